What follows belongs to an exercise in optimizing a design on an open flow for small area, a short achievable clock period and few clock cycles per item; a production flow would make more cautious choices.
Where RTL was checked, it was by simulation tests only, not by an equivalence proof against the original.
Order is by start time. A run may have started before the one above it ended, and the first run may already hold edits.
Not every run is shown, and edits may drop behaviour that the tests do not exercise.
Function not checked in runs 4 to 11, 20, 30 and 32: the RTL went through the layout flow alone.

`flow/run.sh`:
```
#!/bin/bash
# synth_recipe.tcl (not shown) runs the flow's synth.tcl, then flattens the netlist and writes it again
# the make line also repeats each setting of config.mk as NAME=value (left out here)
make -C /OpenROAD-flow-scripts/flow DESIGN_CONFIG=/design/flow/config.mk WORK_HOME=/design/flow/orfs CLKGATE_MAP_FILE= SYNTH_SCRIPT=/design/flow/synth_recipe.tcl finish
```
`flow/constraint.sdc`:
```
create_clock -name core_clock -period 8.0 [get_ports {clk}]
set_input_delay 1.6000 -clock core_clock [delete_from_list [all_inputs] [get_ports {clk}]]
set_output_delay 1.6000 -clock core_clock [all_outputs]
set_load 0.01 [all_outputs]
```
`flow/design.v`:
```
module Halver(a, b);
	input [6:0] a;
	output [6:0] b;
	assign b[0] = a[1] ^ a[0];
	assign b[1] = a[2];
	assign b[2] = a[3];
	assign b[3] = a[4];
	assign b[4] = a[5];
	assign b[5] = a[6];
	assign b[6] = a[0];
endmodule 
module Squarer(a, b);	
	input [6:0] a;
	output [6:0] b;
	assign b[0] = a[0];
	assign b[1] = a[4];
	assign b[2] = a[4] ^ a[1];
	assign b[3] = a[5];
	assign b[4] = a[5] ^ a[2];
	assign b[5] = a[6];
	assign b[6] = a[6] ^ a[3];
endmodule 
module Mastrovito7(a, b, c);
	input [6:0] a, b;
	output wire [6:0] c;
	wire s0, s1, s2, s3, s4, s5, s6, s7, s8, s9, s10, s11, s12;
	assign s0 = a[0] & b[0];
	assign s1 = (a[1] & b[0]) ^ (a[0] & b[1]);
	assign s2 = (a[2] & b[0]) ^ (a[1] & b[1]) ^ (a[0] & b[2]);
	assign s3 = (a[3] & b[0]) ^ (a[2] & b[1]) ^ (a[1] & b[2]) ^ (a[0] & b[3]);
	assign s4 = (a[4] & b[0]) ^ (a[3] & b[1]) ^ (a[2] & b[2]) ^ (a[1] & b[3]) ^ (a[0] & b[4]);
	assign s5 = (a[5] & b[0]) ^ (a[4] & b[1]) ^ (a[3] & b[2]) ^ (a[2] & b[3]) ^ (a[1] & b[4]) ^ (a[0] & b[5]);
	assign s6 = (a[6] & b[0]) ^ (a[5] & b[1]) ^ (a[4] & b[2]) ^ (a[3] & b[3]) ^ (a[2] & b[4]) ^ (a[1] & b[5]) ^ (a[0] & b[6]);
	assign s7 = (a[6] & b[1]) ^ (a[5] & b[2]) ^ (a[4] & b[3]) ^ (a[3] & b[4]) ^ (a[2] & b[5]) ^ (a[1] & b[6]);
	assign s8 = (a[6] & b[2]) ^ (a[5] & b[3]) ^ (a[4] & b[4]) ^ (a[3] & b[5]) ^ (a[2] & b[6]);
	assign s9 = (a[6] & b[3]) ^ (a[5] & b[4]) ^ (a[4] & b[5]) ^ (a[3] & b[6]);
	assign s10 = (a[6] & b[4]) ^ (a[5] & b[5]) ^ (a[4] & b[6]);
	assign s11 = (a[6] & b[5]) ^ (a[5] & b[6]);
	assign s12 = (a[6] & b[6]);
	assign c[0] = s7 ^ s0;
	assign c[1] = s8 ^ s7 ^ s1;
	assign c[2] = s9 ^ s8 ^ s2;
	assign c[3] = s10 ^ s9 ^ s3;
	assign c[4] = s11 ^ s10 ^ s4;
	assign c[5] = s12 ^ s11 ^ s5;
	assign c[6] = s12 ^ s6;
endmodule 
module Inverse(a, b, clk, load);
	input [6:0] a;
	output reg [6:0] b;
	input clk;
	input load;
	reg [7:0] s, t;
	reg [7:0] h1, h2, k1, k2;
	wire [6:0] adder1, adder2, adder3, adder4;
	wire [6:0] h1_half, h2_half, k1_half, k2_half;
	assign adder1 = (h1 ^ a);
	assign adder2 = (h2^ 7'b0000011);
	assign adder3 = (k1 ^ a);
	assign adder4 = (k2 ^ 7'b0000011);
	Halver halver1(adder1, h1_half);
	Halver halver2(adder2, h2_half);
	Halver halver3(adder3, k1_half);
	Halver halver4(adder4, k2_half);
	always@(posedge clk) begin
		if (load) begin
			s <= 8'b10000011;
			t <= a;
			h1 <= 8'b1;
			h2 <= 8'b0;
			k1 <= 8'b0;
			k2 <= 8'b1;
		end else if (s == 0) begin  
			b <= k2[6:0];
		end else begin
			if (s[0] == 0) begin 
				s <= s >> 1;
				if (h1[0] == 0 && h2[0] == 0) begin  
					h1 <= h1 >> 1;
					h2 <= h2 >> 1;
				end else begin  
					h1 <= h1_half;
					h2 <= h2_half ^ 7'b1000000;
				end
			end else if (t[0] == 0) begin  
				t <= t >> 1;
				if (k1[0] == 0 && k2[0] == 0) begin
					k1 <= k1 >> 1;
					k2 <= k2 >> 1;
				end else begin
					k1 <= k1_half;
					k2 <= k2_half ^ 7'b1000000;
				end
			end else if (s >= t) begin  
				s <= s ^ t;
				h1 <= h1 ^ k1;
				h2 <= h2 ^ k2;
			end else begin  
				t <= s ^ t;
				k1 <= h1 ^ k1;
				k2 <= h2 ^ k2;			
			end
			b <= b;
		end
	end
endmodule
module PointAdder(clk, point1, point2, load, sum);
	input [13:0] point1;
	input [13:0] point2;
	input load, clk;
	output [13:0] sum;
	wire [6:0] point1x;
	wire [6:0] point1y;
	wire [6:0] point2x;
	wire [6:0] point2y;
	wire [6:0] point3x;
	wire [6:0] point3y;
	wire [6:0] partial;
	wire [6:0] numerator;
	wire [6:0] denominator;
	wire [6:0] denominator_inv;
	wire [6:0] slope;
	wire [6:0] slopeSquared;
 	assign point1x = point1[6:0];
	assign point1y = point1[13:7];
	assign point2x = point2[6:0];
	assign point2y = point2[13:7];
	assign numerator = point1y ^ point2y;
	assign denominator = point1x ^ point2x;
	Inverse divider(denominator, denominator_inv, clk, load);
	Mastrovito7 mult2(numerator, denominator_inv, slope);
	Squarer square(slope, slopeSquared);
	assign point3x = (slopeSquared ^ slope) ^ (denominator ^ 7'b1);
	wire [6:0] out;
	assign partial = point1x ^ point3x;
	Mastrovito7 mult(slope, partial, out);
	assign point3y = ((out ^ point3x) ^ point1y);
	assign sum = (point1 == 0) ? point2 : ((point2 == 0) ? point1 : ((point1x == point2x) ? 14'b0 : {point3y, point3x}));
endmodule
module PointDouble(point, clk, load, sum);	
	input [13:0] point;
	input load, clk;
	output [13:0] sum;
	wire [6:0] pointx;
	wire [6:0] pointy;
	wire [6:0] point3x;
	wire [6:0] point3y;
	wire [6:0] partial;
	wire [6:0] partial2;
	wire [6:0] partial3;
	wire [6:0] slope;
	wire [6:0] slopeSquared;
 	assign pointx = point[6:0];
	assign pointy = point[13:7];
	Inverse divider(pointx, partial2, clk, load);
	Mastrovito7 mult2(partial2, pointy, partial3);
	assign slope = pointx ^ partial3;
	Squarer square2(slope, slopeSquared);
	assign point3x = (slopeSquared ^ slope ^ 7'b1);
	wire [6:0] out;
	assign partial = pointx ^ point3x;
	Mastrovito7 mult(slope, partial, out);
	assign point3y = ((out ^ point3x) ^ pointy);
	assign sum = (pointx == 0) ? 14'b0 : {point3y, point3x};
endmodule 
module PointMultiplier(point, scalar, clk, start, result, done);
	input [13:0] point;
	input [6:0] scalar;
	input clk, start;
	output reg [13:0] result;
	output reg done;
	reg [7:0] counter;
	reg [13:0] accumulator;
	reg [13:0] currentP;
	reg [6:0] currentS;
	reg cycle;
	wire [13:0] doubledPoint;
	wire [13:0] addedPoint;
	PointDouble doubler(currentP, clk, cycle, doubledPoint);
	PointAdder adder(clk, currentP, accumulator, cycle, addedPoint);
	always@(posedge clk) begin
		if (start) begin
			counter <= 7'b0;
			accumulator <= 14'b0;
			currentP <= point;
			currentS <= scalar;
			cycle <= 1'b1;
			result <= 14'b0;
			done <= 1'b0;
		end else begin
			if (counter[7:5] == 3'b111) begin  
				result <= accumulator;
				done <= 1'b1;
			end else if (counter[4:0] == 5'b11111) begin  
				if (currentS[0] == 1'b1)
					accumulator <= addedPoint;
				counter <= counter + 1'b1;
				cycle <= 1'b1;
				currentP <= doubledPoint;
				currentS <= currentS >> 1;
				result <= 14'b0;
				done <= 1'b0;
			end else begin
				counter <= counter + 1'b1;
				cycle <= 1'b0;
				result <= 14'b0;
				done <= 1'b0;
			end
		end
	end
endmodule 
```
`flow/config.mk`:
```
export PLATFORM = sky130hd
export DESIGN_NAME = PointMultiplier
export DESIGN_NICKNAME = PointMultiplier
export VERILOG_FILES = /design/flow/design.v
export SDC_FILE = /design/flow/constraint.sdc
export NUM_CORES = 4
export LEC_CHECK = 0
export CAP_MARGIN = 20
export CORE_MARGIN = 2
export CORE_UTILIZATION = 40
export SLEW_MARGIN = 20
```
==> impl_results.md, run 1 <==
* Mapped Cells at 1,597
* CP required at 8330 ps
* Synth unique cells at 67
* Clk sinks at 169
* Top post-synthesis cells by area: dfxtp_1, edfxtp_1, xnor2_1
* Initial core utilization at 0.408
* Setup bufs post-CTS at 0
* Final Hold Viols at 0
* Async set-or-reset flop fraction in the synthesized netlist at 0
* Synth warn at 2
* Final period util at 0.630
* Number of global-route vias before repair at 10,200
* Area share of the largest cell type after synthesis at 0.186
* Cell breakdown of the critical path: xor2_1 -> nand2_1 -> xnor3_1 -> xnor2_1 -> xor2_2 -> xnor3_1 -> nand2_1 -> xor2_1 -> xnor2_1 -> xnor3_1 -> and4_1 -> a2111oi_2 -> nand2_1
* Clock Path Buffers at 2
* Top FF cell, synth: dfxtp_1
* WP buf/inv at 0
* Post-synthesis cell area at 12,900 µm²
* Clk Latency, worst-skew pair at 450 ps
* Critical Path Source Type: flip-flop
* CP Capture Type: flip-flop
* Initial antenna violation count at 0
* ANT cells at 0
* Core Area at 31,700 µm²
* DRT Pass-1 Iters at 5
* Mean Syn Cell Area at 8.10 µm²
* Worst-path maximum fanout at 15
* H-tree levels at 4
* Max Cap Viol at 0
* Final setup viols at 0
* Layout cells sized above 1 at 0.0689
* Synth-to-layout area growth at 9.83%
* Largest net degree at the start of global routing at 85
* Global route total overflow at 0
* Routed Antenna Nets at 0
* Peak Freq at between 150 and 200 MHz
* TritonCTS buffer count at 17
* Port bufs at 37
* Residual DRC at 0
* Dpl cells at 1,953
* CP max stage delay at 660 ps
* Unrepaired setup endpoints after global routing: no
* Die height at roughly 180 µm
* Root Driver: clkbuf_16
* Max_slew headroom at 0.255
* Outcome: finished clean
* # fillers at 3,095
* Slew Viols, Final at 0
* Die footprint at 33,800 µm²
* FP Rows at 65
* DR iter-0 viols at 873
* Vias post-DR at 11,200
* Critical path class: reg2reg
* Minimum clock period at 5040 ps
* Worst-path clk slew at approximately 80 ps
* Worst slew pin tran at 1110 ps
* Average via count per standard cell at 5.62
* Fin nets at 1,614
* Clock Skew at 14.1 ps
* I/O Pins at 38
* Slowest CP cell: edfxtp_1
* Cts hold-fix bufs at 0
* Top-count cell post-synth: nand2_1
* WL per Instance at 17.2 µm
* Largest delay share family, worst path: XOR/XNOR gates
* Number of flops mapped to enable cells by yosys at 49
* CTS tree: built
* Part of the Yosys area used for sequential elements at 0.300
* Final Wtd Congestion at between 0.8 and 0.9
* Post_cts resized at 0
* CP Data Arrival Time at 5380 ps
* List of most frequent post-synthesis cells: nand2_1, nor2_1, xnor2_1, o21ai_0, dfxtp_1
* Top cell type by total area after synthesis: dfxtp_1
* Drt total wl at around 34,000 µm
* Mapped Nets at 1,641
* Die W at about 180 µm
* Synthesis-stage register bit count at 169
* Fin cells at between 1,500 and 2,000
* Final TNS setup at 0 ps
* First-pass GRT wire length at 55,300 µm
* GRT Util Overall at 0.204
* Hold Crit Class: reg2reg
* Post-DP HPWL at about 23,000 µm
[final cells by class]
type	instances	area [µm²]	share of cell area
multi-input cells	1271	8490	0.598
flip-flops and latches	169	3870	0.273
repair buffers	68	598	0.0421
well taps	402	503	0.0354
clock buffers	17	425	0.0300
inverters	43	161	0.0114
clock inverters	15	153	0.0107
[sequential cells by signal, summed over array words and instances, names as in the netlist]
name and count:
doubler.divider.k2 8, doubler.divider.s 8, doubler.divider.t 8, done 1, cycle 1, adder.divider.h1 8
currentP 14, adder.divider.b 7, counter 8, doubler.divider.h2 8, adder.divider.k1 8, accumulator 14
adder.divider.s 8, currentS 7, adder.divider.t 8, adder.divider.h2 8, doubler.divider.k1 8, doubler.divider.b 7
result 14, adder.divider.k2 8, doubler.divider.h1 8
[kinds of logic (layout without fill, tap and decap cells)]
kind of cell / count (synthesis) / in the layout / synth area share
xor gates and xnor gates: 269 / 269 / 0.225
adders and majority gates: 21 / 21 / 0.0203
AOI/OAI and AO/OA: 385 / 385 / 0.188
DFF: 169 / 169 / 0.300
buffers and inverters: 157 / 143 / 0.0459
muxes: 42 / 42 / 0.0337
and+or+nand+nor: 554 / 554 / 0.187
[per-stage QoR]
stage,hold slack (ps),util,setup slack (ps),instance area (µm²)
2_1_floorplan,445,-,3990,12900
3_3_place_gp,456,0.429,3030,13600
3_5_place_dp,465,0.429,2950,13600
4_1_cts,474,0.447,2920,14200
5_1_grt,504,0.448,2590,14200
6_report,473,0.448,2960,14200
[cells in the final DEF, fill, tap and decap left out, types with 30 or more instances in the layout]
cell               n
clkdlybuf4s50_1   36
edfxtp_1          49
nor3_1            31
xnor2_1          159
xor2_1            64
nor2_1           176
a21oi_1           80
inv_1             40
mux2i_1           30
dfxtp_1          119
o21ai_0          126
nand2_1          226
buf_4             31
a22oi_1           33
[metal layers]
layer  vias to the layer above  GRT usage  part of all wire  routed length (µm)
met1                      5321      0.293              0.49               16600
met4                         0     0.0477             0.012                 416
met5                         -          0                 0                   0
met3                        26     0.0349             0.055                1890
li1                       5517          -                 -                   -
met2                       297      0.318              0.45               15300
[worst min-delay path: stages (launching register included)]
cell,delay (ps)
dfxtp_1,320
nand2_1,60
a21oi_1,50
[final timing paths]
kind	start	end	slack [ps]	depth (start not counted)
max	currentP[9]	accumulator[9]	2960	13
max reg2reg	currentP[9]	accumulator[9]	2960	13
min reg2reg	doubler.divider.h1[7]	doubler.divider.h1[7]	470	2
min	doubler.divider.h1[7]	doubler.divider.h1[7]	470	2
Testbench counts, summed over its fixed seeds: cycles 86,784, items 384.
Power of run 1 is left out: the tool's default activity adds up to more than one toggle a clock period on the data nets, which glitch-free logic cannot reach.
==> inputs of run 2 (changes only) <==
==> flow/design.v (replaced) <==
module Squarer(a, b);	
	input [6:0] a;
	output [6:0] b;
	assign b[0] = a[0];
	assign b[1] = a[4];
	assign b[2] = a[4] ^ a[1];
	assign b[3] = a[5];
	assign b[4] = a[5] ^ a[2];
	assign b[5] = a[6];
	assign b[6] = a[6] ^ a[3];
endmodule 
module Mastrovito7(a, b, c);
	input [6:0] a, b;
	output wire [6:0] c;
	wire s0, s1, s2, s3, s4, s5, s6, s7, s8, s9, s10, s11, s12;
	assign s0 = a[0] & b[0];
	assign s1 = (a[1] & b[0]) ^ (a[0] & b[1]);
	assign s2 = (a[2] & b[0]) ^ (a[1] & b[1]) ^ (a[0] & b[2]);
	assign s3 = (a[3] & b[0]) ^ (a[2] & b[1]) ^ (a[1] & b[2]) ^ (a[0] & b[3]);
	assign s4 = (a[4] & b[0]) ^ (a[3] & b[1]) ^ (a[2] & b[2]) ^ (a[1] & b[3]) ^ (a[0] & b[4]);
	assign s5 = (a[5] & b[0]) ^ (a[4] & b[1]) ^ (a[3] & b[2]) ^ (a[2] & b[3]) ^ (a[1] & b[4]) ^ (a[0] & b[5]);
	assign s6 = (a[6] & b[0]) ^ (a[5] & b[1]) ^ (a[4] & b[2]) ^ (a[3] & b[3]) ^ (a[2] & b[4]) ^ (a[1] & b[5]) ^ (a[0] & b[6]);
	assign s7 = (a[6] & b[1]) ^ (a[5] & b[2]) ^ (a[4] & b[3]) ^ (a[3] & b[4]) ^ (a[2] & b[5]) ^ (a[1] & b[6]);
	assign s8 = (a[6] & b[2]) ^ (a[5] & b[3]) ^ (a[4] & b[4]) ^ (a[3] & b[5]) ^ (a[2] & b[6]);
	assign s9 = (a[6] & b[3]) ^ (a[5] & b[4]) ^ (a[4] & b[5]) ^ (a[3] & b[6]);
	assign s10 = (a[6] & b[4]) ^ (a[5] & b[5]) ^ (a[4] & b[6]);
	assign s11 = (a[6] & b[5]) ^ (a[5] & b[6]);
	assign s12 = (a[6] & b[6]);
	assign c[0] = s7 ^ s0;
	assign c[1] = s8 ^ s7 ^ s1;
	assign c[2] = s9 ^ s8 ^ s2;
	assign c[3] = s10 ^ s9 ^ s3;
	assign c[4] = s11 ^ s10 ^ s4;
	assign c[5] = s12 ^ s11 ^ s5;
	assign c[6] = s12 ^ s6;
endmodule 
module Inverse(a, b);
	input [6:0] a;
	output reg [6:0] b;
	always @(*) begin
		case (a)
			7'd0: b = 7'd0;
			7'd1: b = 7'd1;
			7'd2: b = 7'd65;
			7'd3: b = 7'd126;
			7'd4: b = 7'd97;
			7'd5: b = 7'd42;
			7'd6: b = 7'd63;
			7'd7: b = 7'd54;
			7'd8: b = 7'd113;
			7'd9: b = 7'd18;
			7'd10: b = 7'd21;
			7'd11: b = 7'd74;
			7'd12: b = 7'd94;
			7'd13: b = 7'd79;
			7'd14: b = 7'd27;
			7'd15: b = 7'd103;
			7'd16: b = 7'd121;
			7'd17: b = 7'd92;
			7'd18: b = 7'd9;
			7'd19: b = 7'd112;
			7'd20: b = 7'd75;
			7'd21: b = 7'd10;
			7'd22: b = 7'd37;
			7'd23: b = 7'd68;
			7'd24: b = 7'd47;
			7'd25: b = 7'd35;
			7'd26: b = 7'd102;
			7'd27: b = 7'd14;
			7'd28: b = 7'd76;
			7'd29: b = 7'd71;
			7'd30: b = 7'd114;
			7'd31: b = 7'd110;
			7'd32: b = 7'd125;
			7'd33: b = 7'd91;
			7'd34: b = 7'd46;
			7'd35: b = 7'd25;
			7'd36: b = 7'd69;
			7'd37: b = 7'd22;
			7'd38: b = 7'd56;
			7'd39: b = 7'd61;
			7'd40: b = 7'd100;
			7'd41: b = 7'd119;
			7'd42: b = 7'd5;
			7'd43: b = 7'd96;
			7'd44: b = 7'd83;
			7'd45: b = 7'd123;
			7'd46: b = 7'd34;
			7'd47: b = 7'd24;
			7'd48: b = 7'd86;
			7'd49: b = 7'd116;
			7'd50: b = 7'd80;
			7'd51: b = 7'd52;
			7'd52: b = 7'd51;
			7'd53: b = 7'd81;
			7'd54: b = 7'd7;
			7'd55: b = 7'd62;
			7'd56: b = 7'd38;
			7'd57: b = 7'd60;
			7'd58: b = 7'd98;
			7'd59: b = 7'd73;
			7'd60: b = 7'd57;
			7'd61: b = 7'd39;
			7'd62: b = 7'd55;
			7'd63: b = 7'd6;
			7'd64: b = 7'd127;
			7'd65: b = 7'd2;
			7'd66: b = 7'd108;
			7'd67: b = 7'd84;
			7'd68: b = 7'd23;
			7'd69: b = 7'd36;
			7'd70: b = 7'd77;
			7'd71: b = 7'd29;
			7'd72: b = 7'd99;
			7'd73: b = 7'd59;
			7'd74: b = 7'd11;
			7'd75: b = 7'd20;
			7'd76: b = 7'd28;
			7'd77: b = 7'd70;
			7'd78: b = 7'd95;
			7'd79: b = 7'd13;
			7'd80: b = 7'd50;
			7'd81: b = 7'd53;
			7'd82: b = 7'd122;
			7'd83: b = 7'd44;
			7'd84: b = 7'd67;
			7'd85: b = 7'd109;
			7'd86: b = 7'd48;
			7'd87: b = 7'd117;
			7'd88: b = 7'd104;
			7'd89: b = 7'd107;
			7'd90: b = 7'd124;
			7'd91: b = 7'd33;
			7'd92: b = 7'd17;
			7'd93: b = 7'd120;
			7'd94: b = 7'd12;
			7'd95: b = 7'd78;
			7'd96: b = 7'd43;
			7'd97: b = 7'd4;
			7'd98: b = 7'd58;
			7'd99: b = 7'd72;
			7'd100: b = 7'd40;
			7'd101: b = 7'd118;
			7'd102: b = 7'd26;
			7'd103: b = 7'd15;
			7'd104: b = 7'd88;
			7'd105: b = 7'd106;
			7'd106: b = 7'd105;
			7'd107: b = 7'd89;
			7'd108: b = 7'd66;
			7'd109: b = 7'd85;
			7'd110: b = 7'd31;
			7'd111: b = 7'd115;
			7'd112: b = 7'd19;
			7'd113: b = 7'd8;
			7'd114: b = 7'd30;
			7'd115: b = 7'd111;
			7'd116: b = 7'd49;
			7'd117: b = 7'd87;
			7'd118: b = 7'd101;
			7'd119: b = 7'd41;
			7'd120: b = 7'd93;
			7'd121: b = 7'd16;
			7'd122: b = 7'd82;
			7'd123: b = 7'd45;
			7'd124: b = 7'd90;
			7'd125: b = 7'd32;
			7'd126: b = 7'd3;
			7'd127: b = 7'd64;
			default: b = 7'd0;
		endcase
	end
endmodule
module PointAdder(point1, point2, dbl, sum);
	input [13:0] point1;
	input [13:0] point2;
	input dbl;
	output [13:0] sum;
	wire [6:0] x1 = point1[6:0];
	wire [6:0] y1 = point1[13:7];
	wire [6:0] x2 = point2[6:0];
	wire [6:0] y2 = point2[13:7];
	wire [6:0] den = x1 ^ (x2 & {7{~dbl}});
	wire [6:0] num = y1 ^ (y2 & {7{~dbl}});
	wire [6:0] den_inv, q, slope, slopeSquared, out;
	Inverse divider(den, den_inv);
	Mastrovito7 mult2(num, den_inv, q);
	assign slope = q ^ (x1 & {7{dbl}});
	Squarer square(slope, slopeSquared);
	wire [6:0] point3x = slopeSquared ^ slope ^ 7'b1 ^ (den & {7{~dbl}});
	Mastrovito7 mult(slope, x1 ^ point3x, out);
	wire [6:0] point3y = out ^ point3x ^ y1;
	assign sum = (den == 7'd0) ? 14'b0 : {point3y, point3x};
endmodule
module PointMultiplier(point, scalar, clk, start, result, done);
	input [13:0] point;
	input [6:0] scalar;
	input clk, start;
	output [13:0] result;
	output reg done;
	reg [13:0] cur;
	reg [13:0] acc;
	reg [6:0] ks;
	reg ph;
	reg accz;
	reg dbl;
	wire cur_zero = (cur == 14'b0);
	wire acc_zero = (acc == 14'b0);
	wire last = (ks[6:1] == 6'b0);
	wire add_now = ks[0] & ~ph;           
	wire [13:0] unit_out;
	PointAdder unit(cur, acc, dbl, unit_out);
	assign result = acc;
	reg [6:0] ks_n;
	reg ph_n, accz_n;
	always @(*) begin
		ks_n = ks;
		ph_n = ph;
		accz_n = acc_zero;
		if (add_now) begin
			if (accz) begin
				accz_n = 1'b0;
				ks_n = ks >> 1;
			end else begin
				ph_n = 1'b1;
			end
		end else begin
			ks_n = ks >> 1;
			ph_n = 1'b0;
		end
	end
	always @(posedge clk) begin
		if (start) begin
			cur <= point;
			acc <= 14'b0;
			ks <= scalar;
			ph <= 1'b0;
			accz <= 1'b1;
			dbl <= 1'b1;
			done <= 1'b0;
		end else if (!done) begin
			ks <= ks_n;
			ph <= ph_n;
			accz <= accz_n;
			dbl <= ~(ks_n[0] & ~ph_n & ~accz_n);
			if (ks == 7'b0 || cur_zero) begin
				done <= 1'b1;
			end else if (add_now) begin
				if (accz) begin
					acc <= cur;
					if (last) done <= 1'b1;
					else begin
						cur <= unit_out;
						if (cur[6:0] == 7'b0) done <= 1'b1;
					end
				end else begin
					acc <= unit_out;
					if (last) done <= 1'b1;
				end
			end else begin
				cur <= unit_out;
				if (cur[6:0] == 7'b0) done <= 1'b1;
			end
		end
	end
endmodule
==> impl_results.md, run 2 <==
* Outcome: finished clean
* Top post-synthesis cells by area: xnor2_1, edfxtp_1, xnor3_1
* Max_slew headroom at 0.238
* I/O Pins at 38
* Top cell type by total area after synthesis: xnor2_1
* Unrepaired setup endpoints after global routing: no
* Clk Latency, worst-skew pair at 290 ps
* Met3 Usage GRT at 0.0416
* DR iter-0 viols at 1,307
* WL per Instance at ~24 µm
* Minimum clock period at 7360 ps
* List of most frequent post-synthesis cells: nor2_1, nand2_1, xnor2_1, o21ai_0, a21oi_1
* CTS tree: built
* Mapped Cells at 1,081
* Mapped Nets at 1,112
* Critical Path Source Type: flip-flop
* Largest registers: acc: 14 flops, cur: 14 flops, ks: 7 flops
* Synthesis-stage register bit count at 39
* Largest net degree at the start of global routing at 64
* Post-DP HPWL at 24,300 µm
* CP Data Arrival Time at 7580 ps
* Final setup viols at 0
* Area share of the largest cell type after synthesis at 0.0832
* Met2 Usage GRT at 0.464
* Core Area at 20,000 µm²
* Most frequent cells in the layout: nor2_1, nand2_1, xnor2_1
* Die height at 146 µm
* Layout cells sized above 1 at 0.0887
* FP Rows at 52
* Clk sinks at 39
* Worst-path maximum fanout at 16
* Most Crowded Layer GR: met2
* Number of flops mapped to enable cells by yosys at 21
* Global route total overflow at 0
* R2R setup slack at about 640 ps
* Fin nets at 1,101
* Synth-to-layout area growth at 8.52%
* Met1 Use GR at 0.407
* GRT Util Overall at 0.299
* Commonest non-fill, non-tap cell in the layout: nor2_1
* Final period util at 0.920
* Mean Syn Cell Area at between 7 and 8 µm²
* Worst slew pin tran at between 1000 and 1500 ps
* Hold Crit Class: reg2reg
* Average via count per standard cell at approximately 6.5
* # fillers at 2,146
* DRT Pass-1 Iters at 7
* Initial core utilization at 0.405
* Clock Skew at 7.35 ps
* Part of the Yosys area used for sequential elements at 0.122
* Async set-or-reset flop fraction in the synthesized netlist at 0
* CP required at 8220 ps
* Vias post-DR at slightly below 9,000
* Root Driver: clkbuf_16
* CP Capture Type: flip-flop
* Die W at 146 µm
* First-pass GRT wire length at 50,200 µm
* Port bufs at 37
* Drt total wl at between 30,000 and 40,000 µm
* Clock Path Buffers at 2
* Residual DRC at 0
* Worst-path clk slew at approximately 60 ps
* Post-synthesis cell area at 8110 µm²
* Final Wtd Congestion at approximately 1
* Number of global-route vias before repair at 8,186
* Cts hold-fix bufs at 0
* Setup ws final at between 600 and 700 ps
* H-tree levels at 2
* Pre-CTS WS at 664 ps
* Setup bufs post-CTS at 0
* Final Hold Viols at 0
* Peak Freq at about 140 MHz
* Critical path class: reg2reg
* Top FF cell, synth: edfxtp_1
* Initial antenna violation count at 0
* Routed Antenna Nets at 0
* ANT cells at 0
* Synth unique cells at 99
* Max Cap Viol at 0
* Die footprint at 21,400 µm²
* TritonCTS buffer count at 5
* Slew Viols, Final at 0
* Synth warn at 2
* Final TNS setup at 0 ps
* Top-count cell post-synth: nor2_1
## run 2: final timing paths
kind	start	to	cells after the start
min	ph	ph	2
max reg2reg	acc[0]	acc[9]	21
max	acc[0]	acc[9]	21
min reg2reg	ph	ph	2
## run 2: layout make-up
cell class | count | area [µm²] | share of cell area
clock buffer | 5 | 125 | 0.0142
clock inverter | 3 | 42.5 | 0.00484
inverter | 26 | 97.6 | 0.0111
multi-input combinational | 922 | 6530 | 0.742
sequential | 39 | 995 | 0.113
tap | 270 | 338 | 0.0384
timing repair buffer | 76 | 671 | 0.0762
## run 2: per-layer routing
| metal | up-vias | wire [µm] |
|---|---|---|
| met5 | - | 0 |
| met1 | 4094 | 13400 |
| met2 | 586 | 14100 |
| met3 | 132 | 3110 |
| met4 | 0 | 1790 |
| li1 | 3951 | - |
## run 2: cell families after synthesis
group,after synthesis,share of synthesized area
AO/OA/AOI/OAI,340,0.309
XOR/XNOR,144,0.218
adder cells (fa/ha/maj),8,0.0123
buffers and inverters,120,0.0742
flip-flops,39,0.122
multiplexers,14,0.0173
AND/OR/NAND/NOR,416,0.247
## run 2: timing repair
item                                    4_1_cts  5_1_grt
resized for setup                             0        1
hold endpoints to repair                      0        0
endpoints found under the setup margin        0        1
## run 2: worst max-delay path, cell delays in order, from the launching register on
cell and delay, ps:
dfxtp_1 560, nor2b_1 330, xnor2_1 330, inv_1 350
ha_2 500, nand3b_1 190, a21oi_1 90, a2111oi_2 630
nand2_1 170, a211o_1 300, a32oi_2 440, nor2_1 100
xor2_1 200, xnor3_2 550, xor2_4 310, xnor3_1 520
nand2_1 120, xnor3_1 340, xnor2_2 230, xnor3_1 490
or3_1 370, a41oi_2 170
## run 2: through the flow
stage	instance area (µm²)	util	hold WS [ps]	instances
global placement	8630	0.431	482	1333
floorplan	8110	-	452	1081
detailed placement	8630	0.431	489	1333
finish	8800	0.439	497	1341
CTS	8800	0.439	498	1341
global route	8800	0.439	531	1341
Testbench counts for the RTL of run 2, summed over its fixed seeds: cycles 3,246, items 384.
Power of run 2 is left out for the same reason.
==> inputs of run 3 (changes only) <==
--- a/flow/config.mk
+++ b/flow/config.mk
@@ -5,6 +5,7 @@
 export SDC_FILE = /design/flow/constraint.sdc
 export NUM_CORES = 4
 export LEC_CHECK = 0
+export ABC_AREA = 1
 export CAP_MARGIN = 20
 export CORE_MARGIN = 2
 export CORE_UTILIZATION = 40
==> impl_results.md, run 3 <==
* First-pass GRT wire length at approximately 38,000 µm
* CTS tree: built
* Async set-or-reset flop fraction in the synthesized netlist at 0
* RR Startpoint: dbl
* Final setup viols at 0
* Top FF cell, synth: edfxtp_1
* Crit-path most repeated cell: nand2_1
* Global route total overflow at 0
* Port bufs at 37
* Top post-synthesis cells by area: nand2_1, nand3_1, edfxtp_1
* CP Data Arrival Time at 6590 ps
* Synth unique cells at 41
* Pre-CTS WS at about 1800 ps
* Clock Path Buffers at 2
* Unrepaired setup endpoints after global routing: no
* Mapped Cells at 1,267
* Drt total wl at roughly 23,000 µm
* Core Area at 16,700 µm²
* Most frequent cells in the layout: nand2_1, nand3_1, inv_1
* Routed Antenna Nets at 0
* Max_slew headroom at 0.358
* Worst slew pin tran at 961 ps
* Top cell type by total area after synthesis: nand2_1
* Peak Freq at 157 MHz
* CP max stage delay at 700 ps
* H-tree levels at 2
* Minimum clock period at about 6400 ps
* Number of flops mapped to enable cells by yosys at 21
* Vias post-DR at slightly above 8,000
* CP endpoint: acc[9]
* Area share of the largest cell type after synthesis at 0.290
* Final TNS setup at 0 ps
* R2R setup slack at 1620 ps
* Fin nets at 1,309
* CP required at 8210 ps
* Clock Skew at 11.1 ps
* Max Cap Viol at 0
* Setup bufs post-CTS at 0
* Initial core utilization at 0.411
* Mapped Nets at 1,298
* Outcome: finished clean
* Critical path class: reg2reg
* DR iter-0 viols at 917
* Clk sinks at 39
* Critical Path Source Type: flip-flop
* Post-synthesis cell area at 6860 µm²
* Synthesis-stage register bit count at 39
* Commonest non-fill, non-tap cell in the layout: nand2_1
* List of most frequent post-synthesis cells: nand2_1, nand3_1, inv_1, nor2_1, nand2_2
* Dpl cells at around 1,500
* Final Hold Viols at 0
* Residual DRC at 0
* Largest net degree at the start of global routing at 52
* Setup ws final at 1620 ps
* ANT cells at 0
* Average via count per standard cell at 5.44
* DRT Pass-1 Iters at 8
* Part of the Yosys area used for sequential elements at 0.144
* I/O Pins at 38
* Synth warn at 2
* Largest registers: acc: 14 flops, cur: 14 flops, ks: 7 flops
* Post-DP HPWL at 17,900 µm
* Cts hold-fix bufs at 0
* WL per Instance at 15.4 µm
* Final period util at 0.797
* FP Rows at 47
* Reg2reg end: acc[9]
* # fillers at 1,885
* Worst-path maximum fanout at 48
* Final Wtd Congestion at 0.994
* Synth-to-layout area growth at 8.32%
* Worst setup path startpoint: dbl
* Die height at 135 µm
* Die footprint at 18,200 µm²
* GRT Util Overall at 0.258
* Clk Latency, worst-skew pair at ~280 ps
* Number of global-route vias before repair at approximately 7,500
* Hold Crit Class: reg2reg
* Fin cells at 1,499
* Initial antenna violation count at 0
* Mean Syn Cell Area at 5.41 µm²
* Reg2reg path depth at 43
* Top-count cell post-synth: nand2_1
* TritonCTS buffer count at 5
* Die W at 135 µm
* Slew Viols, Final at 0
* Slowest CP cell: dfxtp_1
* Worst-path clk slew at 60 ps
* Layout cells sized above 1 at 0.0837
* WHS at 504 ps
* CP Capture Type: flip-flop
* Root Driver: clkbuf_16
* Post_cts resized at 0
## run 3: critical path: cells and delay by family (launching register included)
kind	cells	cell delay, ps
DFF	1	700
xor gates and xnor gates	1	170
AOI/OAI and AO/OA	1	120
buffers and inverters	9	1980
and+or+nand+nor	32	3310
## run 3: area by class of cell
class                      instances  area (µm²)  area share
clock inverter                     3        17.5     0.00236
timing repair buffer              43         415      0.0559
multi-input combinational       1067        5140       0.692
sequential                        39         991       0.133
inverter                         122         463      0.0623
clock buffer                       5         125      0.0168
tap                              220         275      0.0370
## run 3: worst min-delay path by stage
stage / from / to / slack [ps] / cells past startpoint
6_report: ph / ph / 500 / 2
5_1_grt: ph / ph / 560 / 2
4_1_cts: ph / ph / 520 / 2
3_3_place_gp: acc[9] / acc[9] / 500 / 2
3_5_place_dp: acc[7] / acc[7] / 500 / 2
2_1_floorplan: ph / ph / 450 / 2
## run 3: through the flow
stage | utilization | cell area, µm²
after floorplan | - | 6860
after global placement | 0.436 | 7280
after detailed placement | 0.436 | 7280
after CTS | 0.444 | 7420
after global routing | 0.445 | 7430
final | 0.445 | 7430
## run 3: cell families (layout without fill, tap and decap cells)
| logic type | count (synthesis) | after routing | synth area share |
|---|---|---|---|
| adders and majority gates | 8 | 8 | 0.0146 |
| and+or+nand+nor | 925 | 925 | 0.603 |
| buffers and inverters | 161 | 173 | 0.107 |
| xor gates and xnor gates | 51 | 51 | 0.0662 |
| AOI/OAI and AO/OA | 83 | 83 | 0.0651 |
| DFF | 39 | 39 | 0.144 |
## run 3: per-layer routing
layer	wire length, µm	share of wire	global-route usage
met1	10200	0.44	0.352
met2	10500	0.45	0.428
met3	1690	0.073	0.0308
met4	772	0.033	0.0770
met5	0	0	0
Power of run 3 is left out for the same reason.
==> inputs of run 4 (changes only) <==
--- a/flow/design.v
+++ b/flow/design.v
@@ -171,16 +171,15 @@
 		endcase
 	end
 endmodule
-module PointAdder(point1, point2, dbl, sum);
+module PointAdder(point1, point2, den, dbl, sum);
 	input [13:0] point1;
 	input [13:0] point2;
+	input [6:0] den;
 	input dbl;
 	output [13:0] sum;
 	wire [6:0] x1 = point1[6:0];
 	wire [6:0] y1 = point1[13:7];
-	wire [6:0] x2 = point2[6:0];
 	wire [6:0] y2 = point2[13:7];
-	wire [6:0] den = x1 ^ (x2 & {7{~dbl}});
 	wire [6:0] num = y1 ^ (y2 & {7{~dbl}});
 	wire [6:0] den_inv, q, slope, slopeSquared, out;
 	Inverse divider(den, den_inv);
@@ -204,15 +203,20 @@
 	reg ph;
 	reg accz;
 	reg dbl;
+	reg [6:0] den;
 	wire cur_zero = (cur == 14'b0);
 	wire acc_zero = (acc == 14'b0);
 	wire last = (ks[6:1] == 6'b0);
 	wire add_now = ks[0] & ~ph;           
 	wire [13:0] unit_out;
-	PointAdder unit(cur, acc, dbl, unit_out);
+	PointAdder unit(cur, acc, den, dbl, unit_out);
 	assign result = acc;
 	reg [6:0] ks_n;
 	reg ph_n, accz_n;
+	wire dbl_n = ~(ks_n[0] & ~ph_n & ~accz_n);
+	wire [6:0] den_add = accz ? cur[6:0] : acc[6:0];
+	wire [6:0] den_n = (add_now & ~accz) ? cur[6:0] :
+	                   (unit_out[6:0] ^ (den_add & {7{~dbl_n}}));
 	always @(*) begin
 		ks_n = ks;
 		ph_n = ph;
@@ -237,12 +241,14 @@
 			ph <= 1'b0;
 			accz <= 1'b1;
 			dbl <= 1'b1;
+			den <= point[6:0];
 			done <= 1'b0;
 		end else if (!done) begin
 			ks <= ks_n;
 			ph <= ph_n;
 			accz <= accz_n;
-			dbl <= ~(ks_n[0] & ~ph_n & ~accz_n);
+			dbl <= dbl_n;
+			den <= den_n;
 			if (ks == 7'b0 || cur_zero) begin
 				done <= 1'b1;
 			end else if (add_now) begin
==> impl_results.md, run 4 <==
* DR iter-0 viols at 938
* Met2 WL at 10,600 µm
* Worst slew pin tran at roughly 1100 ps
* Top layer in use: met4
* Critical path class: in2reg
* Clk sinks at 53
* ANT cells at 0
* Top post-synthesis cells by area: nand2_1, nand3_1, edfxtp_1
* Clk Latency, worst-skew pair at 320 ps
* Core Area at approximately 17,000 µm²
* Initial antenna violation count at 0
* Max_slew headroom at 0.247
* Cts hold-fix bufs at 0
* Top-count cell post-synth: nand2_1
* I/O Pins at 38
* CP max stage delay at between 700 and 800 ps
* Drt total wl at 23,800 µm
* Port bufs at 37
* Met3 WL post-DR at approximately 1700 µm
* Routed Antenna Nets at 0
* Final setup viols at 0
* Met1 Wirelength at around 11,000 µm
* Max Cap Viol at 0
* Slowest CP cell: o21ai_1
* Unrepaired setup endpoints after global routing: no
* First-pass GRT wire length at roughly 37,000 µm
* Number of flops mapped to enable cells by yosys at 28
* Largest net degree at the start of global routing at 42
* Async set-or-reset flop fraction in the synthesized netlist at 0
* CP required at 8260 ps
* Die height at 136 µm
* Initial core utilization at 0.406
* Post_cts resized at 0
* Peak Freq at approximately 180 MHz
* Part of the Yosys area used for sequential elements at 0.192
* Worst-path maximum fanout at 24
* Final period util at 0.699
* Layout cells sized above 1 at 0.0726
* Top cell type by total area after synthesis: nand2_1
* Mapped Cells at 1,240
* Vias post-DR at about 8,000
* WL per Instance at 16.1 µm
* Slew Viols, Final at 0
* Mapped Nets at 1,271
* Synth warn at 2
* Clock Skew at 9.64 ps
* Mean Syn Cell Area at 5.63 µm²
* Post-DP HPWL at 18,300 µm
* Cell breakdown of the critical path: clkdlybuf4s50_1 -> buf_4 -> nor2_1 -> clkinv_1 -> o21ai_1 -> inv_1 -> ha_1 -> inv_1 -> nor2_1 -> inv_1 -> o21ai_1 -> inv_1 -> nand3_1 -> nand2_1 -> o21ai_1 -> nand2_1 -> nand2_1
* Outcome: finished clean
* Post-synthesis cell area at 6980 µm²
* List of most frequent post-synthesis cells: nand2_1, nand3_1, inv_1, nor2_1, o21ai_0
* H-tree levels at 2
* GRT Util Overall at 0.256
* Residual DRC at 0
* Commonest non-fill, non-tap cell in the layout: nand2_1
* Crit-path most repeated cell: inv_1
* Area share of the largest cell type after synthesis at 0.238
* CTS tree: built
* Worst-path clk slew at 80 ps
* Synthesis-stage register bit count at 53
* Final Wtd Congestion at 0.970
* Synth-to-layout area growth at 9.27%
* Top FF cell, synth: edfxtp_1
* Critical Path Source Type: input pin
* Final TNS setup at 0 ps
* DRT Pass-1 Iters at 8
* Hold Crit Class: reg2reg
* Average via count per standard cell at 5.41
* Clock Path Buffers at 2
* Synth unique cells at 45
* Final Hold Viols at 0
* Root Driver: clkbuf_16
* Number of global-route vias before repair at slightly above 7,000
* Fin nets at 1,284
* Minimum clock period at 5590 ps
* Largest registers: acc: 14 flops, cur: 14 flops
* Global route total overflow at 0
* FP Rows at 48
* Setup bufs post-CTS at 0
* Most frequent cells in the layout: nand2_1, nand3_1, inv_1
* CP Data Arrival Time at 5850 ps
* CP Capture Type: flip-flop
* TritonCTS buffer count at 5
* Die W at 136 µm
* Die footprint at about 19,000 µm²
-- run 4: final timing paths --
kind,from,end,slack [ps],cells after the start
setup / recovery,start,unit.mult2.b[1],2410,17
hold / removal,ph,ph,490,2
setup reg to reg,dbl,unit.mult2.b[4],2610,32
hold reg to reg,ph,ph,490,2
-- run 4: final cells by class --
| cell class | count | area, µm² |
|---|---|---|
| fillers | 1911 | 9550 |
| multi-input cells | 1007 | 4900 |
| flip-flops and latches | 53 | 1340 |
| inverters | 144 | 543 |
| repair buffers | 42 | 408 |
| well taps | 225 | 282 |
| clock buffers | 5 | 125 |
| clock inverters | 3 | 28.8 |
-- run 4: per-stage QoR --
stage,util,hold WS (ps),instances,worst slack [ps],area (µm²)
final,0.444,492,1479,2410,7630
after CTS,0.444,497,1479,2430,7630
after global placement,0.435,475,1471,2210,7470
after detailed placement,0.435,480,1471,2120,7470
after floorplan,-,456,1240,3950,6980
after global routing,0.444,528,1479,1880,7630
-- run 4: logic make-up after synthesis --
group	synth area share
adder cells (fa/ha/maj)	0.0143
AND/OR/NAND/NOR	0.532
AO/OA/AOI/OAI	0.0979
buffers and inverters	0.106
XOR/XNOR	0.0575
flip-flops	0.192
-- run 4: layer usage --
layer / track usage / vias to the layer above
met5: 0 / -
met4: 0.0683 / 0
met3: 0.0362 / 41
met2: 0.411 / 314
met1: 0.360 / 3596
li1: - / 4049
-- run 4: worst max-delay path: cells and delay by family --
family	cells	cell delay, ps
AOI/OAI and AO/OA	3	1030
adders and majority gates	1	430
buffers and inverters	7	2190
and+or+nand+nor	6	580
Power of run 4 is left out for the same reason.
==> inputs of run 5 (changes only) <==
==> flow/flow/run.sh (new file) <==
#!/bin/bash
# Layout flow: the standard flow, except that the synthesis's final
# technology mapping (ABC) uses Yosys's default ABC script with a delay
# target instead of ORFS's abc_speed/abc_area script, and the half/full-adder
# extraction is off (this design is XOR logic, not arithmetic).
# Everything before ABC (and so every register, its name and cell) is
# the standard synthesis (synth_recipe.tcl); everything after synthesis
# is standard.sh.
set -euo pipefail
W=$(pwd)
export MY_ABC_D=$(cat "$W/flow/abc_d.txt" 2>/dev/null || echo 4000)
make -C "$FLOW_HOME" DESIGN_CONFIG="$W/config.mk" WORK_HOME="$W/orfs" CLKGATE_MAP_FILE= \
  SYNTH_SCRIPT="$W/flow/my_synth.tcl" ADDER_MAP_FILE= synth > "$W/synth.log" 2>&1
bash "$W/standard.sh" > "$W/layout.log" 2>&1
==> flow/flow/abc_d.txt (new file) <==
4000
==> flow/flow/my_synth.tcl (new file) <==
proc synth {args} { yosys synth -nofsm -noshare {*}$args }
# Same synthesis as synth_recipe.tcl, but the final technology mapping uses
# Yosys's default ABC script with the delay target from MY_ABC_D (ps).
proc abc {args} {
  set keep {}
  set i 0
  while {$i < [llength $args]} {
    set a [lindex $args $i]
    if {$a eq "-script" || $a eq "-D"} {
      incr i 2
      continue
    }
    lappend keep $a
    incr i
  }
  if {[info exists ::env(MY_ABC_SCRIPT)] && $::env(MY_ABC_SCRIPT) ne ""} {
    lappend keep -script $::env(MY_ABC_SCRIPT)
  }
  yosys abc {*}$keep -D [expr {[info exists ::env(MY_ABC_D)] ? $::env(MY_ABC_D) : 4000}]
}
source $::env(SCRIPTS_DIR)/synth.tcl
# left out here: clear keep_hierarchy, flatten, clean up, hide names made inside functions, write 1_2_yosys.v
==> flow/standard.sh (new file) <==
#!/bin/bash
# synth_recipe.tcl (not shown) runs the flow's synth.tcl, then flattens the netlist and writes it again
# the make line also repeats each setting of config.mk as NAME=value (left out here)
make -C /OpenROAD-flow-scripts/flow DESIGN_CONFIG=/design/flow/config.mk WORK_HOME=/design/flow/orfs CLKGATE_MAP_FILE= SYNTH_SCRIPT=/design/flow/synth_recipe.tcl "${@:-finish}"
--- a/flow/config.mk
+++ b/flow/config.mk
@@ -5,7 +5,6 @@
 export SDC_FILE = /design/flow/constraint.sdc
 export NUM_CORES = 4
 export LEC_CHECK = 0
-export ABC_AREA = 1
 export CAP_MARGIN = 20
 export CORE_MARGIN = 2
 export CORE_UTILIZATION = 40
removed: flow/run.sh
==> impl_results.md, run 5 <==
* Critical path class: reg2reg
* GRT Util Overall at 0.242
* Layout cells sized above 1 at 0.0556
* CP Capture Type: flip-flop
* DR iter-0 viols at 713
* Mapped Cells at 740
* RR Startpoint: dbl
* Worst-path clk slew at 80 ps
* Mean Syn Cell Area at 7.77 µm²
* WL per Instance at 19.4 µm
* Final TNS setup at 0 ps
* FP Rows at 43
* Top cell type by total area after synthesis: edfxtp_1
* Most frequent cells in the layout: nand2_1, nor2_1, xnor2_1
* Worst-path maximum fanout at 24
* Final period util at 0.742
* Synth-to-layout area growth at 11.7%
* Top FF cell, synth: edfxtp_1
* Max_slew headroom at 0.259
* ANT cells at 0
* Worst slew pin tran at approximately 1100 ps
* TritonCTS buffer count at 5
* H-tree levels at 2
* WP buf/inv at 0
* Synthesis-stage register bit count at 53
* Final Hold Viols at 0
* Top post-synthesis cells by area: edfxtp_1, xnor2_1, nand2_1
* DRT Pass-1 Iters at 5
* Initial antenna violation count at 0
* CP Data Arrival Time at about 6100 ps
* Async set-or-reset flop fraction in the synthesized netlist at 0
* List of most frequent post-synthesis cells: nand2_1, nor2_1, xnor2_1, a21oi_1, o21ai_0
* First-pass GRT wire length at 28,600 µm
* Final Wtd Congestion at between 0.9 and 1
* Reg2reg end: unit.mult2.b[4]
* Post-synthesis cell area at about 5800 µm²
* Largest delay share family, worst path: XOR/XNOR gates
* Multi-input gate area at between 4000 and 5000 µm²
* Routed Antenna Nets at 0
* Core Area at 14,000 µm²
* CTS tree: built
* Setup bufs post-CTS at 0
* Die height at 124 µm
* CP required at 8170 ps
* Unrepaired setup endpoints after global routing: no
* Final setup viols at 0
* I/O Pins at 38
* Area share of the largest cell type after synthesis at 0.146
* Residual DRC at 0
* Critical path depth at 17
* Critical Path Source Type: flip-flop
* Clk sinks at 53
* Storage element area at 1340 µm²
* Largest registers: acc: 14 flops, cur: 14 flops
* Mapped Nets at 763
* Synth unique cells at 59
* Average via count per standard cell at between 6 and 7
* Die W at 124 µm
* Number of global-route vias before repair at 5,291
* Post-DP HPWL at 13,600 µm
* Synth warn at 2
* CP max stage delay at 750 ps
* HP Start: ph
* Max Cap Viol at 0
* Drt total wl at between 15,000 and 20,000 µm
* Clk Latency, worst-skew pair at ~300 ps
* Fin nets at 777
* Reg2reg path depth at 17
* Hold Crit Class: reg2reg
* Clock Skew at between 10 and 15 ps
* Cts hold-fix bufs at 0
* Outcome: finished clean
* Root Driver: clkbuf_16
* Minimum clock period at 5940 ps
* Global route total overflow at 0
* Initial core utilization at 0.411
* Crit-path most repeated cell: xnor3_1
* Peak Freq at between 150 and 200 MHz
* Post_cts resized at 0
* Largest net degree at the start of global routing at between 50 and 60
* Hold worst-path end: ph
* Cell breakdown of the critical path: nand2b_1 -> xnor2_2 -> nand2_1 -> xnor3_1 -> xnor3_1 -> xor2_2 -> xnor3_1 -> or2_1 -> xor2_1 -> o211ai_1 -> mux2_2 -> nor2_1 -> a221oi_1 -> o21ai_0 -> o211ai_1 -> o21ai_1 -> a22oi_1
* Number of stages on the worst hold path at 2
* Slew Viols, Final at 0
* Commonest non-fill, non-tap cell in the layout: nand2_1
* R2R setup slack at 2060 ps
* Die footprint at approximately 15,000 µm²
* Part of the Yosys area used for sequential elements at 0.233
* Port bufs at 37
* Number of flops mapped to enable cells by yosys at 28
* # fillers at roughly 1,400
* Slowest CP cell: dfxtp_1
* Clock Path Buffers at 2
* Top-count cell post-synth: nand2_1
* Vias post-DR at 5,693
-- run 5: cell type report --
cell class | count | share of cell area
Clock buffer | 7 | 0.0240
Clock inverter | 1 | 0.00136
Inverter | 8 | 0.00467
Multi-Input combinational cell | 643 | 0.662
Sequential cell | 53 | 0.209
Tap cell | 180 | 0.0351
Timing Repair Buffer | 43 | 0.0639
-- run 5: metal layers --
metal / part of all wire / routed length [µm] / vias up / global-route usage
li1: - / - / 2637 / -
met1: 0.45 / 8240 / 2743 / 0.339
met2: 0.45 / 8120 / 269 / 0.372
met3: 0.071 / 1290 / 44 / 0.0504
met4: 0.028 / 512 / 0 / 0.0801
met5: 0 / 0 / - / 0
-- run 5: how the worst max path moves through the flow --
stage / slack [ps] / startpoint / endpoint
2_1_floorplan: 3580 / acc[11] / acc[8]
3_3_place_gp: 2010 / dbl / unit.mult2.b[4]
3_5_place_dp: 2220 / dbl / unit.mult2.b[4]
4_1_cts: 2200 / dbl / unit.mult2.b[4]
5_1_grt: 1670 / dbl / unit.mult2.b[4]
6_report: 2060 / dbl / unit.mult2.b[4]
-- run 5: logic make-up after synthesis --
family | share of synthesized area
simple gates | 0.233
buf+inv | 0.0302
xor+xnor | 0.264
mux | 0.0176
flops | 0.233
compound gates | 0.222
-- run 5: metrics by stage --
step | area (µm²) | setup WS, ps | hold WS, ps | cells | utilization
after floorplan | 5750 | 3580 | 451 | 740 | -
after global placement | 6250 | 2010 | 465 | 927 | 0.447
after detailed placement | 6260 | 2220 | 469 | 927 | 0.448
after CTS | 6420 | 2200 | 480 | 935 | 0.459
after global routing | 6420 | 1670 | 511 | 935 | 0.459
final | 6420 | 2060 | 480 | 935 | 0.459
-- run 5: worst reg2reg max path, cell delays in order (launching register included) --
cell	delay [ps]
dfxtp_1	750
nand2b_1	240
xnor2_2	200
nand2_1	130
xnor3_1	370
xnor3_1	480
xor2_2	400
xnor3_1	460
or2_1	300
xor2_1	160
o211ai_1	340
mux2_2	530
nor2_1	240
a221oi_1	370
o21ai_0	200
o211ai_1	190
o21ai_1	100
a22oi_1	350
Power of run 5 is left out for the same reason.
==> inputs of run 6 (changes only) <==
--- a/flow/config.mk
+++ b/flow/config.mk
@@ -8,4 +8,5 @@
 export CAP_MARGIN = 20
 export CORE_MARGIN = 2
 export CORE_UTILIZATION = 40
+export SETUP_SLACK_MARGIN = 2.5
 export SLEW_MARGIN = 20
==> impl_results.md, run 6 <==
* Outcome: finished clean
* Reg2reg path depth at 19
* Post-DP HPWL at 13,600 µm
* WL per Instance at 19.5 µm
* Synth warn at 2
* Critical path class: reg2reg
* Residual DRC at 0
* Critical Path Source Type: flip-flop
* Final TNS setup at 0 ps
* Final Hold Viols at 0
* Global route total overflow at 0
* Synth unique cells at roughly 60
* I/O Pins at 38
* FP Rows at 43
* Final Wtd Congestion at between 0.9 and 1
* Top post-synthesis cells by area: edfxtp_1, xnor2_1, nand2_1
* TritonCTS buffer count at 5
* Worst slew pin tran at 1090 ps
* Mapped Cells at 740
* Clk Latency, worst-skew pair at 300 ps
* Top-count cell post-synth: nand2_1
* Drt total wl at between 15,000 and 20,000 µm
* GRT Util Overall at 0.243
* Clk sinks at 53
* Part of the Yosys area used for sequential elements at 0.233
* Slew Viols, Final at 0
* Die height at roughly 120 µm
* Initial antenna violation count at 0
* Largest registers: acc: 14 flops, cur: 14 flops
* Mapped Nets at 763
* DR iter-0 viols at around 730
* Initial core utilization at 0.411
* CP Data Arrival Time at 5490 ps
* Largest net degree at the start of global routing at 57
* Vias post-DR at around 5,700
* First-pass GRT wire length at about 29,000 µm
* Mean Syn Cell Area at 7.77 µm²
* Die W at 124 µm
* Most frequent cells in the layout: nand2_1, nor2_1, xnor2_1
* Number of global-route vias before repair at between 5,000 and 6,000
* Number of stages on the worst hold path at 2
* Async set-or-reset flop fraction in the synthesized netlist at 0
* Average via count per standard cell at 6.04
* Final setup viols at 0
* Die footprint at 15,400 µm²
* Synthesis-stage register bit count at 53
* Root Driver: clkbuf_16
* ANT cells at 0
* Peak Freq at 187 MHz
* Cts hold-fix bufs at 0
* Minimum clock period at around 5400 ps
* Worst-path maximum fanout at 22
* Number of flops mapped to enable cells by yosys at 28
* Core Area at 14,000 µm²
* Commonest non-fill, non-tap cell in the layout: nand2_1
* Fin nets at 781
* CP Capture Type: flip-flop
* Top FF cell, synth: edfxtp_1
* Area share of the largest cell type after synthesis at 0.146
* Synth-to-layout area growth at 14.5%
* Layout cells sized above 1 at 0.0777
* CP required at slightly above 8000 ps
* Hold Crit Class: reg2reg
* Max Cap Viol at 0
* Post-synthesis cell area at 5750 µm²
* Clock Path Buffers at 2
* Unrepaired setup endpoints after global routing: yes
* H-tree levels at 2
* DRT Pass-1 Iters at 6
* Clock Skew at roughly 12 ps
* Port bufs at 37
* List of most frequent post-synthesis cells: nand2_1, nor2_1, xnor2_1, a21oi_1, o21ai_0
* CTS tree: built
* Final period util at 0.670
* Worst-path clk slew at 80 ps
* Max_slew headroom at 0.274
* Top cell type by total area after synthesis: edfxtp_1
* Routed Antenna Nets at 0
## run 6: cell counts after synthesis
No cell type changed its count.
## run 6: final timing paths
path | from | end | slack (ps)
hold reg to reg | ph | ph | 480
hold / removal | ph | ph | 480
setup reg to reg | dbl | unit.mult2.b[6] | 2640
setup / recovery | dbl | unit.mult2.b[6] | 2640
## run 6: logic make-up (layout without fill, tap and decap cells)
logic type,count (synthesis),after routing,share of synthesized area
buffers and inverters,44,63,0.0302
flip-flops,53,53,0.233
AO/OA/AOI/OAI,205,205,0.222
XOR/XNOR,123,123,0.264
multiplexers,10,10,0.0176
AND/OR/NAND/NOR,305,305,0.233
## run 6: timing repair
action	in CTS	in global routing
setup buffers	0	4
setup endpoints to repair	7	9
gates resized for setup	3	21
pin swaps	0	2
## run 6: through the flow
stage | instances | worst slack (ps) | util | cell area (µm²) | hold slack [ps]
final | 939 | 2640 | 0.471 | 6580 | 480
after global routing | 939 | 2480 | 0.471 | 6580 | 511
after CTS | 935 | 2500 | 0.460 | 6440 | 480
after detailed placement | 927 | 2220 | 0.448 | 6260 | 469
after global placement | 927 | 2010 | 0.447 | 6250 | 465
after floorplan | 740 | 3580 | - | 5750 | 451
## run 6: cell type report
type	instances	area (µm²)
tap	180	225
inverter	8	33.8
multi-input combinational	643	4380
fill	1395	7410
clock inverter	1	8.76
clock buffer	7	154
sequential	53	1350
timing repair buffer	47	440
## run 6: layer usage
metal / global-route usage / up-vias / part of all wire
li1: - / 2654 / -
met1: 0.341 / 2725 / 0.44
met4: 0.0815 / 0 / 0.023
met3: 0.0504 / 28 / 0.082
met5: 0 / - / 0
met2: 0.372 / 265 / 0.46
## run 6: worst max-delay path, stage by stage (launching register included)
cell	delay (ps)
dfxtp_4	420
nand2b_1	240
xnor2_4	270
nand2_1	120
xnor3_1	370
xnor3_1	530
xor2_4	300
xnor3_1	440
or2_1	300
xor2_1	160
o211ai_1	110
buf_4	160
buf_4	130
mux2i_4	340
buf_4	310
a21oi_1	130
a221oi_1	310
nor3_1	80
o21ai_0	270
o21ai_0	210
Power of run 6 is left out for the same reason.
==> inputs of run 7 (changes only) <==
--- a/flow/config.mk
+++ b/flow/config.mk
@@ -7,6 +7,6 @@
 export LEC_CHECK = 0
 export CAP_MARGIN = 20
 export CORE_MARGIN = 2
-export CORE_UTILIZATION = 40
+export CORE_UTILIZATION = 65
 export SETUP_SLACK_MARGIN = 2.5
 export SLEW_MARGIN = 20
==> impl_results.md, run 7 <==
* Reg2reg path depth at 16
* Most frequent cells in the layout: nand2_1, nor2_1, xnor2_1
* # fillers at around 630
* CTS tree: built
* FP Rows at 34
* CP Capture Type: flip-flop
* Synth Area in XOR/XNOR at 0.264
* Critical path class: reg2reg
* DRT Pass-1 Iters at 8
* Drt total wl at 18,000 µm
* Outcome: finished clean
* Final setup viols at 0
* Number of stages on the worst hold path at 2
* Port bufs at 37
* Mapped Nets at 763
* Mean Syn Cell Area at 7.77 µm²
* List of most frequent post-synthesis cells: nand2_1, nor2_1, xnor2_1, a21oi_1, o21ai_0
* Setup bufs post-CTS at 0
* First-pass GRT wire length at 28,200 µm
* Mux contribution to synthesized area at 0.0176
* Worst slew pin tran at 1140 ps
* Residual DRC at 0
* Dpl cells at approximately 850
* Slew Viols, Final at 0
* TritonCTS buffer count at 5
* Final TNS setup at 0 ps
* Adder-cell share of the synthesized area at 0
* GRT Util Overall at 0.364
* Final period util at 0.670
* Critical path depth at 16
* Clk sinks at 53
* Core Area at 8640 µm²
* Compound-Gate Fraction of Synth Area at 0.221
* Post-Synth Simple-Gate Area at 0.233
* Die footprint at 9620 µm²
* Fin cells at 862
* Cts hold-fix bufs at 0
* H-tree levels at 2
* CP max stage delay at 500 ps
* Synthesis-stage register bit count at 53
* Pre-CTS WS at 2110 ps
* Die height at 98.1 µm
* Synth unique cells at a little under 60
* Setup ws final at approximately 2600 ps
* Number of flops mapped to enable cells by yosys at 28
* Clk Latency, worst-skew pair at 320 ps
* Synth-to-layout area growth at 10.5%
* CP required at 8190 ps
* Final Hold Viols at 0
* Routed Antenna Nets at 0
* Mapped Cells at 740
* WL per Instance at around 21 µm
* Initial antenna violation count at 0
* Number of global-route vias before repair at 5,365
* Largest registers: acc: 14 flops, cur: 14 flops
* Placed Area at 6160 µm²
* Layout cells sized above 1 at 0.0676
* Max Cap Viol at 0
* DR iter-0 viols at between 700 and 800
* Largest delay share family, worst path: XOR/XNOR gates
* Main combinational cell family by area after synthesis: XOR/XNOR gates
* Synth warn at 2
* HP Start: ph
* WP buf/inv at 0
* Worst-path maximum fanout at 22
* Top FF cell, synth: edfxtp_1
* Post-DP HPWL at 13,100 µm
* Cell breakdown of the critical path: nand2b_1 -> xnor2_2 -> nand2_1 -> xor2_1 -> xnor3_1 -> xnor2_2 -> xnor3_1 -> xnor2_1 -> a21boi_1 -> o21ai_1 -> a31oi_4 -> nor2_1 -> nand2_1 -> a21oi_1 -> o311ai_0 -> a31oi_1
* Hold Crit Class: reg2reg
* Critical Path Source Type: flip-flop
* Hold worst-path end: ph
* Root Driver: clkbuf_8
* Worst setup path startpoint: dbl
* CP Data Arrival Time at 5550 ps
* Final instance area at between 6000 and 7000 µm²
* Top-count cell post-synth: nand2_1
* Average via count per standard cell at roughly 7
* I/O Pins at 38
* Largest net degree at the start of global routing at 57
* R2R setup slack at approximately 2600 ps
* Initial core utilization at 0.666
* Final Wtd Congestion at approximately 1.0
* Part of the Yosys area used for sequential elements at 0.233
* Slowest CP cell: xnor3_1
* Unrepaired setup endpoints after global routing: yes
* Vias post-DR at 5,981
* Reg2reg end: unit.mult2.b[5]
* Worst-path clk slew at 100 ps
* Max_slew headroom at 0.242
* Area share of the largest cell type after synthesis at 0.146
* Global route total overflow at 0
* ANT cells at 0
* Async set-or-reset flop fraction in the synthesized netlist at 0
* Post-synthesis cell area at around 5800 µm²
* Peak Freq at 187 MHz
* Top post-synthesis cells by area: edfxtp_1, xnor2_1, nand2_1
* Fin nets at 776
* Minimum clock period at 5360 ps
* Clock Skew at 19.1 ps
* RR Startpoint: dbl
* Commonest non-fill, non-tap cell in the layout: nand2_1
* Top cell type by total area after synthesis: edfxtp_1
* Die W at 98.1 µm
* Clock Path Buffers at 2
[run 7: cell count changes in the layout (fill, tap and decap cells not counted), sizes merged]
| cell | delta |
|---|---|
| buf | -5 |
| clkbuf | -1 |
| clkinv | +1 |
[run 7: routing by layer]
metal	global-route usage	share of wire
met3	0.0565	0.12
met1	0.485	0.36
met5	0	0
met4	0.145	0.060
met2	0.595	0.46
[run 7: cell type report]
| type | instances | area (µm²) | share of cell area |
|---|---|---|---|
| clock buffers | 6 | 72.6 | 0.0114 |
| clock inverters | 2 | 16.3 | 0.00256 |
| inverters | 8 | 30.0 | 0.00473 |
| multi-input cells | 643 | 4350 | 0.685 |
| flip-flops and latches | 53 | 1340 | 0.211 |
| well taps | 108 | 135 | 0.0213 |
| repair buffers | 42 | 403 | 0.0634 |
[run 7: timing repair]
item                                   CTS  global route
endpoints found under the hold margin    0             0
gates resized for setup                  2            16
setup endpoints to repair                7             9
[run 7: cell families after synthesis]
family	Yosys count
muxes	10
DFF	53
buffers and inverters	44
AOI/OAI and AO/OA	205
and+or+nand+nor	305
xor gates and xnor gates	123
[run 7: worst min-delay path, stage by stage, from the launching register on]
cell and delay (ps):
dfxtp_1 320, inv_1 70, a21oi_1 60
[run 7: metrics by stage]
stage / hold slack, ps / utilization
final: 492 / 0.736
after global routing: 519 / 0.736
after CTS: 494 / 0.724
after detailed placement: 480 / 0.713
after global placement: 464 / 0.713
after floorplan: 451 / -
[run 7: how the worst max path moves through the flow]
stage                                  to  slack [ps]
final                     unit.mult2.b[5]        2640
after global routing      unit.mult2.b[5]        2390
after CTS                 unit.mult2.b[5]        2610
after detailed placement  unit.mult2.b[4]        2110
after global placement    unit.mult2.b[4]        2130
after floorplan                    acc[8]        3580
Power of run 7 is left out for the same reason.
==> inputs of run 8 (changes only) <==
--- a/flow/design.v
+++ b/flow/design.v
@@ -171,25 +171,25 @@
 		endcase
 	end
 endmodule
-module PointAdder(point1, point2, den, dbl, sum);
+module PointAdder(point1, point2, den_inv, dbl, sum);
 	input [13:0] point1;
 	input [13:0] point2;
-	input [6:0] den;
+	input [6:0] den_inv;
 	input dbl;
 	output [13:0] sum;
 	wire [6:0] x1 = point1[6:0];
 	wire [6:0] y1 = point1[13:7];
+	wire [6:0] x2 = point2[6:0];
 	wire [6:0] y2 = point2[13:7];
 	wire [6:0] num = y1 ^ (y2 & {7{~dbl}});
-	wire [6:0] den_inv, q, slope, slopeSquared, out;
-	Inverse divider(den, den_inv);
+	wire [6:0] q, slope, slopeSquared, out;
 	Mastrovito7 mult2(num, den_inv, q);
 	assign slope = q ^ (x1 & {7{dbl}});
 	Squarer square(slope, slopeSquared);
-	wire [6:0] point3x = slopeSquared ^ slope ^ 7'b1 ^ (den & {7{~dbl}});
+	wire [6:0] point3x = slopeSquared ^ slope ^ 7'b1 ^ ((x1 ^ x2) & {7{~dbl}});
 	Mastrovito7 mult(slope, x1 ^ point3x, out);
 	wire [6:0] point3y = out ^ point3x ^ y1;
-	assign sum = (den == 7'd0) ? 14'b0 : {point3y, point3x};
+	assign sum = (den_inv == 7'd0) ? 14'b0 : {point3y, point3x};
 endmodule
 module PointMultiplier(point, scalar, clk, start, result, done);
 	input [13:0] point;
@@ -203,19 +203,22 @@
 	reg ph;
 	reg accz;
 	reg dbl;
-	reg [6:0] den;
+	reg [6:0] invd;
 	wire cur_zero = (cur == 14'b0);
 	wire acc_zero = (acc == 14'b0);
 	wire last = (ks[6:1] == 6'b0);
 	wire add_now = ks[0] & ~ph;           
 	wire [13:0] unit_out;
-	PointAdder unit(cur, acc, den, dbl, unit_out);
+	PointAdder unit(cur, acc, invd, dbl, unit_out);
+	wire [6:0] den_n;
+	wire [6:0] invd_n;
+	Inverse inv_next(start ? point[6:0] : den_n, invd_n);
 	assign result = acc;
 	reg [6:0] ks_n;
 	reg ph_n, accz_n;
 	wire dbl_n = ~(ks_n[0] & ~ph_n & ~accz_n);
 	wire [6:0] den_add = accz ? cur[6:0] : acc[6:0];
-	wire [6:0] den_n = (add_now & ~accz) ? cur[6:0] :
+	assign den_n = (add_now & ~accz) ? cur[6:0] :
 	                   (unit_out[6:0] ^ (den_add & {7{~dbl_n}}));
 	always @(*) begin
 		ks_n = ks;
@@ -241,14 +244,14 @@
 			ph <= 1'b0;
 			accz <= 1'b1;
 			dbl <= 1'b1;
-			den <= point[6:0];
+			invd <= invd_n;
 			done <= 1'b0;
 		end else if (!done) begin
 			ks <= ks_n;
 			ph <= ph_n;
 			accz <= accz_n;
 			dbl <= dbl_n;
-			den <= den_n;
+			invd <= invd_n;
 			if (ks == 7'b0 || cur_zero) begin
 				done <= 1'b1;
 			end else if (add_now) begin
--- a/flow/config.mk
+++ b/flow/config.mk
@@ -7,6 +7,6 @@
 export LEC_CHECK = 0
 export CAP_MARGIN = 20
 export CORE_MARGIN = 2
-export CORE_UTILIZATION = 65
-export SETUP_SLACK_MARGIN = 2.5
+export CORE_UTILIZATION = 55
+export SETUP_SLACK_MARGIN = 4
 export SLEW_MARGIN = 20
==> impl_results.md, run 8 <==
* Outcome: finished clean
* Die W at approximately 100 µm
* Mapped Nets at 744
* Max Cap Viol at 0
* Largest registers: acc: 14 flops, cur: 14 flops
* Minimum clock period at 4890 ps
* Pre-CTS WS at 2760 ps
* Dpl cells at 855
* Synth-to-layout area growth at 34.5%
* Clk sinks at 46
* First-pass GRT wire length at 32,600 µm
* Commonest non-fill, non-tap cell in the layout: nand2_1
* Number of stages on the worst hold path at 2
* Clock Skew at 12.7 ps
* Fin cells at 942
* RR Startpoint: cur[9]
* Number of global-route vias before repair at 6,000
* Initial antenna violation count at 0
* # fillers at 623
* Clk Latency, worst-skew pair at 320 ps
* Clock Path Buffers at 2
* Final TNS setup at 0 ps
* CP Data Arrival Time at 4990 ps
* TritonCTS buffer count at 5
* Fin nets at 831
* Average via count per standard cell at ~7.0
* Final setup viols at 0
* Area share of the largest cell type after synthesis at 0.151
* Routed Antenna Nets at 0
* Mean Syn Cell Area at 7.71 µm²
* Top cell type by total area after synthesis: edfxtp_1
* Hold worst-path end: acc[11]
* WL per Instance at 24.8 µm
* H-tree levels at 2
* CP Capture Type: flip-flop
* Final Wtd Congestion at 0.951
* Reg2reg path depth at 17
* Post-synthesis cell area at approximately 5600 µm²
* Die footprint at 10,900 µm²
* DR iter-0 viols at roughly 1,100
* Peak Freq at 204 MHz
* Synth unique cells at 59
* Hold Crit Class: reg2reg
* Unrepaired setup endpoints after global routing: yes
* Final Hold Viols at 0
* Max_slew headroom at 0.397
* HP Start: acc[11]
* Root Driver: clkbuf_8
* Largest net degree at the start of global routing at 59
* Cts hold-fix bufs at 0
* Part of the Yosys area used for sequential elements at 0.216
* ANT cells at 0
* Final Core Density at 0.765
* Global route total overflow at 0
* Top-count cell post-synth: nand2_1
* Port bufs at 37
* Setup ws final at 3110 ps
* Post-DP HPWL at 13,200 µm
* Residual DRC at 0
* Slew Viols, Final at 0
* Worst-path clk slew at 120 ps
* Synth warn at 2
* Drt total wl at between 20,000 and 25,000 µm
* DRT Pass-1 Iters at 9
* Critical path class: reg2reg
* FP Rows at 36
* Number of flops mapped to enable cells by yosys at 28
* Vias post-DR at 6,616
* Critical Path Source Type: flip-flop
* CTS tree: built
* Synthesis-stage register bit count at 46
* R2R setup slack at 3110 ps
* CP required at 8090 ps
* List of most frequent post-synthesis cells: nand2_1, nor2_1, xnor2_1, o21ai_0, a21oi_1
* Worst slew pin tran at 899 ps
* Most frequent cells in the layout: nand2_1, buf_4, nor2_1
* Top FF cell, synth: edfxtp_1
* Initial core utilization at 0.569
* GRT Util Overall at 0.378
* Die height at roughly 100 µm
* Reg2reg end: invd[1]
* Top post-synthesis cells by area: edfxtp_1, xnor2_1, nand2_1
* Async set-or-reset flop fraction in the synthesized netlist at 0
* Layout cells sized above 1 at 0.267
* Worst-path maximum fanout at 27
* Core Area at about 9800 µm²
* Final period util at 0.612
* I/O Pins at 38
* Mapped Cells at ~720
[run 8: cell types whose count changed in the layout (fill, tap and decap cells not counted), moves of 10 or more]
cell / change
dfxtp_1: -12
xnor2_1: -13
buf_4: +74
nand2_1: -18
xnor3_1: -10
xnor2_4: +11
a21oi_1: -21
nor2b_1: -10
[run 8: per-stage QoR]
stage          cell area, µm²  hold slack [ps]
2_1_floorplan            5810              470
3_3_place_gp             6190              478
3_5_place_dp             6200              484
4_1_cts                  7040              497
5_1_grt                  7480              561
6_report                 7480              550
[run 8: cell type report]
class	instances	area [µm²]	share of cell area
clock buffer	5	68.8	0.00920
clock inverter	3	28.8	0.00385
inverter	5	21.3	0.00284
multi-input combinational	632	4980	0.665
sequential	46	1210	0.162
tap	133	166	0.0223
timing repair buffer	118	1000	0.134
[run 8: cell families (layout without fill, tap and decap cells)]
logic type / count (synthesis) / count (layout) / share of synthesized area
flops: 46 / 46 / 0.216
compound gates: 196 / 196 / 0.227
mux: 7 / 7 / 0.0126
simple gates: 300 / 301 / 0.240
buf+inv: 44 / 131 / 0.0304
xor+xnor: 128 / 128 / 0.274
[run 8: repair_timing]
item | 4_1_cts | 5_1_grt
resized for setup | 69 | 48
buffers inserted | 54 | 24
cloned | 0 | 1
pin swaps | 22 | 17
setup endpoints to repair | 35 | 21
[run 8: layer usage]
layer	GRT usage	vias up	share of wire
li1	-	2758	-
met1	0.470	3016	0.33
met2	0.616	643	0.44
met3	0.0727	199	0.14
met4	0.205	0	0.086
met5	0	-	0
[run 8: how the worst max path moves through the flow]
stage	startpoint	end	slack (ps)	cells after the start
2_1_floorplan	dbl	invd[4]	3870	15
5_1_grt	cur[9]	invd[1]	2970	17
4_1_cts	dbl	invd[1]	3330	16
3_3_place_gp	start	invd[6]	2490	10
6_report	cur[9]	invd[1]	3110	17
3_5_place_dp	dbl	invd[6]	2760	16
[run 8: critical path, stage by stage (launching register included)]
cell and delay (ps):
edfxtp_1 520, xnor2_4 340, buf_4 210, nand2_1 110, xor2_2 200, xnor3_2 420
xnor2_2 230, xnor3_2 580, xnor2_4 270, nand3_2 130, a32oi_4 300, buf_12 170
nand2_8 160, xnor2_2 360, a21oi_1 120, a21oi_1 210, o22ai_1 130, a22o_1 210
Power of run 8 is left out for the same reason.
==> inputs of run 9 (changes only) <==
--- a/flow/config.mk
+++ b/flow/config.mk
@@ -8,5 +8,5 @@
 export CAP_MARGIN = 20
 export CORE_MARGIN = 2
 export CORE_UTILIZATION = 55
-export SETUP_SLACK_MARGIN = 4
+export SETUP_SLACK_MARGIN = 3
 export SLEW_MARGIN = 20
==> impl_results.md, run 9 <==
* Global route total overflow at 0
* Synth unique cells at 59
* Critical path class: reg2reg
* CTS tree: built
* FP Rows at 36
* Final Hold Viols at 0
* WL per Instance at 24.1 µm
* Top post-synthesis cells by area: edfxtp_1, xnor2_1, nand2_1
* Clk Latency, worst-skew pair at 330 ps
* Post-synthesis cell area at 5560 µm²
* Hold Crit Class: reg2reg
* TritonCTS buffer count at 5
* First-pass GRT wire length at 30,100 µm
* R2R setup slack at 2930 ps
* Largest net degree at the start of global routing at 59
* Final period util at 0.633
* Worst-path maximum fanout at 12
* Clock Skew at 5.14 ps
* Largest registers: acc: 14 flops, cur: 14 flops
* Synth warn at 2
* Reg2reg end: acc[10]
* Worst-path clk slew at 100 ps
* Drt total wl at 22,200 µm
* Initial core utilization at 0.569
* H-tree levels at 2
* Final Wtd Congestion at 1.00
* Residual DRC at 0
* Synthesis-stage register bit count at between 40 and 50
* Critical Path Source Type: flip-flop
* Average via count per standard cell at about 7.0
* Clock Path Buffers at 2
* Number of stages on the worst hold path at 2
* Hold worst-path end: acc[10]
* List of most frequent post-synthesis cells: nand2_1, nor2_1, xnor2_1, o21ai_0, a21oi_1
* WHS at 519 ps
* Final TNS setup at 0 ps
* Post-DP HPWL at 13,400 µm
* Area share of the largest cell type after synthesis at 0.151
* Die footprint at 10,900 µm²
* RR Startpoint: dbl
* DR iter-0 viols at 998
* Number of global-route vias before repair at 5,728
* Minimum clock period at around 5100 ps
* Top cell type by total area after synthesis: edfxtp_1
* Die height at 105 µm
* Die W at 105 µm
* Slew Viols, Final at 0
* Clk sinks at 46
* Storage element area at 1210 µm²
* CP required at 8250 ps
* Reg2reg path depth at 19
* Commonest non-fill, non-tap cell in the layout: nand2_1
* Part of the Yosys area used for sequential elements at 0.216
* Vias post-DR at 6,465
* Mean Syn Cell Area at 7.71 µm²
* Root Driver: clkbuf_8
* Routed Antenna Nets at 0
* # fillers at 674
* Core Area at 9770 µm²
* Mapped Cells at slightly above 700
* Final setup viols at 0
* Worst slew pin tran at 986 ps
* I/O Pins at 38
* Fin nets at 810
* Top FF cell, synth: edfxtp_1
* GRT Util Overall at 0.346
* HP Start: acc[10]
* Layout cells sized above 1 at 0.207
* Mapped Nets at approximately 740
* Peak Freq at slightly below 200 MHz
* Top-count cell post-synth: nand2_1
* Max Cap Viol at 0
* DRT Pass-1 Iters at 8
* ANT cells at 0
* CP Data Arrival Time at 5320 ps
* Unrepaired setup endpoints after global routing: no
* Most frequent cells in the layout: nand2_1, nor2_1, xnor2_1
* Port bufs at 37
* Multi-input gate area at 4880 µm²
* Cts hold-fix bufs at 0
* Max_slew headroom at 0.340
* Async set-or-reset flop fraction in the synthesized netlist at 0
* CP Capture Type: flip-flop
* Outcome: finished clean
* Synth-to-layout area growth at 30.3%
* Initial antenna violation count at 0
* Number of flops mapped to enable cells by yosys at 28
run 9: what timing repair did:
item | in CTS | in global routing
setup buffers | 16 | 36
pin swaps | 8 | 40
setup endpoints to repair | 9 | 16
cloned | 0 | 5
gates resized for setup | 46 | 85
run 9: critical path, cell delays in order, from the launching register on:
cell and delay, ps:
dfxtp_4 370, buf_12 150, nand2b_1 240, xnor2_4 270, buf_4 160, nand2_1 80, xor2_2 250, xnor3_1 340
xor3_2 450, buf_12 160, xnor2_4 230, xor3_2 440, nor2_1 150, xnor3_1 430, xor2_1 200, xnor3_1 280
a21oi_1 200, o21ai_0 180, a21o_1 220, a21oi_1 160
run 9: worst max path at each step:
stage             from  endpoint  slack, ps
6_report           dbl   acc[10]       2930
3_5_place_dp       dbl   invd[4]       1950
2_1_floorplan  acc[10]   invd[2]       3440
3_3_place_gp   acc[10]   invd[4]       2030
4_1_cts            dbl   invd[2]       2980
5_1_grt            dbl   acc[10]       2720
run 9: metal layers:
layer / up-vias / wire, µm / track usage
met5: - / 0 / 0
met4: 0 / 1300 / 0.159
met3: 136 / 2700 / 0.0815
li1: 2732 / - / -
met1: 3016 / 8060 / 0.459
met2: 581 / 10100 / 0.535
run 9: kinds of logic (layout without fill, tap and decap cells):
kind of cell	count (synthesis)	count (layout)	share of synthesized area
AND/OR/NAND/NOR	300	302	0.240
AO/OA/AOI/OAI	196	198	0.227
XOR/XNOR	128	128	0.274
multiplexers	7	7	0.0126
buffers and inverters	44	107	0.0304
flip-flops	46	46	0.216
run 9: layout make-up:
class                      instances  area share
clock inverter                     1     0.00104
clock buffer                       7      0.0135
tap                              133      0.0230
multi-input combinational        635       0.673
timing repair buffer              94       0.120
sequential                        46       0.166
inverter                           5     0.00259
run 9: metrics by stage:
step | cells | area, µm² | setup WS (ps) | utilization
after floorplan | 721 | 5560 | 3440 | -
after global placement | 856 | 5970 | 2030 | 0.611
after detailed placement | 856 | 5970 | 1950 | 0.611
after CTS | 880 | 6440 | 2980 | 0.659
after global routing | 921 | 7240 | 2720 | 0.741
final | 921 | 7240 | 2930 | 0.741
Power of run 9 is left out for the same reason.
==> inputs of run 10 (changes only) <==
--- a/flow/design.v
+++ b/flow/design.v
@@ -171,17 +171,17 @@
 		endcase
 	end
 endmodule
-module PointAdder(point1, point2, den_inv, dbl, sum);
+module PointAdder(point1, point2, y2m, den_inv, dbl, sum);
 	input [13:0] point1;
 	input [13:0] point2;
+	input [6:0] y2m;
 	input [6:0] den_inv;
 	input dbl;
 	output [13:0] sum;
 	wire [6:0] x1 = point1[6:0];
 	wire [6:0] y1 = point1[13:7];
 	wire [6:0] x2 = point2[6:0];
-	wire [6:0] y2 = point2[13:7];
-	wire [6:0] num = y1 ^ (y2 & {7{~dbl}});
+	wire [6:0] num = y1 ^ y2m;
 	wire [6:0] q, slope, slopeSquared, out;
 	Mastrovito7 mult2(num, den_inv, q);
 	assign slope = q ^ (x1 & {7{dbl}});
@@ -204,12 +204,13 @@
 	reg accz;
 	reg dbl;
 	reg [6:0] invd;
+	reg [6:0] y2m;
 	wire cur_zero = (cur == 14'b0);
 	wire acc_zero = (acc == 14'b0);
 	wire last = (ks[6:1] == 6'b0);
 	wire add_now = ks[0] & ~ph;           
 	wire [13:0] unit_out;
-	PointAdder unit(cur, acc, invd, dbl, unit_out);
+	PointAdder unit(cur, acc, y2m, invd, dbl, unit_out);
 	wire [6:0] den_n;
 	wire [6:0] invd_n;
 	Inverse inv_next(start ? point[6:0] : den_n, invd_n);
@@ -218,6 +219,7 @@
 	reg ph_n, accz_n;
 	wire dbl_n = ~(ks_n[0] & ~ph_n & ~accz_n);
 	wire [6:0] den_add = accz ? cur[6:0] : acc[6:0];
+	wire [6:0] den_add_y = accz ? cur[13:7] : acc[13:7];
 	assign den_n = (add_now & ~accz) ? cur[6:0] :
 	                   (unit_out[6:0] ^ (den_add & {7{~dbl_n}}));
 	always @(*) begin
@@ -245,6 +247,7 @@
 			accz <= 1'b1;
 			dbl <= 1'b1;
 			invd <= invd_n;
+			y2m <= 7'b0;
 			done <= 1'b0;
 		end else if (!done) begin
 			ks <= ks_n;
@@ -252,6 +255,7 @@
 			accz <= accz_n;
 			dbl <= dbl_n;
 			invd <= invd_n;
+			y2m <= den_add_y & {7{~dbl_n}};
 			if (ks == 7'b0 || cur_zero) begin
 				done <= 1'b1;
 			end else if (add_now) begin
==> flow/flow/run.sh (replaced) <==
#!/bin/bash
# Layout flow: the standard flow, except that the synthesis's final
# technology mapping (ABC) runs flow/abc.script (Yosys's default ABC script
# for a liberty library, with a relaxed delay target for area recovery)
# instead of ORFS's abc_speed/abc_area script, and the half/full-adder
# extraction is off (this design is XOR logic, not arithmetic).
# Everything before ABC (and so every register, its name and cell) is
# the standard synthesis (synth_recipe.tcl); everything after synthesis
# is standard.sh. Logs: synth.log, layout.log.
set -euo pipefail
W=$(pwd)
export MY_ABC_D=$(cat "$W/flow/abc_d.txt" 2>/dev/null || echo 4000)
export MY_ABC_SCRIPT="$W/flow/abc.script"
make -C "$FLOW_HOME" DESIGN_CONFIG="$W/config.mk" WORK_HOME="$W/orfs" CLKGATE_MAP_FILE= \
  SYNTH_SCRIPT="$W/flow/my_synth.tcl" ADDER_MAP_FILE= synth > "$W/synth.log" 2>&1
bash "$W/standard.sh" > "$W/layout.log" 2>&1
==> flow/flow/abc.script (new file) <==
strash; &get -n; &fraig -x; &put; dc2; strash; &get -n; &dch -f; &nf -R 20 {D}; &put; buffer; upsize {D}; dnsize {D}; stime -p
--- a/flow/config.mk
+++ b/flow/config.mk
@@ -8,5 +8,5 @@
 export CAP_MARGIN = 20
 export CORE_MARGIN = 2
 export CORE_UTILIZATION = 55
-export SETUP_SLACK_MARGIN = 3
+export SETUP_SLACK_MARGIN = 2
 export SLEW_MARGIN = 20
==> impl_results.md, run 10 <==
* Fin nets at 782
* Average via count per standard cell at roughly 6.5
* List of most frequent post-synthesis cells: nand2_1, nor2_1, xnor2_1, a21oi_1, o21ai_0
* Unrepaired setup endpoints after global routing: no
* Mapped Nets at a little under 800
* Die W at 107 µm
* Final Wtd Congestion at just over 1
* Die footprint at about 11,000 µm²
* RR Startpoint: cur[13]
* First-pass GRT wire length at around 29,000 µm
* Post-synthesis cell area at 5790 µm²
* Mean Syn Cell Area at 7.75 µm²
* Minimum clock period at roughly 5700 ps
* FP Rows at 37
* Storage element area at 1340 µm²
* Synth-to-layout area growth at 9.79%
* Largest net degree at the start of global routing at 56
* Initial core utilization at 0.563
* CP Capture Type: flip-flop
* Clk sinks at 53
* HP Start: ph
* Slowest CP cell: o311ai_4
* Final TNS setup at 0 ps
* ANT cells at 0
* Root Driver: clkbuf_8
* Layout cells sized above 1 at 0.0684
* # fillers at 908
* Max_slew headroom at 0.284
* WL per Instance at 20.3 µm
* WP buf/inv at 0
* Area share of the largest cell type after synthesis at 0.145
* GRT Util Overall at 0.322
* Hold worst-path end: ph
* Peak Freq at 177 MHz
* Residual DRC at 0
* DR iter-0 viols at 912
* TritonCTS buffer count at 5
* Synthesis-stage register bit count at 53
* Clk Latency, worst-skew pair at 320 ps
* H-tree levels at 2
* Max Cap Viol at 0
* Cell breakdown of the critical path: xor2_2 -> nand2_1 -> xor2_1 -> xnor3_1 -> xnor3_2 -> xnor2_1 -> xor2_2 -> nor3_1 -> o311ai_4 -> nand2_1 -> nand2_1 -> o21ai_0 -> a21oi_1 -> o21ai_0 -> o311ai_0 -> o21ai_1
* Number of flops mapped to enable cells by yosys at 28
* Clock Path Buffers at 2
* Final period util at 0.707
* Largest registers: acc: 14 flops, cur: 14 flops
* I/O Pins at 38
* Slew Viols, Final at 0
* Crit-path most repeated cell: nand2_1
* Number of global-route vias before repair at about 5,500
* Most frequent cells in the layout: nand2_1, nor2_1, xnor2_1
* Multi-input gate area at approximately 4300 µm²
* Routed Antenna Nets at 0
* Worst-path maximum fanout at 14
* Global route total overflow at 0
* Final Hold Viols at 0
* Worst slew pin tran at 1070 ps
* Final setup viols at 0
* CP Data Arrival Time at 5720 ps
* Critical path class: reg2reg
* Reg2reg end: invd[1]
* Core Area at 10,300 µm²
* Async set-or-reset flop fraction in the synthesized netlist at 0
* Post-DP HPWL at around 13,000 µm
* Synth warn at 2
* Reg2reg path depth at 16
* Initial antenna violation count at 0
* Drt total wl at 18,200 µm
* Largest delay share family, worst path: XOR/XNOR gates
* Port bufs at 37
* Worst-path clk slew at 110 ps
* Outcome: finished clean
* R2R setup slack at 2340 ps
* Mapped Cells at between 700 and 800
* Synth unique cells at 58
* CP max stage delay at 710 ps
* Clock Skew at 6.68 ps
* Critical Path Source Type: flip-flop
* Die height at between 100 and 150 µm
* Top FF cell, synth: edfxtp_1
* Number of stages on the worst hold path at 2
* CTS tree: built
* Top post-synthesis cells by area: edfxtp_1, nand2_1, xnor2_1
* Top-count cell post-synth: nand2_1
* Commonest non-fill, non-tap cell in the layout: nand2_1
* CP required at 8060 ps
* DRT Pass-1 Iters at 5
* Hold Crit Class: reg2reg
* Part of the Yosys area used for sequential elements at 0.232
* Vias post-DR at 5,780
* Top cell type by total area after synthesis: edfxtp_1
-- run 10: final cells by class --
class,count,area share
Sequential cell,53,0.211
Tap cell,136,0.0268
Multi-Input combinational cell,649,0.677
Clock buffer,7,0.0154
Clock inverter,1,0.00138
Timing Repair Buffer,43,0.0646
Inverter,7,0.00413
-- run 10: worst max-delay path by stage --
stage	end	from	cells after the start	slack [ps]
finish	invd[1]	cur[13]	16	2340
global route	invd[1]	cur[13]	16	2040
CTS	invd[5]	cur[8]	16	2320
detailed placement	invd[5]	cur[8]	16	2350
global placement	invd[5]	cur[8]	16	1850
floorplan	acc[8]	cur[13]	16	3710
-- run 10: worst register-to-register path, cell delays in order, from the launching register on --
cell and delay, ps:
edfxtp_1 520, xor2_2 440, nand2_1 140, xor2_1 200
xnor3_1 420, xnor3_2 520, xnor2_1 360, xor2_2 390
nor3_1 150, o311ai_4 710, nand2_1 470, nand2_1 420
o21ai_0 150, a21oi_1 180, o21ai_0 120, o311ai_0 110
o21ai_1 120
-- run 10: timing repair --
item | 4_1_cts | 5_1_grt
endpoints found under the setup margin | 0 | 5
resized for setup | 0 | 1
hold buffers | 0 | 0
endpoints found under the hold margin | 0 | 0
setup buffers | 0 | 0
-- run 10: cells by family (layout without fill, tap and decap cells) --
family          after synthesis  after routing  share of synthesized area
simple gates                311            311                      0.232
compound gates              193            193                      0.217
xor+xnor                    134            134                      0.270
flops                        53             53                      0.232
buf+inv                      45             58                     0.0300
mux                          11             11                     0.0190
-- run 10: layer usage --
layer / wire length [µm] / global-route usage / vias up
met3: 2050 / 0.0954 / 38
met2: 8030 / 0.482 / 347
met5: 0 / 0 / -
li1: - / - / 2654
met1: 7720 / 0.451 / 2741
met4: 364 / 0.0928 / 0
-- run 10: per-stage QoR --
step	worst slack [ps]	instance area, µm²	cells	util	hold WS (ps)
floorplan	3710	5790	747	-	445
global placement	1850	6230	888	0.606	459
detailed placement	2350	6240	888	0.607	464
CTS	2320	6350	896	0.618	481
global route	2040	6360	896	0.618	525
finish	2340	6360	896	0.618	480
Power of run 10 is left out for the same reason.
==> inputs of run 11 (changes only) <==
--- a/flow/design.v
+++ b/flow/design.v
@@ -171,17 +171,17 @@
 		endcase
 	end
 endmodule
-module PointAdder(point1, point2, y2m, den_inv, dbl, sum);
+module PointAdder(point1, point2, den_inv, dbl, sum);
 	input [13:0] point1;
 	input [13:0] point2;
-	input [6:0] y2m;
 	input [6:0] den_inv;
 	input dbl;
 	output [13:0] sum;
 	wire [6:0] x1 = point1[6:0];
 	wire [6:0] y1 = point1[13:7];
 	wire [6:0] x2 = point2[6:0];
-	wire [6:0] num = y1 ^ y2m;
+	wire [6:0] y2 = point2[13:7];
+	wire [6:0] num = y1 ^ (y2 & {7{~dbl}});
 	wire [6:0] q, slope, slopeSquared, out;
 	Mastrovito7 mult2(num, den_inv, q);
 	assign slope = q ^ (x1 & {7{dbl}});
@@ -204,13 +204,12 @@
 	reg accz;
 	reg dbl;
 	reg [6:0] invd;
-	reg [6:0] y2m;
 	wire cur_zero = (cur == 14'b0);
 	wire acc_zero = (acc == 14'b0);
 	wire last = (ks[6:1] == 6'b0);
 	wire add_now = ks[0] & ~ph;           
 	wire [13:0] unit_out;
-	PointAdder unit(cur, acc, y2m, invd, dbl, unit_out);
+	PointAdder unit(cur, acc, invd, dbl, unit_out);
 	wire [6:0] den_n;
 	wire [6:0] invd_n;
 	Inverse inv_next(start ? point[6:0] : den_n, invd_n);
@@ -219,7 +218,6 @@
 	reg ph_n, accz_n;
 	wire dbl_n = ~(ks_n[0] & ~ph_n & ~accz_n);
 	wire [6:0] den_add = accz ? cur[6:0] : acc[6:0];
-	wire [6:0] den_add_y = accz ? cur[13:7] : acc[13:7];
 	assign den_n = (add_now & ~accz) ? cur[6:0] :
 	                   (unit_out[6:0] ^ (den_add & {7{~dbl_n}}));
 	always @(*) begin
@@ -247,7 +245,6 @@
 			accz <= 1'b1;
 			dbl <= 1'b1;
 			invd <= invd_n;
-			y2m <= 7'b0;
 			done <= 1'b0;
 		end else if (!done) begin
 			ks <= ks_n;
@@ -255,7 +252,6 @@
 			accz <= accz_n;
 			dbl <= dbl_n;
 			invd <= invd_n;
-			y2m <= den_add_y & {7{~dbl_n}};
 			if (ks == 7'b0 || cur_zero) begin
 				done <= 1'b1;
 			end else if (add_now) begin
==> impl_results.md, run 11 <==
* Final Hold Viols at 0
* Root Driver: clkbuf_8
* Initial core utilization at 0.563
* WP buf/inv at 1
* Cell breakdown of the critical path: nand2b_4 -> xnor2_2 -> nand2_1 -> xnor3_1 -> xnor3_2 -> xor2_2 -> xnor3_2 -> xnor2_2 -> nand2_1 -> xor2_1 -> o211ai_1 -> buf_4 -> nand2_1 -> nand2_1 -> nor2_1 -> a21oi_1 -> a22oi_1 -> o22ai_1 -> o21a_1
* Clk sinks at 46
* DR iter-0 viols at 726
* Core Area at roughly 9700 µm²
* Vias post-DR at 5,686
* Largest registers: acc: 14 flops, cur: 14 flops
* Mean Syn Cell Area at roughly 7.5 µm²
* DRT Pass-1 Iters at 6
* Peak Freq at 175 MHz
* Clock Skew at roughly 14 ps
* Clock Path Buffers at 2
* Final setup viols at 0
* CP Capture Type: flip-flop
* Unrepaired setup endpoints after global routing: no
* Minimum clock period at about 5700 ps
* Post-synthesis cell area at 5460 µm²
* CTS tree: built
* Die footprint at about 11,000 µm²
* Clk Latency, worst-skew pair at 320 ps
* # fillers at 867
* Worst-path clk slew at about 110 ps
* Top FF cell, synth: edfxtp_1
* Slowest CP cell: dfxtp_2
* Die W at 104 µm
* Residual DRC at 0
* FP Rows at 36
* CP max stage delay at 610 ps
* List of most frequent post-synthesis cells: nand2_1, nor2_1, xnor2_1, o21ai_0, a21oi_1
* GRT Util Overall at 0.320
* Post-DP HPWL at 12,900 µm
* Area share of the largest cell type after synthesis at 0.154
* Drt total wl at 17,400 µm
* Number of flops mapped to enable cells by yosys at 28
* Max Cap Viol at 0
* First-pass GRT wire length at 27,800 µm
* Final Wtd Congestion at 1.01
* Fin nets at 770
* Synth-to-layout area growth at 10.2%
* Largest net degree at the start of global routing at 32
* Max_slew headroom at 0.358
* TritonCTS buffer count at 5
* Slew Viols, Final at 0
* Top post-synthesis cells by area: edfxtp_1, xnor2_1, nand2_1
* Worst slew pin tran at 960 ps
* Final TNS setup at 0 ps
* CP Data Arrival Time at 5810 ps
* Worst-path maximum fanout at 24
* Most frequent cells in the layout: nand2_1, nor2_1, xnor2_1
* Critical Path Source Type: flip-flop
* ANT cells at 0
* Top-count cell post-synth: nand2_1
* I/O Pins at 38
* Final period util at 0.716
* Critical path class: reg2reg
* Synthesis-stage register bit count at 46
* Average via count per standard cell at 6.45
* Part of the Yosys area used for sequential elements at 0.220
* Top cell type by total area after synthesis: edfxtp_1
* H-tree levels at 2
* Layout cells sized above 1 at 0.0668
* Outcome: finished clean
* Die height at 104 µm
* WL per Instance at 19.8 µm
* Largest delay share family, worst path: XOR/XNOR gates
* Synth unique cells at 60
* CP required at 8090 ps
* Port bufs at 37
* Number of global-route vias before repair at roughly 5,300
* Hold Crit Class: reg2reg
* Mapped Nets at 755
* Mapped Cells at 732
* Cts hold-fix bufs at 0
* Commonest non-fill, non-tap cell in the layout: nand2_1
* Synth warn at 2
* Async set-or-reset flop fraction in the synthesized netlist at 0
* Crit-path most repeated cell: nand2_1
* Initial antenna violation count at 0
* Routed Antenna Nets at 0
* Global route total overflow at 0
==> run 11: per-layer routing <==
metal | share of wire | track usage | vias up
met5 | 0 | 0 | -
met3 | 0.10 | 0.0522 | 73
li1 | - | - | 2589
met2 | 0.45 | 0.509 | 421
met4 | 0.050 | 0.160 | 0
met1 | 0.39 | 0.422 | 2603
==> run 11: stage by stage <==
step	util	instance area (µm²)	std cells	worst slack [ps]	hold slack [ps]
6_report	0.621	6010	881	2270	539
5_1_grt	0.621	6010	881	2000	555
4_1_cts	0.618	5990	878	2000	528
3_5_place_dp	0.607	5870	870	2040	514
3_3_place_gp	0.607	5870	870	1990	514
2_1_floorplan	-	5460	732	3470	490
==> run 11: final cells by class <==
cell class / instances / area, µm² / area share
multi-input cells: 641 / 4070 / 0.677
inverters: 7 / 26.3 / 0.00437
flip-flops and latches: 46 / 1200 / 0.200
clock buffers: 5 / 68.8 / 0.0114
clock inverters: 3 / 43.8 / 0.00728
well taps: 133 / 166 / 0.0277
repair buffers: 46 / 433 / 0.0720
==> run 11: cell families after synthesis <==
| logic type | share of synthesized area |
|---|---|
| flops | 0.220 |
| xor+xnor | 0.272 |
| mux | 0.0165 |
| simple gates | 0.240 |
| compound gates | 0.217 |
| buf+inv | 0.0339 |
==> run 11: worst min-delay path, delay by kind of cell (launching register included) <==
kind,cells,cell delay [ps]
compound gates,1,120
buf+inv,1,80
flops,1,320
==> run 11: worst paths after layout <==
kind,slack (ps),to,from,cells after the start
setup / recovery,2270,invd[5],dbl,19
hold / removal,540,ph,ph,2
setup reg to reg,2270,invd[5],dbl,19
hold reg to reg,540,ph,ph,2
==> run 11: repair_timing <==
| item | CTS | global route |
|---|---|---|
| buffers inserted | 0 | 3 |
| endpoints found under the setup margin | 0 | 7 |
| resized for setup | 0 | 2 |
Power of run 11 is left out for the same reason.
==> inputs of run 12 (changes only) <==
--- a/flow/design.v
+++ b/flow/design.v
@@ -11,29 +11,26 @@
 endmodule 
 module Mastrovito7(a, b, c);
 	input [6:0] a, b;
-	output wire [6:0] c;
-	wire s0, s1, s2, s3, s4, s5, s6, s7, s8, s9, s10, s11, s12;
-	assign s0 = a[0] & b[0];
-	assign s1 = (a[1] & b[0]) ^ (a[0] & b[1]);
-	assign s2 = (a[2] & b[0]) ^ (a[1] & b[1]) ^ (a[0] & b[2]);
-	assign s3 = (a[3] & b[0]) ^ (a[2] & b[1]) ^ (a[1] & b[2]) ^ (a[0] & b[3]);
-	assign s4 = (a[4] & b[0]) ^ (a[3] & b[1]) ^ (a[2] & b[2]) ^ (a[1] & b[3]) ^ (a[0] & b[4]);
-	assign s5 = (a[5] & b[0]) ^ (a[4] & b[1]) ^ (a[3] & b[2]) ^ (a[2] & b[3]) ^ (a[1] & b[4]) ^ (a[0] & b[5]);
-	assign s6 = (a[6] & b[0]) ^ (a[5] & b[1]) ^ (a[4] & b[2]) ^ (a[3] & b[3]) ^ (a[2] & b[4]) ^ (a[1] & b[5]) ^ (a[0] & b[6]);
-	assign s7 = (a[6] & b[1]) ^ (a[5] & b[2]) ^ (a[4] & b[3]) ^ (a[3] & b[4]) ^ (a[2] & b[5]) ^ (a[1] & b[6]);
-	assign s8 = (a[6] & b[2]) ^ (a[5] & b[3]) ^ (a[4] & b[4]) ^ (a[3] & b[5]) ^ (a[2] & b[6]);
-	assign s9 = (a[6] & b[3]) ^ (a[5] & b[4]) ^ (a[4] & b[5]) ^ (a[3] & b[6]);
-	assign s10 = (a[6] & b[4]) ^ (a[5] & b[5]) ^ (a[4] & b[6]);
-	assign s11 = (a[6] & b[5]) ^ (a[5] & b[6]);
-	assign s12 = (a[6] & b[6]);
-	assign c[0] = s7 ^ s0;
-	assign c[1] = s8 ^ s7 ^ s1;
-	assign c[2] = s9 ^ s8 ^ s2;
-	assign c[3] = s10 ^ s9 ^ s3;
-	assign c[4] = s11 ^ s10 ^ s4;
-	assign c[5] = s12 ^ s11 ^ s5;
-	assign c[6] = s12 ^ s6;
-endmodule 
+	output [6:0] c;
+	assign c[0] = (a[0] & b[0]) ^ (a[1] & b[6]) ^ (a[2] & b[5]) ^ (a[3] & b[4]) ^ (a[4] & b[3]) ^ (a[5] & b[2]) ^ (a[6] & b[1]);
+	assign c[1] = (a[0] & b[1]) ^ (a[1] & b[0]) ^ (a[1] & b[6]) ^ (a[2] & b[5]) ^ (a[2] & b[6]) ^ (a[3] & b[4]) ^ (a[3] & b[5]) ^ (a[4] & b[3]) ^ (a[4] & b[4]) ^ (a[5] & b[2]) ^ (a[5] & b[3]) ^ (a[6] & b[1]) ^ (a[6] & b[2]);
+	assign c[2] = (a[0] & b[2]) ^ (a[1] & b[1]) ^ (a[2] & b[0]) ^ (a[2] & b[6]) ^ (a[3] & b[5]) ^ (a[3] & b[6]) ^ (a[4] & b[4]) ^ (a[4] & b[5]) ^ (a[5] & b[3]) ^ (a[5] & b[4]) ^ (a[6] & b[2]) ^ (a[6] & b[3]);
+	assign c[3] = (a[0] & b[3]) ^ (a[1] & b[2]) ^ (a[2] & b[1]) ^ (a[3] & b[0]) ^ (a[3] & b[6]) ^ (a[4] & b[5]) ^ (a[4] & b[6]) ^ (a[5] & b[4]) ^ (a[5] & b[5]) ^ (a[6] & b[3]) ^ (a[6] & b[4]);
+	assign c[4] = (a[0] & b[4]) ^ (a[1] & b[3]) ^ (a[2] & b[2]) ^ (a[3] & b[1]) ^ (a[4] & b[0]) ^ (a[4] & b[6]) ^ (a[5] & b[5]) ^ (a[5] & b[6]) ^ (a[6] & b[4]) ^ (a[6] & b[5]);
+	assign c[5] = (a[0] & b[5]) ^ (a[1] & b[4]) ^ (a[2] & b[3]) ^ (a[3] & b[2]) ^ (a[4] & b[1]) ^ (a[5] & b[0]) ^ (a[5] & b[6]) ^ (a[6] & b[5]) ^ (a[6] & b[6]);
+	assign c[6] = (a[0] & b[6]) ^ (a[1] & b[5]) ^ (a[2] & b[4]) ^ (a[3] & b[3]) ^ (a[4] & b[2]) ^ (a[5] & b[1]) ^ (a[6] & b[0]) ^ (a[6] & b[6]);
+endmodule
+module MastrovitoL7(a, b, c);
+	input [6:0] a, b;
+	output [6:0] c;
+	assign c[0] = 1'b0;
+	assign c[1] = (a[0] & b[1]) ^ (a[0] & b[4]) ^ (a[1] & b[0]) ^ (a[1] & b[3]) ^ (a[1] & b[6]) ^ (a[2] & b[2]) ^ (a[2] & b[5]) ^ (a[2] & b[6]) ^ (a[3] & b[1]) ^ (a[3] & b[4]) ^ (a[3] & b[5]) ^ (a[4] & b[0]) ^ (a[4] & b[3]) ^ (a[4] & b[4]) ^ (a[4] & b[6]) ^ (a[5] & b[2]) ^ (a[5] & b[3]) ^ (a[5] & b[5]) ^ (a[5] & b[6]) ^ (a[6] & b[1]) ^ (a[6] & b[2]) ^ (a[6] & b[4]) ^ (a[6] & b[5]);
+	assign c[2] = (a[0] & b[1]) ^ (a[0] & b[2]) ^ (a[0] & b[4]) ^ (a[1] & b[0]) ^ (a[1] & b[1]) ^ (a[1] & b[3]) ^ (a[1] & b[6]) ^ (a[2] & b[0]) ^ (a[2] & b[2]) ^ (a[2] & b[5]) ^ (a[3] & b[1]) ^ (a[3] & b[4]) ^ (a[3] & b[6]) ^ (a[4] & b[0]) ^ (a[4] & b[3]) ^ (a[4] & b[5]) ^ (a[4] & b[6]) ^ (a[5] & b[2]) ^ (a[5] & b[4]) ^ (a[5] & b[5]) ^ (a[5] & b[6]) ^ (a[6] & b[1]) ^ (a[6] & b[3]) ^ (a[6] & b[4]) ^ (a[6] & b[5]);
+	assign c[3] = (a[0] & b[3]) ^ (a[0] & b[5]) ^ (a[1] & b[2]) ^ (a[1] & b[4]) ^ (a[2] & b[1]) ^ (a[2] & b[3]) ^ (a[3] & b[0]) ^ (a[3] & b[2]) ^ (a[3] & b[6]) ^ (a[4] & b[1]) ^ (a[4] & b[5]) ^ (a[4] & b[6]) ^ (a[5] & b[0]) ^ (a[5] & b[4]) ^ (a[5] & b[5]) ^ (a[5] & b[6]) ^ (a[6] & b[3]) ^ (a[6] & b[4]) ^ (a[6] & b[5]) ^ (a[6] & b[6]);
+	assign c[4] = (a[0] & b[2]) ^ (a[0] & b[4]) ^ (a[0] & b[5]) ^ (a[1] & b[1]) ^ (a[1] & b[3]) ^ (a[1] & b[4]) ^ (a[2] & b[0]) ^ (a[2] & b[2]) ^ (a[2] & b[3]) ^ (a[2] & b[6]) ^ (a[3] & b[1]) ^ (a[3] & b[2]) ^ (a[3] & b[5]) ^ (a[3] & b[6]) ^ (a[4] & b[0]) ^ (a[4] & b[1]) ^ (a[4] & b[4]) ^ (a[4] & b[5]) ^ (a[4] & b[6]) ^ (a[5] & b[0]) ^ (a[5] & b[3]) ^ (a[5] & b[4]) ^ (a[5] & b[5]) ^ (a[6] & b[2]) ^ (a[6] & b[3]) ^ (a[6] & b[4]) ^ (a[6] & b[6]);
+	assign c[5] = (a[0] & b[5]) ^ (a[0] & b[6]) ^ (a[1] & b[4]) ^ (a[1] & b[5]) ^ (a[2] & b[3]) ^ (a[2] & b[4]) ^ (a[3] & b[2]) ^ (a[3] & b[3]) ^ (a[4] & b[1]) ^ (a[4] & b[2]) ^ (a[5] & b[0]) ^ (a[5] & b[1]) ^ (a[5] & b[6]) ^ (a[6] & b[0]) ^ (a[6] & b[5]);
+	assign c[6] = (a[0] & b[3]) ^ (a[1] & b[2]) ^ (a[2] & b[1]) ^ (a[3] & b[0]) ^ (a[3] & b[6]) ^ (a[4] & b[5]) ^ (a[4] & b[6]) ^ (a[5] & b[4]) ^ (a[5] & b[5]) ^ (a[6] & b[3]) ^ (a[6] & b[4]);
+endmodule
 module Inverse(a, b);
 	input [6:0] a;
 	output reg [6:0] b;
@@ -171,24 +168,27 @@
 		endcase
 	end
 endmodule
-module PointAdder(point1, point2, den_inv, dbl, sum);
+module PointAdder(point1, point2, den_inv, dbl, sum, x3_raw);
 	input [13:0] point1;
 	input [13:0] point2;
 	input [6:0] den_inv;
 	input dbl;
 	output [13:0] sum;
+	output [6:0] x3_raw;
 	wire [6:0] x1 = point1[6:0];
 	wire [6:0] y1 = point1[13:7];
 	wire [6:0] x2 = point2[6:0];
 	wire [6:0] y2 = point2[13:7];
 	wire [6:0] num = y1 ^ (y2 & {7{~dbl}});
-	wire [6:0] q, slope, slopeSquared, out;
+	wire [6:0] c = x1 & {7{dbl}};
+	wire [6:0] q, c_sq, out;
 	Mastrovito7 mult2(num, den_inv, q);
-	assign slope = q ^ (x1 & {7{dbl}});
-	Squarer square(slope, slopeSquared);
-	wire [6:0] point3x = slopeSquared ^ slope ^ 7'b1 ^ ((x1 ^ x2) & {7{~dbl}});
+	wire [6:0] slope = q ^ c;
+	Squarer square(slope, c_sq);
+	wire [6:0] point3x = c_sq ^ slope ^ 7'b1 ^ ((x1 ^ x2) & {7{~dbl}});
 	Mastrovito7 mult(slope, x1 ^ point3x, out);
 	wire [6:0] point3y = out ^ point3x ^ y1;
+	assign x3_raw = point3x;
 	assign sum = (den_inv == 7'd0) ? 14'b0 : {point3y, point3x};
 endmodule
 module PointMultiplier(point, scalar, clk, start, result, done);
@@ -204,71 +204,52 @@
 	reg accz;
 	reg dbl;
 	reg [6:0] invd;
-	wire cur_zero = (cur == 14'b0);
+	wire add_now = ks[0] & ~ph;           
+	wire real_add = add_now & ~accz;      
+	wire triv = add_now & accz;           
+	wire last = (ks[6:1] == 6'b0);
 	wire acc_zero = (acc == 14'b0);
-	wire last = (ks[6:1] == 6'b0);
-	wire add_now = ks[0] & ~ph;           
 	wire [13:0] unit_out;
-	PointAdder unit(cur, acc, invd, dbl, unit_out);
-	wire [6:0] den_n;
+	wire [6:0] x3_raw;
+	PointAdder unit(cur, acc, invd, dbl, unit_out, x3_raw);
+	assign result = acc;
+	wire accz_n = ~triv & acc_zero;
+	wire ks1_n = real_add ? ks[0] : ks[1];
+	wire dbl_n = ~(ks1_n & ~real_add & ~accz_n);
+	wire [6:0] den_add = accz ? cur[6:0] : acc[6:0];
+	wire [6:0] den_n = real_add ? cur[6:0] : (x3_raw ^ (den_add & {7{~dbl_n}}));
 	wire [6:0] invd_n;
 	Inverse inv_next(start ? point[6:0] : den_n, invd_n);
-	assign result = acc;
-	reg [6:0] ks_n;
-	reg ph_n, accz_n;
-	wire dbl_n = ~(ks_n[0] & ~ph_n & ~accz_n);
-	wire [6:0] den_add = accz ? cur[6:0] : acc[6:0];
-	assign den_n = (add_now & ~accz) ? cur[6:0] :
-	                   (unit_out[6:0] ^ (den_add & {7{~dbl_n}}));
-	always @(*) begin
-		ks_n = ks;
-		ph_n = ph;
-		accz_n = acc_zero;
-		if (add_now) begin
-			if (accz) begin
-				accz_n = 1'b0;
-				ks_n = ks >> 1;
-			end else begin
-				ph_n = 1'b1;
+	always @(posedge clk) begin
+		invd <= invd_n;
+		if (start) begin
+			cur <= point;
+			ks <= scalar;
+			ph <= 1'b0;
+			accz <= 1'b1;
+			dbl <= 1'b1;
+		end else begin
+			ph <= real_add;
+			accz <= accz_n;
+			dbl <= dbl_n;
+			if (!real_add) begin
+				cur <= unit_out;
+				ks <= ks >> 1;
 			end
-		end else begin
-			ks_n = ks >> 1;
-			ph_n = 1'b0;
 		end
 	end
 	always @(posedge clk) begin
 		if (start) begin
-			cur <= point;
 			acc <= 14'b0;
-			ks <= scalar;
-			ph <= 1'b0;
-			accz <= 1'b1;
-			dbl <= 1'b1;
-			invd <= invd_n;
 			done <= 1'b0;
 		end else if (!done) begin
-			ks <= ks_n;
-			ph <= ph_n;
-			accz <= accz_n;
-			dbl <= dbl_n;
-			invd <= invd_n;
-			if (ks == 7'b0 || cur_zero) begin
+			if (ks == 7'b0) begin
 				done <= 1'b1;
-			end else if (add_now) begin
-				if (accz) begin
-					acc <= cur;
-					if (last) done <= 1'b1;
-					else begin
-						cur <= unit_out;
-						if (cur[6:0] == 7'b0) done <= 1'b1;
-					end
-				end else begin
-					acc <= unit_out;
-					if (last) done <= 1'b1;
-				end
 			end else begin
-				cur <= unit_out;
-				if (cur[6:0] == 7'b0) done <= 1'b1;
+				if (triv) acc <= cur;
+				if (real_add) acc <= unit_out;
+				if ((add_now & last) | (~real_add & (cur[6:0] == 7'b0)))
+					done <= 1'b1;
 			end
 		end
 	end
==> impl_results.md, run 12 <==
* Root Driver: clkbuf_8
* R2R setup slack at between 2000 and 3000 ps
* Post-DP HPWL at 13,100 µm
* Die footprint at 10,800 µm²
* Number of stages on the worst hold path at 2
* Minimum clock period at 5280 ps
* Top FF cell, synth: dfxtp_1
* Drt total wl at 17,600 µm
* Largest registers: acc: 14 flops, cur: 14 flops
* Slew Viols, Final at 0
* Cts hold-fix bufs at 0
* ANT cells at 0
* Final Hold Viols at 0
* Fin nets at 791
* Die W at approximately 100 µm
* Most frequent cells in the layout: nand2_1, xnor2_1, nor2_1
* Setup ws final at 2720 ps
* Layout cells sized above 1 at 0.0767
* Largest net degree at the start of global routing at 66
* Peak Freq at approximately 190 MHz
* Worst-path clk slew at 90 ps
* Synth warn at 2
* Synth-to-layout area growth at 9.78%
* H-tree levels at 2
* GRT Util Overall at 0.324
* Number of flops mapped to enable cells by yosys at 21
* Clock Skew at 24.7 ps
* Core Area at just under 10,000 µm²
* Worst slew pin tran at between 1000 and 1500 ps
* Post-synthesis cell area at around 5500 µm²
* Unrepaired setup endpoints after global routing: no
* Outcome: finished clean
* DRT Pass-1 Iters at 5
* Die height at 104 µm
* Average via count per standard cell at 6.24
* DR iter-0 viols at between 700 and 800
* Vias post-DR at around 5,600
* CTS tree: built
* Part of the Yosys area used for sequential elements at 0.205
* Clock Path Buffers at 2
* Reg2reg end: invd[4]
* Commonest non-fill, non-tap cell in the layout: nand2_1
* Residual DRC at 0
* First-pass GRT wire length at roughly 28,000 µm
* Clk Latency, worst-skew pair at 320 ps
* CP endpoint: invd[4]
* Initial antenna violation count at 0
* Final setup viols at 0
* WL per Instance at 19.5 µm
* Mean Syn Cell Area at ~7.3 µm²
* Top-count cell post-synth: nand2_1
* Mapped Nets at 783
* Mapped Cells at 760
* Top post-synthesis cells by area: xnor2_1, edfxtp_1, dfxtp_1
* I/O Pins at 38
* Worst-path maximum fanout at 23
* RR Startpoint: dbl
* Critical path class: reg2reg
* Reg2reg path depth at 19
* Port bufs at 37
* CP required at approximately 8200 ps
* Clk sinks at 46
* Top cell type by total area after synthesis: xnor2_1
* Number of global-route vias before repair at 5,317
* Hold Crit Class: reg2reg
* Initial core utilization at 0.567
* FP Rows at 36
* Global route total overflow at 0
* Area share of the largest cell type after synthesis at 0.164
* Max_slew headroom at 0.288
* Final period util at 0.660
* List of most frequent post-synthesis cells: nand2_1, xnor2_1, nor2_1, a21oi_1, o21ai_0
* Final Wtd Congestion at around 1.1
* Final TNS setup at 0 ps
* Synth unique cells at 56
* Max Cap Viol at 0
* Pre-CTS WS at approximately 2700 ps
* CP Data Arrival Time at 5460 ps
* TritonCTS buffer count at 5
* Worst setup path startpoint: dbl
* Synthesis-stage register bit count at between 40 and 50
* CP Capture Type: flip-flop
* Routed Antenna Nets at 0
* Critical Path Source Type: flip-flop
* Async set-or-reset flop fraction in the synthesized netlist at 0
==> run 12: cell count changes after synthesis, sizes merged, moves of 8 or more <==
cell    before  now
xnor2       88  121
a221oi       3   12
nor2b        5   15
inv          7   15
nand2      146  127
==> run 12: worst min path at each step <==
stage | end | slack [ps] | from
floorplan | acc[1] | 520 | acc[1]
global placement | done | 530 | done
detailed placement | acc[1] | 550 | acc[1]
CTS | acc[1] | 570 | acc[1]
global route | done | 600 | done
finish | acc[1] | 570 | acc[1]
==> run 12: stage by stage <==
stage | util | cells | hold WS, ps | instance area (µm²)
after floorplan | - | 760 | 520 | 5510
after global placement | 0.611 | 894 | 532 | 5940
after detailed placement | 0.611 | 894 | 552 | 5940
after CTS | 0.622 | 902 | 567 | 6050
after global routing | 0.622 | 902 | 601 | 6050
final | 0.622 | 902 | 568 | 6050
==> run 12: logic make-up after synthesis <==
| group | after synthesis | synth area share |
|---|---|---|
| simple gates | 301 | 0.236 |
| xor+xnor | 154 | 0.282 |
| mux | 11 | 0.0213 |
| compound gates | 188 | 0.211 |
| flops | 46 | 0.205 |
| buf+inv | 60 | 0.0443 |
==> run 12: timing repair <==
item / CTS / global route
buffers inserted: 0 / 0
gates resized for setup: 0 / 1
endpoints found under the setup margin: 0 / 1
==> run 12: worst max-delay path: stages (launching register included) <==
cell and delay, ps:
dfxtp_2 610, nor2b_1 110, xnor2_1 460, nand2_1 130
xnor2_1 180, xnor3_1 450, xnor2_2 390, xor2_2 210
xnor2_2 370, mux2i_1 370, o31a_1 500, nand2_2 190
nand3_1 190, nand2_1 130, o21ai_1 280, a21oi_1 60
o21ai_0 220, o21ai_0 140, nand2_1 110, o21ai_1 60
==> run 12: final cells by class <==
| type | count | area, µm² |
|---|---|---|
| Tap cell | 133 | 166 |
| Timing Repair Buffer | 46 | 433 |
| Fill cell | 908 | 3680 |
| Clock buffer | 5 | 68.8 |
| Sequential cell | 46 | 1130 |
| Clock inverter | 3 | 40.0 |
| Multi-Input combinational cell | 654 | 4160 |
| Inverter | 15 | 56.3 |
==> run 12: per-layer routing <==
layer  vias up  part of all wire  global-route usage
met3        49              0.10              0.0533
li1       2637                 -                   -
met2       356              0.46               0.524
met1      2588              0.41               0.439
met5         -                 0                   0
met4         0             0.036               0.114
Testbench counts for the RTL of run 12, summed over its fixed seeds: cycles 3,246, items 384.
Power of run 12 is left out for the same reason.
==> inputs of run 13 (changes only) <==
--- a/flow/config.mk
+++ b/flow/config.mk
@@ -8,5 +8,5 @@
 export CAP_MARGIN = 20
 export CORE_MARGIN = 2
 export CORE_UTILIZATION = 55
-export SETUP_SLACK_MARGIN = 2
+export SETUP_SLACK_MARGIN = 2.5
 export SLEW_MARGIN = 20
==> impl_results.md, run 13 <==
* Minimum clock period at 5180 ps
* Synth-to-layout area growth at 10.1%
* Post-DP HPWL at 13,100 µm
* List of most frequent post-synthesis cells: nand2_1, xnor2_1, nor2_1, a21oi_1, o21ai_0
* FP Rows at 36
* Max_slew headroom at 0.291
* Port bufs at 37
* Die footprint at 10,800 µm²
* ANT cells at 0
* Part of the Yosys area used for sequential elements at 0.205
* Top post-synthesis cells by area: xnor2_1, edfxtp_1, dfxtp_1
* Most Crowded Layer GR: met2
* Commonest non-fill, non-tap cell in the layout: nand2_1
* Average via count per standard cell at 6.31
* Post-Synth Simple-Gate Area at 0.236
* Pre-CTS WS at 2670 ps
* Adder-cell share of the synthesized area at 0
* DR iter-0 viols at 669
* CTS tree: built
* WHS at 572 ps
* CP Capture Type: flip-flop
* Vias post-DR at 5,689
* Setup bufs post-CTS at 0
* Number of flops mapped to enable cells by yosys at 21
* Largest registers: acc: 14 flops, cur: 14 flops
* Clock Path Buffers at 2
* Residual DRC at 0
* Met3 Usage GRT at 0.0533
* H-tree levels at 2
* Mapped Nets at 783
* Max Cap Viol at 0
* Final Core Density at 0.624
* Mux contribution to synthesized area at 0.0213
* Slew Viols, Final at 0
* Met1 Use GR at 0.439
* Synth warn at 2
* Area share of the largest cell type after synthesis at 0.164
* Layout cells sized above 1 at 0.0793
* Main combinational cell family by area after synthesis: XOR/XNOR gates
* CP required at 8190 ps
* DRT Pass-1 Iters at 6
* Compound-Gate Fraction of Synth Area at 0.211
* Clock Skew at approximately 21 ps
* Synthesis-stage register bit count at 46
* Final Wtd Congestion at roughly 1.1
* Synth unique cells at 56
* Die height at 104 µm
* Number of global-route vias before repair at 5,317
* Post-synthesis cell area at 5510 µm²
* Worst-path clk slew at 90 ps
* Clk Latency, worst-skew pair at 310 ps
* Global route total overflow at 0
* Largest net degree at the start of global routing at 66
* Final setup viols at 0
* Met2 Usage GRT at 0.524
* Initial antenna violation count at 0
* Drt total wl at around 18,000 µm
* Fin nets at 791
* Mean Syn Cell Area at ~7.3 µm²
* Unrepaired setup endpoints after global routing: yes
* Top cell type by total area after synthesis: xnor2_1
* Die W at 104 µm
* GRT Util Overall at 0.324
* Core Area at 9730 µm²
* Critical Path Source Type: flip-flop
* Top FF cell, synth: dfxtp_1
* WL per Instance at 19.6 µm
* TritonCTS buffer count at 5
* Initial core utilization at 0.567
* Hold Crit Class: reg2reg
* Top-count cell post-synth: nand2_1
* CP Data Arrival Time at 5370 ps
* Worst slew pin tran at 1060 ps
* Root Driver: clkbuf_8
* Outcome: finished clean
* Final TNS setup at 0 ps
* Synth Area in XOR/XNOR at 0.282
* Final period util at 0.648
* Critical path class: reg2reg
* Peak Freq at 193 MHz
* Worst-path maximum fanout at 23
* Setup ws final at 2820 ps
* Routed Antenna Nets at 0
* I/O Pins at 38
* Most frequent cells in the layout: nand2_1, xnor2_1, nor2_1
* First-pass GRT wire length at 28,400 µm
* Mapped Cells at 760
* Clk sinks at 46
* Async set-or-reset flop fraction in the synthesized netlist at 0
* Final Hold Viols at 0
==> run 13: cell counts after synthesis <==
Identical to the previous run, type by type.
==> run 13: cells by family (layout without fill, tap and decap cells) <==
family	count (synthesis)	after routing
and+or+nand+nor	301	301
AOI/OAI and AO/OA	188	188
xor gates and xnor gates	154	154
buffers and inverters	60	69
DFF	46	46
muxes	11	11
==> run 13: timing repair <==
action / CTS / global route
hold buffers: 0 / 0
setup endpoints to repair: 0 / 15
gates resized for setup: 0 / 4
==> run 13: worst max-delay path: stages, from the launching register on <==
cell	delay (ps)
dfxtp_2	610
nor2b_1	130
xnor2_1	470
nand2_1	130
xor2_1	190
xnor2_1	160
xnor3_2	560
xor2_2	250
xnor2_2	370
mux2i_1	370
o31a_1	480
nand2_2	180
nand3_1	190
nand2_1	130
o21ai_1	250
a21oi_1	60
o21ai_0	220
o21ai_0	140
nand2_1	110
o21ai_1	60
==> run 13: layer usage <==
| layer | share of wire | up-vias |
|---|---|---|
| met5 | 0 | - |
| met4 | 0.037 | 0 |
| met3 | 0.11 | 62 |
| met2 | 0.45 | 388 |
| met1 | 0.40 | 2603 |
| li1 | - | 2636 |
==> run 13: path summary, 6_finish.rpt <==
path | start | endpoint | slack [ps] | cells past startpoint
worst max-delay path | dbl | invd[4] | 2820 | 19
worst min-delay path | acc[1] | acc[1] | 570 | 2
worst max register to register | dbl | invd[4] | 2820 | 19
worst min register to register | acc[1] | acc[1] | 570 | 2
==> run 13: cell type report <==
class,instances,area (µm²)
timing repair buffer,46,433
tap,133,166
clock inverter,3,40.0
fill,908,3660
multi-input combinational,654,4170
inverter,15,56.3
clock buffer,5,68.8
sequential,46,1130
==> run 13: metrics by stage <==
step	cell area [µm²]	std cells
after floorplan	5510	760
after global placement	5940	894
after detailed placement	5940	894
after CTS	6050	902
after global routing	6070	902
final	6070	902
Power of run 13 is left out for the same reason.
==> inputs of run 14 (changes only) <==
--- a/flow/config.mk
+++ b/flow/config.mk
@@ -8,5 +8,5 @@
 export CAP_MARGIN = 20
 export CORE_MARGIN = 2
 export CORE_UTILIZATION = 55
-export SETUP_SLACK_MARGIN = 2.5
+export SETUP_SLACK_MARGIN = 4
 export SLEW_MARGIN = 20
==> impl_results.md, run 14 <==
* Top FF cell, synth: dfxtp_1
* Largest registers: acc: 14 flops, cur: 14 flops
* Async set-or-reset flop fraction in the synthesized netlist at 0
* Global route total overflow at 0
* Die height at 104 µm
* Layout cells sized above 1 at 0.335
* Number of flops mapped to enable cells by yosys at 21
* Part of the Yosys area used for sequential elements at 0.205
* WHS at about 560 ps
* Synthesis-stage register bit count at 46
* Worst-path maximum fanout at 8
* Initial antenna violation count at 0
* Area share of the largest cell type after synthesis at 0.164
* Synth unique cells at 56
* H-tree levels at 2
* CP Data Arrival Time at 4890 ps
* WL per Instance at approximately 25 µm
* CTS tree: built
* Unrepaired setup endpoints after global routing: yes
* Critical Path Source Type: flip-flop
* Die footprint at 10,800 µm²
* Final instance area at between 7000 and 8000 µm²
* Max_slew headroom at 0.350
* GRT Util Overall at 0.372
* Commonest non-fill, non-tap cell in the layout: nand2_1
* Port bufs at 37
* Die W at approximately 100 µm
* Mapped Cells at 760
* Minimum clock period at 4720 ps
* Slew Viols, Final at 0
* Clk Latency, worst-skew pair at 310 ps
* ANT cells at 0
* I/O Pins at 38
* Placed Area at 5960 µm²
* Met1 Use GR at 0.492
* CP Capture Type: flip-flop
* Final Hold Viols at 0
* Peak Freq at ~210 MHz
* Root Driver: clkbuf_8
* Largest net degree at the start of global routing at 66
* DR iter-0 viols at roughly 1,500
* Clk sinks at 46
* List of most frequent post-synthesis cells: nand2_1, xnor2_1, nor2_1, a21oi_1, o21ai_0
* Post-synthesis cell area at 5510 µm²
* Mapped Nets at 783
* Met2 Usage GRT at 0.578
* Vias post-DR at 6,963
* First-pass GRT wire length at 32,600 µm
* Final Wtd Congestion at 0.987
* Synth-to-layout area growth at 43.1%
* TritonCTS buffer count at 5
* Outcome: finished clean
* Critical path class: reg2reg
* Worst slew pin tran at 975 ps
* Core Area at just under 10,000 µm²
* Top-count cell post-synth: nand2_1
* DRT Pass-1 Iters at 8
* Final setup viols at 0
* Most Crowded Layer GR: met2
* Routed Antenna Nets at 0
* Drt total wl at ~25,000 µm
* Initial core utilization at 0.567
* Clock Path Buffers at 2
* Average via count per standard cell at 6.94
* Top cell type by total area after synthesis: xnor2_1
* Mean Syn Cell Area at approximately 7.3 µm²
* Final TNS setup at 0 ps
* Number of global-route vias before repair at approximately 6,000
* Clock Skew at ~20 ps
* Most frequent cells in the layout: nand2_1, buf_4, xnor2_1
* Met3 Usage GRT at 0.0708
* Fin nets at 893
* Top post-synthesis cells by area: xnor2_1, edfxtp_1, dfxtp_1
* CP required at 8170 ps
* Synth warn at 2
* Residual DRC at 0
* Final period util at 0.590
* Max Cap Viol at 0
* Hold Crit Class: reg2reg
* FP Rows at 36
* Post-DP HPWL at 13,000 µm
* Worst-path clk slew at 110 ps
[run 14: cell types whose count changed in the layout (fill, tap and decap cells not counted), sizes merged]
cell / before / now
clkinv: 2 / 1
buf: 10 / 111
bufinv: 1 / 0
clkdlybuf4s18: 0 / 1
inv: 15 / 17
[run 14: area by class of cell]
type	count	area, µm²
multi-input combinational	654	5080
fill	550	1840
timing repair buffer	148	1330
sequential	46	1150
tap	133	166
clock buffer	5	68.8
inverter	15	61.3
clock inverter	3	28.8
[run 14: metrics by stage]
stage               std cells  setup slack, ps  utilization
floorplan                 760             4010            -
global placement          893             2700        0.612
detailed placement        893             2700        0.612
CTS                       961             3880        0.724
global route             1004             3190        0.811
finish                   1004             3280        0.811
[run 14: critical path, cell delays in order (launching register included)]
cell and delay [ps]:
dfxtp_4 490, nor2b_2 80, xnor2_2 240, buf_4 170
nand2_1 80, xor2_2 200, xnor2_2 250, xnor3_2 480
xor2_4 210, buf_12 160, xnor2_4 150, buf_6 140
xnor2_4 290, nand2b_4 130, xor2_1 290, xnor2_1 150
xnor2_1 390, a21oi_1 140, o21ai_1 160, a221oi_1 130
a21oi_1 180, nor2_1 60
[run 14: final timing paths]
kind | startpoint | endpoint | slack, ps | cells past startpoint
setup / recovery | dbl | acc[8] | 3280 | 21
setup reg to reg | dbl | acc[8] | 3280 | 21
hold reg to reg | done | done | 560 | 2
hold / removal | done | done | 560 | 2
[run 14: what timing repair did]
action | 4_1_cts | 5_1_grt
gates resized for setup | 121 | 96
hold endpoints to repair | 0 | 0
pin swaps | 68 | 72
setup endpoints to repair | 21 | 21
hold buffers | 0 | 0
buffers inserted | 58 | 43
cloned | 2 | 0
[run 14: kinds of logic after synthesis]
kind of cell	after synthesis	share of synthesized area
buf+inv	60	0.0443
xor+xnor	154	0.282
simple gates	301	0.236
mux	11	0.0213
flops	46	0.205
compound gates	188	0.211
[run 14: per-layer routing]
| layer | part of all wire | vias to the layer above |
|---|---|---|
| met1 | 0.34 | 3112 |
| met4 | 0.099 | 2 |
| li1 | - | 2822 |
| met5 | 0.00024 | - |
| met3 | 0.14 | 268 |
| met2 | 0.42 | 759 |
Power of run 14 is left out for the same reason.
==> inputs of run 15 (changes only) <==
--- a/flow/config.mk
+++ b/flow/config.mk
@@ -8,5 +8,5 @@
 export CAP_MARGIN = 20
 export CORE_MARGIN = 2
 export CORE_UTILIZATION = 55
-export SETUP_SLACK_MARGIN = 4
+export SETUP_SLACK_MARGIN = 3.5
 export SLEW_MARGIN = 20
==> impl_results.md, run 15 <==
* Final setup viols at 0
* Top post-synthesis cells by area: xnor2_1, edfxtp_1, dfxtp_1
* Async set-or-reset flop fraction in the synthesized netlist at 0
* Initial antenna violation count at 0
* Routed Antenna Nets at 0
* DRT Pass-1 Iters at 8
* Final period util at 0.568
* Layout cells sized above 1 at 0.179
* CP max stage delay at 500 ps
* Storage element area at roughly 1100 µm²
* HP Start: acc[8]
* Crit-path most repeated cell: xnor2_1
* Met3 WL post-DR at 2100 µm
* Die footprint at 10,800 µm²
* Part of the Yosys area used for sequential elements at 0.205
* Synth Area in XOR/XNOR at 0.282
* WL per Instance at 21.3 µm
* Top-count cell post-synth: nand2_1
* Most frequent cells in the layout: nand2_1, xnor2_1, nor2_1
* Port bufs at 37
* Max Cap Viol at 0
* Synthesis-stage register bit count at 46
* Residual DRC at 0
* Post-DP HPWL at 13,100 µm
* Synth unique cells at between 50 and 60
* Clock Path Buffers at 2
* CTS tree: built
* Vias post-DR at 6,127
* Commonest non-fill, non-tap cell in the layout: nand2_1
* Minimum clock period at 4550 ps
* Fin nets at between 800 and 900
* CP Capture Type: flip-flop
* Final Wtd Congestion at 1.05
* Top FF cell, synth: dfxtp_1
* Synth-to-layout area growth at 24.5%
* Global route total overflow at 0
* Cts hold-fix bufs at 0
* Slew Viols, Final at 0
* Average via count per standard cell at 6.49
* Reg2reg end: acc[8]
* Mapped Cells at 760
* Top layer in use: met4
* Die height at 104 µm
* Max_slew headroom at 0.266
* Worst slew pin tran at approximately 1100 ps
* Largest net degree at the start of global routing at 66
* Met2 WL at 9120 µm
* Largest delay share family, worst path: XOR/XNOR gates
* Critical Path Source Type: flip-flop
* Worst-path clk slew at around 90 ps
* Root Driver: clkbuf_8
* GRT Util Overall at 0.334
* Top cell type by total area after synthesis: xnor2_1
* Clk sinks at 46
* I/O Pins at 38
* Unrepaired setup endpoints after global routing: yes
* Clock Skew at 27.5 ps
* R2R setup slack at between 3000 and 4000 ps
* TritonCTS buffer count at 5
* Peak Freq at 220 MHz
* Cell breakdown of the critical path: nor2b_2 -> xnor2_2 -> nand2_1 -> xnor2_1 -> xnor3_2 -> xnor2_4 -> xor2_4 -> buf_12 -> xnor2_4 -> xnor2_2 -> nor2b_1 -> xnor2_1 -> xnor2_1 -> xnor2_1 -> a21oi_1 -> o21ai_1 -> a221oi_1 -> a21oi_1 -> nor2_1
* DR iter-0 viols at about 870
* H-tree levels at 2
* Multi-input gate area at 4600 µm²
* Worst-path maximum fanout at 7
* Area share of the largest cell type after synthesis at 0.164
* Slowest CP cell: xnor3_2
* Reg2reg path depth at 19
* Clk Latency, worst-skew pair at 320 ps
* Hold Crit Class: reg2reg
* Outcome: finished clean
* Adder-cell share of the synthesized area at 0
* Initial core utilization at 0.567
* CP required at 8170 ps
* Mean Syn Cell Area at 7.25 µm²
* WP buf/inv at 1
* Hold worst-path end: acc[8]
* Mux contribution to synthesized area at 0.0213
* Mapped Nets at 783
* Drt total wl at 20,100 µm
* # fillers at 778
* First-pass GRT wire length at 29,200 µm
* ANT cells at 0
* Number of global-route vias before repair at 5,375
* Die W at 104 µm
* Final Hold Viols at 0
* Compound-Gate Fraction of Synth Area at 0.211
* Largest registers: acc: 14 flops, cur: 14 flops
* Number of stages on the worst hold path at 2
* CP Data Arrival Time at 4720 ps
* List of most frequent post-synthesis cells: nand2_1, xnor2_1, nor2_1, a21oi_1, o21ai_0
* Final TNS setup at 0 ps
* Worst setup path startpoint: acc[9]
* Met1 Wirelength at 7610 µm
* Critical path class: reg2reg
* Post-Synth Simple-Gate Area at 0.236
* Synth warn at 2
* FP Rows at 36
* Post-synthesis cell area at 5510 µm²
* Main combinational cell family by area after synthesis: XOR/XNOR gates
* RR Startpoint: acc[9]
* Core Area at roughly 9700 µm²
* Number of flops mapped to enable cells by yosys at 21
-- run 15: cell counts after synthesis --
Identical to the previous run, type by type.
-- run 15: cells by family after synthesis --
kind of cell	after synthesis
AOI/OAI and AO/OA	188
xor gates and xnor gates	154
buffers and inverters	60
DFF	46
muxes	11
and+or+nand+nor	301
-- run 15: worst max-delay path by stage --
stage	endpoint	slack [ps]	cells after the start
finish	acc[8]	3450	19
global route	acc[8]	3230	19
CTS	invd[5]	3500	18
detailed placement	invd[5]	2670	16
floorplan	invd[6]	3960	19
global placement	invd[5]	2620	17
-- run 15: final cells by class --
class,instances,area share
tap,133,0.0242
clock buffer,5,0.0100
timing repair buffer,88,0.115
sequential,46,0.166
clock inverter,3,0.00583
inverter,15,0.00820
multi-input combinational,654,0.670
-- run 15: per-layer routing --
metal / vias to the layer above / GRT usage
met5: - / 0
met2: 494 / 0.535
met4: 0 / 0.125
met1: 2800 / 0.458
li1: 2726 / -
met3: 107 / 0.0482
-- run 15: stage by stage --
stage | worst slack (ps) | instances | hold WS, ps | cell area [µm²] | utilization
after floorplan | 3960 | 760 | 520 | 5510 | -
after global placement | 2620 | 894 | 532 | 5940 | 0.611
after detailed placement | 2670 | 894 | 552 | 5940 | 0.611
after CTS | 3500 | 910 | 567 | 6280 | 0.645
after global routing | 3230 | 944 | 581 | 6870 | 0.706
final | 3450 | 944 | 564 | 6870 | 0.706
-- run 15: what timing repair did --
action	in CTS	in global routing
endpoints found under the setup margin	21	18
cloned	0	2
pin swaps	8	16
gates resized for setup	25	55
hold endpoints to repair	0	0
buffers inserted	8	32
-- run 15: worst register-to-register path, delay by kind of cell, from the launching register on --
kind | cells | cell delay (ps)
AND/OR/NAND/NOR | 4 | 740
AO/OA/AOI/OAI | 4 | 520
flip-flops | 1 | 470
buffers and inverters | 1 | 150
XOR/XNOR | 10 | 2530
Power of run 15 is left out for the same reason.
==> inputs of run 16 (changes only) <==
--- a/flow/config.mk
+++ b/flow/config.mk
@@ -8,5 +8,5 @@
 export CAP_MARGIN = 20
 export CORE_MARGIN = 2
 export CORE_UTILIZATION = 55
-export SETUP_SLACK_MARGIN = 3.5
+export SETUP_SLACK_MARGIN = 3
 export SLEW_MARGIN = 20
==> impl_results.md, run 16 <==
* Mapped Nets at 783
* Met1 Wirelength at between 7000 and 8000 µm
* Met2 WL at roughly 8300 µm
* H-tree levels at 2
* Synth-to-layout area growth at 13.3%
* WL per Instance at between 15 and 20 µm
* Cell breakdown of the critical path: nor2b_1 -> xnor2_2 -> buf_4 -> nand2_1 -> xnor2_1 -> xnor3_1 -> xnor2_4 -> xor2_4 -> xnor2_4 -> mux2i_2 -> o31a_2 -> nand2_2 -> nand3_1 -> nand2_1 -> o21ai_1 -> a21oi_1 -> o21ai_0 -> o21ai_0 -> nand2_1 -> o21ai_1
* Slowest CP cell: xnor3_1
* Die height at 104 µm
* Final period util at 0.598
* Placed Area at 5940 µm²
* Top FF cell, synth: dfxtp_1
* # fillers at 880
* ANT cells at 0
* Number of flops mapped to enable cells by yosys at 21
* Cts hold-fix bufs at 0
* Global route total overflow at 0
* Outcome: finished clean
* Crit-path most repeated cell: nand2_1
* CP required at 8190 ps
* Minimum clock period at 4780 ps
* Average via count per standard cell at 6.29
* Top-count cell post-synth: nand2_1
* Core Area at between 9000 and 10,000 µm²
* Worst slew pin tran at 1100 ps
* Die W at 104 µm
* Synth unique cells at 56
* Async set-or-reset flop fraction in the synthesized netlist at 0
* Commonest non-fill, non-tap cell in the layout: nand2_1
* DRT Pass-1 Iters at 8
* First-pass GRT wire length at 28,300 µm
* List of most frequent post-synthesis cells: nand2_1, xnor2_1, nor2_1, a21oi_1, o21ai_0
* Initial core utilization at 0.567
* Clk Latency, worst-skew pair at 320 ps
* Residual DRC at 0
* Final TNS setup at 0 ps
* Final instance area at 6240 µm²
* Vias post-DR at 5,721
* Critical Path Source Type: flip-flop
* Post-DP HPWL at 13,100 µm
* Fin nets at 798
* DR iter-0 viols at 753
* Port bufs at 37
* Mean Syn Cell Area at 7.25 µm²
* Final setup viols at 0
* Die footprint at around 11,000 µm²
* Top post-synthesis cells by area: xnor2_1, edfxtp_1, dfxtp_1
* Layout cells sized above 1 at 0.102
* Largest net degree at the start of global routing at 66
* FP Rows at 36
* Root Driver: clkbuf_8
* CTS tree: built
* Post-synthesis cell area at around 5500 µm²
* Synth warn at 2
* Hold Crit Class: reg2reg
* Largest registers: acc: 14 flops, cur: 14 flops
* Routed Antenna Nets at 0
* Most frequent cells in the layout: nand2_1, xnor2_1, nor2_1
* Drt total wl at 18,000 µm
* I/O Pins at 38
* Initial antenna violation count at 0
* Peak Freq at about 210 MHz
* Final Hold Viols at 0
* Max Cap Viol at 0
* CP max stage delay at roughly 490 ps
* CP Capture Type: flip-flop
* Worst-path clk slew at ~90 ps
* Clock Skew at 23.1 ps
* Worst-path maximum fanout at 10
* Mapped Cells at 760
* Area share of the largest cell type after synthesis at 0.164
* Top layer in use: met4
* Critical path class: reg2reg
* Met3 WL post-DR at 1850 µm
* Number of global-route vias before repair at approximately 5,300
* Slew Viols, Final at 0
* Max_slew headroom at 0.264
* Clk sinks at 46
* GRT Util Overall at 0.324
* Top cell type by total area after synthesis: xnor2_1
* Clock Path Buffers at 2
* TritonCTS buffer count at 5
* Unrepaired setup endpoints after global routing: no
* Final Wtd Congestion at 1.05
* Synthesis-stage register bit count at 46
* CP Data Arrival Time at about 5000 ps
* Part of the Yosys area used for sequential elements at 0.205
run 16: cell counts after synthesis:
Identical to the previous run, type by type.
run 16: cell families after synthesis:
group | share of synthesized area
buffers and inverters | 0.0443
AO/OA/AOI/OAI | 0.211
XOR/XNOR | 0.282
AND/OR/NAND/NOR | 0.236
multiplexers | 0.0213
flip-flops | 0.205
run 16: worst paths after layout:
check | cells after the start | start | endpoint | slack, ps
hold reg to reg | 2 | acc[1] | acc[1] | 570
hold / removal | 2 | acc[1] | acc[1] | 570
setup / recovery | 20 | acc[11] | invd[4] | 3220
setup reg to reg | 20 | acc[11] | invd[4] | 3220
run 16: per-stage QoR:
step	hold slack, ps	instances	util	worst slack [ps]
finish	566	909	0.642	3220
global placement	532	894	0.611	2620
global route	601	909	0.642	3030
CTS	567	902	0.623	3010
detailed placement	552	894	0.611	2670
floorplan	520	760	-	3960
run 16: timing repair:
item | 4_1_cts | 5_1_grt
pin swaps | 0 | 3
resized for setup | 4 | 18
setup buffers | 0 | 7
endpoints found under the setup margin | 15 | 20
run 16: routing by layer:
layer,up-vias,track usage
li1,2645,-
met1,2631,0.436
met2,381,0.524
met3,64,0.0533
met4,0,0.114
met5,-,0
run 16: cell type report:
class | instances | area [µm²] | area share
Clock buffer | 5 | 68.8 | 0.0110
Inverter | 15 | 56.3 | 0.00902
Sequential cell | 46 | 1130 | 0.182
Timing Repair Buffer | 53 | 502 | 0.0803
Tap cell | 133 | 166 | 0.0266
Multi-Input combinational cell | 654 | 4280 | 0.685
Clock inverter | 3 | 40.0 | 0.00641
run 16: critical path: cells and delay by family, from the launching register on:
| family | cells | cell delay, ps |
|---|---|---|
| XOR/XNOR | 6 | 1660 |
| AO/OA/AOI/OAI | 6 | 1110 |
| AND/OR/NAND/NOR | 6 | 920 |
| flip-flops | 1 | 470 |
| multiplexers | 1 | 330 |
| buffers and inverters | 1 | 160 |
Power of run 16 is left out for the same reason.
==> inputs of run 17 (changes only) <==
--- a/flow/flow/run.sh
+++ b/flow/flow/run.sh
@@ -6,11 +6,15 @@
 # extraction is off (this design is XOR logic, not arithmetic).
 # Everything before ABC (and so every register, its name and cell) is
 # the standard synthesis (synth_recipe.tcl); everything after synthesis
-# is standard.sh. Logs: synth.log, layout.log.
+# is standard.sh, with the port buffers that global placement inserts made
+# of buf_1 cells (ORFS's BUFFER_PORTS_ARGS) instead of the resizer's pick,
+# clkdlybuf4s50_1; repair_design and repair_timing still resize them.
+# Logs: synth.log, layout.log.
 set -euo pipefail
 W=$(pwd)
 export MY_ABC_D=$(cat "$W/flow/abc_d.txt" 2>/dev/null || echo 4000)
 export MY_ABC_SCRIPT="$W/flow/abc.script"
 make -C "$FLOW_HOME" DESIGN_CONFIG="$W/config.mk" WORK_HOME="$W/orfs" CLKGATE_MAP_FILE= \
   SYNTH_SCRIPT="$W/flow/my_synth.tcl" ADDER_MAP_FILE= synth > "$W/synth.log" 2>&1
+export BUFFER_PORTS_ARGS="-buffer_cell sky130_fd_sc_hd__buf_1"
 bash "$W/standard.sh" > "$W/layout.log" 2>&1
==> impl_results.md, run 17 <==
* Reg2reg path depth at 18
* Top post-synthesis cells by area: xnor2_1, edfxtp_1, dfxtp_1
* Final TNS setup at 0 ps
* Placed Area at ~5700 µm²
* Global route total overflow at 0
* Initial core utilization at 0.567
* FP Rows at 36
* Final setup viols at 0
* Worst slew pin tran at ~1100 ps
* GRT Util Overall at 0.315
* First-pass GRT wire length at between 20,000 and 30,000 µm
* Die footprint at between 10,000 and 15,000 µm²
* CP Capture Type: flip-flop
* Critical path class: reg2reg
* Post-synthesis cell area at 5510 µm²
* Mapped Nets at 783
* List of most frequent post-synthesis cells: nand2_1, xnor2_1, nor2_1, a21oi_1, o21ai_0
* Synthesis-stage register bit count at 46
* WHS at 552 ps
* Routed Antenna Nets at 0
* Drt total wl at around 18,000 µm
* CP Data Arrival Time at 5110 ps
* Cts hold-fix bufs at 0
* Worst-path clk slew at around 90 ps
* Top FF cell, synth: dfxtp_1
* Layout cells sized above 1 at 0.0832
* Clock Skew at between 10 and 15 ps
* Port bufs at 37
* Mean Syn Cell Area at 7.25 µm²
* DRT Pass-1 Iters at 6
* Minimum clock period at approximately 4900 ps
* Synth unique cells at 56
* Slew Viols, Final at 0
* Setup bufs post-CTS at 0
* Peak Freq at 205 MHz
* CP required at 8220 ps
* ANT cells at 0
* Async set-or-reset flop fraction in the synthesized netlist at 0
* Top cell type by total area after synthesis: xnor2_1
* H-tree levels at 2
* Synth warn at 2
* DR iter-0 viols at 740
* Final Wtd Congestion at 1.02
* Fin nets at around 790
* Top-count cell post-synth: nand2_1
* CP endpoint: invd[4]
* Area share of the largest cell type after synthesis at 0.164
* I/O Pins at 38
* Initial antenna violation count at 0
* Clk sinks at between 40 and 50
* Average via count per standard cell at 6.25
* Clock Path Buffers at 2
* Final Core Density at 0.608
* Reg2reg end: invd[4]
* TritonCTS buffer count at 5
* Critical Path Source Type: flip-flop
* Die height at 104 µm
* Vias post-DR at 5,638
* Clk Latency, worst-skew pair at 300 ps
* Number of flops mapped to enable cells by yosys at 21
* CTS tree: built
* Synth-to-layout area growth at 7.33%
* Mapped Cells at 760
* Largest net degree at the start of global routing at 66
* Core Area at 9730 µm²
* Worst setup path startpoint: dbl
* Most frequent cells in the layout: nand2_1, xnor2_1, nor2_1
* Unrepaired setup endpoints after global routing: yes
* Part of the Yosys area used for sequential elements at 0.205
* RR Startpoint: dbl
* Number of global-route vias before repair at 5,385
* Final period util at 0.611
* Outcome: finished clean
* Max_slew headroom at 0.266
* R2R setup slack at 3110 ps
* Residual DRC at 0
* Largest registers: acc: 14 flops, cur: 14 flops
* Final Hold Viols at 0
* Post-DP HPWL at 12,800 µm
* WL per Instance at 19.4 µm
* Final instance area at about 5900 µm²
* Commonest non-fill, non-tap cell in the layout: nand2_1
* Worst-path maximum fanout at 23
* Max Cap Viol at 0
* Root Driver: clkbuf_8
* Hold Crit Class: reg2reg
* Die W at 104 µm
## run 17: cell counts after synthesis
No cell type changed its count.
## run 17: cell type report
| class | instances | area [µm²] |
|---|---|---|
| multi-input cells | 654 | 4250 |
| repair buffers | 46 | 208 |
| clock buffers | 7 | 76.3 |
| fillers | 930 | 3810 |
| well taps | 133 | 166 |
| flip-flops and latches | 46 | 1130 |
| inverters | 15 | 56.3 |
| clock inverters | 1 | 30.0 |
## run 17: worst min path at each step
stage          startpoint      to  cells past startpoint
5_1_grt              done    done                      2
6_report             done    done                      2
3_3_place_gp         done    done                      2
3_5_place_dp         done    done                      2
2_1_floorplan      acc[1]  acc[1]                      2
4_1_cts              done    done                      2
## run 17: kinds of logic after synthesis
| logic type | synth area share |
|---|---|
| AND/OR/NAND/NOR | 0.236 |
| multiplexers | 0.0213 |
| flip-flops | 0.205 |
| AO/OA/AOI/OAI | 0.211 |
| XOR/XNOR | 0.282 |
| buffers and inverters | 0.0443 |
## run 17: critical path: stages, from the launching register on
cell      delay, ps
dfxtp_4         500
nor2b_1         110
xnor2_2         330
nand2_1         160
xnor2_1         240
xnor3_1         540
xnor2_4         340
xor2_4          170
xnor2_4         350
xor2_1          180
nor2_1           80
o31ai_2         230
buf_4           300
nand2_1         170
nand2_1         200
nor2_1          130
a311oi_1        410
o22ai_1         170
o21ai_1         170
## run 17: layer usage
layer | share of wire | track usage | vias to the layer above
li1 | - | - | 2633
met1 | 0.41 | 0.438 | 2597
met2 | 0.46 | 0.505 | 344
met3 | 0.091 | 0.0401 | 64
met4 | 0.037 | 0.109 | 0
met5 | 0 | 0 | -
## run 17: repair_timing
item	in CTS	in global routing
pin swaps	0	0
gates resized for setup	3	12
setup endpoints to repair	14	18
## run 17: stage by stage
| step | cells | setup WS, ps |
|---|---|---|
| 2_1_floorplan | 760 | 3960 |
| 3_3_place_gp | 894 | 2600 |
| 3_5_place_dp | 894 | 2570 |
| 4_1_cts | 902 | 3020 |
| 5_1_grt | 902 | 2920 |
| 6_report | 902 | 3110 |
Power of run 17 is left out for the same reason.
==> inputs of run 18 (changes only) <==
--- a/flow/config.mk
+++ b/flow/config.mk
@@ -7,6 +7,6 @@
 export LEC_CHECK = 0
 export CAP_MARGIN = 20
 export CORE_MARGIN = 2
-export CORE_UTILIZATION = 55
+export CORE_UTILIZATION = 65
 export SETUP_SLACK_MARGIN = 3
 export SLEW_MARGIN = 20
==> impl_results.md, run 18 <==
* WL per Instance at 20.3 µm
* Die W at between 90 and 100 µm
* List of most frequent post-synthesis cells: nand2_1, xnor2_1, nor2_1, a21oi_1, o21ai_0
* ANT cells at 0
* Post-Synth Simple-Gate Area at 0.236
* Fin nets at 793
* Die height at 96.1 µm
* Clk Latency, worst-skew pair at 300 ps
* Average via count per standard cell at 6.67
* Final setup viols at 0
* Final period util at 0.593
* Commonest non-fill, non-tap cell in the layout: nand2_1
* Global route total overflow at 0
* Post-synthesis cell area at around 5500 µm²
* Worst-path maximum fanout at 23
* Placed Area at about 5700 µm²
* RR Startpoint: dbl
* Max Cap Viol at 0
* DR iter-0 viols at 877
* Worst slew pin tran at between 1000 and 1500 ps
* Root Driver: clkbuf_8
* Critical path class: reg2reg
* Largest net degree at the start of global routing at 66
* Final TNS setup at 0 ps
* Worst setup path startpoint: dbl
* Clk sinks at between 40 and 50
* Drt total wl at 17,800 µm
* Cts hold-fix bufs at 0
* CTS tree: built
* Synth Area in XOR/XNOR at 0.282
* Final Hold Viols at 0
* Initial core utilization at 0.671
* Final Wtd Congestion at 1.00
* CP Data Arrival Time at 4970 ps
* Compound-Gate Fraction of Synth Area at 0.211
* Worst-path clk slew at 90 ps
* Slew Viols, Final at 0
* Top-count cell post-synth: nand2_1
* Synth warn at 2
* Pre-CTS WS at 2660 ps
* Vias post-DR at 5,845
* Minimum clock period at 4740 ps
* Post-DP HPWL at 13,000 µm
* Largest registers: acc: 14 flops, cur: 14 flops
* First-pass GRT wire length at 27,400 µm
* Core Area at around 8000 µm²
* Number of flops mapped to enable cells by yosys at 21
* Reg2reg path depth at 18
* Most frequent cells in the layout: nand2_1, xnor2_1, nor2_1
* I/O Pins at 38
* Port bufs at 37
* Storage element area at roughly 1100 µm²
* Unrepaired setup endpoints after global routing: yes
* Main combinational cell family by area after synthesis: XOR/XNOR gates
* Synthesis-stage register bit count at 46
* CP required at around 8200 ps
* Clock Skew at 9.58 ps
* Reg2reg end: invd[3]
* GRT Util Overall at 0.383
* Routed Antenna Nets at 0
* Layout cells sized above 1 at 0.0895
* Final instance area at around 5900 µm²
* Hold Crit Class: reg2reg
* Mux contribution to synthesized area at 0.0213
* Part of the Yosys area used for sequential elements at 0.205
* Clock Path Buffers at 2
* Synth-to-layout area growth at 7.17%
* # fillers at 608
* Adder-cell share of the synthesized area at 0
* Number of global-route vias before repair at 5,459
* Die footprint at 9230 µm²
* Residual DRC at 0
* Multi-input gate area at about 4300 µm²
* Mapped Nets at 783
* Peak Freq at 211 MHz
* Top FF cell, synth: dfxtp_1
* TritonCTS buffer count at 5
* CP endpoint: invd[3]
* Async set-or-reset flop fraction in the synthesized netlist at 0
* Area share of the largest cell type after synthesis at 0.164
* Setup ws final at about 3300 ps
* Synth unique cells at 56
* CP Capture Type: flip-flop
* R2R setup slack at about 3300 ps
* Mapped Cells at 760
* Critical Path Source Type: flip-flop
* DRT Pass-1 Iters at 8
* Final Core Density at 0.719
* Outcome: finished clean
* Top post-synthesis cells by area: xnor2_1, edfxtp_1, dfxtp_1
* Max_slew headroom at 0.269
* Top cell type by total area after synthesis: xnor2_1
* H-tree levels at 2
* Initial antenna violation count at 0
* FP Rows at 33
* Mean Syn Cell Area at 7.25 µm²
run 18: cell counts after synthesis:
No cell type changed its count.
run 18: final cells by class:
class                           instances  share of cell area
Multi-Input combinational cell        654               0.724
Sequential cell                        46               0.192
Clock buffer                            5              0.0116
Tap cell                              105              0.0222
Clock inverter                          3             0.00275
Inverter                               15             0.00953
Timing Repair Buffer                   48              0.0377
run 18: worst min-delay path by stage:
| stage | slack [ps] | to | startpoint | depth (start not counted) |
|---|---|---|---|---|
| final | 590 | acc[1] | acc[1] | 2 |
| after CTS | 580 | acc[1] | acc[1] | 2 |
| after global placement | 530 | done | done | 2 |
| after detailed placement | 560 | done | done | 2 |
| after global routing | 600 | acc[1] | acc[1] | 2 |
| after floorplan | 520 | acc[1] | acc[1] | 2 |
run 18: repair_timing:
action                                  4_1_cts  5_1_grt
pin swaps                                     0        1
endpoints found under the setup margin       13       18
buffers inserted                              0        2
endpoints found under the hold margin         0        0
gates resized for setup                       4       15
run 18: stage by stage:
step	hold WS (ps)	std cells
global placement	526	866
finish	589	876
global route	603	876
floorplan	520	760
CTS	581	874
detailed placement	560	866
run 18: critical path, cell delays in order (launching register included):
cell	delay, ps
dfxtp_4	500
nor2b_1	130
xnor2_2	300
nand2_1	170
xnor2_1	190
xnor3_1	490
xnor2_4	340
xor2_4	340
xnor2_4	200
mux2i_1	370
o31ai_4	150
buf_4	180
nand2_1	130
nand2_1	160
nor2_2	280
a21oi_1	60
a221oi_1	410
nor3_1	100
a21oi_1	150
run 18: logic make-up after synthesis:
logic type	count (synthesis)
AO/OA/AOI/OAI	188
multiplexers	11
AND/OR/NAND/NOR	301
flip-flops	46
buffers and inverters	60
XOR/XNOR	154
run 18: metal layers:
layer | vias up | part of all wire | track usage | routed length (µm)
met3 | 123 | 0.11 | 0.0666 | 2010
met2 | 465 | 0.46 | 0.615 | 8110
li1 | 2634 | - | - | -
met5 | - | 0 | 0 | 0
met4 | 0 | 0.058 | 0.177 | 1040
met1 | 2623 | 0.37 | 0.501 | 6630
Power of run 18 is left out for the same reason.
==> inputs of run 19 (changes only) <==
--- a/flow/design.v
+++ b/flow/design.v
@@ -168,27 +168,28 @@
 		endcase
 	end
 endmodule
-module PointAdder(point1, point2, den_inv, dbl, sum, x3_raw);
+module PointAdder(point1, point2, den_inv, dbl, add, sum, x3_q, x3_e);
 	input [13:0] point1;
 	input [13:0] point2;
 	input [6:0] den_inv;
-	input dbl;
+	input dbl, add;
 	output [13:0] sum;
-	output [6:0] x3_raw;
+	output [6:0] x3_q, x3_e;
 	wire [6:0] x1 = point1[6:0];
 	wire [6:0] y1 = point1[13:7];
 	wire [6:0] x2 = point2[6:0];
 	wire [6:0] y2 = point2[13:7];
-	wire [6:0] num = y1 ^ (y2 & {7{~dbl}});
+	wire [6:0] num = y1 ^ (y2 & {7{add}});
 	wire [6:0] c = x1 & {7{dbl}};
 	wire [6:0] q, c_sq, out;
 	Mastrovito7 mult2(num, den_inv, q);
 	wire [6:0] slope = q ^ c;
 	Squarer square(slope, c_sq);
-	wire [6:0] point3x = c_sq ^ slope ^ 7'b1 ^ ((x1 ^ x2) & {7{~dbl}});
+	wire [6:0] point3x = c_sq ^ slope ^ 7'b1 ^ ((x1 ^ x2) & {7{add}});
+	assign x3_q = point3x;
+	assign x3_e = 7'b0;
 	Mastrovito7 mult(slope, x1 ^ point3x, out);
 	wire [6:0] point3y = out ^ point3x ^ y1;
-	assign x3_raw = point3x;
 	assign sum = (den_inv == 7'd0) ? 14'b0 : {point3y, point3x};
 endmodule
 module PointMultiplier(point, scalar, clk, start, result, done);
@@ -203,6 +204,7 @@
 	reg ph;
 	reg accz;
 	reg dbl;
+	reg add;
 	reg [6:0] invd;
 	wire add_now = ks[0] & ~ph;           
 	wire real_add = add_now & ~accz;      
@@ -210,14 +212,14 @@
 	wire last = (ks[6:1] == 6'b0);
 	wire acc_zero = (acc == 14'b0);
 	wire [13:0] unit_out;
-	wire [6:0] x3_raw;
-	PointAdder unit(cur, acc, invd, dbl, unit_out, x3_raw);
+	wire [6:0] x3_q, x3_e;
+	PointAdder unit(cur, acc, invd, dbl, add, unit_out, x3_q, x3_e);
 	assign result = acc;
 	wire accz_n = ~triv & acc_zero;
 	wire ks1_n = real_add ? ks[0] : ks[1];
 	wire dbl_n = ~(ks1_n & ~real_add & ~accz_n);
 	wire [6:0] den_add = accz ? cur[6:0] : acc[6:0];
-	wire [6:0] den_n = real_add ? cur[6:0] : (x3_raw ^ (den_add & {7{~dbl_n}}));
+	wire [6:0] den_n = real_add ? cur[6:0] : (x3_q ^ (x3_e ^ (den_add & {7{~dbl_n}})));
 	wire [6:0] invd_n;
 	Inverse inv_next(start ? point[6:0] : den_n, invd_n);
 	always @(posedge clk) begin
@@ -228,10 +230,12 @@
 			ph <= 1'b0;
 			accz <= 1'b1;
 			dbl <= 1'b1;
+			add <= 1'b0;
 		end else begin
 			ph <= real_add;
 			accz <= accz_n;
 			dbl <= dbl_n;
+			add <= ~dbl_n;
 			if (!real_add) begin
 				cur <= unit_out;
 				ks <= ks >> 1;
--- a/flow/config.mk
+++ b/flow/config.mk
@@ -7,6 +7,6 @@
 export LEC_CHECK = 0
 export CAP_MARGIN = 20
 export CORE_MARGIN = 2
-export CORE_UTILIZATION = 65
+export CORE_UTILIZATION = 55
 export SETUP_SLACK_MARGIN = 3
 export SLEW_MARGIN = 20
==> impl_results.md, run 19 <==
* Final Hold Viols at 0
* CP Data Arrival Time at ~5000 ps
* Drt total wl at 17,900 µm
* Die height at 105 µm
* Worst slew pin tran at 962 ps
* Core Area at 9820 µm²
* Multi-input gate area at roughly 4300 µm²
* Max Cap Viol at 0
* I/O Pins at 38
* Number of global-route vias before repair at 5,217
* Async set-or-reset flop fraction in the synthesized netlist at 0
* Commonest non-fill, non-tap cell in the layout: nor2_1
* Top cell type by total area after synthesis: xnor2_1
* Minimum clock period at 4790 ps
* Port bufs at 37
* Post-synthesis cell area at ~5600 µm²
* Fin nets at 794
* Clk sinks at 47
* Top FF cell, synth: dfxtp_1
* Root Driver: clkbuf_8
* WHS at 568 ps
* Area share of the largest cell type after synthesis at 0.156
* CP required at 8240 ps
* Number of flops mapped to enable cells by yosys at 21
* TritonCTS buffer count at 5
* Clk Latency, worst-skew pair at 310 ps
* Routed Antenna Nets at 0
* Unrepaired setup endpoints after global routing: no
* Largest net degree at the start of global routing at 44
* Clock Path Buffers at 2
* Max_slew headroom at 0.358
* Largest registers: acc: 14 flops, cur: 14 flops
* Top-count cell post-synth: nor2_1
* Top post-synthesis cells by area: xnor2_1, edfxtp_1, dfxtp_1
* # fillers at 908
* Synth warn at 2
* Global route total overflow at 0
* CP Capture Type: flip-flop
* Final setup viols at 0
* Critical path class: reg2reg
* Hold Crit Class: reg2reg
* FP Rows at 36
* Final Core Density at 0.611
* Cts hold-fix bufs at 0
* Die footprint at 10,900 µm²
* Initial core utilization at 0.567
* Mapped Cells at between 700 and 800
* Critical Path Source Type: flip-flop
* Mapped Nets at 777
* Outcome: finished clean
* Mean Syn Cell Area at approximately 7.4 µm²
* List of most frequent post-synthesis cells: nor2_1, xnor2_1, nand2_1, a21oi_1, nand3_1
* Peak Freq at 209 MHz
* Average via count per standard cell at 6.42
* GRT Util Overall at 0.318
* DR iter-0 viols at around 490
* ANT cells at 0
* Final Wtd Congestion at 1.02
* WL per Instance at 19.8 µm
* Worst-path maximum fanout at 24
* Die W at 105 µm
* Clock Skew at 11.2 ps
* H-tree levels at 2
* Final period util at 0.599
* Post-DP HPWL at between 10,000 and 15,000 µm
* First-pass GRT wire length at 27,800 µm
* Storage element area at between 1000 and 1500 µm²
* Residual DRC at 0
* Fin cells at 905
* DRT Pass-1 Iters at 7
* Synthesis-stage register bit count at 47
* Synth unique cells at 62
* Worst-path clk slew at around 90 ps
* Layout cells sized above 1 at 0.102
* Synth-to-layout area growth at 7.80%
* Vias post-DR at 5,814
* Final TNS setup at 0 ps
* Most frequent cells in the layout: nor2_1, xnor2_1, nand2_1
* Dpl cells at between 800 and 900
* Slew Viols, Final at 0
* Initial antenna violation count at 0
* Part of the Yosys area used for sequential elements at 0.207
* CTS tree: built
==> run 19: kinds of logic after synthesis <==
family	after synthesis	synth area share
and+or+nand+nor	296	0.246
AOI/OAI and AO/OA	195	0.225
xor gates and xnor gates	148	0.259
buffers and inverters	56	0.0407
DFF	47	0.207
muxes	12	0.0229
==> run 19: metal layers <==
metal | GRT usage | vias up | routed length [µm]
li1 | - | 2710 | -
met1 | 0.424 | 2734 | 7500
met2 | 0.524 | 316 | 8400
met3 | 0.0274 | 54 | 1310
met4 | 0.145 | 0 | 726
met5 | 0 | - | 0
==> run 19: final cells by class <==
cell class | instances | area share
clock buffer | 5 | 0.0115
clock inverter | 3 | 0.00375
inverter | 14 | 0.00876
multi-input combinational | 651 | 0.714
sequential | 47 | 0.192
tap | 133 | 0.0277
timing repair buffer | 52 | 0.0421
==> run 19: through the flow <==
stage	area [µm²]	worst slack, ps
6_report	6000	3210
5_1_grt	6000	2910
4_1_cts	5870	3140
3_5_place_dp	5770	2590
3_3_place_gp	5760	2200
2_1_floorplan	5570	4030
==> run 19: final timing paths <==
check,slack (ps),to,cells after the start,start
max,3210,acc[11],18,add
min,570,acc[8],2,acc[8]
max reg2reg,3210,acc[11],18,add
min reg2reg,570,acc[8],2,acc[8]
==> run 19: what timing repair did <==
| item | in CTS | in global routing |
|---|---|---|
| buffers inserted | 1 | 7 |
| endpoints found under the setup margin | 17 | 11 |
| pin swaps | 1 | 2 |
| endpoints found under the hold margin | 0 | 0 |
| resized for setup | 2 | 12 |
==> run 19: worst max-delay path, cell delays in order (launching register included) <==
cell,delay [ps]
dfxtp_4,570
a21o_1,300
nand3_1,120
xor2_1,200
xnor2_1,320
xnor2_2,210
xnor2_1,570
xnor2_2,280
xor2_2,430
nor2_1,100
xor2_1,170
xnor2_1,190
xnor2_1,150
xnor2_1,120
a21oi_1,160
o21ai_0,140
a221oi_1,480
a21oi_1,100
nor2_1,120
Testbench counts for the RTL of run 19, summed over its fixed seeds: cycles 3,246, items 384.
Power of run 19 is left out for the same reason.
==> inputs of run 20 (changes only) <==
--- a/flow/design.v
+++ b/flow/design.v
@@ -168,28 +168,27 @@
 		endcase
 	end
 endmodule
-module PointAdder(point1, point2, den_inv, dbl, add, sum, x3_q, x3_e);
+module PointAdder(point1, point2, y2m, den_inv, dbl, sum, x3_raw);
 	input [13:0] point1;
 	input [13:0] point2;
+	input [6:0] y2m;
 	input [6:0] den_inv;
-	input dbl, add;
+	input dbl;
 	output [13:0] sum;
-	output [6:0] x3_q, x3_e;
+	output [6:0] x3_raw;
 	wire [6:0] x1 = point1[6:0];
 	wire [6:0] y1 = point1[13:7];
 	wire [6:0] x2 = point2[6:0];
-	wire [6:0] y2 = point2[13:7];
-	wire [6:0] num = y1 ^ (y2 & {7{add}});
+	wire [6:0] num = y1 ^ y2m;
 	wire [6:0] c = x1 & {7{dbl}};
 	wire [6:0] q, c_sq, out;
 	Mastrovito7 mult2(num, den_inv, q);
 	wire [6:0] slope = q ^ c;
 	Squarer square(slope, c_sq);
-	wire [6:0] point3x = c_sq ^ slope ^ 7'b1 ^ ((x1 ^ x2) & {7{add}});
-	assign x3_q = point3x;
-	assign x3_e = 7'b0;
+	wire [6:0] point3x = c_sq ^ slope ^ 7'b1 ^ ((x1 ^ x2) & {7{~dbl}});
 	Mastrovito7 mult(slope, x1 ^ point3x, out);
 	wire [6:0] point3y = out ^ point3x ^ y1;
+	assign x3_raw = point3x;
 	assign sum = (den_inv == 7'd0) ? 14'b0 : {point3y, point3x};
 endmodule
 module PointMultiplier(point, scalar, clk, start, result, done);
@@ -204,22 +203,22 @@
 	reg ph;
 	reg accz;
 	reg dbl;
-	reg add;
 	reg [6:0] invd;
+	reg [6:0] y2m;
 	wire add_now = ks[0] & ~ph;           
 	wire real_add = add_now & ~accz;      
 	wire triv = add_now & accz;           
 	wire last = (ks[6:1] == 6'b0);
 	wire acc_zero = (acc == 14'b0);
 	wire [13:0] unit_out;
-	wire [6:0] x3_q, x3_e;
-	PointAdder unit(cur, acc, invd, dbl, add, unit_out, x3_q, x3_e);
+	wire [6:0] x3_raw;
+	PointAdder unit(cur, acc, y2m, invd, dbl, unit_out, x3_raw);
 	assign result = acc;
 	wire accz_n = ~triv & acc_zero;
 	wire ks1_n = real_add ? ks[0] : ks[1];
 	wire dbl_n = ~(ks1_n & ~real_add & ~accz_n);
 	wire [6:0] den_add = accz ? cur[6:0] : acc[6:0];
-	wire [6:0] den_n = real_add ? cur[6:0] : (x3_q ^ (x3_e ^ (den_add & {7{~dbl_n}})));
+	wire [6:0] den_n = real_add ? cur[6:0] : (x3_raw ^ (den_add & {7{~dbl_n}}));
 	wire [6:0] invd_n;
 	Inverse inv_next(start ? point[6:0] : den_n, invd_n);
 	always @(posedge clk) begin
@@ -230,12 +229,12 @@
 			ph <= 1'b0;
 			accz <= 1'b1;
 			dbl <= 1'b1;
-			add <= 1'b0;
+			y2m <= 7'b0;
 		end else begin
 			ph <= real_add;
 			accz <= accz_n;
 			dbl <= dbl_n;
-			add <= ~dbl_n;
+			y2m <= (accz ? cur[13:7] : acc[13:7]) & {7{~dbl_n}};
 			if (!real_add) begin
 				cur <= unit_out;
 				ks <= ks >> 1;
==> impl_results.md, run 20 <==
* Root Driver: clkbuf_8
* Minimum clock period at just under 5000 ps
* Async set-or-reset flop fraction in the synthesized netlist at 0
* # fillers at 970
* Synth-to-layout area growth at 8.02%
* Most frequent cells in the layout: nand2_1, xnor2_1, nor2_1
* Number of global-route vias before repair at 5,406
* Outcome: finished clean
* Met3 WL post-DR at ~1400 µm
* RR Startpoint: invd[6]
* WHS at 539 ps
* DRT Pass-1 Iters at 6
* Largest net degree at the start of global routing at 41
* Clk Latency, worst-skew pair at 330 ps
* Reg2reg path depth at 17
* DR iter-0 viols at ~680
* R2R setup slack at 3120 ps
* H-tree levels at 2
* Routed Antenna Nets at 0
* Post-synthesis cell area at roughly 5700 µm²
* Post-DP HPWL at 12,800 µm
* Core Area at 10,200 µm²
* Post-Synth Simple-Gate Area at 0.236
* CP Data Arrival Time at 5070 ps
* Synthesis-stage register bit count at 53
* Fin nets at roughly 800
* Top FF cell, synth: dfxtp_1
* Peak Freq at 205 MHz
* Reg2reg end: invd[6]
* Mapped Cells at 765
* Compound-Gate Fraction of Synth Area at 0.217
* Final period util at 0.609
* Critical Path Source Type: flip-flop
* Critical path class: reg2reg
* Clk sinks at 53
* Part of the Yosys area used for sequential elements at 0.224
* Final instance area at 6140 µm²
* Die footprint at 11,200 µm²
* First-pass GRT wire length at 28,500 µm
* I/O Pins at 38
* Final TNS setup at 0 ps
* Top layer in use: met4
* Die height at about 110 µm
* Final Core Density at 0.602
* Residual DRC at 0
* Clock Path Buffers at 2
* Global route total overflow at 0
* Top cell type by total area after synthesis: xnor2_1
* FP Rows at 37
* CTS tree: built
* Initial antenna violation count at 0
* Hold Crit Class: reg2reg
* Area share of the largest cell type after synthesis at 0.156
* Clock Skew at 10.4 ps
* Number of flops mapped to enable cells by yosys at 21
* Top-count cell post-synth: nand2_1
* Final Wtd Congestion at 1.06
* Number of stages on the worst hold path at 2
* Max_slew headroom at 0.253
* Placed Area at just under 6000 µm²
* List of most frequent post-synthesis cells: nand2_1, xnor2_1, nor2_1, a21oi_1, o21ai_0
* Top post-synthesis cells by area: xnor2_1, dfxtp_1, edfxtp_1
* Layout cells sized above 1 at 0.0882
* Largest registers: acc: 14 flops, cur: 14 flops
* Met2 WL at 7980 µm
* Final Hold Viols at 0
* Die W at 106 µm
* Synth warn at 2
* Worst slew pin tran at 1120 ps
* GRT Util Overall at 0.320
* Synth Area in XOR/XNOR at 0.267
* Port bufs at 37
* HP Start: acc[12]
* Synth unique cells at 60
* Worst-path maximum fanout at 14
* Vias post-DR at 5,793
* CP required at 8200 ps
* Max Cap Viol at 0
* Commonest non-fill, non-tap cell in the layout: nand2_1
* Mapped Nets at 788
* Adder-cell share of the synthesized area at 0
* Hold worst-path end: y2m[5]
* Mux contribution to synthesized area at 0.0189
* WL per Instance at 19.1 µm
* Average via count per standard cell at between 6 and 7
* Final setup viols at 0
* Mean Syn Cell Area at 7.43 µm²
* Main combinational cell family by area after synthesis: XOR/XNOR gates
* Unrepaired setup endpoints after global routing: no
* Slew Viols, Final at 0
* CP Capture Type: flip-flop
* Met1 Wirelength at 7390 µm
* TritonCTS buffer count at 5
* ANT cells at 0
* Worst-path clk slew at 110 ps
* Initial core utilization at 0.558
* Drt total wl at 17,500 µm
==> run 20: critical path, cell delays in order, from the launching register on <==
cell      delay (ps)
dfxtp_1          570
xor2_1           380
nand2_1          120
xnor2_1          150
xnor2_1          260
xnor2_1          150
xnor2_2          380
xor2_2           380
xnor2_4          190
o211ai_1         220
a32oi_4          170
buf_12           180
nor2_2           390
nand2_1          250
nand2_1          150
nor3_1            70
o311ai_0         530
a31oi_1          180
==> run 20: what timing repair did <==
item,CTS,global route
buffers inserted,0,5
pin swaps,0,2
hold buffers,0,0
endpoints found under the setup margin,3,14
resized for setup,1,11
==> run 20: layout make-up <==
| class | instances | area (µm²) | share of cell area |
|---|---|---|---|
| Inverter | 9 | 33.8 | 0.00551 |
| Sequential cell | 53 | 1270 | 0.207 |
| Clock inverter | 2 | 13.8 | 0.00224 |
| Tap cell | 136 | 170 | 0.0277 |
| Multi-Input combinational cell | 660 | 4310 | 0.703 |
| Timing Repair Buffer | 52 | 263 | 0.0428 |
| Clock buffer | 6 | 72.6 | 0.0118 |
==> run 20: cells by family (layout without fill, tap and decap cells) <==
logic type | count (synthesis) | in the layout
multiplexers | 10 | 10
XOR/XNOR | 151 | 151
buffers and inverters | 52 | 69
AND/OR/NAND/NOR | 304 | 304
flip-flops | 53 | 53
AO/OA/AOI/OAI | 195 | 195
==> run 20: per-stage QoR <==
step	std cells	setup slack, ps
2_1_floorplan	765	3830
3_3_place_gp	904	2950
3_5_place_dp	904	2990
4_1_cts	912	3070
5_1_grt	918	2980
6_report	918	3120
==> run 20: worst max path at each step <==
stage	start	endpoint	slack, ps	depth (start not counted)
detailed placement	cur[13]	invd[6]	2990	17
finish	invd[6]	invd[6]	3120	17
global route	invd[6]	invd[2]	2980	17
CTS	cur[10]	invd[6]	3070	16
global placement	cur[13]	invd[0]	2950	16
floorplan	start	invd[4]	3830	10
==> run 20: layer usage <==
layer,global-route usage,vias to the layer above
met5,0,-
met2,0.510,339
li1,-,2664
met3,0.0544,69
met1,0.437,2721
met4,0.117,0
Power of run 20 is left out for the same reason.
==> inputs of run 21 (changes only) <==
--- a/flow/design.v
+++ b/flow/design.v
@@ -168,10 +168,9 @@
 		endcase
 	end
 endmodule
-module PointAdder(point1, point2, y2m, den_inv, dbl, sum, x3_raw);
+module PointAdder(point1, point2, den_inv, dbl, sum, x3_raw);
 	input [13:0] point1;
 	input [13:0] point2;
-	input [6:0] y2m;
 	input [6:0] den_inv;
 	input dbl;
 	output [13:0] sum;
@@ -179,7 +178,8 @@
 	wire [6:0] x1 = point1[6:0];
 	wire [6:0] y1 = point1[13:7];
 	wire [6:0] x2 = point2[6:0];
-	wire [6:0] num = y1 ^ y2m;
+	wire [6:0] y2 = point2[13:7];
+	wire [6:0] num = y1 ^ (y2 & {7{~dbl}});
 	wire [6:0] c = x1 & {7{dbl}};
 	wire [6:0] q, c_sq, out;
 	Mastrovito7 mult2(num, den_inv, q);
@@ -204,7 +204,6 @@
 	reg accz;
 	reg dbl;
 	reg [6:0] invd;
-	reg [6:0] y2m;
 	wire add_now = ks[0] & ~ph;           
 	wire real_add = add_now & ~accz;      
 	wire triv = add_now & accz;           
@@ -212,7 +211,7 @@
 	wire acc_zero = (acc == 14'b0);
 	wire [13:0] unit_out;
 	wire [6:0] x3_raw;
-	PointAdder unit(cur, acc, y2m, invd, dbl, unit_out, x3_raw);
+	PointAdder unit(cur, acc, invd, dbl, unit_out, x3_raw);
 	assign result = acc;
 	wire accz_n = ~triv & acc_zero;
 	wire ks1_n = real_add ? ks[0] : ks[1];
@@ -229,12 +228,10 @@
 			ph <= 1'b0;
 			accz <= 1'b1;
 			dbl <= 1'b1;
-			y2m <= 7'b0;
 		end else begin
 			ph <= real_add;
 			accz <= accz_n;
 			dbl <= dbl_n;
-			y2m <= (accz ? cur[13:7] : acc[13:7]) & {7{~dbl_n}};
 			if (!real_add) begin
 				cur <= unit_out;
 				ks <= ks >> 1;
--- a/flow/config.mk
+++ b/flow/config.mk
@@ -8,5 +8,6 @@
 export CAP_MARGIN = 20
 export CORE_MARGIN = 2
 export CORE_UTILIZATION = 55
+export PLACE_DENSITY = 0.8
 export SETUP_SLACK_MARGIN = 3
 export SLEW_MARGIN = 20
==> impl_results.md, run 21 <==
* Outcome: finished clean
* Largest registers: acc: 14 flops, cur: 14 flops
* Top-count cell post-synth: nand2_1
* Die footprint at ~11,000 µm²
* Top post-synthesis cells by area: xnor2_1, edfxtp_1, dfxtp_1
* Final Hold Viols at 0
* Async set-or-reset flop fraction in the synthesized netlist at 0
* Global route total overflow at 0
* Vias post-DR at 5,775
* Most frequent cells in the layout: nand2_1, xnor2_1, nor2_1
* Slew Viols, Final at 0
* Worst-path maximum fanout at 23
* CP Data Arrival Time at slightly below 5000 ps
* H-tree levels at 2
* Synth Area in XOR/XNOR at 0.282
* Synth unique cells at 56
* Commonest non-fill, non-tap cell in the layout: nand2_1
* Core Area at around 10000 µm²
* Mean Syn Cell Area at 7.25 µm²
* ANT cells at 0
* First-pass GRT wire length at 28,300 µm
* Drt total wl at 17,900 µm
* Fin cells at 907
* Worst slew pin tran at 1120 ps
* Peak Freq at between 200 and 250 MHz
* Area share of the largest cell type after synthesis at 0.164
* Final Wtd Congestion at 1.05
* List of most frequent post-synthesis cells: nand2_1, xnor2_1, nor2_1, a21oi_1, o21ai_0
* Top FF cell, synth: dfxtp_1
* Met2 WL at about 8500 µm
* Reg2reg path depth at 17
* CP endpoint: invd[1]
* DR iter-0 viols at 689
* Adder-cell share of the synthesized area at 0
* HP Start: acc[1]
* Max Cap Viol at 0
* CTS tree: built
* Layout cells sized above 1 at 0.0956
* Mapped Cells at 760
* Final setup viols at 0
* DRT Pass-1 Iters at 5
* Clk Latency, worst-skew pair at roughly 300 ps
* Final TNS setup at 0 ps
* Synthesis-stage register bit count at between 40 and 50
* Slowest CP cell: xnor3_2
* Clock Path Buffers at 2
* Largest net degree at the start of global routing at 66
* Top cell type by total area after synthesis: xnor2_1
* FP Rows at 36
* Critical path class: reg2reg
* Average via count per standard cell at 6.37
* Clock Skew at 13.9 ps
* Residual DRC at 0
* Worst-path clk slew at about 90 ps
* Max_slew headroom at 0.246
* Synth-to-layout area growth at 7.88%
* Minimum clock period at 4730 ps
* WHS at 582 ps
* Post-DP HPWL at 13,400 µm
* R2R setup slack at 3270 ps
* Die W at 104 µm
* Cell breakdown of the critical path: nor2b_1 -> xnor2_2 -> nand2_1 -> xor2_1 -> xnor2_1 -> xnor3_2 -> xor2_4 -> xnor2_2 -> mux2i_2 -> o31a_2 -> nand2_1 -> nor2_1 -> nor2_1 -> o311ai_0 -> o32ai_1 -> nand2_1 -> o21ai_1
* Number of flops mapped to enable cells by yosys at 21
* Fin nets at 796
* Initial antenna violation count at 0
* Compound-Gate Fraction of Synth Area at 0.211
* Post-Synth Simple-Gate Area at 0.236
* Final period util at 0.592
* Met3 WL post-DR at 1500 µm
* WL per Instance at 19.7 µm
* Unrepaired setup endpoints after global routing: no
* CP max stage delay at ~600 ps
* Mux contribution to synthesized area at 0.0213
* Top layer in use: met4
* Mapped Nets at 783
* Port bufs at 37
* Part of the Yosys area used for sequential elements at 0.205
* Number of global-route vias before repair at 5,378
* Die height at 104 µm
* Worst setup path startpoint: dbl
* Dpl cells at 894
* Critical Path Source Type: flip-flop
* CP required at 8190 ps
* Initial core utilization at 0.567
* TritonCTS buffer count at 5
* I/O Pins at 38
* Synth warn at 2
* Main combinational cell family by area after synthesis: XOR/XNOR gates
* CP Capture Type: flip-flop
* RR Startpoint: dbl
* Reg2reg end: invd[1]
* Met1 Wirelength at 6990 µm
* Hold Crit Class: reg2reg
* Clk sinks at 46
* Routed Antenna Nets at 0
* Post-synthesis cell area at 5510 µm²
* # fillers at 894
* Crit-path most repeated cell: nand2_1
* GRT Util Overall at 0.322
* Root Driver: clkbuf_8
## run 21: what timing repair did
item,4_1_cts,5_1_grt
gates resized for setup,4,14
setup endpoints to repair,13,20
buffers inserted,0,5
hold buffers,0,0
cloned,0,0
endpoints found under the hold margin,0,0
pin swaps,0,2
## run 21: layout make-up
cell class              count  area (µm²)  area share
well taps                 133         166      0.0280
flip-flops and latches     46        1130       0.191
clock buffers               6        72.6      0.0122
inverters                  15        56.3     0.00947
multi-input cells         654        4260       0.717
clock inverters             2        10.0     0.00168
repair buffers             51         245      0.0412
## run 21: how the worst min path moves through the flow
stage               slack [ps]  cells after the start  endpoint
floorplan                  520                      2    acc[1]
global placement           540                      2    acc[1]
detailed placement         560                      1     ks[4]
CTS                        580                      2    acc[1]
global route               600                      2   acc[12]
finish                     580                      2    acc[1]
## run 21: cells by family (layout without fill, tap and decap cells)
logic type | Yosys count | after routing
buffers and inverters | 60 | 74
AND/OR/NAND/NOR | 301 | 301
AO/OA/AOI/OAI | 188 | 188
flip-flops | 46 | 46
multiplexers | 11 | 11
XOR/XNOR | 154 | 154
## run 21: per-stage QoR
stage / util / cell area (µm²) / setup WS [ps]
finish: 0.611 / 5950 / 3270
global route: 0.611 / 5950 / 2980
CTS: 0.597 / 5810 / 3010
detailed placement: 0.588 / 5720 / 2620
global placement: 0.588 / 5720 / 2590
floorplan: - / 5510 / 3960
## run 21: per-layer routing
layer | up-vias | global-route usage
met1 | 2654 | 0.413
met3 | 84 | 0.0332
met5 | - | 0
met4 | 0 | 0.136
met2 | 395 | 0.551
li1 | 2642 | -
## run 21: critical path, delay by kind of cell, from the launching register on
| family | cells | cell delay [ps] |
|---|---|---|
| xor gates and xnor gates | 6 | 1920 |
| and+or+nand+nor | 6 | 960 |
| AOI/OAI and AO/OA | 4 | 890 |
| DFF | 1 | 500 |
| muxes | 1 | 350 |
Testbench counts for the RTL of run 21, summed over its fixed seeds: cycles 3,246, items 384.
Power of run 21 is left out for the same reason.
==> inputs of run 22 (changes only) <==
--- a/flow/design.v
+++ b/flow/design.v
@@ -168,27 +168,28 @@
 		endcase
 	end
 endmodule
-module PointAdder(point1, point2, den_inv, dbl, sum, x3_raw);
+module PointAdder(point1, point2, den_inv, dbl, add, sum, x3_q, x3_e);
 	input [13:0] point1;
 	input [13:0] point2;
 	input [6:0] den_inv;
-	input dbl;
+	input dbl, add;
 	output [13:0] sum;
-	output [6:0] x3_raw;
+	output [6:0] x3_q, x3_e;
 	wire [6:0] x1 = point1[6:0];
 	wire [6:0] y1 = point1[13:7];
 	wire [6:0] x2 = point2[6:0];
 	wire [6:0] y2 = point2[13:7];
-	wire [6:0] num = y1 ^ (y2 & {7{~dbl}});
+	wire [6:0] num = y1 ^ (y2 & {7{add}});
 	wire [6:0] c = x1 & {7{dbl}};
 	wire [6:0] q, c_sq, out;
 	Mastrovito7 mult2(num, den_inv, q);
 	wire [6:0] slope = q ^ c;
 	Squarer square(slope, c_sq);
-	wire [6:0] point3x = c_sq ^ slope ^ 7'b1 ^ ((x1 ^ x2) & {7{~dbl}});
+	wire [6:0] point3x = c_sq ^ slope ^ 7'b1 ^ ((x1 ^ x2) & {7{add}});
+	assign x3_q = point3x;
+	assign x3_e = 7'b0;
 	Mastrovito7 mult(slope, x1 ^ point3x, out);
 	wire [6:0] point3y = out ^ point3x ^ y1;
-	assign x3_raw = point3x;
 	assign sum = (den_inv == 7'd0) ? 14'b0 : {point3y, point3x};
 endmodule
 module PointMultiplier(point, scalar, clk, start, result, done);
@@ -203,6 +204,7 @@
 	reg ph;
 	reg accz;
 	reg dbl;
+	reg add;
 	reg [6:0] invd;
 	wire add_now = ks[0] & ~ph;           
 	wire real_add = add_now & ~accz;      
@@ -210,14 +212,14 @@
 	wire last = (ks[6:1] == 6'b0);
 	wire acc_zero = (acc == 14'b0);
 	wire [13:0] unit_out;
-	wire [6:0] x3_raw;
-	PointAdder unit(cur, acc, invd, dbl, unit_out, x3_raw);
+	wire [6:0] x3_q, x3_e;
+	PointAdder unit(cur, acc, invd, dbl, add, unit_out, x3_q, x3_e);
 	assign result = acc;
 	wire accz_n = ~triv & acc_zero;
 	wire ks1_n = real_add ? ks[0] : ks[1];
 	wire dbl_n = ~(ks1_n & ~real_add & ~accz_n);
 	wire [6:0] den_add = accz ? cur[6:0] : acc[6:0];
-	wire [6:0] den_n = real_add ? cur[6:0] : (x3_raw ^ (den_add & {7{~dbl_n}}));
+	wire [6:0] den_n = real_add ? cur[6:0] : (x3_q ^ (x3_e ^ (den_add & {7{~dbl_n}})));
 	wire [6:0] invd_n;
 	Inverse inv_next(start ? point[6:0] : den_n, invd_n);
 	always @(posedge clk) begin
@@ -228,10 +230,12 @@
 			ph <= 1'b0;
 			accz <= 1'b1;
 			dbl <= 1'b1;
+			add <= 1'b0;
 		end else begin
 			ph <= real_add;
 			accz <= accz_n;
 			dbl <= dbl_n;
+			add <= ~dbl_n;
 			if (!real_add) begin
 				cur <= unit_out;
 				ks <= ks >> 1;
==> flow/flow/abc.script (replaced) <==
strash; &get -n; &fraig -x; &put; dc2; strash; &get -n; &dch -f; &nf -R 20 {D}; &put
==> impl_results.md, run 22 <==
* Outcome: finished clean
* CP required at 8240 ps
* Die height at 101 µm
* Post-DP HPWL at 12,400 µm
* CP Capture Type: flip-flop
* Mapped Cells at 712
* Mean Syn Cell Area at about 7.3 µm²
* Worst-path maximum fanout at 10
* Number of global-route vias before repair at around 5,400
* Clock Path Buffers at 2
* Root Driver: clkbuf_8
* Commonest non-fill, non-tap cell in the layout: xnor2_1
* Drt total wl at between 15,000 and 20,000 µm
* WL per Instance at 19.4 µm
* Unrepaired setup endpoints after global routing: yes
* List of most frequent post-synthesis cells: xnor2_1, nor2_1, nand2_1, nand3_1, a21oi_1
* Final Hold Viols at 0
* Part of the Yosys area used for sequential elements at 0.223
* Worst slew pin tran at 1030 ps
* Synth unique cells at 44
* GRT Util Overall at 0.338
* Core Area at 9200 µm²
* Max_slew headroom at 0.315
* ANT cells at 0
* Fin nets at 794
* Global route total overflow at 0
* DRT Pass-1 Iters at 5
* Clk Latency, worst-skew pair at 310 ps
* Die W at 101 µm
* Synthesis-stage register bit count at 47
* Top cell type by total area after synthesis: xnor2_1
* Final setup viols at 0
* Async set-or-reset flop fraction in the synthesized netlist at 0
* Average via count per standard cell at ~6.5
* # fillers at 840
* Clock Skew at 9.71 ps
* Top FF cell, synth: dfxtp_1
* Largest net degree at the start of global routing at 51
* Initial antenna violation count at 0
* Max Cap Viol at 0
* Synth warn at 2
* Port bufs at 37
* CTS tree: built
* First-pass GRT wire length at roughly 28,000 µm
* TritonCTS buffer count at 5
* Mapped Nets at 735
* Post-synthesis cell area at between 5000 and 6000 µm²
* Top post-synthesis cells by area: xnor2_1, edfxtp_1, dfxtp_1
* Cts hold-fix bufs at 0
* Minimum clock period at 4710 ps
* Slew Viols, Final at 0
* Top-count cell post-synth: xnor2_1
* Number of flops mapped to enable cells by yosys at 21
* Final TNS setup at 0 ps
* I/O Pins at 38
* Layout cells sized above 1 at 0.0622
* Hold Crit Class: reg2reg
* Routed Antenna Nets at 0
* DR iter-0 viols at ~560
* FP Rows at 35
* Residual DRC at 0
* Peak Freq at 212 MHz
* Critical Path Source Type: flip-flop
* Critical path class: reg2reg
* Storage element area at 1150 µm²
* Final period util at 0.589
* Final Wtd Congestion at between 0.9 and 1
* Multi-input gate area at 4100 µm²
* Worst-path clk slew at around 100 ps
* Area share of the largest cell type after synthesis at 0.190
* Most frequent cells in the layout: xnor2_1, nor2_1, nand2_1
* CP Data Arrival Time at 4950 ps
* Clk sinks at 47
* Vias post-DR at 5,736
* Largest registers: acc: 14 flops, cur: 14 flops
* H-tree levels at 2
* Synth-to-layout area growth at 12.1%
* Initial core utilization at 0.562
* Die footprint at 10,200 µm²
## run 22: cell count changes after synthesis, sizes merged, moves of 9 or more
| cell | delta |
|---|---|
| nand3 | +51 |
| nand2 | -48 |
| clkbuf | -35 |
| inv | -15 |
| clkinv | +14 |
| o21ai | -14 |
| nor3 | -11 |
| buf | -10 |
| xnor2 | -9 |
## run 22: logic make-up after synthesis
group,Yosys count,share of synthesized area
XOR/XNOR,148,0.251
multiplexers,12,0.0247
flip-flops,47,0.223
AO/OA/AOI/OAI,195,0.238
AND/OR/NAND/NOR,296,0.254
buffers and inverters,14,0.0102
## run 22: worst max-delay path, cell delays in order (launching register included)
cell and delay (ps):
dfxtp_1 520, xor2_2 380, nand3_1 140, xor2_1 170, xnor2_1 140, xnor2_1 190, xnor2_2 500, xnor2_1 310
xnor2_1 500, nand2_1 190, xnor2_1 200, xnor2_1 160, xnor2_1 150, xnor2_1 170, xnor2_1 140, a21oi_1 170
o21ai_0 150, a221o_1 340, a21oi_1 140
## run 22: worst paths after layout
check / cells after the start / slack [ps] / from / end
hold / removal: 2 / 550 / acc[8] / acc[8]
setup reg to reg: 18 / 3290 / invd[6] / acc[8]
setup / recovery: 18 / 3290 / invd[6] / acc[8]
hold reg to reg: 2 / 550 / acc[8] / acc[8]
## run 22: area by class of cell
type	count	area share
clock buffer	5	0.0119
clock inverter	3	0.00389
inverter	14	0.00907
multi-input combinational	651	0.708
sequential	47	0.199
tap	111	0.0240
timing repair buffer	52	0.0436
## run 22: timing repair
item                                    CTS  global route
pin swaps                                 0             2
hold endpoints to repair                  0             0
setup buffers                             0             5
endpoints found under the setup margin   21            17
resized for setup                        10            12
## run 22: per-stage QoR
step	area [µm²]	hold WS [ps]	worst slack, ps	utilization	std cells
2_1_floorplan	5170	502	3090	-	712
3_5_place_dp	5530	530	2250	0.601	870
3_3_place_gp	5530	516	2320	0.601	870
6_report	5790	551	3290	0.630	883
4_1_cts	5690	543	3050	0.619	878
5_1_grt	5790	561	2980	0.630	883
## run 22: layer usage
metal  track usage  vias to the layer above  wire length (µm)
met1         0.444                     2670              6940
met2         0.553                      321              7970
met4         0.169                        0               819
li1              -                     2683                 -
met3        0.0354                       62              1430
met5             0                        -                 0
Testbench counts for the RTL of run 22, summed over its fixed seeds: cycles 3,246, items 384.
Power of run 22 is left out for the same reason.
==> inputs of run 23 (changes only) <==
--- a/flow/config.mk
+++ b/flow/config.mk
@@ -9,5 +9,5 @@
 export CORE_MARGIN = 2
 export CORE_UTILIZATION = 55
 export PLACE_DENSITY = 0.8
-export SETUP_SLACK_MARGIN = 3
+export SETUP_SLACK_MARGIN = 3.25
 export SLEW_MARGIN = 20
==> impl_results.md, run 23 <==
* Final period util at 0.579
* Part of the Yosys area used for sequential elements at 0.223
* Top cell type by total area after synthesis: xnor2_1
* Synth unique cells at between 40 and 50
* Unrepaired setup endpoints after global routing: yes
* Post-DP HPWL at 12,600 µm
* Most frequent cells in the layout: nor2_1, xnor2_1, nand2_1
* Fin nets at 796
* Synth warn at 2
* # fillers at 776
* Die footprint at between 10,000 and 15,000 µm²
* Worst setup path startpoint: add
* Vias post-DR at 5,902
* CP Capture Type: flip-flop
* Critical Path Source Type: flip-flop
* CTS tree: built
* CP Data Arrival Time at 4810 ps
* Worst slew pin tran at 1080 ps
* Clock Skew at 11.1 ps
* I/O Pins at 38
* Clk sinks at 47
* First-pass GRT wire length at about 28,000 µm
* Pre-CTS WS at 2060 ps
* CP required at 8180 ps
* Critical path class: reg2reg
* WL per Instance at 20.7 µm
* Port bufs at 37
* GRT Util Overall at 0.346
* HP Start: acc[8]
* Slew Viols, Final at 0
* Die W at 101 µm
* Mean Syn Cell Area at 7.26 µm²
* Worst-path clk slew at 110 ps
* Top post-synthesis cells by area: xnor2_1, edfxtp_1, dfxtp_1
* Mapped Nets at 735
* Initial core utilization at 0.562
* Root Driver: clkbuf_8
* Number of flops mapped to enable cells by yosys at 21
* Final Hold Viols at 0
* Hold Crit Class: reg2reg
* Clock Path Buffers at 2
* Initial antenna violation count at 0
* DR iter-0 viols at 628
* DRT Pass-1 Iters at 6
* Largest net degree at the start of global routing at 53
* List of most frequent post-synthesis cells: xnor2_1, nor2_1, nand2_1, nand3_1, a21oi_1
* Post-synthesis cell area at 5170 µm²
* Residual DRC at 0
* Drt total wl at ~18,000 µm
* Outcome: finished clean
* ANT cells at 0
* FP Rows at 35
* Final Core Density at 0.650
* Async set-or-reset flop fraction in the synthesized netlist at 0
* Mapped Cells at 712
* Routed Antenna Nets at 0
* Top FF cell, synth: dfxtp_1
* Final setup viols at 0
* Core Area at approximately 9200 µm²
* Global route total overflow at 0
* Largest registers: acc: 14 flops, cur: 14 flops
* Minimum clock period at between 4000 and 5000 ps
* Synthesis-stage register bit count at 47
* Worst-path maximum fanout at 24
* Clk Latency, worst-skew pair at 320 ps
* TritonCTS buffer count at 5
* Final TNS setup at 0 ps
* Average via count per standard cell at roughly 6.7
* Synth-to-layout area growth at 15.7%
* Commonest non-fill, non-tap cell in the layout: nor2_1
* Setup ws final at 3370 ps
* Area share of the largest cell type after synthesis at 0.190
* RR Startpoint: add
* Final Wtd Congestion at 0.990
* H-tree levels at 2
* Peak Freq at 216 MHz
* Top-count cell post-synth: xnor2_1
* Layout cells sized above 1 at 0.0827
* Max_slew headroom at 0.281
* Die height at 101 µm
* Number of global-route vias before repair at 5,416
* Max Cap Viol at 0
[run 23: cell counts after synthesis]
No cell type changed its count.
[run 23: area by class of cell]
cell class,count,area (µm²),area share
clock buffer,5,68.8,0.0115
clock inverter,3,22.5,0.00377
inverter,14,52.6,0.00879
multi-input combinational,651,4270,0.715
sequential,47,1160,0.193
tap,111,139,0.0232
timing repair buffer,54,268,0.0448
[run 23: final timing paths]
path,slack [ps],cells after the start,endpoint
worst max-delay path,3370,19,invd[5]
worst min-delay path,560,2,acc[8]
worst max register to register,3370,19,invd[5]
worst min register to register,560,2,acc[8]
[run 23: kinds of logic after synthesis]
kind of cell	synth area share
compound gates	0.238
buf+inv	0.0102
mux	0.0247
flops	0.223
xor+xnor	0.251
simple gates	0.254
[run 23: stage by stage]
stage	hold slack, ps	area (µm²)	instances
after CTS	553	5740	879
after global placement	529	5520	869
final	563	5980	885
after detailed placement	539	5520	869
after floorplan	502	5170	712
after global routing	595	5980	885
[run 23: timing repair]
action	in CTS	in global routing
setup buffers	2	6
pin swaps	1	2
resized for setup	19	27
setup endpoints to repair	21	21
hold buffers	0	0
[run 23: metal layers]
layer	global-route usage	routed length [µm]
met1	0.457	7120
met2	0.552	8560
met3	0.0437	1850
met4	0.184	784
met5	0	0
[run 23: critical path: stages (launching register included)]
cell	delay, ps
dfxtp_4	500
a21o_1	310
nand3_1	140
xnor2_1	180
xnor2_1	360
xnor2_2	170
xor2_2	160
buf_4	190
xnor2_4	320
xor2_4	280
mux2i_1	150
a22o_2	340
nand2_1	190
nand2_1	180
a21oi_1	320
a21oi_1	140
o21ai_0	130
o21ai_0	110
a211oi_1	250
a31oi_1	70
Power of run 23 is left out for the same reason.
==> inputs of run 24 (changes only) <==
--- a/flow/config.mk
+++ b/flow/config.mk
@@ -8,6 +8,5 @@
 export CAP_MARGIN = 20
 export CORE_MARGIN = 2
 export CORE_UTILIZATION = 55
-export PLACE_DENSITY = 0.8
-export SETUP_SLACK_MARGIN = 3.25
+export SETUP_SLACK_MARGIN = 3
 export SLEW_MARGIN = 20
==> impl_results.md, run 24 <==
* Outcome: finished clean
* Max Cap Viol at 0
* Top cell type by total area after synthesis: xnor2_1
* CP Capture Type: flip-flop
* Clock Path Buffers at 2
* Die height at 101 µm
* Clk Latency, worst-skew pair at approximately 330 ps
* Met1 Use GR at 0.433
* Fin cells at approximately 880
* Commonest non-fill, non-tap cell in the layout: xnor2_1
* I/O Pins at 38
* DRT Pass-1 Iters at 5
* Cell breakdown of the critical path: and3_1 -> nor3_1 -> xor2_1 -> xnor2_1 -> xnor2_1 -> buf_4 -> xnor2_1 -> xnor2_1 -> xor2_1 -> nor2_1 -> o31a_1 -> buf_4 -> nand2_1 -> a21oi_1 -> a21oi_1 -> o21ai_0 -> o21ai_0 -> a211oi_1 -> a31oi_1
* Final setup viols at 0
* Final period util at 0.583
* CP max stage delay at 540 ps
* Largest net degree at the start of global routing at 38
* WL per Instance at 19.1 µm
* DR iter-0 viols at 430
* Root Driver: clkbuf_8
* Number of flops mapped to enable cells by yosys at 21
* Minimum clock period at 4670 ps
* Initial antenna violation count at 0
* WHS at approximately 530 ps
* Critical path class: reg2reg
* H-tree levels at 2
* Largest registers: acc: 14 flops, cur: 14 flops
* Final Core Density at 0.629
* Worst slew pin tran at 1090 ps
* Synthesis-stage register bit count at 47
* Fin nets at 792
* Die footprint at a little over 10,000 µm²
* Unrepaired setup endpoints after global routing: no
* TritonCTS buffer count at 5
* Layout cells sized above 1 at 0.0545
* Final TNS setup at 0 ps
* Mean Syn Cell Area at 7.26 µm²
* Worst-path maximum fanout at 37
* Crit-path most repeated cell: xnor2_1
* Residual DRC at 0
* Peak Freq at 214 MHz
* ANT cells at 0
* Hold Crit Class: reg2reg
* Top FF cell, synth: dfxtp_1
* Global route total overflow at 0
* Average via count per standard cell at 6.45
* Synth warn at 2
* Slowest CP cell: edfxtp_1
* Port bufs at 37
* Mapped Cells at 712
* First-pass GRT wire length at 27,200 µm
* Die W at 101 µm
* Top-count cell post-synth: xnor2_1
* Clock Skew at 24.1 ps
* Slew Viols, Final at 0
* List of most frequent post-synthesis cells: xnor2_1, nor2_1, nand2_1, nand3_1, a21oi_1
* Final Hold Viols at 0
* CTS tree: built
* Critical Path Source Type: flip-flop
* Final Wtd Congestion at 0.996
* Worst-path clk slew at 120 ps
* Post-DP HPWL at between 10,000 and 15,000 µm
* # fillers at roughly 850
* Top post-synthesis cells by area: xnor2_1, edfxtp_1, dfxtp_1
* Number of global-route vias before repair at 5,445
* Clk sinks at 47
* Vias post-DR at 5,680
* Met2 Usage GRT at 0.551
* Area share of the largest cell type after synthesis at 0.190
* Part of the Yosys area used for sequential elements at 0.223
* Met3 Usage GRT at 0.0527
* Max_slew headroom at 0.276
* Async set-or-reset flop fraction in the synthesized netlist at 0
* CP Data Arrival Time at 4840 ps
* GRT Util Overall at 0.335
* Most frequent cells in the layout: xnor2_1, nor2_1, nand2_1
* CP required at 8170 ps
* Drt total wl at 16,900 µm
* FP Rows at 35
* Most Crowded Layer GR: met2
* Synth-to-layout area growth at 11.9%
* Cts hold-fix bufs at 0
* Routed Antenna Nets at 0
* Dpl cells at 872
* Synth unique cells at 44
* Post-synthesis cell area at between 5000 and 6000 µm²
* Mapped Nets at 735
* Initial core utilization at 0.562
* Core Area at 9200 µm²
## run 24: cell counts after synthesis
Identical to the previous run, type by type.
## run 24: through the flow
step / cell area [µm²] / setup WS [ps]
global placement: 5550 / 2570
finish: 5780 / 3330
CTS: 5690 / 3020
detailed placement: 5550 / 2450
floorplan: 5170 / 3090
global route: 5780 / 3010
## run 24: timing repair
action	4_1_cts	5_1_grt
resized for setup	7	14
pin swaps	0	2
buffers inserted	0	1
endpoints found under the setup margin	21	17
## run 24: cell families after synthesis
group	count (synthesis)	synth area share
and+or+nand+nor	296	0.254
AOI/OAI and AO/OA	195	0.238
xor gates and xnor gates	148	0.251
DFF	47	0.223
buffers and inverters	14	0.0102
muxes	12	0.0247
## run 24: routing by layer
layer,up-vias,routed length (µm),part of all wire
met1,2619,6820,0.40
met3,50,1450,0.086
met4,0,597,0.035
li1,2691,-,-
met5,-,0,0
met2,320,8000,0.47
## run 24: final timing paths
check               start       to  slack, ps  depth (start not counted)
hold / removal     acc[8]   acc[8]        530                          2
hold reg to reg    acc[8]   acc[8]        530                          2
setup reg to reg  cur[13]  invd[5]       3330                         19
setup / recovery  cur[13]  invd[5]       3330                         19
## run 24: worst max-delay path: cells and delay by family, from the launching register on
kind,cells,cell delay (ps)
AO/OA/AOI/OAI,7,1160
flip-flops,1,540
AND/OR/NAND/NOR,4,950
XOR/XNOR,6,1270
buffers and inverters,2,560
## run 24: final cells by class
class                   count  area (µm²)  share of cell area
clock buffers               6        93.8              0.0162
clock inverters             2        17.5             0.00303
inverters                  14        52.6             0.00909
multi-input cells         651        4090               0.707
flip-flops and latches     47        1150               0.200
well taps                 111         139              0.0240
repair buffers             50         238              0.0411
Power of run 24 is left out for the same reason.
==> inputs of run 25 (changes only) <==
==> flow/flow/abc.script (replaced) <==
strash; &get -n; &fraig -x; &put; dc2; strash; &get -n; &dch -f; &nf -R 50 {D}; &put
==> impl_results.md, run 25 <==
* Initial core utilization at 0.559
* Final Hold Viols at 0
* TritonCTS buffer count at 5
* Final period util at 0.608
* Minimum clock period at 4870 ps
* R2R setup slack at roughly 3100 ps
* Number of flops mapped to enable cells by yosys at 21
* Critical Path Source Type: flip-flop
* Synth unique cells at 42
* Storage element area at 1150 µm²
* Max Cap Viol at 0
* # fillers at 794
* Commonest non-fill, non-tap cell in the layout: nand2_1
* DRT Pass-1 Iters at 6
* Top FF cell, synth: dfxtp_1
* DR iter-0 viols at 583
* GRT Util Overall at 0.335
* Final setup viols at 0
* Cts hold-fix bufs at 0
* Mean Syn Cell Area at around 7.2 µm²
* Clk Latency, worst-skew pair at 320 ps
* Peak Freq at 206 MHz
* Top cell type by total area after synthesis: xnor2_1
* Most frequent cells in the layout: nand2_1, xnor2_1, nor2_1
* Top post-synthesis cells by area: xnor2_1, edfxtp_1, nand2_1
* First-pass GRT wire length at 26,800 µm
* Critical path class: reg2reg
* CP Capture Type: flip-flop
* Mapped Nets at 730
* CTS tree: built
* Clock Path Buffers at 2
* Number of stages on the worst hold path at 2
* Post-synthesis cell area at 5090 µm²
* CP required at 8210 ps
* Slowest CP cell: dfxtp_4
* Max_slew headroom at 0.303
* Synthesis-stage register bit count at 47
* Root Driver: clkbuf_8
* CP max stage delay at around 460 ps
* Clk sinks at 47
* Multi-input gate area at 4180 µm²
* WP buf/inv at 0
* Largest delay share family, worst path: XOR/XNOR gates
* Worst-path clk slew at 100 ps
* Unrepaired setup endpoints after global routing: yes
* Vias post-DR at 5,662
* I/O Pins at 38
* Cell breakdown of the critical path: nand2_1 -> xnor2_4 -> nand2_1 -> xnor2_1 -> xnor2_1 -> xnor2_1 -> xor2_2 -> xnor2_1 -> xnor2_2 -> or3_1 -> nand3_1 -> nand2_2 -> nand2_1 -> nand2_1 -> a221o_1 -> a21oi_1 -> a21oi_1 -> mux2_1
* ANT cells at 0
* HP Start: acc[10]
* Fin nets at 792
* Top-count cell post-synth: nand2_1
* Post-DP HPWL at 12,000 µm
* Layout cells sized above 1 at 0.0792
* Mapped Cells at 707
* Average via count per standard cell at 6.43
* Port bufs at 37
* Largest net degree at the start of global routing at 40
* Die footprint at 10,000 µm²
* Initial antenna violation count at 0
* FP Rows at 35
* Final TNS setup at 0 ps
* Pre-CTS WS at 1990 ps
* CP Data Arrival Time at roughly 5100 ps
* WL per Instance at 19.8 µm
* Async set-or-reset flop fraction in the synthesized netlist at 0
* Hold Crit Class: reg2reg
* Worst-path maximum fanout at 15
* Synth warn at 2
* Core Area at 9110 µm²
* Number of global-route vias before repair at just over 5,000
* Slew Viols, Final at 0
* Reg2reg path depth at 18
* H-tree levels at 2
* Area share of the largest cell type after synthesis at 0.212
* Drt total wl at 17,400 µm
* Part of the Yosys area used for sequential elements at 0.226
* Hold worst-path end: acc[10]
* Routed Antenna Nets at 0
* Reg2reg end: invd[3]
* Final Wtd Congestion at 0.996
* Global route total overflow at 0
* WHS at 560 ps
* Synth-to-layout area growth at 16.6%
* Residual DRC at 0
* RR Startpoint: add
* Setup ws final at 3130 ps
* Die height at 100 µm
* Largest registers: acc: 14 flops, cur: 14 flops
* Worst slew pin tran at 1050 ps
* Clock Skew at between 15 and 20 ps
* List of most frequent post-synthesis cells: nand2_1, xnor2_1, nor2_1, a21oi_1, o21ai_0
* Die W at 100 µm
* Outcome: finished clean
==> run 25: worst max path at each step <==
stage / end / depth (start not counted) / slack (ps) / startpoint
finish: invd[3] / 18 / 3130 / add
global route: invd[6] / 21 / 2910 / add
CTS: acc[8] / 20 / 3020 / add
detailed placement: acc[8] / 20 / 1990 / add
global placement: acc[8] / 20 / 2160 / add
floorplan: invd[6] / 15 / 3100 / add
==> run 25: logic make-up after synthesis <==
group                  synth area share
XOR/XNOR                          0.270
AND/OR/NAND/NOR                   0.239
multiplexers                     0.0273
buffers and inverters            0.0111
AO/OA/AOI/OAI                     0.227
flip-flops                        0.226
==> run 25: area by class of cell <==
cell class | count | area share
clock inverter | 2 | 0.0101
inverter | 15 | 0.00949
timing repair buffer | 55 | 0.0464
sequential | 47 | 0.195
tap | 111 | 0.0234
multi-input combinational | 645 | 0.704
clock buffer | 6 | 0.0122
==> run 25: stage by stage <==
stage | std cells | cell area [µm²] | util
floorplan | 707 | 5090 | -
global placement | 864 | 5440 | 0.598
detailed placement | 864 | 5440 | 0.598
CTS | 872 | 5700 | 0.626
global route | 881 | 5930 | 0.651
finish | 881 | 5930 | 0.651
==> run 25: worst register-to-register path: cells and delay by family, from the launching register on <==
kind / cells / cell delay [ps]
xor+xnor: 7 / 1850
simple gates: 7 / 1660
flops: 1 / 460
compound gates: 3 / 540
mux: 1 / 300
==> run 25: what timing repair did <==
action	4_1_cts	5_1_grt
pin swaps	0	5
resized for setup	21	24
buffers inserted	0	9
endpoints found under the setup margin	21	17
==> run 25: metal layers <==
metal,vias up,global-route usage,part of all wire
met2,366,0.548,0.47
met3,73,0.0418,0.090
met5,-,0,0
met1,2618,0.449,0.40
met4,0,0.136,0.044
li1,2605,-,-
Power of run 25 is left out for the same reason.
==> inputs of run 26 (changes only) <==
--- a/flow/design.v
+++ b/flow/design.v
@@ -168,28 +168,27 @@
 		endcase
 	end
 endmodule
-module PointAdder(point1, point2, den_inv, dbl, add, sum, x3_q, x3_e);
+module PointAdder(point1, point2, den_inv, dbl, sum, x3_raw);
 	input [13:0] point1;
 	input [13:0] point2;
 	input [6:0] den_inv;
-	input dbl, add;
+	input dbl;
 	output [13:0] sum;
-	output [6:0] x3_q, x3_e;
+	output [6:0] x3_raw;
 	wire [6:0] x1 = point1[6:0];
 	wire [6:0] y1 = point1[13:7];
 	wire [6:0] x2 = point2[6:0];
 	wire [6:0] y2 = point2[13:7];
-	wire [6:0] num = y1 ^ (y2 & {7{add}});
+	wire [6:0] num = y1 ^ (y2 & {7{~dbl}});
 	wire [6:0] c = x1 & {7{dbl}};
 	wire [6:0] q, c_sq, out;
 	Mastrovito7 mult2(num, den_inv, q);
 	wire [6:0] slope = q ^ c;
 	Squarer square(slope, c_sq);
-	wire [6:0] point3x = c_sq ^ slope ^ 7'b1 ^ ((x1 ^ x2) & {7{add}});
-	assign x3_q = point3x;
-	assign x3_e = 7'b0;
+	wire [6:0] point3x = c_sq ^ slope ^ 7'b1 ^ ((x1 ^ x2) & {7{~dbl}});
 	Mastrovito7 mult(slope, x1 ^ point3x, out);
 	wire [6:0] point3y = out ^ point3x ^ y1;
+	assign x3_raw = point3x;
 	assign sum = (den_inv == 7'd0) ? 14'b0 : {point3y, point3x};
 endmodule
 module PointMultiplier(point, scalar, clk, start, result, done);
@@ -204,7 +203,6 @@
 	reg ph;
 	reg accz;
 	reg dbl;
-	reg add;
 	reg [6:0] invd;
 	wire add_now = ks[0] & ~ph;           
 	wire real_add = add_now & ~accz;      
@@ -212,14 +210,14 @@
 	wire last = (ks[6:1] == 6'b0);
 	wire acc_zero = (acc == 14'b0);
 	wire [13:0] unit_out;
-	wire [6:0] x3_q, x3_e;
-	PointAdder unit(cur, acc, invd, dbl, add, unit_out, x3_q, x3_e);
+	wire [6:0] x3_raw;
+	PointAdder unit(cur, acc, invd, dbl, unit_out, x3_raw);
 	assign result = acc;
 	wire accz_n = ~triv & acc_zero;
 	wire ks1_n = real_add ? ks[0] : ks[1];
 	wire dbl_n = ~(ks1_n & ~real_add & ~accz_n);
 	wire [6:0] den_add = accz ? cur[6:0] : acc[6:0];
-	wire [6:0] den_n = real_add ? cur[6:0] : (x3_q ^ (x3_e ^ (den_add & {7{~dbl_n}})));
+	wire [6:0] den_n = real_add ? cur[6:0] : (x3_raw ^ (den_add & {7{~dbl_n}}));
 	wire [6:0] invd_n;
 	Inverse inv_next(start ? point[6:0] : den_n, invd_n);
 	always @(posedge clk) begin
@@ -230,12 +228,10 @@
 			ph <= 1'b0;
 			accz <= 1'b1;
 			dbl <= 1'b1;
-			add <= 1'b0;
 		end else begin
 			ph <= real_add;
 			accz <= accz_n;
 			dbl <= dbl_n;
-			add <= ~dbl_n;
 			if (!real_add) begin
 				cur <= unit_out;
 				ks <= ks >> 1;
==> flow/flow/abc.script (replaced) <==
strash; &get -n; &fraig -x; &put; dc2; strash; &get -n; &dch -f; &nf -R 20 {D}; &put
==> impl_results.md, run 26 <==
* Worst slew pin tran at 953 ps
* Clk Latency, worst-skew pair at about 310 ps
* Port bufs at 37
* Synthesis-stage register bit count at between 40 and 50
* Initial antenna violation count at 0
* DR iter-0 viols at 525
* CTS tree: built
* CP Capture Type: flip-flop
* Synth unique cells at 40
* H-tree levels at 2
* Top-count cell post-synth: nand2_1
* Post-DP HPWL at 12,500 µm
* Peak Freq at slightly above 200 MHz
* Max_slew headroom at 0.361
* Clock Skew at around 9.7 ps
* Synth warn at 2
* Initial core utilization at 0.560
* Final period util at 0.607
* Final Wtd Congestion at ~1.0
* Fin nets at 802
* Critical Path Source Type: flip-flop
* Synth-to-layout area growth at 15.3%
* Die height at 101 µm
* GRT Util Overall at 0.343
* Layout cells sized above 1 at 0.0808
* Routed Antenna Nets at 0
* Mean Syn Cell Area at 7.17 µm²
* Async set-or-reset flop fraction in the synthesized netlist at 0
* Final TNS setup at 0 ps
* Global route total overflow at 0
* Post-synthesis cell area at 5120 µm²
* Synth Area in XOR/XNOR at 0.271
* Final setup viols at 0
* Vias post-DR at 5,822
* Top FF cell, synth: dfxtp_1
* Adder-cell share of the synthesized area at 0
* Slew Viols, Final at 0
* Core Area at 9150 µm²
* First-pass GRT wire length at 27,500 µm
* Mapped Cells at about 720
* Average via count per standard cell at 6.53
* Top post-synthesis cells by area: xnor2_1, edfxtp_1, dfxtp_1
* WL per Instance at 19.7 µm
* Top cell type by total area after synthesis: xnor2_1
* Clock Path Buffers at 2
* FP Rows at 35
* # fillers at around 830
* Clk sinks at 46
* Max Cap Viol at 0
* Die footprint at 10,100 µm²
* Most frequent cells in the layout: nand2_1, xnor2_1, nor2_1
* Compound-Gate Fraction of Synth Area at 0.224
* Mux contribution to synthesized area at 0.0230
* Worst-path clk slew at 100 ps
* Minimum clock period at 4860 ps
* Commonest non-fill, non-tap cell in the layout: nand2_1
* Final Hold Viols at 0
* Main combinational cell family by area after synthesis: XOR/XNOR gates
* CP Data Arrival Time at 5110 ps
* Critical path class: reg2reg
* Root Driver: clkbuf_8
* Largest net degree at the start of global routing at 45
* Largest registers: acc: 14 flops, cur: 14 flops
* Unrepaired setup endpoints after global routing: yes
* I/O Pins at 38
* Cts hold-fix bufs at 0
* Hold Crit Class: reg2reg
* Post-Synth Simple-Gate Area at 0.250
* Mapped Nets at between 700 and 800
* Residual DRC at 0
* Drt total wl at between 15,000 and 20,000 µm
* Worst-path maximum fanout at 23
* Die W at 101 µm
* DRT Pass-1 Iters at 6
* TritonCTS buffer count at 5
* Part of the Yosys area used for sequential elements at 0.221
* Number of flops mapped to enable cells by yosys at 21
* Area share of the largest cell type after synthesis at 0.207
* List of most frequent post-synthesis cells: nand2_1, xnor2_1, nor2_1, o21ai_0, a21oi_1
* CP required at 8250 ps
* Number of global-route vias before repair at 5,474
* Outcome: finished clean
* ANT cells at 0
## run 26: metrics by stage
step | instances | hold slack (ps) | utilization | setup slack, ps | cell area (µm²)
after floorplan | 715 | 514 | - | 3050 | 5150
after detailed placement | 873 | 528 | 0.603 | 1370 | 5520
after global placement | 873 | 525 | 0.603 | 1220 | 5520
after CTS | 890 | 547 | 0.635 | 3010 | 5810
after global routing | 891 | 587 | 0.645 | 2950 | 5910
final | 891 | 545 | 0.645 | 3140 | 5910
## run 26: path summary, 6_finish.rpt
| path | slack (ps) | to | startpoint | depth (start not counted) |
|---|---|---|---|---|
| max | 3140 | acc[8] | dbl | 20 |
| min | 550 | acc[1] | acc[1] | 2 |
| max reg2reg | 3140 | acc[8] | dbl | 20 |
| min reg2reg | 550 | acc[1] | acc[1] | 2 |
## run 26: cells by family (layout without fill, tap and decap cells)
group | after synthesis | count (layout)
buffers and inverters | 15 | 79
AND/OR/NAND/NOR | 301 | 301
AO/OA/AOI/OAI | 188 | 189
multiplexers | 11 | 11
flip-flops | 46 | 46
XOR/XNOR | 154 | 154
## run 26: layout make-up
cell class | instances | area, µm² | share of cell area
inverters | 15 | 56.3 | 0.00953
well taps | 111 | 139 | 0.0235
repair buffers | 56 | 283 | 0.0479
clock buffers | 5 | 68.8 | 0.0117
flip-flops and latches | 46 | 1130 | 0.192
multi-input cells | 655 | 4200 | 0.711
clock inverters | 3 | 25.0 | 0.00424
## run 26: routing by layer
layer	vias to the layer above	GRT usage	wire length, µm
met3	89	0.0576	1850
met2	414	0.545	7990
met5	-	0	0
met4	0	0.168	914
li1	2656	-	-
met1	2663	0.454	6820
## run 26: critical path, cell delays in order (launching register included)
cell      delay (ps)
dfxtp_4          500
nor2b_1          110
xnor2_2          340
buf_4            190
nand2_1           70
xnor2_1          200
xnor2_1          160
xnor2_1           90
buf_4            190
xor2_1           180
xnor2_1          590
xor2_2           460
xor2_1           240
nand2_1          100
xor2_1           180
xnor2_1          150
xnor2_1          310
o21ai_0          210
a221oi_1         350
a21oi_1           70
nor2_1            90
## run 26: what timing repair did
action                                  in CTS  in global routing
endpoints found under the setup margin      21                 11
setup buffers                                8                  1
pin swaps                                    4                  1
gates cloned                                 1                  0
gates resized for setup                     19                 16
endpoints found under the hold margin        0                  0
Testbench counts for the RTL of run 26, summed over its fixed seeds: cycles 3,246, items 384.
Power of run 26 is left out for the same reason.
==> inputs of run 27 (changes only) <==
--- a/flow/design.v
+++ b/flow/design.v
@@ -168,27 +168,28 @@
 		endcase
 	end
 endmodule
-module PointAdder(point1, point2, den_inv, dbl, sum, x3_raw);
+module PointAdder(point1, point2, den_inv, dbl, add, sum, x3_q, x3_e);
 	input [13:0] point1;
 	input [13:0] point2;
 	input [6:0] den_inv;
-	input dbl;
+	input dbl, add;
 	output [13:0] sum;
-	output [6:0] x3_raw;
+	output [6:0] x3_q, x3_e;
 	wire [6:0] x1 = point1[6:0];
 	wire [6:0] y1 = point1[13:7];
 	wire [6:0] x2 = point2[6:0];
 	wire [6:0] y2 = point2[13:7];
-	wire [6:0] num = y1 ^ (y2 & {7{~dbl}});
+	wire [6:0] num = y1 ^ (y2 & {7{add}});
 	wire [6:0] c = x1 & {7{dbl}};
 	wire [6:0] q, c_sq, out;
 	Mastrovito7 mult2(num, den_inv, q);
 	wire [6:0] slope = q ^ c;
 	Squarer square(slope, c_sq);
-	wire [6:0] point3x = c_sq ^ slope ^ 7'b1 ^ ((x1 ^ x2) & {7{~dbl}});
+	wire [6:0] point3x = c_sq ^ slope ^ 7'b1 ^ ((x1 ^ x2) & {7{add}});
+	assign x3_q = point3x;
+	assign x3_e = 7'b0;
 	Mastrovito7 mult(slope, x1 ^ point3x, out);
 	wire [6:0] point3y = out ^ point3x ^ y1;
-	assign x3_raw = point3x;
 	assign sum = (den_inv == 7'd0) ? 14'b0 : {point3y, point3x};
 endmodule
 module PointMultiplier(point, scalar, clk, start, result, done);
@@ -203,6 +204,7 @@
 	reg ph;
 	reg accz;
 	reg dbl;
+	reg add;
 	reg [6:0] invd;
 	wire add_now = ks[0] & ~ph;           
 	wire real_add = add_now & ~accz;      
@@ -210,14 +212,14 @@
 	wire last = (ks[6:1] == 6'b0);
 	wire acc_zero = (acc == 14'b0);
 	wire [13:0] unit_out;
-	wire [6:0] x3_raw;
-	PointAdder unit(cur, acc, invd, dbl, unit_out, x3_raw);
+	wire [6:0] x3_q, x3_e;
+	PointAdder unit(cur, acc, invd, dbl, add, unit_out, x3_q, x3_e);
 	assign result = acc;
 	wire accz_n = ~triv & acc_zero;
 	wire ks1_n = real_add ? ks[0] : ks[1];
 	wire dbl_n = ~(ks1_n & ~real_add & ~accz_n);
 	wire [6:0] den_add = accz ? cur[6:0] : acc[6:0];
-	wire [6:0] den_n = real_add ? cur[6:0] : (x3_raw ^ (den_add & {7{~dbl_n}}));
+	wire [6:0] den_n = real_add ? cur[6:0] : (x3_q ^ (x3_e ^ (den_add & {7{~dbl_n}})));
 	wire [6:0] invd_n;
 	Inverse inv_next(start ? point[6:0] : den_n, invd_n);
 	always @(posedge clk) begin
@@ -228,10 +230,12 @@
 			ph <= 1'b0;
 			accz <= 1'b1;
 			dbl <= 1'b1;
+			add <= 1'b0;
 		end else begin
 			ph <= real_add;
 			accz <= accz_n;
 			dbl <= dbl_n;
+			add <= ~dbl_n;
 			if (!real_add) begin
 				cur <= unit_out;
 				ks <= ks >> 1;
==> flow/flow/abc.script (replaced) <==
strash; &get -n; &fraig -x; &put; dc2; strash; &get -n; &dch -f; &nf -R 20 {D}; &put; &get -n; &dch -f; &nf -R 20 {D}; &put
==> impl_results.md, run 27 <==
* Crit-path most repeated cell: xnor2_2
* Largest delay share family, worst path: simple AND/OR/NAND/NOR gates
* Clk sinks at 47
* Synth warn at 2
* Async set-or-reset flop fraction in the synthesized netlist at 0
* Slew Viols, Final at 0
* List of most frequent post-synthesis cells: xnor2_1, nand2_1, nor2_1, a21oi_1, nand3_1
* Minimum clock period at 4770 ps
* Critical path depth at 19
* CP Data Arrival Time at 5000 ps
* R2R setup slack at 3230 ps
* Hold Crit Class: reg2reg
* Core Area at between 9000 and 10,000 µm²
* Most frequent cells in the layout: nand2_1, xnor2_1, nor2_1
* Number of global-route vias before repair at 5,618
* CP max stage delay at 550 ps
* WP buf/inv at 1
* Die W at around 100 µm
* Average via count per standard cell at 6.74
* WL per Instance at around 20 µm
* Slowest CP cell: edfxtp_1
* Synth unique cells at 42
* Vias post-DR at 5,974
* H-tree levels at 2
* Residual DRC at 0
* Final Hold Viols at 0
* Post-synthesis cell area at 5180 µm²
* CP endpoint: invd[0]
* Number of flops mapped to enable cells by yosys at 21
* I/O Pins at 38
* Peak Freq at between 200 and 250 MHz
* CP required at 8230 ps
* Worst setup path startpoint: cur[13]
* Worst-path clk slew at 110 ps
* Port bufs at 37
* FP Rows at 35
* Part of the Yosys area used for sequential elements at 0.222
* Clk Latency, worst-skew pair at roughly 310 ps
* Unrepaired setup endpoints after global routing: no
* Drt total wl at 17,800 µm
* CTS tree: built
* First-pass GRT wire length at 28,500 µm
* Root Driver: clkbuf_8
* GRT Util Overall at 0.350
* Largest net degree at the start of global routing at 47
* Worst-path maximum fanout at 7
* Final Core Density at 0.633
* ANT cells at 0
* Fin nets at 798
* RR Startpoint: cur[13]
* Final period util at 0.596
* Critical Path Source Type: flip-flop
* Die height at 101 µm
* Clock Path Buffers at 2
* Commonest non-fill, non-tap cell in the layout: nand2_1
* Critical path class: reg2reg
* Post-DP HPWL at ~13,000 µm
* DR iter-0 viols at between 600 and 700
* Largest registers: acc: 14 flops, cur: 14 flops
* Worst slew pin tran at 928 ps
* Mapped Nets at 740
* Top-count cell post-synth: xnor2_1
* Mean Syn Cell Area at 7.22 µm²
* Reg2reg end: invd[0]
* Max Cap Viol at 0
* Cell breakdown of the critical path: and3_1 -> nor4b_1 -> xor2_1 -> xnor2_1 -> xnor2_1 -> xnor2_2 -> buf_4 -> xnor2_2 -> xnor2_2 -> mux2i_1 -> a21boi_2 -> nor2_1 -> nand2_1 -> nand2_1 -> nor2_1 -> nor3_1 -> nor3_1 -> a31oi_1 -> mux2i_1
* Reg2reg path depth at 19
* Top FF cell, synth: dfxtp_1
* Final TNS setup at 0 ps
* CP Capture Type: flip-flop
* Initial core utilization at 0.563
* Final setup viols at 0
* Area share of the largest cell type after synthesis at 0.178
* Initial antenna violation count at 0
* Routed Antenna Nets at 0
* Layout cells sized above 1 at 0.0644
* DRT Pass-1 Iters at 6
* TritonCTS buffer count at 5
* Final Wtd Congestion at 0.993
* Synth-to-layout area growth at 12.3%
* Max_slew headroom at 0.381
* Cts hold-fix bufs at 0
* Die footprint at 10,200 µm²
* Top post-synthesis cells by area: xnor2_1, edfxtp_1, dfxtp_1
* Mapped Cells at 717
* Clock Skew at 14.2 ps
* Top cell type by total area after synthesis: xnor2_1
* Synthesis-stage register bit count at between 40 and 50
* Global route total overflow at 0
* Outcome: finished clean
-- run 27: logic make-up after synthesis --
logic type,count (synthesis),share of synthesized area
AOI/OAI and AO/OA,198,0.239
xor gates and xnor gates,146,0.247
buffers and inverters,13,0.00942
DFF,47,0.222
muxes,15,0.0304
and+or+nand+nor,298,0.252
-- run 27: cell type report --
type / instances / area [µm²]
sequential: 47 / 1150
multi-input combinational: 657 / 4140
tap: 111 / 139
timing repair buffer: 51 / 245
fill: 787 / 3380
clock inverter: 3 / 25.0
inverter: 13 / 48.8
clock buffer: 5 / 68.8
-- run 27: routing by layer --
| layer | global-route usage | routed length [µm] | vias up |
|---|---|---|---|
| li1 | - | - | 2711 |
| met1 | 0.436 | 6740 | 2710 |
| met2 | 0.592 | 8350 | 459 |
| met3 | 0.0485 | 1770 | 94 |
| met4 | 0.176 | 931 | 0 |
| met5 | 0 | 0 | - |
-- run 27: worst min-delay path, stage by stage (launching register included) --
cell and delay (ps):
dfxtp_1 390, a311oi_1 60, nor2_1 70
-- run 27: how the worst min path moves through the flow --
| stage | from | to | slack (ps) | depth (start not counted) |
|---|---|---|---|---|
| after detailed placement | done | done | 530 | 2 |
| after global routing | acc[8] | acc[8] | 580 | 2 |
| after CTS | done | done | 550 | 2 |
| final | done | done | 550 | 2 |
| after floorplan | acc[8] | acc[8] | 500 | 2 |
| after global placement | done | done | 510 | 2 |
-- run 27: per-stage QoR --
step | instance area, µm² | setup WS (ps) | hold slack [ps] | instances
finish | 5820 | 3230 | 546 | 887
CTS | 5690 | 3020 | 546 | 884
global placement | 5550 | 1540 | 514 | 875
detailed placement | 5560 | 2180 | 526 | 876
floorplan | 5180 | 3210 | 502 | 717
global route | 5820 | 2990 | 579 | 887
-- run 27: what timing repair did --
| action | 4_1_cts | 5_1_grt |
|---|---|---|
| pin swaps | 0 | 1 |
| setup endpoints to repair | 20 | 18 |
| cloned | 0 | 0 |
| gates resized for setup | 9 | 19 |
| setup buffers | 0 | 3 |
| endpoints found under the hold margin | 0 | 0 |
Testbench counts for the RTL of run 27, summed over its fixed seeds: cycles 3,246, items 384.
Power of run 27 is left out for the same reason.
==> inputs of run 28 (changes only) <==
==> flow/flow/abc.script (replaced) <==
strash; &get -n; &fraig -x; &put; dc2; strash; &get -n; &dch -f; &nf -R 20 {D}; &put
--- a/flow/config.mk
+++ b/flow/config.mk
@@ -7,6 +7,6 @@
 export LEC_CHECK = 0
 export CAP_MARGIN = 20
 export CORE_MARGIN = 2
-export CORE_UTILIZATION = 55
+export CORE_UTILIZATION = 60
 export SETUP_SLACK_MARGIN = 3
 export SLEW_MARGIN = 20
==> impl_results.md, run 28 <==
* Outcome: finished clean
* Post-Synth Simple-Gate Area at 0.254
* Die height at 96.8 µm
* Post-synthesis cell area at 5170 µm²
* WL per Instance at 20.0 µm
* Reg2reg path depth at 17
* Main combinational cell family by area after synthesis: simple AND/OR/NAND/NOR gates
* Final period util at 0.603
* Hold worst-path end: acc[8]
* Average via count per standard cell at roughly 6.7
* Critical path class: reg2reg
* Top layer in use: met4
* Area share of the largest cell type after synthesis at 0.190
* Mean Syn Cell Area at around 7.3 µm²
* FP Rows at 33
* Crit-path most repeated cell: xnor2_1
* CTS tree: built
* Dpl cells at 864
* Met1 Wirelength at 6600 µm
* Mapped Nets at 735
* Clock Path Buffers at 2
* Async set-or-reset flop fraction in the synthesized netlist at 0
* RR Startpoint: invd[6]
* GRT Util Overall at 0.361
* Worst setup path startpoint: invd[6]
* Post-DP HPWL at 12,400 µm
* Pre-CTS WS at 2220 ps
* Number of stages on the worst hold path at 2
* Clk Latency, worst-skew pair at 320 ps
* Commonest non-fill, non-tap cell in the layout: nor2_1
* I/O Pins at 38
* Fin cells at just under 900
* Initial antenna violation count at 0
* Final Hold Viols at 0
* CP Data Arrival Time at roughly 5100 ps
* Fin nets at 789
* Residual DRC at 0
* Largest registers: acc: 14 flops, cur: 14 flops
* Synth unique cells at 44
* Synth warn at 2
* Reg2reg end: acc[8]
* Top FF cell, synth: dfxtp_1
* Layout cells sized above 1 at 0.0587
* Cts hold-fix bufs at 0
* List of most frequent post-synthesis cells: xnor2_1, nor2_1, nand2_1, nand3_1, a21oi_1
* Peak Freq at between 200 and 250 MHz
* Setup ws final at 3170 ps
* Number of flops mapped to enable cells by yosys at 21
* CP Capture Type: flip-flop
* Synthesis-stage register bit count at 47
* Global route total overflow at 0
* Most frequent cells in the layout: nor2_1, xnor2_1, nand2_1
* Mapped Cells at around 710
* Synth Area in XOR/XNOR at 0.251
* Adder-cell share of the synthesized area at 0
* Cell breakdown of the critical path: xor2_2 -> nand3_1 -> xor2_1 -> xnor2_1 -> xnor2_1 -> xnor2_2 -> xnor2_1 -> xnor2_2 -> xor2_1 -> nor2_1 -> xnor2_1 -> xnor2_1 -> xnor2_1 -> a21oi_1 -> o21ai_0 -> a221o_1 -> a21oi_1
* Port bufs at 37
* H-tree levels at 2
* Met3 WL post-DR at roughly 2000 µm
* Part of the Yosys area used for sequential elements at 0.223
* ANT cells at 0
* Core Area at roughly 8300 µm²
* Final TNS setup at 0 ps
* Worst slew pin tran at 1120 ps
* Top post-synthesis cells by area: xnor2_1, edfxtp_1, dfxtp_1
* Worst-path clk slew at 100 ps
* R2R setup slack at approximately 3200 ps
* Setup bufs post-CTS at 0
* TritonCTS buffer count at 5
* Die W at 96.8 µm
* CP required at between 8000 and 9000 ps
* DRT Pass-1 Iters at 6
* Mux contribution to synthesized area at 0.0247
* Hold Crit Class: reg2reg
* Top cell type by total area after synthesis: xnor2_1
* Drt total wl at 17,400 µm
* Largest net degree at the start of global routing at 48
* Unrepaired setup endpoints after global routing: yes
* HP Start: acc[8]
* CP max stage delay at about 570 ps
* Root Driver: clkbuf_8
* Final setup viols at 0
* First-pass GRT wire length at 28,000 µm
* Max_slew headroom at 0.250
* Met2 WL at 7940 µm
* # fillers at approximately 650
* Initial core utilization at 0.623
* Minimum clock period at 4830 ps
* Clock Skew at 13.4 ps
* Final Wtd Congestion at ~1.0
* Critical Path Source Type: flip-flop
* Vias post-DR at around 6,000
* Clk sinks at 47
* Worst-path maximum fanout at 10
* DR iter-0 viols at 690
* Slowest CP cell: xnor2_2
* Number of global-route vias before repair at 5,460
* Max Cap Viol at 0
* Die footprint at approximately 9400 µm²
* Compound-Gate Fraction of Synth Area at 0.238
* Synth-to-layout area growth at 12.3%
* Routed Antenna Nets at 0
* Slew Viols, Final at 0
* Top-count cell post-synth: xnor2_1
-- run 28: cell types whose count changed after synthesis, sizes merged, moves of 6 or more --
cell    delta
nand2     -25
nor2      +15
o211ai    -11
xnor2      +7
a211oi     +6
nand3      +8
-- run 28: layout make-up --
class                   instances  area (µm²)  area share
clock buffers                   5        68.8      0.0119
well taps                     105         131      0.0226
inverters                      14        52.6     0.00906
flip-flops and latches         47        1150       0.199
repair buffers                 47         215      0.0371
clock inverters                 3        23.8     0.00410
multi-input cells             651        4150       0.716
-- run 28: metrics by stage --
step                 util  area, µm²  hold slack [ps]
floorplan               -       5170              502
global placement    0.666       5520              516
detailed placement  0.666       5520              521
CTS                 0.685       5690              535
global route        0.699       5800              564
finish              0.699       5800              546
-- run 28: critical path, delay by kind of cell, from the launching register on --
family          cells  cell delay [ps]
simple gates        2              260
flops               1              540
compound gates      4              740
xor+xnor           11             3190
-- run 28: worst max path at each step --
stage                     endpoint  cells after the start
after floorplan            invd[3]                     15
after global placement      acc[8]                     18
after detailed placement    acc[8]                     18
after CTS                   acc[8]                     18
after global routing       invd[5]                     17
final                       acc[8]                     17
-- run 28: repair_timing --
action,CTS,global route
pin swaps,0,1
endpoints found under the hold margin,0,0
setup endpoints to repair,21,21
gates resized for setup,12,17
-- run 28: logic make-up (layout without fill, tap and decap cells) --
family                    count (synthesis)  count (layout)
muxes                                    12              12
buffers and inverters                    14              69
DFF                                      47              47
and+or+nand+nor                         296             296
AOI/OAI and AO/OA                       195             195
xor gates and xnor gates                148             148
-- run 28: routing by layer --
metal / up-vias / GRT usage
met3: 88 / 0.0513
li1: 2687 / -
met2: 446 / 0.585
met5: - / 0
met1: 2664 / 0.478
met4: 0 / 0.160
Power of run 28 is left out for the same reason.
==> inputs of run 29 (changes only) <==
--- a/flow/config.mk
+++ b/flow/config.mk
@@ -7,6 +7,6 @@
 export LEC_CHECK = 0
 export CAP_MARGIN = 20
 export CORE_MARGIN = 2
-export CORE_UTILIZATION = 60
-export SETUP_SLACK_MARGIN = 3
+export CORE_UTILIZATION = 55
+export SETUP_SLACK_MARGIN = 2.75
 export SLEW_MARGIN = 20
==> impl_results.md, run 29 <==
* Outcome: finished clean
* I/O Pins at 38
* DRT Pass-1 Iters at 5
* Root Driver: clkbuf_8
* Core Area at 9200 µm²
* Synth unique cells at 44
* Die W at 101 µm
* Layout cells sized above 1 at 0.0494
* Number of flops mapped to enable cells by yosys at 21
* Reg2reg end: acc[8]
* Routed Antenna Nets at 0
* Unrepaired setup endpoints after global routing: no
* Largest registers: acc: 14 flops, cur: 14 flops
* HP Start: acc[8]
* Main combinational cell family by area after synthesis: simple AND/OR/NAND/NOR gates
* Hold Crit Class: reg2reg
* Final Wtd Congestion at 0.996
* FP Rows at 35
* Worst setup path startpoint: add
* ANT cells at 0
* DR iter-0 viols at 467
* # fillers at 858
* RR Startpoint: add
* Max_slew headroom at 0.290
* Post-Synth Simple-Gate Area at 0.254
* Most frequent cells in the layout: xnor2_1, nor2_1, nand2_1
* Average via count per standard cell at 6.51
* Max Cap Viol at 0
* Adder-cell share of the synthesized area at 0
* Number of global-route vias before repair at 5,481
* Final TNS setup at 0 ps
* CP Capture Type: flip-flop
* Initial core utilization at 0.562
* Fin nets at 791
* Die height at ~100 µm
* Final setup viols at 0
* CP required at 8250 ps
* R2R setup slack at about 3100 ps
* Mean Syn Cell Area at 7.26 µm²
* Worst-path maximum fanout at 24
* Synthesis-stage register bit count at 47
* First-pass GRT wire length at 27,200 µm
* Slew Viols, Final at 0
* Critical path class: reg2reg
* List of most frequent post-synthesis cells: xnor2_1, nor2_1, nand2_1, nand3_1, a21oi_1
* Global route total overflow at 0
* Reg2reg path depth at 18
* TritonCTS buffer count at 5
* Top post-synthesis cells by area: xnor2_1, edfxtp_1, dfxtp_1
* Final Core Density at 0.624
* Minimum clock period at 4900 ps
* Synth Area in XOR/XNOR at 0.251
* Part of the Yosys area used for sequential elements at 0.223
* Area share of the largest cell type after synthesis at 0.190
* CP Data Arrival Time at 5150 ps
* Peak Freq at just over 200 MHz
* Residual DRC at 0
* Mapped Cells at 712
* CP endpoint: acc[8]
* Top FF cell, synth: dfxtp_1
* Clk sinks at 47
* Vias post-DR at 5,729
* Final period util at 0.613
* GRT Util Overall at 0.334
* Clk Latency, worst-skew pair at 330 ps
* Compound-Gate Fraction of Synth Area at 0.238
* Clock Path Buffers at 2
* Largest net degree at the start of global routing at 38
* Die footprint at 10,200 µm²
* Number of stages on the worst hold path at 2
* Mapped Nets at 735
* Drt total wl at about 17,000 µm
* Top-count cell post-synth: xnor2_1
* Worst slew pin tran at 1070 ps
* Synth-to-layout area growth at 11.0%
* H-tree levels at 2
* Commonest non-fill, non-tap cell in the layout: xnor2_1
* Mux contribution to synthesized area at 0.0247
* Synth warn at 2
* Post-synthesis cell area at 5170 µm²
* Final Hold Viols at 0
* Cts hold-fix bufs at 0
* Clock Skew at between 20 and 25 ps
* WL per Instance at 19.2 µm
* Post-DP HPWL at 12,200 µm
* Port bufs at 37
* CTS tree: built
* Initial antenna violation count at 0
* Top cell type by total area after synthesis: xnor2_1
* Critical Path Source Type: flip-flop
* Async set-or-reset flop fraction in the synthesized netlist at 0
* Worst-path clk slew at 100 ps
-- run 29: area by class of cell --
type	count	area, µm²	share of cell area
multi-input cells	651	4050	0.706
inverters	14	52.6	0.00916
clock buffers	6	93.8	0.0164
flip-flops and latches	47	1150	0.201
clock inverters	2	17.5	0.00305
repair buffers	49	230	0.0401
well taps	111	139	0.0242
-- run 29: cells by family (layout without fill, tap and decap cells) --
kind of cell	after synthesis	in the layout
XOR/XNOR	148	148
flip-flops	47	47
buffers and inverters	14	71
AO/OA/AOI/OAI	195	195
multiplexers	12	12
AND/OR/NAND/NOR	296	296
-- run 29: worst min-delay path by stage --
stage / to
2_1_floorplan: acc[8]
3_3_place_gp: acc[8]
3_5_place_dp: acc[8]
4_1_cts: acc[8]
5_1_grt: acc[8]
6_report: acc[8]
-- run 29: timing repair --
action	4_1_cts	5_1_grt
buffers inserted	0	0
gates resized for setup	3	13
setup endpoints to repair	13	11
-- run 29: critical path: stages, from the launching register on --
cell,delay [ps]
dfxtp_2,610
nand3_1,350
nand3_1,210
xor2_1,180
xnor2_1,130
xnor2_2,460
xnor2_1,230
xnor2_1,590
xor2_2,440
nor2_1,110
xnor2_1,210
xnor2_1,160
xnor2_1,160
xnor2_1,150
xnor2_1,110
a21oi_1,140
o21ai_0,120
a221o_1,330
a21oi_1,140
-- run 29: per-layer routing --
metal / vias to the layer above / wire length (µm) / GRT usage
met5: - / 0 / 0
met4: 0 / 769 / 0.154
met3: 70 / 1510 / 0.0534
met2: 362 / 7910 / 0.554
met1: 2598 / 6690 / 0.426
li1: 2699 / - / -
-- run 29: per-stage QoR --
| stage | area [µm²] | hold slack (ps) | instances | setup slack [ps] |
|---|---|---|---|---|
| 2_1_floorplan | 5170 | 502 | 712 | 3090 |
| 3_3_place_gp | 5550 | 486 | 872 | 2570 |
| 3_5_place_dp | 5550 | 510 | 872 | 2450 |
| 4_1_cts | 5670 | 525 | 880 | 2800 |
| 5_1_grt | 5740 | 551 | 880 | 2740 |
| 6_report | 5740 | 525 | 880 | 3100 |
Power of run 29 is left out for the same reason.
==> inputs of run 30 (changes only) <==
--- a/flow/design.v
+++ b/flow/design.v
@@ -168,13 +168,13 @@
 		endcase
 	end
 endmodule
-module PointAdder(point1, point2, den_inv, dbl, add, sum, x3_q, x3_e);
+module PointAdder(point1, point2, den_inv, dbl, add, sum, sum_raw);
 	input [13:0] point1;
 	input [13:0] point2;
 	input [6:0] den_inv;
 	input dbl, add;
 	output [13:0] sum;
-	output [6:0] x3_q, x3_e;
+	output [13:0] sum_raw;
 	wire [6:0] x1 = point1[6:0];
 	wire [6:0] y1 = point1[13:7];
 	wire [6:0] x2 = point2[6:0];
@@ -186,11 +186,10 @@
 	wire [6:0] slope = q ^ c;
 	Squarer square(slope, c_sq);
 	wire [6:0] point3x = c_sq ^ slope ^ 7'b1 ^ ((x1 ^ x2) & {7{add}});
-	assign x3_q = point3x;
-	assign x3_e = 7'b0;
 	Mastrovito7 mult(slope, x1 ^ point3x, out);
 	wire [6:0] point3y = out ^ point3x ^ y1;
-	assign sum = (den_inv == 7'd0) ? 14'b0 : {point3y, point3x};
+	assign sum_raw = {point3y, point3x};
+	assign sum = (den_inv == 7'd0) ? 14'b0 : sum_raw;
 endmodule
 module PointMultiplier(point, scalar, clk, start, result, done);
 	input [13:0] point;
@@ -210,16 +209,16 @@
 	wire real_add = add_now & ~accz;      
 	wire triv = add_now & accz;           
 	wire last = (ks[6:1] == 6'b0);
+	wire dbl_last = ~ks[0] & ~ph & accz & ks[1] & (ks[6:2] == 5'b0);
 	wire acc_zero = (acc == 14'b0);
-	wire [13:0] unit_out;
-	wire [6:0] x3_q, x3_e;
-	PointAdder unit(cur, acc, invd, dbl, add, unit_out, x3_q, x3_e);
+	wire [13:0] unit_out, unit_raw;
+	PointAdder unit(cur, acc, invd, dbl, add, unit_out, unit_raw);
 	assign result = acc;
 	wire accz_n = ~triv & acc_zero;
 	wire ks1_n = real_add ? ks[0] : ks[1];
 	wire dbl_n = ~(ks1_n & ~real_add & ~accz_n);
 	wire [6:0] den_add = accz ? cur[6:0] : acc[6:0];
-	wire [6:0] den_n = real_add ? cur[6:0] : (x3_q ^ (x3_e ^ (den_add & {7{~dbl_n}})));
+	wire [6:0] den_n = real_add ? cur[6:0] : (unit_raw[6:0] ^ (den_add & {7{~dbl_n}}));
 	wire [6:0] invd_n;
 	Inverse inv_next(start ? point[6:0] : den_n, invd_n);
 	always @(posedge clk) begin
@@ -237,7 +236,7 @@
 			dbl <= dbl_n;
 			add <= ~dbl_n;
 			if (!real_add) begin
-				cur <= unit_out;
+				cur <= unit_raw;
 				ks <= ks >> 1;
 			end
 		end
@@ -251,8 +250,8 @@
 				done <= 1'b1;
 			end else begin
 				if (triv) acc <= cur;
-				if (real_add) acc <= unit_out;
-				if ((add_now & last) | (~real_add & (cur[6:0] == 7'b0)))
+				if (real_add | dbl_last) acc <= unit_out;
+				if ((add_now & last) | dbl_last | (~real_add & (cur[6:0] == 7'b0)))
 					done <= 1'b1;
 			end
 		end
--- a/flow/config.mk
+++ b/flow/config.mk
@@ -8,5 +8,5 @@
 export CAP_MARGIN = 20
 export CORE_MARGIN = 2
 export CORE_UTILIZATION = 55
-export SETUP_SLACK_MARGIN = 2.75
+export SETUP_SLACK_MARGIN = 3
 export SLEW_MARGIN = 20
==> impl_results.md, run 30 <==
* Routed Antenna Nets at 0
* Port bufs at 37
* Storage element area at 1150 µm²
* Mux contribution to synthesized area at 0.0529
* Hold Crit Class: reg2reg
* Top-count cell post-synth: xnor2_1
* CP required at 8210 ps
* Top FF cell, synth: dfxtp_1
* Unrepaired setup endpoints after global routing: yes
* DR iter-0 viols at 536
* R2R setup slack at 3250 ps
* Synth-to-layout area growth at 11.2%
* Critical path class: reg2reg
* Global route total overflow at 0
* Root Driver: clkbuf_8
* List of most frequent post-synthesis cells: xnor2_1, nand2_1, nor2_1, nand3_1, o21ai_0
* Core Area at 9150 µm²
* ANT cells at 0
* Part of the Yosys area used for sequential elements at 0.224
* Top cell type by total area after synthesis: xnor2_1
* Peak Freq at 210 MHz
* CTS tree: built
* Compound-Gate Fraction of Synth Area at 0.209
* Minimum clock period at 4750 ps
* Outcome: finished clean
* Most frequent cells in the layout: xnor2_1, nand2_1, nor2_1
* Final period util at 0.594
* Clock Path Buffers at 2
* I/O Pins at 38
* Post-Synth Simple-Gate Area at 0.230
* Area share of the largest cell type after synthesis at 0.201
* Final Wtd Congestion at 0.979
* Worst setup path startpoint: cur[13]
* Mapped Cells at 672
* Mean Syn Cell Area at 7.64 µm²
* Max Cap Viol at 0
* Drt total wl at 17,300 µm
* WL per Instance at 20.6 µm
* Worst-path maximum fanout at 16
* HP Start: done
* Largest registers: acc: 14 flops, cur: 14 flops
* Worst slew pin tran at 959 ps
* Post-DP HPWL at 12,500 µm
* Final TNS setup at 0 ps
* H-tree levels at 2
* First-pass GRT wire length at 27,300 µm
* CP endpoint: invd[4]
* RR Startpoint: cur[13]
* DRT Pass-1 Iters at 5
* Setup bufs post-CTS at 0
* Synth warn at 2
* Number of global-route vias before repair at 5,139
* Die W at 101 µm
* FP Rows at 35
* Top post-synthesis cells by area: xnor2_1, edfxtp_1, dfxtp_1
* CP Data Arrival Time at approximately 5000 ps
* Clock Skew at around 9.5 ps
* Commonest non-fill, non-tap cell in the layout: xnor2_1
* Reg2reg end: invd[4]
* Max_slew headroom at 0.360
* Die footprint at just over 10,000 µm²
* Initial antenna violation count at 0
* Slew Viols, Final at 0
* Clk Latency, worst-skew pair at 310 ps
* Final Hold Viols at 0
* # fillers at 839
* Die height at 101 µm
* Main combinational cell family by area after synthesis: XOR/XNOR gates
* Vias post-DR at 5,625
* Largest net degree at the start of global routing at 51
* Critical Path Source Type: flip-flop
* CP Capture Type: flip-flop
* TritonCTS buffer count at 5
* Async set-or-reset flop fraction in the synthesized netlist at 0
* Mapped Nets at 695
* Layout cells sized above 1 at 0.0535
* Synth Area in XOR/XNOR at 0.279
* Initial core utilization at 0.561
* Residual DRC at 0
* Average via count per standard cell at 6.70
* Final setup viols at 0
* WP buf/inv at 0
* Reg2reg path depth at 14
* Cell breakdown of the critical path: and3_1 -> nor3b_1 -> xnor2_1 -> xnor2_1 -> xnor3_2 -> xnor2_2 -> xnor2_2 -> xnor2_1 -> o21ai_4 -> o21ai_0 -> a21oi_1 -> a311oi_1 -> o32ai_1 -> a21oi_1
* Clk sinks at 47
* Largest delay share family, worst path: compound AO/OA/AOI/OAI gates
* GRT Util Overall at 0.343
* Worst-path clk slew at 100 ps
* Multi-input gate area at 4070 µm²
* Synth unique cells at 43
* Synthesis-stage register bit count at 47
* Fin nets at 751
* Cts hold-fix bufs at 0
* Adder-cell share of the synthesized area at 0
* CP max stage delay at between 600 and 700 ps
* Crit-path most repeated cell: xnor2_1
* Critical path depth at 14
* Post-synthesis cell area at 5130 µm²
* Number of flops mapped to enable cells by yosys at 21
* Slowest CP cell: o21ai_0
==> run 30: cell types whose count changed after synthesis, sizes merged, moves of 7 or more <==
cell,delta
nor2b,-7
clkinv,-7
nand3,-8
mux2,+11
nand2b,-11
nor3,+26
nor2,-38
a21oi,-15
==> run 30: cell type report <==
cell class              count  area share
multi-input cells         618       0.713
flip-flops and latches     47       0.202
repair buffers             49      0.0403
well taps                 111      0.0243
clock buffers               6      0.0127
inverters                   7     0.00460
clock inverters             2     0.00285
==> run 30: kinds of logic after synthesis <==
logic type / after synthesis
AO/OA/AOI/OAI: 170
XOR/XNOR: 157
buffers and inverters: 7
flip-flops: 47
multiplexers: 25
AND/OR/NAND/NOR: 266
==> run 30: routing by layer <==
| metal | GRT usage | routed length, µm | share of wire | up-vias |
|---|---|---|---|---|
| met5 | 0 | 0 | 0 | - |
| met4 | 0.149 | 729 | 0.042 | 0 |
| met3 | 0.0437 | 1670 | 0.096 | 74 |
| met2 | 0.553 | 8010 | 0.46 | 365 |
| met1 | 0.460 | 6880 | 0.40 | 2610 |
| li1 | - | - | - | 2576 |
==> run 30: repair_timing <==
action | in CTS | in global routing
gates resized for setup | 9 | 13
pin swaps | 0 | 1
gates cloned | 0 | 0
endpoints found under the setup margin | 21 | 21
==> run 30: worst register-to-register path, cell delays in order, from the launching register on <==
cell and delay (ps):
edfxtp_1 510, and3_1 320, nor3b_1 320, xnor2_1 140, xnor2_1 210, xnor3_2 490, xnor2_2 340, xnor2_2 190
xnor2_1 330, o21ai_4 190, o21ai_0 650, a21oi_1 170, a311oi_1 370, o32ai_1 150, a21oi_1 270
==> run 30: per-stage QoR <==
| stage | cells | setup WS, ps | cell area, µm² | hold slack [ps] | utilization |
|---|---|---|---|---|---|
| finish | 840 | 3250 | 5710 | 558 | 0.624 |
| floorplan | 672 | 3240 | 5140 | 528 | - |
| CTS | 840 | 3010 | 5640 | 562 | 0.616 |
| detailed placement | 832 | 1940 | 5510 | 541 | 0.602 |
| global route | 840 | 2990 | 5710 | 597 | 0.624 |
| global placement | 832 | 2150 | 5510 | 530 | 0.602 |
==> run 30: worst min-delay path by stage <==
| stage | endpoint | cells after the start | slack (ps) |
|---|---|---|---|
| after floorplan | dbl | 1 | 530 |
| after global placement | done | 2 | 530 |
| after detailed placement | done | 2 | 540 |
| after CTS | done | 2 | 560 |
| after global routing | ks[1] | 1 | 600 |
| final | done | 2 | 560 |
Power of run 30 is left out for the same reason.
==> inputs of run 31 (changes only) <==
--- a/flow/design.v
+++ b/flow/design.v
@@ -201,23 +201,22 @@
 	reg [13:0] acc;
 	reg [6:0] ks;
 	reg ph;
-	reg accz;
 	reg dbl;
 	reg add;
 	reg [6:0] invd;
+	wire acc_zero = (acc == 14'b0);
 	wire add_now = ks[0] & ~ph;           
-	wire real_add = add_now & ~accz;      
-	wire triv = add_now & accz;           
+	wire real_add = add_now & ~acc_zero;  
+	wire triv = add_now & acc_zero;       
 	wire last = (ks[6:1] == 6'b0);
-	wire dbl_last = ~ks[0] & ~ph & accz & ks[1] & (ks[6:2] == 5'b0);
-	wire acc_zero = (acc == 14'b0);
+	wire dbl_last = ~ks[0] & ~ph & acc_zero & ks[1] & (ks[6:2] == 5'b0);
 	wire [13:0] unit_out, unit_raw;
 	PointAdder unit(cur, acc, invd, dbl, add, unit_out, unit_raw);
 	assign result = acc;
 	wire accz_n = ~triv & acc_zero;
 	wire ks1_n = real_add ? ks[0] : ks[1];
 	wire dbl_n = ~(ks1_n & ~real_add & ~accz_n);
-	wire [6:0] den_add = accz ? cur[6:0] : acc[6:0];
+	wire [6:0] den_add = acc_zero ? cur[6:0] : acc[6:0];
 	wire [6:0] den_n = real_add ? cur[6:0] : (unit_raw[6:0] ^ (den_add & {7{~dbl_n}}));
 	wire [6:0] invd_n;
 	Inverse inv_next(start ? point[6:0] : den_n, invd_n);
@@ -227,12 +226,10 @@
 			cur <= point;
 			ks <= scalar;
 			ph <= 1'b0;
-			accz <= 1'b1;
 			dbl <= 1'b1;
 			add <= 1'b0;
 		end else begin
 			ph <= real_add;
-			accz <= accz_n;
 			dbl <= dbl_n;
 			add <= ~dbl_n;
 			if (!real_add) begin
==> impl_results.md, run 31 <==
* Reg2reg path depth at 18
* Fin nets at 782
* Synthesis-stage register bit count at 46
* Number of flops mapped to enable cells by yosys at 21
* R2R setup slack at roughly 3200 ps
* Vias post-DR at 5,669
* RR Startpoint: invd[6]
* Most Crowded Layer GR: met2
* Largest registers: acc: 14 flops, cur: 14 flops
* Routed Antenna Nets at 0
* Die footprint at 10,000 µm²
* Met1 Use GR at 0.464
* Final instance area at 5690 µm²
* H-tree levels at 2
* Top post-synthesis cells by area: xnor2_1, edfxtp_1, dfxtp_1
* Max Cap Viol at 0
* Final setup viols at 0
* Post-DP HPWL at about 12,000 µm
* Met2 Usage GRT at 0.551
* Final TNS setup at 0 ps
* Synth-to-layout area growth at 12.0%
* Async set-or-reset flop fraction in the synthesized netlist at 0
* WL per Instance at between 15 and 20 µm
* Hold worst-path end: ks[2]
* Worst-path maximum fanout at 12
* List of most frequent post-synthesis cells: nand2_1, xnor2_1, nor2_1, o21ai_0, a21oi_1
* First-pass GRT wire length at 27,100 µm
* GRT Util Overall at 0.340
* Clock Skew at 11.3 ps
* Port bufs at 37
* Placed Area at 5460 µm²
* Clk Latency, worst-skew pair at just over 300 ps
* Outcome: finished clean
* Number of global-route vias before repair at 5,229
* CP required at 8180 ps
* Top-count cell post-synth: nand2_1
* Final Wtd Congestion at 1.06
* Mapped Cells at around 700
* CP max stage delay at just over 500 ps
* Critical Path Source Type: flip-flop
* Top cell type by total area after synthesis: xnor2_1
* Die W at 100 µm
* Post-synthesis cell area at 5080 µm²
* Slew Viols, Final at 0
* Number of stages on the worst hold path at 1
* DRT Pass-1 Iters at 5
* Hold Crit Class: reg2reg
* Met3 Usage GRT at 0.0446
* Top FF cell, synth: dfxtp_1
* CP Data Arrival Time at ~5000 ps
* Layout cells sized above 1 at 0.0539
* Peak Freq at 207 MHz
* Worst slew pin tran at 938 ps
* TritonCTS buffer count at 5
* Part of the Yosys area used for sequential elements at 0.223
* ANT cells at 0
* Most frequent cells in the layout: nand2_1, xnor2_1, nor2_1
* Cell breakdown of the critical path: xnor2_1 -> nor3_1 -> xnor2_1 -> xnor3_1 -> xnor3_1 -> xnor2_1 -> xnor3_2 -> xor2_1 -> mux2i_1 -> o21ai_4 -> nand2_1 -> nand2_1 -> nand2_1 -> a21oi_1 -> nor3_1 -> nor3_1 -> nor3_1 -> a31oi_1
* HP Start: ks[3]
* Final Core Density at 0.625
* Crit-path most repeated cell: nor3_1
* Worst-path clk slew at ~100 ps
* Minimum clock period at around 4800 ps
* Average via count per standard cell at about 6.5
* Max_slew headroom at 0.373
* Drt total wl at between 15,000 and 20,000 µm
* Initial core utilization at 0.558
* Commonest non-fill, non-tap cell in the layout: nand2_1
* Clock Path Buffers at 2
* Residual DRC at 0
* Synth unique cells at between 40 and 50
* Die height at 100 µm
* Final period util at 0.605
* Area share of the largest cell type after synthesis at 0.193
* CTS tree: built
* Initial antenna violation count at 0
* Core Area at 9110 µm²
* Mean Syn Cell Area at approximately 7.3 µm²
* Root Driver: clkbuf_8
* DR iter-0 viols at between 500 and 600
* Synth warn at 2
* CP Capture Type: flip-flop
* Reg2reg end: invd[5]
* I/O Pins at 38
* Critical path class: reg2reg
* Unrepaired setup endpoints after global routing: yes
* FP Rows at 35
* Slowest CP cell: xnor2_1
* Largest net degree at the start of global routing at 50
* Mapped Nets at a little over 700
* Final Hold Viols at 0
* Clk sinks at 46
* Global route total overflow at 0
-- run 31: cell count changes after synthesis, sizes merged, moves of 6 or more --
cell,delta
nand3,-21
mux2,-11
a211oi,-7
a221oi,-8
xnor2,-6
nand2,+35
o21ai,+12
o211a,+6
nor2,+39
nor3,-19
-- run 31: through the flow --
stage / cells / setup slack, ps / hold slack (ps)
floorplan: 701 / 3030 / 519
global placement: 861 / 1600 / 540
detailed placement: 861 / 1770 / 550
CTS: 869 / 3070 / 575
global route: 871 / 2990 / 585
finish: 871 / 3160 / 566
-- run 31: how the worst max path moves through the flow --
stage,from,endpoint,depth (start not counted)
3_5_place_dp,add,invd[5],16
4_1_cts,add,invd[0],18
6_report,invd[6],invd[5],18
5_1_grt,invd[6],invd[3],15
2_1_floorplan,add,invd[5],16
3_3_place_gp,add,invd[5],16
-- run 31: critical path: cells and delay by family (launching register included) --
family / cells / cell delay, ps
XOR/XNOR: 7 / 2280
AND/OR/NAND/NOR: 7 / 1420
flip-flops: 1 / 420
AO/OA/AOI/OAI: 3 / 290
multiplexers: 1 / 280
-- run 31: area by class of cell --
| cell class | count | area [µm²] |
|---|---|---|
| flip-flops and latches | 46 | 1130 |
| inverters | 10 | 37.5 |
| well taps | 111 | 139 |
| clock buffers | 7 | 97.6 |
| fillers | 842 | 3420 |
| clock inverters | 1 | 6.26 |
| multi-input cells | 645 | 4030 |
| repair buffers | 51 | 245 |
-- run 31: metal layers --
| layer | wire length, µm | vias up |
|---|---|---|
| met3 | 1720 | 75 |
| met5 | 0 | - |
| met1 | 6710 | 2571 |
| li1 | - | 2619 |
| met4 | 784 | 0 |
| met2 | 7730 | 404 |
-- run 31: repair_timing --
action,in CTS,in global routing
pin swaps,0,2
hold buffers,0,0
setup endpoints to repair,18,18
resized for setup,9,15
buffers inserted,0,2
-- run 31: cells by family after synthesis --
logic type,count (synthesis),synth area share
simple gates,302,0.250
compound gates,180,0.225
xor+xnor,153,0.274
flops,46,0.223
mux,10,0.0212
buf+inv,10,0.00739
Testbench counts for the RTL of run 31, summed over its fixed seeds: cycles 3,221, items 384.
Power of run 31 is left out for the same reason.
==> inputs of run 32 (changes only) <==
--- a/flow/design.v
+++ b/flow/design.v
@@ -201,22 +201,23 @@
 	reg [13:0] acc;
 	reg [6:0] ks;
 	reg ph;
+	reg accz;
 	reg dbl;
 	reg add;
 	reg [6:0] invd;
+	wire add_now = ks[0] & ~ph;           
+	wire real_add = add_now & ~accz;      
+	wire triv = add_now & accz;           
+	wire last = (ks[6:1] == 6'b0);
+	wire dbl_last = ~ks[0] & ~ph & accz & ks[1] & (ks[6:2] == 5'b0);
 	wire acc_zero = (acc == 14'b0);
-	wire add_now = ks[0] & ~ph;           
-	wire real_add = add_now & ~acc_zero;  
-	wire triv = add_now & acc_zero;       
-	wire last = (ks[6:1] == 6'b0);
-	wire dbl_last = ~ks[0] & ~ph & acc_zero & ks[1] & (ks[6:2] == 5'b0);
 	wire [13:0] unit_out, unit_raw;
 	PointAdder unit(cur, acc, invd, dbl, add, unit_out, unit_raw);
 	assign result = acc;
 	wire accz_n = ~triv & acc_zero;
 	wire ks1_n = real_add ? ks[0] : ks[1];
 	wire dbl_n = ~(ks1_n & ~real_add & ~accz_n);
-	wire [6:0] den_add = acc_zero ? cur[6:0] : acc[6:0];
+	wire [6:0] den_add = accz ? cur[6:0] : acc[6:0];
 	wire [6:0] den_n = real_add ? cur[6:0] : (unit_raw[6:0] ^ (den_add & {7{~dbl_n}}));
 	wire [6:0] invd_n;
 	Inverse inv_next(start ? point[6:0] : den_n, invd_n);
@@ -226,10 +227,12 @@
 			cur <= point;
 			ks <= scalar;
 			ph <= 1'b0;
+			accz <= 1'b1;
 			dbl <= 1'b1;
 			add <= 1'b0;
 		end else begin
 			ph <= real_add;
+			accz <= accz_n;
 			dbl <= dbl_n;
 			add <= ~dbl_n;
 			if (!real_add) begin
--- a/flow/config.mk
+++ b/flow/config.mk
@@ -8,5 +8,6 @@
 export CAP_MARGIN = 20
 export CORE_MARGIN = 2
 export CORE_UTILIZATION = 55
+export PLACE_DENSITY = 0.7
 export SETUP_SLACK_MARGIN = 3
 export SLEW_MARGIN = 20
==> impl_results.md, run 32 <==
* Layout cells sized above 1 at 0.0630
* Mean Syn Cell Area at 7.64 µm²
* Max_slew headroom at 0.387
* Critical Path Source Type: flip-flop
* CTS tree: built
* Slew Viols, Final at 0
* Worst setup path startpoint: cur[13]
* Placed Area at 5490 µm²
* Number of flops mapped to enable cells by yosys at 21
* Synth unique cells at 43
* Mapped Cells at 672
* Port bufs at 37
* Die height at 101 µm
* Synth warn at 2
* Fin cells at 841
* Worst-path maximum fanout at 11
* Initial core utilization at 0.561
* First-pass GRT wire length at around 27,000 µm
* Final period util at 0.606
* Most frequent cells in the layout: xnor2_1, nand2_1, nor2_1
* WHS at 575 ps
* Max Cap Viol at 0
* GRT Util Overall at 0.345
* Unrepaired setup endpoints after global routing: yes
* RR Startpoint: cur[13]
* Clock Skew at 24.0 ps
* I/O Pins at 38
* Final Hold Viols at 0
* ANT cells at 0
* FP Rows at 35
* Initial antenna violation count at 0
* Post-synthesis cell area at 5130 µm²
* TritonCTS buffer count at 5
* Synthesis-stage register bit count at 47
* Commonest non-fill, non-tap cell in the layout: xnor2_1
* Final instance area at between 5000 and 6000 µm²
* Critical path class: reg2reg
* CP max stage delay at about 510 ps
* Outcome: finished clean
* Routed Antenna Nets at 0
* Reg2reg end: invd[6]
* CP Data Arrival Time at 5050 ps
* Vias post-DR at roughly 5,600
* Synth-to-layout area growth at 11.6%
* List of most frequent post-synthesis cells: xnor2_1, nand2_1, nor2_1, nand3_1, o21ai_0
* Dpl cells at just over 800
* Mapped Nets at 695
* CP required at roughly 8200 ps
* Largest net degree at the start of global routing at 51
* Top post-synthesis cells by area: xnor2_1, edfxtp_1, dfxtp_1
* Cts hold-fix bufs at 0
* Worst-path clk slew at 110 ps
* Minimum clock period at 4850 ps
* Clk sinks at 47
* Final setup viols at 0
* Drt total wl at 17,200 µm
* Cell breakdown of the critical path: and3_1 -> nor3b_1 -> xnor2_1 -> xnor2_1 -> xnor3_2 -> xnor2_2 -> xnor2_2 -> xnor2_1 -> o21a_2 -> nor2_1 -> o21ai_1 -> a21oi_1 -> a311oi_1 -> nor3_1 -> a311oi_1 -> a21oi_1
* R2R setup slack at 3150 ps
* Top FF cell, synth: dfxtp_1
* Number of global-route vias before repair at 5,354
* CP Capture Type: flip-flop
* Worst slew pin tran at 914 ps
* Crit-path most repeated cell: xnor2_1
* Hold Crit Class: reg2reg
* Die W at between 100 and 150 µm
* Fin nets at 752
* DRT Pass-1 Iters at 5
* WL per Instance at 20.5 µm
* Average via count per standard cell at 6.62
* Final TNS setup at 0 ps
* Die footprint at 10,100 µm²
* Root Driver: clkbuf_8
* Largest registers: acc: 14 flops, cur: 14 flops
* Top-count cell post-synth: xnor2_1
* Post-DP HPWL at 12,500 µm
* Slowest CP cell: edfxtp_1
* Part of the Yosys area used for sequential elements at 0.224
* Peak Freq at 206 MHz
* Clk Latency, worst-skew pair at 310 ps
* DR iter-0 viols at roughly 440
* Area share of the largest cell type after synthesis at 0.201
* Global route total overflow at 0
* Clock Path Buffers at 2
* Async set-or-reset flop fraction in the synthesized netlist at 0
* Core Area at 9150 µm²
* H-tree levels at 2
* Final Wtd Congestion at 1.04
* Reg2reg path depth at 16
* Top cell type by total area after synthesis: xnor2_1
* Residual DRC at 0
* CP endpoint: invd[6]
* # fillers at slightly above 800
-- run 32: timing repair --
item / in CTS / in global routing
buffers inserted: 0 / 3
gates resized for setup: 14 / 16
setup endpoints to repair: 21 / 21
pin swaps: 0 / 1
-- run 32: through the flow --
stage	setup slack (ps)	util
floorplan	3240	-
global placement	2100	0.600
detailed placement	1980	0.600
CTS	2990	0.616
global route	2990	0.626
finish	3150	0.626
-- run 32: cell type report --
type / count / area (µm²) / share of cell area
Sequential cell: 47 / 1160 / 0.202
Inverter: 7 / 26.3 / 0.00459
Tap cell: 111 / 139 / 0.0242
Clock inverter: 2 / 12.5 / 0.00218
Clock buffer: 6 / 72.6 / 0.0127
Multi-Input combinational cell: 618 / 4080 / 0.713
Timing Repair Buffer: 50 / 238 / 0.0415
-- run 32: critical path: cells and delay by family (launching register included) --
kind	cells	cell delay (ps)
AO/OA/AOI/OAI	6	1640
XOR/XNOR	6	1780
flip-flops	1	510
AND/OR/NAND/NOR	4	810
-- run 32: routing by layer --
metal,part of all wire,vias up,global-route usage
li1,-,2572,-
met1,0.39,2626,0.436
met2,0.48,309,0.570
met3,0.085,63,0.0465
met4,0.046,0,0.187
met5,0,-,0
-- run 32: cells by family after synthesis --
| logic type | Yosys count | synth area share |
|---|---|---|
| mux | 25 | 0.0529 |
| buf+inv | 7 | 0.00512 |
| xor+xnor | 157 | 0.279 |
| flops | 47 | 0.224 |
| compound gates | 170 | 0.209 |
| simple gates | 266 | 0.230 |
-- run 32: worst min-delay path by stage --
stage	slack, ps	end	from	cells past startpoint
after floorplan	530	dbl	ks[1]	1
after global placement	530	done	done	2
after detailed placement	550	done	done	2
after CTS	580	done	done	2
after global routing	610	ks[1]	ks[2]	1
final	570	ks[4]	ks[5]	1
Power of run 32 is left out for the same reason.
==> inputs of run 33 (changes only) <==
--- a/flow/design.v
+++ b/flow/design.v
@@ -201,23 +201,22 @@
 	reg [13:0] acc;
 	reg [6:0] ks;
 	reg ph;
-	reg accz;
 	reg dbl;
 	reg add;
 	reg [6:0] invd;
+	wire acc_zero = (acc == 14'b0);
 	wire add_now = ks[0] & ~ph;           
-	wire real_add = add_now & ~accz;      
-	wire triv = add_now & accz;           
+	wire real_add = add_now & ~acc_zero;  
+	wire triv = add_now & acc_zero;       
 	wire last = (ks[6:1] == 6'b0);
-	wire dbl_last = ~ks[0] & ~ph & accz & ks[1] & (ks[6:2] == 5'b0);
-	wire acc_zero = (acc == 14'b0);
+	wire dbl_last = ~ks[0] & ~ph & acc_zero & ks[1] & (ks[6:2] == 5'b0);
 	wire [13:0] unit_out, unit_raw;
 	PointAdder unit(cur, acc, invd, dbl, add, unit_out, unit_raw);
 	assign result = acc;
 	wire accz_n = ~triv & acc_zero;
 	wire ks1_n = real_add ? ks[0] : ks[1];
 	wire dbl_n = ~(ks1_n & ~real_add & ~accz_n);
-	wire [6:0] den_add = accz ? cur[6:0] : acc[6:0];
+	wire [6:0] den_add = acc_zero ? cur[6:0] : acc[6:0];
 	wire [6:0] den_n = real_add ? cur[6:0] : (unit_raw[6:0] ^ (den_add & {7{~dbl_n}}));
 	wire [6:0] invd_n;
 	Inverse inv_next(start ? point[6:0] : den_n, invd_n);
@@ -227,12 +226,10 @@
 			cur <= point;
 			ks <= scalar;
 			ph <= 1'b0;
-			accz <= 1'b1;
 			dbl <= 1'b1;
 			add <= 1'b0;
 		end else begin
 			ph <= real_add;
-			accz <= accz_n;
 			dbl <= dbl_n;
 			add <= ~dbl_n;
 			if (!real_add) begin
--- a/flow/config.mk
+++ b/flow/config.mk
@@ -7,7 +7,7 @@
 export LEC_CHECK = 0
 export CAP_MARGIN = 20
 export CORE_MARGIN = 2
-export CORE_UTILIZATION = 55
+export CORE_UTILIZATION = 60
 export PLACE_DENSITY = 0.7
 export SETUP_SLACK_MARGIN = 3
 export SLEW_MARGIN = 20
==> impl_results.md, run 33 <==
* Largest registers: acc: 14 flops, cur: 14 flops
* Final Wtd Congestion at 1.01
* Hold Crit Class: reg2reg
* Met1 Use GR at 0.492
* Cell breakdown of the critical path: and3_1 -> nor2_1 -> nand2_1 -> xnor2_1 -> xnor3_1 -> xnor2_4 -> xnor3_1 -> xor2_1 -> mux2i_1 -> o21a_1 -> nand2_2 -> a21oi_2 -> o21ai_0 -> a311oi_1 -> nor3_1 -> a31oi_1
* Peak Freq at 208 MHz
* Worst slew pin tran at 991 ps
* GRT Util Overall at 0.378
* CP max stage delay at 550 ps
* Core Area at 8220 µm²
* H-tree levels at 2
* Port bufs at 37
* Synth-to-layout area growth at 12.6%
* Critical Path Source Type: flip-flop
* Top FF cell, synth: dfxtp_1
* Number of global-route vias before repair at 5,347
* CP Capture Type: flip-flop
* Fin nets at 783
* Vias post-DR at 5,839
* Max_slew headroom at 0.337
* Drt total wl at approximately 17,000 µm
* CTS tree: built
* Top-count cell post-synth: nand2_1
* Mapped Nets at between 700 and 800
* Met3 Usage GRT at 0.0791
* Final Hold Viols at 0
* Crit-path most repeated cell: xnor3_1
* Post-DP HPWL at 12,300 µm
* Worst-path maximum fanout at 10
* Die W at 96.0 µm
* Met2 Usage GRT at 0.592
* Post-synthesis cell area at 5080 µm²
* Clock Path Buffers at 2
* Unrepaired setup endpoints after global routing: no
* DR iter-0 viols at ~720
* Largest net degree at the start of global routing at 50
* Global route total overflow at 0
* Synth unique cells at 45
* Slowest CP cell: xnor3_1
* FP Rows at 33
* Layout cells sized above 1 at 0.0578
* Commonest non-fill, non-tap cell in the layout: nand2_1
* Critical path class: reg2reg
* Worst-path clk slew at roughly 110 ps
* Initial antenna violation count at 0
* Number of flops mapped to enable cells by yosys at 21
* Final period util at 0.602
* List of most frequent post-synthesis cells: nand2_1, xnor2_1, nor2_1, o21ai_0, a21oi_1
* Mapped Cells at ~700
* Root Driver: clkbuf_8
* Outcome: finished clean
* Most frequent cells in the layout: nand2_1, xnor2_1, nor2_1
* Clk Latency, worst-skew pair at about 320 ps
* Clk sinks at 46
* CP Data Arrival Time at 5030 ps
* First-pass GRT wire length at 27,300 µm
* Top cell type by total area after synthesis: xnor2_1
* ANT cells at 0
* Cts hold-fix bufs at 0
* Synth warn at 2
* Final setup viols at 0
* Max Cap Viol at 0
* CP required at 8220 ps
* Initial core utilization at 0.619
* Die footprint at 9220 µm²
* DRT Pass-1 Iters at 6
* Synthesis-stage register bit count at 46
* Minimum clock period at 4810 ps
* Most Crowded Layer GR: met2
* Die height at 96.0 µm
* Area share of the largest cell type after synthesis at 0.193
* Top post-synthesis cells by area: xnor2_1, edfxtp_1, dfxtp_1
* Clock Skew at 27.9 ps
* I/O Pins at 38
* Part of the Yosys area used for sequential elements at 0.223
* WL per Instance at roughly 20 µm
* Async set-or-reset flop fraction in the synthesized netlist at 0
* Mean Syn Cell Area at 7.25 µm²
* TritonCTS buffer count at 5
* Residual DRC at 0
* Slew Viols, Final at 0
* Routed Antenna Nets at 0
* Average via count per standard cell at 6.74
* Final TNS setup at 0 ps
## run 33: changes by cell type after synthesis, moves of 11 or more
| cell | previous run | this run |
|---|---|---|
| nand2_1 | 85 | 120 |
| nor3_1 | 36 | 17 |
| nor2_1 | 64 | 103 |
| nand3_1 | 55 | 34 |
| mux2_1 | 17 | 6 |
| o21ai_0 | 47 | 59 |
## run 33: worst paths after layout
path	from	end	slack [ps]	depth (start not counted)
max	cur[9]	invd[5]	3190	16
min reg2reg	ks[3]	ks[2]	560	1
min	ks[3]	ks[2]	560	1
max reg2reg	cur[9]	invd[5]	3190	16
## run 33: timing repair
| action | 4_1_cts | 5_1_grt |
|---|---|---|
| setup buffers | 0 | 7 |
| pin swaps | 0 | 3 |
| setup endpoints to repair | 18 | 17 |
| resized for setup | 11 | 14 |
## run 33: metrics by stage
stage               hold WS, ps  worst slack (ps)  cells  area (µm²)  utilization
CTS                         557              3010    859        5580        0.679
global placement            527              1570    851        5440        0.662
floorplan                   519              3030    701        5090            -
detailed placement          541              1610    851        5440        0.662
global route                601              2990    866        5720        0.696
finish                      564              3190    866        5720        0.696
## run 33: kinds of logic (layout without fill, tap and decap cells)
kind of cell | count (synthesis) | count (layout) | synth area share
muxes | 10 | 10 | 0.0212
buffers and inverters | 10 | 70 | 0.00739
xor gates and xnor gates | 153 | 153 | 0.274
AOI/OAI and AO/OA | 180 | 180 | 0.225
and+or+nand+nor | 302 | 302 | 0.250
DFF | 46 | 46 | 0.223
## run 33: worst max-delay path, delay by kind of cell (launching register included)
kind                      cells  cell delay [ps]
AOI/OAI and AO/OA             5             1320
and+or+nand+nor               5             1000
xor gates and xnor gates      5             1590
muxes                         1              300
DFF                           1              520
## run 33: cell type report
cell class	count	area, µm²
clock buffers	5	68.8
clock inverters	3	21.3
fillers	673	2500
inverters	10	37.5
multi-input cells	645	4060
flip-flops and latches	46	1130
well taps	105	131
repair buffers	52	265
## run 33: per-layer routing
layer  wire (µm)  vias up  part of all wire
met5           0        -                 0
met4         836        0             0.049
met2        7920      461              0.46
li1            -     2614                 -
met1        6320     2666              0.37
met3        2100       98              0.12
Testbench counts for the RTL of run 33, summed over its fixed seeds: cycles 3,221, items 384.
Power of run 33 is left out for the same reason.
==> inputs of run 34 (changes only) <==
--- a/flow/config.mk
+++ b/flow/config.mk
@@ -7,7 +7,6 @@
 export LEC_CHECK = 0
 export CAP_MARGIN = 20
 export CORE_MARGIN = 2
-export CORE_UTILIZATION = 60
-export PLACE_DENSITY = 0.7
+export CORE_UTILIZATION = 50
 export SETUP_SLACK_MARGIN = 3
 export SLEW_MARGIN = 20
==> impl_results.md, run 34 <==
* Number of global-route vias before repair at between 5,000 and 6,000
* First-pass GRT wire length at roughly 28,000 µm
* Routed Antenna Nets at 0
* Top-count cell post-synth: nand2_1
* Crit-path most repeated cell: xnor2_1
* Root Driver: clkbuf_8
* Number of flops mapped to enable cells by yosys at 21
* WL per Instance at between 15 and 20 µm
* Synthesis-stage register bit count at 46
* CTS tree: built
* Die footprint at around 11,000 µm²
* Max_slew headroom at 0.457
* Unrepaired setup endpoints after global routing: no
* Critical path class: reg2reg
* Synth-to-layout area growth at 12.9%
* Cell breakdown of the critical path: and3_1 -> nor2_2 -> nand2_1 -> xnor2_1 -> xnor3_1 -> xnor2_1 -> buf_4 -> xnor2_1 -> xnor2_2 -> or3_1 -> a32oi_4 -> nand2_1 -> nor2_2 -> nor2_1 -> o21ai_0 -> o311a_1 -> a21oi_1 -> o22ai_1 -> a22o_1
* CP required at 8240 ps
* Clock Path Buffers at 2
* Top post-synthesis cells by area: xnor2_1, edfxtp_1, dfxtp_1
* ANT cells at 0
* Final setup viols at 0
* H-tree levels at 2
* CP Capture Type: flip-flop
* Largest net degree at the start of global routing at 50
* Final TNS setup at 0 ps
* WHS at 570 ps
* Final Hold Viols at 0
* Top FF cell, synth: dfxtp_1
* Placed Area at 5480 µm²
* Largest registers: acc: 14 flops, cur: 14 flops
* Cts hold-fix bufs at 0
* Global route total overflow at 0
* FP Rows at 36
* Area share of the largest cell type after synthesis at 0.193
* Slowest CP cell: edfxtp_1
* Peak Freq at approximately 210 MHz
* Final period util at 0.600
* Worst-path maximum fanout at 10
* Mapped Cells at 701
* Top cell type by total area after synthesis: xnor2_1
* GRT Util Overall at 0.316
* Synth warn at 2
* Most frequent cells in the layout: nand2_1, xnor2_1, nor2_1
* DRT Pass-1 Iters at 5
* Final Wtd Congestion at roughly 0.99
* Final Core Density at 0.584
* Vias post-DR at 5,689
* Clock Skew at 23.5 ps
* Die W at 105 µm
* Die height at approximately 100 µm
* Residual DRC at 0
* Fin nets at roughly 780
* List of most frequent post-synthesis cells: nand2_1, xnor2_1, nor2_1, o21ai_0, a21oi_1
* Drt total wl at roughly 17,000 µm
* Core Area at 9820 µm²
* Critical Path Source Type: flip-flop
* Commonest non-fill, non-tap cell in the layout: nand2_1
* Minimum clock period at 4800 ps
* CP Data Arrival Time at 5040 ps
* DR iter-0 viols at 614
* Post-synthesis cell area at 5080 µm²
* Mean Syn Cell Area at 7.25 µm²
* Outcome: finished clean
* Synth unique cells at 45
* Final instance area at between 5000 and 6000 µm²
* CP max stage delay at 490 ps
* Worst-path clk slew at 110 ps
* I/O Pins at 38
* Async set-or-reset flop fraction in the synthesized netlist at 0
* Clk sinks at 46
* Clk Latency, worst-skew pair at about 310 ps
* # fillers at 941
* Max Cap Viol at 0
* Hold Crit Class: reg2reg
* Mapped Nets at 724
* Initial antenna violation count at 0
* Port bufs at 37
* Part of the Yosys area used for sequential elements at 0.223
* Worst slew pin tran at 809 ps
* Layout cells sized above 1 at 0.0656
* Slew Viols, Final at 0
* Post-DP HPWL at 12,700 µm
* Average via count per standard cell at approximately 6.4
* Initial core utilization at 0.518
* TritonCTS buffer count at 5
[run 34: cell counts after synthesis]
No cell type changed its count.
[run 34: worst max-delay path, delay by kind of cell, from the launching register on]
family	cells	cell delay, ps
AO/OA/AOI/OAI	6	1160
XOR/XNOR	5	1310
buffers and inverters	1	180
flip-flops	1	490
AND/OR/NAND/NOR	7	1590
[run 34: per-layer routing]
metal | vias up | part of all wire | track usage | wire (µm)
li1 | 2621 | - | - | -
met4 | 0 | 0.043 | 0.145 | 751
met1 | 2623 | 0.39 | 0.405 | 6870
met3 | 72 | 0.096 | 0.0561 | 1680
met5 | - | 0 | 0 | 0
met2 | 373 | 0.47 | 0.518 | 8110
[run 34: timing repair]
| item | 4_1_cts | 5_1_grt |
|---|---|---|
| endpoints found under the setup margin | 16 | 19 |
| resized for setup | 13 | 19 |
| buffers inserted | 0 | 5 |
| cloned | 0 | 0 |
| pin swaps | 0 | 1 |
[run 34: layout make-up]
| class | count | area (µm²) | share of cell area |
|---|---|---|---|
| well taps | 133 | 166 | 0.0290 |
| multi-input cells | 645 | 4050 | 0.706 |
| flip-flops and latches | 46 | 1130 | 0.198 |
| clock inverters | 3 | 21.3 | 0.00371 |
| clock buffers | 5 | 68.8 | 0.0120 |
| inverters | 10 | 37.5 | 0.00654 |
| repair buffers | 53 | 260 | 0.0453 |
[run 34: cell families after synthesis]
family                 after synthesis  synth area share
flip-flops                          46             0.223
AO/OA/AOI/OAI                      180             0.225
buffers and inverters               10           0.00739
AND/OR/NAND/NOR                    302             0.250
XOR/XNOR                           153             0.274
multiplexers                        10            0.0212
[run 34: path summary, 6_finish.rpt]
path / start / endpoint / slack (ps) / cells past startpoint
hold / removal: ks[3] / ks[2] / 570 / 1
hold reg to reg: ks[3] / ks[2] / 570 / 1
setup reg to reg: cur[9] / invd[4] / 3200 / 19
setup / recovery: cur[9] / invd[4] / 3200 / 19
[run 34: through the flow]
step / cells / setup slack (ps)
floorplan: 701 / 3030
global placement: 881 / 1660
detailed placement: 881 / 1820
CTS: 889 / 3050
global route: 895 / 2990
finish: 895 / 3200
Power of run 34 is left out for the same reason.

==> what the ideal ports hide <==
In the flow no input, the clock included, has a driving cell. The finished layouts below were timed again as built, in two steps.
Step 1 sets driving cells, clkbuf_16 on the clock port and buf_2 on the other inputs (assumed; they add their load-dependent delay and slew).
Step 2, shift: input delay + t, output delay - t, t = (earliest + latest rising clock arrival at the registers) / 2. This alone moves slack from input paths to output paths.
Slacks: ideal ports / drivers / drivers and shift; pairs: ideal ports / drivers.
run | t, ns | setup WS [ns] | worst hold slack (ns) | slew at the worst register clock pin (ns) | pins driven straight from the clock port
run 1 | 0.492 | 2.957 / 2.957 / 2.957 | 0.473 / 0.473 / 0.473 | 0.08 / 0.08 | 1
run 2 | 0.317 | 0.640 / 0.640 / 0.640 | 0.497 / 0.497 / 0.497 | 0.06 / 0.06 | 1
run 3 | 0.304 | 1.622 / 1.622 / 1.622 | 0.504 / 0.504 / 0.504 | 0.06 / 0.06 | 1
run 4 | 0.348 | 2.408 / 2.425 / 2.077 | 0.492 / 0.492 / 0.492 | 0.08 / 0.08 | 1
run 5 | 0.341 | 2.061 / 2.061 / 2.061 | 0.480 / 0.480 / 0.480 | 0.08 / 0.08 | 1
run 6 | 0.343 | 2.644 / 2.644 / 2.461 | 0.480 / 0.480 / 0.480 | 0.08 / 0.08 | 1
run 7 | 0.345 | 2.641 / 2.641 / 2.401 | 0.492 / 0.492 / 0.492 | 0.11 / 0.11 | 1
run 8 | 0.349 | 3.107 / 3.107 / 3.065 | 0.550 / 0.550 / 0.550 | 0.12 / 0.12 | 1
run 9 | 0.358 | 2.934 / 2.934 / 2.698 | 0.519 / 0.519 / 0.519 | 0.10 / 0.10 | 1
run 10 | 0.353 | 2.341 / 2.341 / 2.341 | 0.480 / 0.480 / 0.480 | 0.11 / 0.11 | 1
run 11 | 0.348 | 2.275 / 2.275 / 2.275 | 0.539 / 0.539 / 0.539 | 0.11 / 0.11 | 1
run 12 | 0.338 | 2.721 / 2.721 / 2.721 | 0.568 / 0.568 / 0.568 | 0.11 / 0.11 | 1
run 13 | 0.337 | 2.817 / 2.817 / 2.817 | 0.572 / 0.572 / 0.572 | 0.11 / 0.11 | 1
run 14 | 0.336 | 3.283 / 3.283 / 3.283 | 0.561 / 0.561 / 0.561 | 0.11 / 0.11 | 1
run 15 | 0.341 | 3.453 / 3.453 / 3.453 | 0.564 / 0.564 / 0.564 | 0.12 / 0.12 | 1
run 16 | 0.339 | 3.217 / 3.217 / 3.217 | 0.566 / 0.566 / 0.566 | 0.11 / 0.11 | 1
run 17 | 0.327 | 3.111 / 3.111 / 3.111 | 0.552 / 0.552 / 0.552 | 0.09 / 0.09 | 1
run 18 | 0.325 | 3.259 / 3.259 / 3.259 | 0.589 / 0.589 / 0.589 | 0.09 / 0.09 | 1
run 19 | 0.343 | 3.211 / 3.211 / 3.211 | 0.568 / 0.568 / 0.568 | 0.10 / 0.10 | 1
run 20 | 0.357 | 3.124 / 3.124 / 3.124 | 0.539 / 0.539 / 0.539 | 0.11 / 0.11 | 1
run 21 | 0.330 | 3.266 / 3.266 / 3.266 | 0.582 / 0.582 / 0.582 | 0.09 / 0.09 | 1
run 22 | 0.335 | 3.287 / 3.287 / 3.287 | 0.551 / 0.551 / 0.551 | 0.11 / 0.11 | 1
run 23 | 0.350 | 3.368 / 3.368 / 3.368 | 0.563 / 0.563 / 0.563 | 0.11 / 0.11 | 1
run 24 | 0.355 | 3.333 / 3.333 / 3.333 | 0.525 / 0.525 / 0.525 | 0.12 / 0.12 | 1
run 25 | 0.342 | 3.134 / 3.134 / 3.134 | 0.560 / 0.560 / 0.560 | 0.10 / 0.10 | 1
run 26 | 0.341 | 3.145 / 3.145 / 3.145 | 0.545 / 0.545 / 0.545 | 0.11 / 0.11 | 1
run 27 | 0.338 | 3.230 / 3.230 / 3.230 | 0.546 / 0.546 / 0.546 | 0.11 / 0.11 | 1
run 28 | 0.353 | 3.172 / 3.172 / 3.172 | 0.546 / 0.546 / 0.546 | 0.11 / 0.11 | 1
run 29 | 0.353 | 3.097 / 3.097 / 3.097 | 0.525 / 0.525 / 0.525 | 0.12 / 0.12 | 1
run 30 | 0.340 | 3.249 / 3.249 / 3.098 | 0.558 / 0.558 / 0.558 | 0.10 / 0.10 | 1
run 31 | 0.337 | 3.163 / 3.163 / 3.163 | 0.566 / 0.566 / 0.566 | 0.10 / 0.10 | 1
run 32 | 0.335 | 3.152 / 3.152 / 3.018 | 0.575 / 0.575 / 0.575 | 0.11 / 0.11 | 1
run 33 | 0.340 | 3.188 / 3.188 / 3.188 | 0.564 / 0.564 / 0.564 | 0.11 / 0.11 | 1
run 34 | 0.335 | 3.201 / 3.201 / 3.201 | 0.570 / 0.570 / 0.570 | 0.11 / 0.11 | 1
After both steps setup and hold are still met in every run listed. For run 4, which loses most, drivers alone change the setup slack by +0.017 ns; drivers and shift together by -0.331 ns.
